From an optimization exercise on the open Yosys and OpenROAD flow, aimed at small area; shortcuts taken in it are not production practice. Function was checked by simulation only, so behaviour that the tests miss may differ from the original. Order is by start time. A run may have started before the one above it ended, and the first run may already hold edits. The series may have gaps, and a smaller design here may also do less where the tests do not look. No driver is modelled on the clock port, so clocking that relies on it looks cheaper here than on a real chip.

==> flow/run.sh <==
#!/bin/bash
# synth_recipe.tcl (not shown) runs the flow's synth.tcl, then flattens the netlist and writes it again
# the make line also repeats each setting of config.mk as NAME=value (left out here)
make -C /OpenROAD-flow-scripts/flow DESIGN_CONFIG=/design/flow/config.mk WORK_HOME=/design/flow/orfs CLKGATE_MAP_FILE= SYNTH_SCRIPT=/design/flow/synth_recipe.tcl finish
==> flow/config.mk <==
export PLATFORM = sky130hd
export DESIGN_NAME = rv32i_core
export DESIGN_NICKNAME = rv32i_core
export VERILOG_FILES = /design/flow/design.v
export SDC_FILE = /design/flow/constraint.sdc
export NUM_CORES = 8
export LEC_CHECK = 0
export CAP_MARGIN = 30
export CORE_MARGIN = 2
export CORE_UTILIZATION = 40
export SETUP_SLACK_MARGIN = 0.5
export SLEW_MARGIN = 20
==> flow/constraint.sdc <==
create_clock -name core_clock -period 15.0 [get_ports {Clk}]
set_input_delay 3.0000 -clock core_clock [delete_from_list [all_inputs] [get_ports {Clk}]]
set_output_delay 3.0000 -clock core_clock [all_outputs]
set_load 0.01 [all_outputs]
==> flow/design.v <==
module ALU (
    input logic [31:0] inA,
    input logic [31:0] inB,
    input logic [3:0] ALUCtrlOut,
    output logic [31:0] ALUOut,
    output logic Zero
);
    logic signed [31:0] sa, sb;
    always_comb begin
        sa = $signed(inA);
        sb = $signed(inB);
        ALUOut = 0;
        case(ALUCtrlOut)
            4'b0000: ALUOut = sa + sb;
            4'b0001: ALUOut = sa - sb;
            4'b0010: ALUOut = inA & inB;
            4'b0011: ALUOut = inA | inB;
            4'b0100: ALUOut = inA ^ inB;
            4'b0101: ALUOut = inA << inB[4:0];
            4'b0110: ALUOut = inA >> inB[4:0];
            4'b0111: ALUOut = sa >>> inB[4:0];
            4'b1000: ALUOut = (sa < sb) ? 32'h1 : 32'h0;
            4'b1001: ALUOut = (inA < inB) ? 32'h1 : 32'h0;
            default begin end
        endcase
        Zero = (inA - inB == 32'h0) ? 1'b1 : 1'b0;
    end
endmodule
module ALUCtrl (
    input logic [1:0] ALUOp,
    input logic [2:0] funct3,
    input logic [6:0] funct7,
    output logic [3:0] ALUCtrlOut
);
    always_comb begin
        ALUCtrlOut = 4'b0000;
        case(ALUOp)
            2'b00: ALUCtrlOut = 4'b0000;
            2'b01: begin
                case(funct3)
                    3'b000: ALUCtrlOut = 4'b0001;
                    3'b100: ALUCtrlOut = 4'b1000;
                    3'b101: ALUCtrlOut = 4'b1000;
                    3'b110: ALUCtrlOut = 4'b1001;
                    3'b111: ALUCtrlOut = 4'b1001;
                    default begin
                    end
                endcase
            end
            2'b10: begin
                case(funct3)
                    3'b000: ALUCtrlOut = (funct7 == 7'b0100000) ? 4'b0001 : 4'b0000;
                    3'b111: ALUCtrlOut = 4'b0010;
                    3'b110: ALUCtrlOut = 4'b0011;
                    3'b100: ALUCtrlOut = 4'b0100;
                    3'b001: ALUCtrlOut = 4'b0101;
                    3'b101: ALUCtrlOut = (funct7 == 7'b0100000) ? 4'b0111 : 4'b0110;
                    3'b010: ALUCtrlOut = 4'b1000;
                    3'b011: ALUCtrlOut = 4'b1001;
                    default begin
                    end
                endcase
            end
            2'b11: begin
                case(funct3)
                    3'b000: ALUCtrlOut = 4'b0000;
                    3'b111: ALUCtrlOut = 4'b0010;
                    3'b110: ALUCtrlOut = 4'b0011;
                    3'b100: ALUCtrlOut = 4'b0100;
                    3'b001: ALUCtrlOut = 4'b0101;
                    3'b101: ALUCtrlOut = (funct7 == 7'b0100000) ? 4'b0111 : 4'b0110;
                    3'b010: ALUCtrlOut = 4'b1000;
                    3'b011: ALUCtrlOut = 4'b1001;
                    default begin
                    end
                endcase
            end
            default begin
            end
        endcase
    end
endmodule
module BranchConditionUnit (
    input logic Zero, Branch,
    input logic [31:0] ALUResult,
    input logic [2:0] funct3,
    output logic TakeBranch
);
    always_comb begin
        TakeBranch = 1'b0;
        case(funct3)
            3'b000: TakeBranch = Zero & Branch;
            3'b001: TakeBranch = ~Zero & Branch;
            3'b100: TakeBranch = ALUResult[0] & Branch;
            3'b101: TakeBranch = ~ALUResult[0] & Branch;
            3'b110: TakeBranch = ALUResult[0] & Branch;
            3'b111: TakeBranch = ~ALUResult[0] & Branch;
            default begin end
        endcase
    end
endmodule
module CtrlUnit (
    input logic [6:0] OpCode,
    output logic RegWrite, MemRead, MemWrite, Branch, Jump, JumpReg, ALUSrcA, ALUSrcB,
    output logic [1:0] ResultSrc, ALUOp,
    output logic [2:0] immSrc
);
    always_comb begin
        RegWrite = 1'b0;
        MemRead = 1'b0;
        MemWrite = 1'b0;
        Branch = 1'b0;
        Jump = 1'b0;
        JumpReg = 1'b0;
        ALUSrcA = 1'b0;
        ALUSrcB = 1'b0;
        ResultSrc = 2'b00; 
        ALUOp = 2'b00;
        immSrc = 3'b000;
        case(OpCode)
            7'h33: begin
                RegWrite = 1'b1;
                ALUSrcB = 1'b1;
                ALUOp = 2'b10;
            end
            7'h13: begin
                RegWrite = 1'b1;
                ALUOp = 2'b11;
            end
            7'h03: begin
                RegWrite = 1'b1;
                MemRead = 1'b1;
                ResultSrc = 2'b01;
            end
            7'h23: begin
                MemWrite = 1'b1;
                immSrc = 3'b001;
            end
            7'h63: begin
                Branch = 1'b1;
                ALUSrcB = 1'b1;
                ALUOp = 2'b01;
                immSrc = 3'b010;
            end
            7'h6f: begin
                RegWrite = 1'b1;
                Jump = 1'b1;
                ALUSrcA = 1'b1;
                ResultSrc = 2'b10;
                immSrc = 3'b100;
            end
            7'h67: begin
                RegWrite = 1'b1;
                JumpReg = 1'b1;
                ResultSrc = 2'b10;
            end
            7'h37: begin
                RegWrite = 1'b1;
                ResultSrc = 2'b11;
                immSrc = 3'b011;
            end
            7'h17: begin
                RegWrite = 1'b1;
                ALUSrcA = 1'b1;
                immSrc = 3'b011;
            end
            default begin
            end
        endcase
    end
endmodule
module Decoder1 (
    input logic [31:0] Inst,
    output logic [6:0] OpCode,
    output logic [4:0] rd,
    output logic [2:0] funct3,
    output logic [4:0] rs1,
    output logic [4:0] rs2,
    output logic [6:0] funct7,
    output logic [31:0] immI,
    output logic [31:0] immS,
    output logic [31:0] immB,
    output logic [31:0] immU,
    output logic [31:0] immJ
);
    assign OpCode = Inst[6:0];
    assign rd = Inst[11:7];
    assign funct3 = Inst[14:12];
    assign rs1 = Inst[19:15];
    assign rs2 = Inst[24:20];
    assign funct7 = Inst[31:25];
    assign immI = {{20{Inst[31]}}, Inst[31:20]};
    assign immS = {{20{Inst[31]}}, Inst[31:25], Inst[11:7]};
    assign immB = {{19{Inst[31]}}, Inst[31], Inst[7], Inst[30:25], Inst[11:8], 1'b0};
    assign immU = {Inst[31:12], {12{1'b0}}};
    assign immJ = {{11{Inst[31]}}, Inst[31], Inst[19:12], Inst[20], Inst[30:21], 1'b0};
endmodule
module LoadStoreUnit (
    input logic [31:0] rs,
    input logic [1:0] size, whichbit,
    output logic [3:0] wmask,
    output logic [31:0] WMemData
);
    always_comb begin
        WMemData = {4{rs[7:0]}};
        wmask = 4'b0000;
        case(size)
            2'b00: begin
                WMemData = {4{rs[7:0]}};
                case(whichbit)
                    2'b00: wmask = 4'b0001;
                    2'b01: wmask = 4'b0010;
                    2'b10: wmask = 4'b0100;
                    2'b11: wmask = 4'b1000;
                endcase
            end
            2'b01: begin
                WMemData = {2{rs[15:8], rs[7:0]}};
                case(whichbit[1])
                    1'b0: wmask = 4'b0011;
                    1'b1: wmask = 4'b1100;
                endcase
            end
            2'b10: begin
                WMemData = rs;
                wmask = 4'b1111;
            end
            default begin end
        endcase
    end
endmodule
module LoadExtend (
    input  logic SiUned,
    input  logic MemRead,
    input  logic [1:0]  size,
    input  logic [31:0] RawData,
    output logic [31:0] DataRead
);
    always_comb begin
        DataRead = 32'b0;
        if (MemRead) begin
            case(size)
                2'b00: begin
                    case(SiUned)
                        1'b0: DataRead = { {24{RawData[7]}}, RawData[7:0] };
                        1'b1: DataRead = { 24'b0, RawData[7:0] };
                    endcase
                end
                2'b01: begin
                    case(SiUned)
                        1'b0: DataRead = { {16{RawData[15]}}, RawData[15:0] };
                        1'b1: DataRead = { 16'b0, RawData[15:0] };
                    endcase
                end
                2'b10: DataRead = RawData;
                default: DataRead = 32'b0;
            endcase
        end
    end
endmodule
module PC32Bit (
    input logic Clk,
    input logic Rst,
    input logic [31:0] NewPC,
    output logic [31:0] CurPC
);
    always_ff @(posedge Clk or posedge Rst) begin
        if (Rst) begin
            CurPC <= 32'h0;
        end
        else begin
            CurPC <= NewPC;
        end
    end
endmodule
module PCCtrl (
    input logic [31:0] CurPC, immB, immJ, immI, ReadVal1,
    input logic Branch, Jump, JumpReg,
    output logic [31:0] CurPC4, NewPC
);
    logic [1:0] sel;
    always_comb begin
        if (JumpReg)
            sel = 2'b11;
        else if (Jump)
            sel = 2'b10;
        else if (Branch)
            sel = 2'b01;
        else
            sel = 2'b00;
        case(sel)
            2'b00: NewPC = CurPC + 32'h4;
            2'b01: NewPC = CurPC + (immB);
            2'b10: NewPC = CurPC + (immJ);
            2'b11: NewPC = (ReadVal1) + (immI);
            default begin end
        endcase
        CurPC4 = CurPC + 32'h4;
    end
endmodule
module RegisterFile (
    input logic Clk, Rst, RegWrite,
    input logic [31:0] wdata,
    input logic [4:0] rd, rs1, rs2,
    output logic [31:0] ReadVal1, ReadVal2
);
    logic [31:0] regs [31:0];
    assign ReadVal1 = (rs1 != 0) ? regs[rs1] : 32'b0;  
    assign ReadVal2 = (rs2 != 0) ? regs[rs2] : 32'b0;
    always_ff @(posedge Clk or posedge Rst) begin
        if (Rst) begin
            for (int i = 0; i < 32; i++) begin
                regs[i] <= 32'b0;
            end
        end else if (RegWrite && (rd != 0)) begin
            regs[rd] <= wdata;
        end
    end
endmodule
module rv32i_core (
    input  logic Rst,
    input  logic Clk,
    output logic [31:0] imem_addr,
    input  logic [31:0] imem_rdata,
    output logic        dmem_re,
    output logic        dmem_we,
    output logic [1:0]  dmem_size,
    output logic [31:0] dmem_addr,
    output logic [31:0] dmem_wdata,
    input  logic [31:0] dmem_rdata,
    output logic        retire_valid,
    output logic [31:0] retire_pc,
    output logic        retire_we,
    output logic [4:0]  retire_rd,
    output logic [31:0] retire_wdata
);
    logic [31:0] tNewPC, tCurPC, tCurPC4, tInst, timmI, timmB, timmJ, timmU, timmS, tReadVal1, tReadVal2, tA, tB;
    logic [31:0] tALUOut;
    logic [31:0] tWMemData, tDataRead, timm, twdata;
    logic [6:0] tOpCode, tfunct7;
    logic [4:0] trd, trs1, trs2;
    logic [3:0] tALUCtrlOut, twmask;
    logic [2:0] tfunct3, timmSrc;
    logic [1:0] tResultSrc, tALUOp;
    logic tBranch, tJump, tJumpReg, tRegWrite, tMemWrite, tMemRead, tALUSrcA, tALUSrcB, tZero, tTakeBranch;
    always_comb begin
        timm  = 32'b0;
        tA    = 32'b0;
        tB    = 32'b0;
        twdata = 32'b0;
        case(timmSrc)
            3'b000: timm = timmI;
            3'b001: timm = timmS;
            3'b010: timm = timmB;
            3'b011: timm = timmU;
            3'b100: timm = timmJ;
            default: timm = 32'b0;
        endcase
        case(tResultSrc)
            2'b00: twdata = tALUOut;
            2'b01: twdata = tDataRead;
            2'b10: twdata = tCurPC4;
            2'b11: twdata = timm;
            default: twdata = 32'b0;
        endcase
        case(tALUSrcA)
            1'b0: tA = tReadVal1;
            1'b1: tA = tCurPC;
            default: tA = 32'b0;
        endcase
        case(tALUSrcB)
            1'b0: tB = timm;
            1'b1: tB = tReadVal2;
            default: tB = 32'b0;
        endcase
    end
    assign imem_addr = tCurPC;
    assign tInst     = imem_rdata;
    assign dmem_re    = tMemRead & ~Rst;
    assign dmem_we    = tMemWrite & ~Rst;
    assign dmem_size  = tfunct3[1:0];
    assign dmem_addr  = tALUOut;
    assign dmem_wdata = tWMemData;
    assign retire_valid = ~Rst;
    assign retire_pc    = tCurPC;
    assign retire_we    = tRegWrite && (trd != 0);
    assign retire_rd    = trd;
    assign retire_wdata = twdata;
    PC32Bit Programm_Counter(
        .Clk(Clk),
        .Rst(Rst),
        .NewPC(tNewPC),
        .CurPC(tCurPC)
    );
    PCCtrl Next_PC(
        .CurPC(tCurPC),
        .immI(timmI),
        .immB(timmB),
        .immJ(timmJ),
        .ReadVal1(tReadVal1),
        .Branch(tTakeBranch),
        .Jump(tJump),
        .JumpReg(tJumpReg),
        .NewPC(tNewPC),
        .CurPC4(tCurPC4)
    );
    Decoder1 Decode1(
        .Inst(tInst),
        .OpCode(tOpCode),
        .rd(trd),
        .funct3(tfunct3),
        .rs1(trs1),
        .rs2(trs2),
        .funct7(tfunct7),
        .immI(timmI),
        .immS(timmS),
        .immB(timmB),
        .immU(timmU),
        .immJ(timmJ)
    );
    RegisterFile RegFile(
        .Clk(Clk),
        .Rst(Rst),
        .RegWrite(tRegWrite),
        .wdata(twdata),
        .rd(trd),
        .rs1(trs1),
        .rs2(trs2),
        .ReadVal1(tReadVal1),
        .ReadVal2(tReadVal2)
    );
    CtrlUnit CtrlU(
        .OpCode(tOpCode),
        .RegWrite(tRegWrite),
        .MemWrite(tMemWrite),
        .MemRead(tMemRead),
        .Branch(tBranch),
        .Jump(tJump),
        .JumpReg(tJumpReg),
        .ALUSrcA(tALUSrcA),
        .ALUSrcB(tALUSrcB),
        .ResultSrc(tResultSrc),
        .immSrc(timmSrc),
        .ALUOp(tALUOp)
    );
    ALUCtrl ALUControl(
        .ALUOp(tALUOp),
        .funct3(tfunct3),
        .funct7(tfunct7),
        .ALUCtrlOut(tALUCtrlOut)
    );
    ALU ALU1(
        .inA(tA),
        .inB(tB),
        .ALUCtrlOut(tALUCtrlOut),
        .ALUOut(tALUOut),
        .Zero(tZero)
    );
    BranchConditionUnit BCU(
        .Zero(tZero),
        .Branch(tBranch),
        .ALUResult(tALUOut),
        .funct3(tfunct3),
        .TakeBranch(tTakeBranch)
    );
    LoadStoreUnit LSU(
        .rs(tReadVal2),
        .size(tfunct3[1:0]),
        .whichbit(tALUOut[1:0]),
        .wmask(twmask),
        .WMemData(tWMemData)
    );
    LoadExtend LoadExt(
        .SiUned(tfunct3[2]),
        .MemRead(tMemRead),
        .size(tfunct3[1:0]),
        .RawData(dmem_rdata),
        .DataRead(tDataRead)
    );
endmodule
==> metrics.cfg, run 1 <==
[worst_setup_path]
cp-end-kind=output port
worstPathArrival_ns=11.33
critPathMaxFanout=8
criticalPathCategory=in2out
cp_data_required_time_ns=12.00
start_kind=primary input

[grt]
grt_pass1_vias=70600
grt_remaining_overflow=0
grt_max_degree=166
antenna_found_initial=38
grt_pass1_wl_mm=605
track_usage=0.498

[place]
placed_area_um2=75800
dpl.hpwl_mm=319
routabilityCongestion=1.07
io_buffers=236

[floorplan]
initial_core_util=0.402
rows=152
die-area_um2=175000
fp.dieH_um=419
fp.dieW_um=419
core_um2=171000
ios=237

[synthesis]
syn_area_per_cell_um2=8.63
yosysSeqAreaShare=0.373
async_flop_share=1.00
ys_warn_count=11
synth_edf_count=0
syn_area_um2=68700
synth_cell_types=100
synth_seq_cells=1024
syn_inst=7968
ys.flop_type=dfrtp_1

[run]
drv_cap=0

[clock_network]
cts_tree=built
clk_pin_slew_worst_paths_ns=0.06
ctsHoldBuffers=0
clock_latency_ns=0.83
cts_max_level=3
clock-root-buffer=clkbuf_16
clockBufferDepth=3
cts_sinks=1024
cts_buffers=113

[drt]
first_iter_violations=12700
wl_per_cell_um=43.2
drtPass1Iterations=10
drc=0
num_vias=76200
via_per_inst=7.33
final_antenna_net_count=0
wirelength_mm=449

[run_status]
outcome=complete, no violations

[sta]
slew_headroom=0.218
fin_skew_ns=0.0630
rsz0062_at_grt=no
setup_viol=0
fmax_mhz=69.8
finalHoldViolCount=0
post-route-period-util=0.955
worst_pin_slew_ns=1.17
layout_min_cycle_time_ns=14.33
slew_viol_final=0

[layout]
synthToLayoutAreaGrowth_pct=16.6
regArea_um2=25600
n_fill_cell=16600
drive_above_1_share=0.161
final_area_um2=80100
multi_input_area_um2=39900
nets=8270

[min_path]
min_path_type=reg2reg

==> synthesized netlist by cell type, types with 32 or more instances <==
master / count / area share
nand4_1: 136 / 0.012
and2_1: 34 / 0.0031
o31ai_1: 199 / 0.022
a22oi_1: 354 / 0.039
nand2_1: 862 / 0.047
xnor2_1: 87 / 0.011
or3_1: 38 / 0.0035
a21o_1: 50 / 0.0055
nand2b_1: 36 / 0.0033
xor2_1: 33 / 0.0042
and4_1: 34 / 0.0043
nand3_1: 403 / 0.029
dfrtp_1: 1024 / 0.37
o41ai_1: 95 / 0.012
o21ai_0: 489 / 0.036
nor2b_1: 32 / 0.0029
a22o_1: 100 / 0.013
a211oi_1: 33 / 0.0036
nor4_1: 48 / 0.0044
inv_1: 138 / 0.0075
buf_2: 92 / 0.0067
buf_1: 33 / 0.0018
and3_1: 549 / 0.050
a21oi_1: 351 / 0.026
a221oi_1: 128 / 0.016
ha_1: 165 / 0.030
clkbuf_1: 652 / 0.036
o21ai_1: 60 / 0.0044
o211ai_1: 129 / 0.014
o22ai_1: 34 / 0.0031
a31oi_1: 58 / 0.0053
mux2_2: 323 / 0.053
mux2i_1: 57 / 0.0083
nor2_1: 398 / 0.022
a2111oi_0: 123 / 0.016
nor3_1: 71 / 0.0052
a222oi_1: 32 / 0.0047
buf_4: 54 / 0.0059
==> worst max-delay path, stage by stage <==
cell             delay (ns)
clkdlybuf4s50_1        0.62
buf_4                  0.29
or3b_2                 0.60
nor2_4                 0.55
buf_4                  0.34
a22oi_1                0.13
nand4_1                0.16
or3_1                  0.41
nor2_1                 0.10
a31oi_1                0.60
buf_4                  0.24
ha_1                   0.21
inv_1                  0.07
o21ai_0                0.17
o211ai_1               0.20
a221oi_1               0.68
nor4_1                 0.14
buf_4                  0.21
o21ai_0                0.28
buf_4                  0.19
o21ba_2                0.12
o22ai_1                0.10
xnor2_1                0.42
a22oi_1                0.16
nand3_1                0.41
o22a_1                 0.29
clkdlybuf4s50_1        0.60
==> sequential cells by signal (all words and copies together) (netlist names) <==
signal                  cells
RegFile.regs              992
Programm_Counter.CurPC     32
==> through the flow <==
step	std cells	worst slack (ns)	hold WS (ns)	TNS [ns]	utilization
2_1_floorplan	7968	-3.21	0.455	-2207.31	-
3_3_place_gp	10100	0.686	0.472	0	0.442
3_5_place_dp	10100	0.736	0.485	0	0.443
4_1_cts	10300	0.713	0.500	0	0.466
5_1_grt	10400	0.692	0.514	0	0.468
6_report	10400	0.668	0.500	0	0.468
==> layout by cell type (no fill, tap or decap), types with 55 or more instances in the layout <==
cell type | netlist | final
nor2_1 | 398 | 341
clkbuf_16 | 0 | 114
clkdlybuf4s50_1 | 0 | 230
o21ai_0 | 489 | 486
a22oi_1 | 354 | 354
xnor2_1 | 87 | 86
nand2_1 | 862 | 830
a31oi_1 | 58 | 56
o21ai_1 | 60 | 55
inv_1 | 138 | 136
nor3_1 | 71 | 68
buf_4 | 54 | 506
nand4_1 | 136 | 136
o41ai_1 | 95 | 95
a21oi_1 | 351 | 347
o211ai_1 | 129 | 129
o31ai_1 | 199 | 199
and3_1 | 549 | 548
a22o_1 | 100 | 100
a221oi_1 | 128 | 125
mux2_2 | 323 | 323
nand3_1 | 403 | 401
a2111oi_0 | 123 | 122
dfrtp_1 | 1024 | 1024
ha_1 | 165 | 164
mux2i_1 | 57 | 57
==> metal layers <==
metal | track usage | routed length [µm]
met4 | 0.412 | 46800
met5 | 0 | 243
met3 | 0.194 | 61800
met2 | 0.708 | 182000
met1 | 0.593 | 158000
==> logic make-up (layout without fill, tap and decap cells) <==
group	count (synthesis)	in the layout	share of synthesized area
DFF	1024	1024	0.373
muxes	391	391	0.0648
AOI/OAI and AO/OA	2499	2499	0.254
xor gates and xnor gates	120	120	0.0153
and+or+nand+nor	2767	2767	0.202
adders and majority gates	169	169	0.0312
buffers and inverters	998	1161	0.0604
other	0	25	0
==> final timing paths <==
| kind | from | to | slack [ns] | cells after the start |
|---|---|---|---|---|
| setup reg to reg | RegFile.regs[24][16] | Programm_Counter.CurPC[29] | 5.54 | 25 |
| hold reg to reg | RegFile.regs[7][26] | RegFile.regs[7][26] | 0.50 | 2 |
| hold / removal | RegFile.regs[7][26] | RegFile.regs[7][26] | 0.50 | 2 |
| setup / recovery | imem_rdata[22] | retire_wdata[23] | 0.67 | 27 |
| max in group asynchronous | Rst | RegFile.regs[22][8] | 9.47 | 6 |
| min in group asynchronous | Rst | RegFile.regs[24][26] | 2.75 | 2 |
==> layout make-up <==
cell class / count / share of cell area
well taps: 2233 / 0.0349
diodes: 25 / 0.000781
clock buffers: 165 / 0.0411
repair buffers: 796 / 0.0899
multi-input cells: 5946 / 0.498
inverters: 154 / 0.00726
flip-flops and latches: 1024 / 0.320
clock inverters: 46 / 0.00788
==> what timing repair did <==
| item | in CTS | in global routing |
|---|---|---|
| setup buffers | 0 | 6 |
| endpoints found under the hold margin | 0 | 0 |
| setup endpoints to repair | 0 | 2 |
| resized for setup | 0 | 1 |
Power of run 1 is not shown: the default activity estimate is doubtful for this run.
==> run 2: changes to the inputs <==
==> flow/design.v (replaced) <==
module rv32i_core (
    input  logic Rst,
    input  logic Clk,
    output logic [31:0] imem_addr,
    input  logic [31:0] imem_rdata,
    output logic        dmem_re,
    output logic        dmem_we,
    output logic [1:0]  dmem_size,
    output logic [31:0] dmem_addr,
    output logic [31:0] dmem_wdata,
    input  logic [31:0] dmem_rdata,
    output logic        retire_valid,
    output logic [31:0] retire_pc,
    output logic        retire_we,
    output logic [4:0]  retire_rd,
    output logic [31:0] retire_wdata
);
    logic [4:0]  cnt;      
    logic [1:0]  fr;       
    logic        clr;      
    logic [31:2] pc;
    logic [31:0] adr, dat;
    logic        c;        
    logic        flag;     
    logic [4:0]  k;        
    wire [31:0] I = imem_rdata;
    wire [2:0]  f3 = I[14:12];
    wire [4:0]  rs1 = I[19:15];
    wire [4:0]  rs2 = I[24:20];
    wire [4:0]  rd  = I[11:7];
    wire is_ld    = ~I[6] & ~I[4] & ~I[5];
    wire is_st    = ~I[6] & ~I[4] &  I[5];
    wire is_br    =  I[6] & ~I[2];
    wire is_jalr  =  I[6] &  I[2] & ~I[3];
    wire is_jal   =  I[6] &  I[3];
    wire is_u     = ~I[6] &  I[4] &  I[2];
    wire is_lui   = is_u &  I[5];
    wire is_auipc = is_u & ~I[5];
    wire is_alu   = ~I[6] &  I[4] & ~I[2];
    wire is_op    = is_alu & I[5];
    wire is_sh    = is_alu & ~f3[1] & f3[0];
    wire is_slt   = is_alu & ~f3[2] & f3[1];
    wire left     = ~f3[2];
    wire [1:0] lastfr = is_sh ? 2'd3 : (is_ld | is_jalr | is_slt) ? 2'd2 : 2'd1;
    wire f1   = (fr == 2'd0) & ~clr;
    wire f2   = (fr == 2'd1);
    wire f3r  = (fr == 2'd2);
    wire pf   = (fr == lastfr) & ~clr;
    wire c0   = (cnt == 5'd0);
    wire c31  = (cnt == 5'd31);
    always_ff @(posedge Clk or posedge Rst)
        if (Rst) begin
            cnt <= 5'd0;
            fr  <= 2'd0;
            clr <= 1'b1;
        end else begin
            cnt <= cnt + 5'd1;
            if (c31) begin
                clr <= 1'b0;
                fr  <= (clr | pf) ? 2'd0 : fr + 2'd1;
            end
        end
    logic [31:0] rb0;                       
    logic        wbit;
    wire [4:0] ra1 = (is_sh & f3r) ? rd : rs1;
    wire r1 = rb0[ra1];
    wire r2 = rb0[rs2];
    wire rf_we = (f1 & ((is_alu & ~is_sh & ~is_slt) | is_u | is_jal)) |
                 (f2 & (is_slt | is_jalr | is_ld | is_sh));
    wire wb = wbit & ~clr;
    assign rb0[0] = 1'b0;
    for (genvar r = 1; r < 32; r++) begin : g_reg
        logic [31:0] q;
        wire sel = clr | (rf_we & (rd == r));
        always_ff @(posedge Clk)
            q <= {sel ? wb : q[0], q[31:1]};
        assign rb0[r] = q[0];
    end
    wire [31:0] pcw  = {pc, 2'b00};
    wire        pcbit = pcw[cnt];
    wire        four  = (cnt == 5'd2);
    wire [31:0] immI = {{20{I[31]}}, I[31:20]};
    wire [31:0] immS = {{20{I[31]}}, I[31:25], I[11:7]};
    wire [31:0] immB = {{19{I[31]}}, I[31], I[7], I[30:25], I[11:8], 1'b0};
    wire [31:0] immU = {I[31:12], 12'b0};
    wire [31:0] immJ = {{11{I[31]}}, I[31], I[19:12], I[20], I[30:21], 1'b0};
    logic a, b, sub;
    always_comb begin
        if (f1) begin
            a   = (is_lui | is_sh) ? 1'b0 : (is_auipc | is_jal) ? pcbit : r1;
            b   = is_jal ? four : is_u ? immU[cnt] : is_st ? immS[cnt] :
                  (is_op | is_br) ? r2 : immI[cnt];
            sub = is_br | is_slt | (is_sh & left) | (is_op & (f3 == 3'b000) & I[30]);
        end else begin
            a   = pcbit;
            b   = (pf & is_jal) ? immJ[cnt] : (pf & is_br & flag) ? immB[cnt] : four;
            sub = 1'b0;
        end
    end
    wire bx   = b ^ sub;
    wire cin  = c0 ? sub : c;
    wire sum  = a ^ bx ^ cin;
    wire cout = (a & bx) | (a & cin) | (bx & cin);
    logic res;
    always_comb
        case ({is_alu, f3})
            4'b1100: res = a ^ b;
            4'b1110: res = a | b;
            4'b1111: res = a & b;
            default: res = sum;
        endcase
    wire acc  = ~c0 & flag;
    wire neq  = acc | sum;
    wire lt_u = ~cout;
    wire lt_s = (a ^ b) ? a : sum;
    wire taken = f3[0] ^ (f3[2] ? (f3[1] ? lt_u : lt_s) : ~neq);
    wire sltv  = f3[0] ? lt_u : lt_s;
    wire kz  = (k == 5'd0);
    wire tap = dat[k];
    wire ldin = f3[1] | (f3[0] ? ~cnt[4] : (cnt[4:3] == 2'b00));
    wire ldbit = c0 ? dmem_rdata[0] : ldin ? dat[0] : (~f3[2] & dat[31]);
    wire shbit = (left & kz) ? r1 : tap;
    always_comb
        if (f1) wbit = res;
        else if (is_slt) wbit = c0 & flag;
        else if (is_jalr) wbit = sum;
        else if (is_ld) wbit = ldbit;
        else wbit = shbit;
    logic dat_in;
    always_comb
        if (is_sh) begin
            if (f3r) dat_in = r1;
            else if (f1) dat_in = ~left & r1;
            else dat_in = left ? r1 : (I[30] & dat[31]);
        end else if (f1 & is_st) dat_in = r2;
        else dat_in = wbit;
    wire dat_ld = f2 & is_ld & c0;
    wire adr_in = clr ? 1'b0 : (is_jalr & ~f1) ? adr[0] : sum;
    always_ff @(posedge Clk) begin
        c   <= cout;
        adr <= {adr_in, adr[31:1]};
        if (dat_ld) dat <= {dmem_rdata[0], dmem_rdata[31:1]};
        else dat <= {dat_in, dat[31:1]};
        if (f1) flag <= c31 ? (is_br ? taken : sltv) : neq;
        if (f1 & is_sh & (cnt < 5'd5)) k <= {sum, k[4:1]};
        if (c31 & (pf | clr)) pc <= {adr_in, adr[31:3]};
    end
    assign imem_addr    = pcw;
    assign dmem_re      = f2 & is_ld & c0;
    assign dmem_we      = pf & is_st & c0;
    assign dmem_size    = f3[1:0];
    assign dmem_addr    = adr;
    assign dmem_wdata   = dat;
    assign retire_valid = pf & c0;
    assign retire_pc    = pcw;
    assign retire_we    = ~is_br & ~is_st & (rd != 5'd0);
    assign retire_rd    = rd;
    assign retire_wdata = dat;
endmodule
==> metrics.cfg, run 2 <==
[run]
drv_cap=0

[sta]
layout_min_cycle_time_ns=9.09
slew_headroom=0.434
finalHoldViolCount=0
fmax_mhz=110
slew_viol_final=0
fin_skew_ns=0.0206
final.setup.tns_ns=0
worst_pin_slew_ns=0.846
setup_viol=0
rsz0062_at_grt=no
post-route-period-util=0.606

[place]
io_buffers=230
dpl.hpwl_mm=32.7
routabilityCongestion=0.865

[worst_setup_path]
r2r_slack_ns=9.09
cp_data_required_time_ns=12.00
criticalPathCategory=in2out
worstPathArrival_ns=6.09
critical-path-max-stage-delay_ns=0.70
path_cells=clkdlybuf4s50_1 > or3b_1 > nor3_1 > nand3_1 > a21o_1 > nor3_1 > clkdlybuf4s50_1
critPathSlowestCell=or3b_1
cp-end-kind=output port
critPathMaxFanout=14
start_kind=primary input

[min_path]
min_path_type=reg2reg

[layout]
regMostFlops=g.q
final_common_cell=dfxtp_1
largest_reg_flops=992
mostFrequentLayoutCells=dfxtp_1, clkdlybuf4s50_1, clkbuf_16
drive_above_1_share=0.122
n_fill_cell=5670
synthToLayoutAreaGrowth_pct=22.0
nets=2049
largestRegisters=g.q (992), adr (32), dat (32)

[floorplan]
die-area_um2=70100
fp.dieW_um=265
fp.dieH_um=265
core_um2=67300
ios=237
initial_core_util=0.404
rows=95

[synthesis]
synth_cell_types=85
yosys-top-cells-count=dfxtp_1, buf_4, nand2_1, a21oi_1, o21ai_0
synth_edf_count=36
synth.area.top_cells=dfxtp_1, edfxtp_1, mux4_2, buf_4, mux2_2
yosysSeqAreaShare=0.825
yosysMostFrequentCell=dfxtp_1
ys.flop_type=dfxtp_1
syn_area_per_cell_um2=15.5
synth.largest_area_cell=dfxtp_1
yosys.area.top_type_share=0.778
ys_warn_count=1
syn_inst=1754
synth_seq_cells=1101
syn_area_um2=27200
async_flop_share=0.00727

[clock_network]
cts_max_level=3
clock_latency_ns=0.64
ctsHoldBuffers=0
clk_pin_slew_worst_paths_ns=0.06
cts_resized=0
cts_sinks=1101
post_cts_buffers=0
cts_tree=built
clock-root-buffer=clkbuf_16
clockBufferDepth=3
cts_buffers=95

[drt]
drtPass1Iterations=5
num_vias=13000
first_iter_violations=722
via_per_inst=4.45
final_antenna_net_count=0
wl_per_cell_um=16.8
drc=0
wirelength_mm=49.1

[grt]
grt_pass1_vias=13000
antenna_found_initial=1
grt_max_degree=39
track_usage=0.140
grt_pass1_wl_mm=75.8
grt_remaining_overflow=0

[run_status]
outcome=complete, no violations

run 2: cell count changes after synthesis, moves of 446 or more:
cell | previous run | this run
o21ai_0 | 489 | 43
clkbuf_1 | 652 | 25
dfxtp_1 | 0 | 1057
and3_1 | 549 | 5
nand2_1 | 862 | 59
dfrtp_1 | 1024 | 7
run 2: per-stage QoR:
stage | util | area [µm²] | cells | setup WS, ns | hold slack, ns
floorplan | - | 27200 | 1757 | 7.62 | 0.310
global placement | 0.444 | 29900 | 2747 | 5.94 | 0.310
detailed placement | 0.444 | 29900 | 2749 | 5.97 | 0.312
CTS | 0.493 | 33200 | 2923 | 5.95 | 0.306
global route | 0.493 | 33200 | 2924 | 5.76 | 0.317
finish | 0.493 | 33200 | 2926 | 5.91 | 0.311
run 2: worst paths after layout:
check,startpoint,to,cells past startpoint
min reg2reg,g_reg[29].q[28],g_reg[29].q[27],0
max,imem_rdata[6],dmem_we,7
min,g_reg[29].q[28],g_reg[29].q[27],0
min in group asynchronous,Rst,cnt[0],2
max reg2reg,fr[0],g_reg[4].q[31],17
max in group asynchronous,Rst,clr,2
run 2: kinds of logic (layout without fill, tap and decap cells):
kind of cell / Yosys count / in the layout / synth area share
buffers and inverters: 137 / 431 / 0.0315
adders and majority gates: 9 / 9 / 0.00414
xor gates and xnor gates: 3 / 3 / 0.00124
other: 1 / 6 / 0.000138
AOI/OAI and AO/OA: 184 / 184 / 0.0450
muxes: 88 / 88 / 0.0467
DFF: 1101 / 1101 / 0.825
and+or+nand+nor: 231 / 231 / 0.0461
run 2: cell type report:
cell class                 instances  area [µm²]  area share
timing repair buffer             240        2390      0.0720
inverter                          17        63.8     0.00192
sequential                      1101       22400       0.676
antenna                            2        5.00    0.000151
clock buffer                     138        2790      0.0841
multi-input combinational        519        3910       0.118
tap                              873        1090      0.0329
clock inverter                    36         485      0.0146
run 2: critical path: cells and delay by family:
family                 cells  cell delay [ns]
AO/OA/AOI/OAI              1             0.25
buffers and inverters      2             1.27
AND/OR/NAND/NOR            4             1.55
run 2: routing by layer:
| layer | global-route usage | vias to the layer above | share of wire |
|---|---|---|---|
| li1 | - | 6310 | - |
| met1 | 0.197 | 6343 | 0.48 |
| met2 | 0.212 | 275 | 0.45 |
| met3 | 0.0316 | 103 | 0.044 |
| met4 | 0.0550 | 0 | 0.028 |
| met5 | 0 | - | 0 |
Power of run 2 is not shown: the default activity estimate is doubtful for this run.
==> run 3: changes to the inputs <==
--- a/flow/design.v
+++ b/flow/design.v
@@ -40,8 +40,10 @@
     wire is_op    = is_alu & I[5];
     wire is_sh    = is_alu & ~f3[1] & f3[0];
     wire is_slt   = is_alu & ~f3[2] & f3[1];
+    wire is_calc  = is_alu & ~is_sh & ~is_slt;    
     wire left     = ~f3[2];
-    wire [1:0] lastfr = is_sh ? 2'd3 : (is_ld | is_jalr | is_slt) ? 2'd2 : 2'd1;
+    wire [1:0] lastfr = (is_sh | (is_slt & is_op)) ? 2'd3 :
+                        ((is_calc & ~is_op) | is_u | is_jal) ? 2'd1 : 2'd2;
     wire f1   = (fr == 2'd0) & ~clr;
     wire f2   = (fr == 2'd1);
     wire f3r  = (fr == 2'd2);
@@ -62,19 +64,20 @@
         end
     logic [31:0] rb0;                       
     logic        wbit;
-    wire [4:0] ra1 = (is_sh & f3r) ? rd : rs1;
-    wire r1 = rb0[ra1];
-    wire r2 = rb0[rs2];
-    wire rf_we = (f1 & ((is_alu & ~is_sh & ~is_slt) | is_u | is_jal)) |
-                 (f2 & (is_slt | is_jalr | is_ld | is_sh));
+    wire use_rs2 = is_sh ? (fr == 2'd0) : (fr == 2'd1);
+    wire [4:0] ra = use_rs2 ? rs2 : rs1;
+    wire r = rb0[ra];
+    wire rf_we = (f1 & ((is_calc & ~is_op) | is_u | is_jal)) |
+                 (f2 & ((is_calc & is_op) | (is_slt & ~is_op) | is_ld | is_jalr)) |
+                 (f3r & (is_sh | is_slt));
     wire wb = wbit & ~clr;
     assign rb0[0] = 1'b0;
-    for (genvar r = 1; r < 32; r++) begin : g_reg
+    for (genvar i = 1; i < 32; i++) begin : g_reg
         logic [31:0] q;
-        wire sel = clr | (rf_we & (rd == r));
+        wire sel = clr | (rf_we & (rd == i));
         always_ff @(posedge Clk)
             q <= {sel ? wb : q[0], q[31:1]};
-        assign rb0[r] = q[0];
+        assign rb0[i] = q[0];
     end
     wire [31:0] pcw  = {pc, 2'b00};
     wire        pcbit = pcw[cnt];
@@ -84,17 +87,23 @@
     wire [31:0] immB = {{19{I[31]}}, I[31], I[7], I[30:25], I[11:8], 1'b0};
     wire [31:0] immU = {I[31:12], 12'b0};
     wire [31:0] immJ = {{11{I[31]}}, I[31], I[19:12], I[20], I[30:21], 1'b0};
+    wire [31:0] immv = is_u ? immU : is_st ? immS : is_br ? immB : is_jal ? immJ : immI;
+    wire imm = immv[cnt];
     logic a, b, sub;
     always_comb begin
+        a = pcbit;
+        b = four;
+        sub = 1'b0;
         if (f1) begin
-            a   = (is_lui | is_sh) ? 1'b0 : (is_auipc | is_jal) ? pcbit : r1;
-            b   = is_jal ? four : is_u ? immU[cnt] : is_st ? immS[cnt] :
-                  (is_op | is_br) ? r2 : immI[cnt];
-            sub = is_br | is_slt | (is_sh & left) | (is_op & (f3 == 3'b000) & I[30]);
-        end else begin
-            a   = pcbit;
-            b   = (pf & is_jal) ? immJ[cnt] : (pf & is_br & flag) ? immB[cnt] : four;
-            sub = 1'b0;
+            a   = (is_lui | is_sh) ? 1'b0 : (is_auipc | is_jal) ? pcbit : r;
+            b   = is_jal ? four : is_op ? r : imm;
+            sub = is_slt | (is_sh & left);
+        end else if (f2 & ~pf & (is_alu | is_br)) begin
+            a   = dat[0];
+            b   = r;
+            sub = is_slt | is_br | ((f3 == 3'b000) & I[30]);
+        end else if (pf) begin
+            b   = (is_jal | (is_br & flag)) ? imm : four;
         end
     end
     wire bx   = b ^ sub;
@@ -109,6 +118,7 @@
             4'b1111: res = a & b;
             default: res = sum;
         endcase
+    wire cmpf = (f1 & is_slt & ~is_op) | (f2 & ((is_slt & is_op) | is_br));
     wire acc  = ~c0 & flag;
     wire neq  = acc | sum;
     wire lt_u = ~cout;
@@ -116,32 +126,36 @@
     wire taken = f3[0] ^ (f3[2] ? (f3[1] ? lt_u : lt_s) : ~neq);
     wire sltv  = f3[0] ? lt_u : lt_s;
     wire kz  = (k == 5'd0);
-    wire tap = dat[k];
+    wire tap = adr[k];
     wire ldin = f3[1] | (f3[0] ? ~cnt[4] : (cnt[4:3] == 2'b00));
     wire ldbit = c0 ? dmem_rdata[0] : ldin ? dat[0] : (~f3[2] & dat[31]);
-    wire shbit = (left & kz) ? r1 : tap;
+    wire shbit = (left & kz) ? r : tap;
     always_comb
         if (f1) wbit = res;
+        else if (f2 & is_calc) wbit = res;
         else if (is_slt) wbit = c0 & flag;
         else if (is_jalr) wbit = sum;
         else if (is_ld) wbit = ldbit;
         else wbit = shbit;
     logic dat_in;
     always_comb
-        if (is_sh) begin
-            if (f3r) dat_in = r1;
-            else if (f1) dat_in = ~left & r1;
-            else dat_in = left ? r1 : (I[30] & dat[31]);
-        end else if (f1 & is_st) dat_in = r2;
+        if (f1 & (is_op | is_br)) dat_in = r;          
+        else if (f2 & is_st) dat_in = r;               
+        else if (f1 & is_ld) dat_in = 1'b0;            
         else dat_in = wbit;
+    logic adr_in;
+    always_comb
+        if (clr) adr_in = 1'b0;
+        else if (is_sh & f2) adr_in = ~left & r;
+        else if (is_sh & f3r) adr_in = left ? r : (I[30] & adr[31]);
+        else if ((f2 & is_st) | (~f1 & is_jalr)) adr_in = adr[0];
+        else adr_in = sum;
     wire dat_ld = f2 & is_ld & c0;
-    wire adr_in = clr ? 1'b0 : (is_jalr & ~f1) ? adr[0] : sum;
     always_ff @(posedge Clk) begin
         c   <= cout;
         adr <= {adr_in, adr[31:1]};
-        if (dat_ld) dat <= {dmem_rdata[0], dmem_rdata[31:1]};
-        else dat <= {dat_in, dat[31:1]};
-        if (f1) flag <= c31 ? (is_br ? taken : sltv) : neq;
+        dat <= {dat_in | (dat_ld & dmem_rdata[0]), dat[31:1] | ({31{dat_ld}} & dmem_rdata[31:1])};
+        if (cmpf) flag <= c31 ? (is_br ? taken : sltv) : neq;
         if (f1 & is_sh & (cnt < 5'd5)) k <= {sum, k[4:1]};
         if (c31 & (pf | clr)) pc <= {adr_in, adr[31:3]};
     end
==> flow/flow/run.sh (new file) <==
#!/bin/bash
# Standard ORFS layout with two changes: ports are buffered with the smallest
# buffer (buf_1) instead of clkdlybuf4s50_1, and CTS clusters more sinks per
# clock buffer and inserts no dummy loads.
set -euo pipefail
bash standard.sh \
  "BUFFER_PORTS_ARGS=-buffer_cell sky130_fd_sc_hd__buf_1" \
  "CTS_ARGS=-sink_clustering_enable -repair_clock_nets -dont_use_dummy_load -sink_clustering_size 25 -sink_clustering_max_diameter 100" \
  finish > standard_flow.log 2>&1
==> flow/standard.sh (new file) <==
#!/bin/bash
# synth_recipe.tcl (not shown) runs the flow's synth.tcl, then flattens the netlist and writes it again
# the make line also repeats each setting of config.mk as NAME=value (left out here)
make -C /OpenROAD-flow-scripts/flow DESIGN_CONFIG=/design/flow/config.mk WORK_HOME=/design/flow/orfs CLKGATE_MAP_FILE= SYNTH_SCRIPT=/design/flow/synth_recipe.tcl "${@:-finish}"
--- a/flow/config.mk
+++ b/flow/config.mk
@@ -5,7 +5,8 @@
 export SDC_FILE = /design/flow/constraint.sdc
 export NUM_CORES = 8
 export LEC_CHECK = 0
-export CAP_MARGIN = 30
+export ABC_AREA = 1
+export CAP_MARGIN = 20
 export CORE_MARGIN = 2
 export CORE_UTILIZATION = 40
 export SETUP_SLACK_MARGIN = 0.5
removed: flow/run.sh
==> metrics.cfg, run 3 <==
[synthesis]
synth_cell_types=45
synth_top_family_by_area=simple AND/OR/NAND/NOR gates
syn_inst=1871
ys_warn_count=1
synth_seq_cells=1101
yosys.area.top_type_share=0.795
async_flop_share=0.00727
yosys-top-cells-count=dfxtp_1, nand2_1, o21ai_0, nor2_1, inv_1
syn_area_um2=26600
synth_mux_area_frac=0
synthSimpleGateAreaFrac=0.0613
synth.largest_area_cell=dfxtp_1
synth-compound-area-share=0.0516
yosysSeqAreaShare=0.843
synthAdderAreaFrac=0.00451
synth_edf_count=36
synth.area.top_cells=dfxtp_1, edfxtp_1, buf_4, o21ai_0, nand2_1
synth-xor-area-share=0.000658
syn_area_per_cell_um2=14.2
ys.flop_type=dfxtp_1
yosysMostFrequentCell=dfxtp_1

[layout]
drive_above_1_share=0.0555
final_common_cell=dfxtp_1
nets=2132
mostFrequentLayoutCells=dfxtp_1, buf_1, nand2_1
largest_reg_flops=992
regMostFlops=g.q
synthToLayoutAreaGrowth_pct=9.76
largestRegisters=g.q (992), adr (32), dat (32)

[worst_setup_path]
r2r_slack_ns=9.81
criticalPathCategory=in2out
r2r_cells=22
crit_start=imem_rdata[11]
cp-endpoint=retire_we
cp_data_required_time_ns=12.00
start_kind=primary input
cp-end-kind=output port
reg2reg_from=fr[1]
worstPathArrival_ns=5.27
r2r_end=g_reg[5].q[31]
critPathMaxFanout=18

[sta]
finalHoldViolCount=0
rsz0062_at_grt=no
worst_pin_slew_ns=0.991
setup_viol=0
fin_skew_ns=0.0623
slew_headroom=0.339
final.setup.tns_ns=0
layout_min_cycle_time_ns=8.27
slew_viol_final=0
fmax_mhz=121
post-route-period-util=0.551

[drt]
num_vias=12800
wirelength_mm=45.1
via_per_inst=4.37
first_iter_violations=839
drtPass1Iterations=6
final_antenna_net_count=0
wl_per_cell_um=15.4
drc=0

[min_path]
min_path_type=reg2reg

[floorplan]
core_um2=65900
ios=237
initial_core_util=0.404
fp.dieH_um=262
fp.dieW_um=262
die-area_um2=68600
rows=94

[clock_network]
ctsHoldBuffers=0
clock-root-buffer=clkbuf_16
cts_max_level=2
post_cts_buffers=0
cts_resized=0
cts_buffers=51
clockBufferDepth=3
cts_tree=built
clk_pin_slew_worst_paths_ns=0.09
cts_sinks=1101
clock_latency_ns=0.61

[place]
routabilityCongestion=0.886
dpl.hpwl_mm=30.2
io_buffers=230

[grt]
grt_pass1_wl_mm=68.4
track_usage=0.130
grt_max_degree=40
grt_remaining_overflow=0
antenna_found_initial=0
grt_pass1_vias=12200

[run]
drv_cap=0

[run_status]
outcome=complete, no violations

## run 3: changes by cell type after synthesis, moves of 27 or more
cell,previous run,this run
a21o_1,2,30
a21oi_1,58,15
a21oi_2,0,29
inv_1,17,79
mux2_2,41,0
mux4_2,27,0
nand2_1,59,120
nand3_1,12,74
nor2_1,37,91
o21ai_0,43,95
## run 3: stage by stage
stage / cells / area [µm²] / setup slack, ns / util / hold WS (ns)
2_1_floorplan: 1874 / 26600 / 7.69 / - / 0.310
4_1_cts: 2919 / 29200 / 6.69 / 0.443 / 0.290
3_3_place_gp: 2867 / 27900 / 6.72 / 0.423 / 0.310
6_report: 2925 / 29200 / 6.73 / 0.444 / 0.287
5_1_grt: 2919 / 29200 / 6.53 / 0.443 / 0.292
3_5_place_dp: 2868 / 27900 / 6.70 / 0.424 / 0.312
## run 3: worst min-delay path by stage
stage                     from  depth (start not counted)         endpoint
2_1_floorplan   g_reg[10].q[1]                          0   g_reg[10].q[0]
3_3_place_gp    g_reg[28].q[5]                          0   g_reg[28].q[4]
3_5_place_dp   g_reg[13].q[29]                          0  g_reg[13].q[28]
4_1_cts        g_reg[16].q[28]                          0  g_reg[16].q[27]
5_1_grt        g_reg[16].q[28]                          0  g_reg[16].q[27]
6_report       g_reg[16].q[28]                          0  g_reg[16].q[27]
## run 3: cell families (layout without fill, tap and decap cells)
family | count (synthesis) | after routing
flops | 1101 | 1101
simple gates | 350 | 350
compound gates | 217 | 217
buf+inv | 191 | 372
fa+ha+maj | 9 | 9
xor+xnor | 2 | 2
other cells | 1 | 10
## run 3: layout make-up
type,instances,area [µm²]
Multi-Input combinational cell,582,3170
Timing Repair Buffer,233,906
Clock buffer,51,1280
Antenna cell,6,15.0
Fill cell,5946,36600
Inverter,88,330
Sequential cell,1101,22400
Tap cell,864,1080
## run 3: metal layers
| metal | vias to the layer above | part of all wire | global-route usage |
|---|---|---|---|
| li1 | 6275 | - | - |
| met1 | 6043 | 0.48 | 0.178 |
| met2 | 375 | 0.44 | 0.207 |
| met3 | 81 | 0.055 | 0.0232 |
| met4 | 0 | 0.026 | 0.0443 |
| met5 | - | 0 | 0 |
## run 3: worst max-delay path: stages
cell      delay, ns
buf_1          0.69
clkinv_1       0.82
a31oi_1        0.54
buf_1          0.21
Power of run 3 is not shown: the default activity estimate is doubtful for this run.
==> run 4: changes to the inputs <==
==> flow/flow/run.sh (replaced) <==
#!/bin/bash
# Layout flow: the standard ORFS flow with three changes.
#  1. Synthesis is the standard synthesis (same passes, same registers)
#     but Yosys's abc call uses an area-oriented ABC script (flow/area.abc)
#     without a delay target.
#  2. Ports are buffered with the smallest buffer (buf_1).
#  3. CTS clusters more sinks per clock buffer and inserts no dummy loads.
set -euo pipefail
H=$(pwd)
VARS=(
  "SYNTH_SCRIPT=$H/flow/my_synth.tcl"
  "BUFFER_PORTS_ARGS=-buffer_cell sky130_fd_sc_hd__buf_1"
  "CTS_ARGS=-sink_clustering_enable -repair_clock_nets -dont_use_dummy_load -sink_clustering_size 30 -sink_clustering_max_diameter 100"
)
bash standard.sh "${VARS[@]}" synth > synth.log 2>&1
bash standard.sh "${VARS[@]}" finish > layout.log 2>&1
==> flow/flow/area.abc (new file) <==
strash
&get -n
&deepsyn -T 60
&dch -f
&nf -R 1000
&put
==> flow/flow/my_synth.tcl (new file) <==
# The standard synthesis (synth_recipe.tcl), with Yosys's abc call given an
# area-oriented ABC script and no delay target.
proc synth {args} { yosys synth -nofsm -noshare {*}$args }
set ::my_abc_script [file join [file dirname [file normalize [info script]]] area.abc]
proc abc {args} {
  set out {}
  set skip 0
  foreach a $args {
    if {$skip} { set skip 0; continue }
    if {$a in {-script -constr -D}} { set skip 1; continue }
    lappend out $a
  }
  yosys abc -script $::my_abc_script {*}$out
}
source $::env(SCRIPTS_DIR)/synth.tcl
# left out here: clear keep_hierarchy, flatten, clean up, hide names made inside functions, write 1_2_yosys.v
==> metrics.cfg, run 4 <==
[run_status]
outcome=complete, no violations

[layout]
largest_reg_flops=992
multi_input_area_um2=2520
nets=1892
final_common_cell=dfxtp_1
final_area_um2=28000
drive_above_1_share=0.0264
regMostFlops=g.q
n_fill_cell=5653
largestRegisters=g.q (992), adr (32), dat (32)
fin_util=0.444
regArea_um2=22400
mostFrequentLayoutCells=dfxtp_1, buf_1, o21ai_0
synthToLayoutAreaGrowth_pct=9.66

[synthesis]
async_flop_share=0.00727
yosys-top-cells-count=dfxtp_1, o21ai_0, buf_4, nor2_1, nand2_1
synth_cell_types=54
yosysSeqAreaShare=0.878
synth.area.top_cells=dfxtp_1, edfxtp_1, buf_4, o21ai_0, a21o_1
synth.largest_area_cell=dfxtp_1
yosys.area.top_type_share=0.828
synth_edf_count=36
ys.flop_type=dfxtp_1
syn_area_um2=25500
syn_area_per_cell_um2=15.9
synth_seq_cells=1101
syn_inst=1610
ys_warn_count=1
yosysMostFrequentCell=dfxtp_1

[worst_setup_path]
cp-end-kind=flip-flop
cp_data_required_time_ns=15.52
cp_num_buf_inv=2
r2r_end=g_reg[23].q[31]
critPathSlowestCell=nor3b_1
reg2reg_from=fr[1]
critical-path-max-stage-delay_ns=0.82
worst-path-stages=21
worstPathArrival_ns=10.66
critPathTopFamily=simple AND/OR/NAND/NOR gates
path_common_cell=o21ai_0
critPathMaxFanout=8
cp-endpoint=g_reg[23].q[31]
r2r_slack_ns=8.30
start_kind=primary input
criticalPathCategory=in2reg
r2r_cells=20
crit_start=imem_rdata[6]
path_cells=buf_1 > nor3b_1 > nor3b_1 > mux2i_1 > mux2i_1 > nor2_1 > a222oi_1 > nand2_1 > a21oi_1 > a31oi_1 > a21oi_1 > nor4_1 > nor3_1 > clkinv_1 > fa_1 > o21ai_0 > a31oi_1 > o21ai_0 > or2_0 > or3_1 > o21ai_0

[floorplan]
die-area_um2=65900
fp.dieH_um=257
rows=92
initial_core_util=0.405
core_um2=63100
ios=237
fp.dieW_um=257

[sta]
fin_skew_ns=0.0489
final.setup.tns_ns=0
slew_viol_final=0
worst_pin_slew_ns=1.14
whs_ns=0.305
layout_min_cycle_time_ns=10.14
setup_viol=0
post-route-period-util=0.676
slew_headroom=0.239
fmax_mhz=98.6
finalHoldViolCount=0
rsz0062_at_grt=no

[run]
drv_cap=0

[grt]
antenna_found_initial=4
grt_remaining_overflow=0
grt_max_degree=33
grt_pass1_wl_mm=65.0
grt_pass1_vias=11300
track_usage=0.127

[min_path]
min_path_type=reg2reg
holdPathStages=0

[drt]
final_antenna_net_count=0
via_per_inst=4.34
drtPass1Iterations=5
first_iter_violations=770
num_vias=11600
wl_per_cell_um=16.1
drc=0
wirelength_mm=42.8

[place]
placed_area_um2=27000
routabilityCongestion=0.839
io_buffers=230
dpl.hpwl_mm=28.8

[clock_network]
post_cts_buffers=0
cts_tree=built
clk_pin_slew_worst_paths_ns=0.11
clockBufferDepth=3
cts_sinks=1101
clock_latency_ns=0.60
cts_resized=0
clock-root-buffer=clkbuf_16
cts_max_level=2
ctsHoldBuffers=0
cts_buffers=42

[run 4: worst min path at each step]
stage,end,startpoint
final,g_reg[27].q[0],g_reg[27].q[1]
after floorplan,g_reg[10].q[0],g_reg[10].q[1]
after global routing,g_reg[29].q[0],g_reg[29].q[1]
after CTS,g_reg[11].q[18],g_reg[11].q[19]
after detailed placement,g_reg[22].q[4],g_reg[22].q[5]
after global placement,g_reg[31].q[5],g_reg[31].q[6]
[run 4: metal layers]
metal  track usage  part of all wire
met4        0.0439             0.023
met5             0           0.00019
met2         0.184              0.42
met3        0.0261             0.054
met1         0.187              0.50
[run 4: cell families (layout without fill, tap and decap cells)]
kind of cell             after synthesis  count (layout)  share of synthesized area
AO/OA/AOI/OAI                        230             230                     0.0565
XOR/XNOR                               4               4                    0.00137
adder cells (fa/ha/maj)                9               9                    0.00470
buffers and inverters                 88             290                     0.0237
flip-flops                          1101            1101                      0.878
multiplexers                           9               9                    0.00362
other                                  1               6                   0.000147
AND/OR/NAND/NOR                      168             168                     0.0316
[run 4: final cells by class]
cell class | instances | share of cell area
clock buffers | 42 | 0.0375
flip-flops and latches | 1101 | 0.801
repair buffers | 233 | 0.0316
well taps | 846 | 0.0378
inverters | 15 | 0.00201
diodes | 2 | 0.000179
multi-input cells | 424 | 0.0899
[run 4: through the flow]
step / setup WS, ns / cells
after floorplan: 6.44 / 1613
after global placement: 4.27 / 2619
after detailed placement: 4.42 / 2619
after CTS: 4.99 / 2661
after global routing: 4.28 / 2661
final: 4.86 / 2663
Power of run 4 is not shown: the default activity estimate is doubtful for this run.
==> run 5: changes to the inputs <==
==> flow/design.v (replaced) <==
module rv32i_core (
    input  logic Rst,
    input  logic Clk,
    output logic [31:0] imem_addr,
    input  logic [31:0] imem_rdata,
    output logic        dmem_re,
    output logic        dmem_we,
    output logic [1:0]  dmem_size,
    output logic [31:0] dmem_addr,
    output logic [31:0] dmem_wdata,
    input  logic [31:0] dmem_rdata,
    output logic        retire_valid,
    output logic [31:0] retire_pc,
    output logic        retire_we,
    output logic [4:0]  retire_rd,
    output logic [31:0] retire_wdata
);
    logic [4:0]  cnt;      
    logic [1:0]  fr;       
    logic        clr;      
    logic [31:2] pc;
    logic [31:0] adr, dat;
    logic        c;        
    logic        flag;     
    logic [4:0]  k;        
    wire [31:0] I = imem_rdata;
    wire [2:0]  f3 = I[14:12];
    wire [4:0]  rs1 = I[19:15];
    wire [4:0]  rs2 = I[24:20];
    wire [4:0]  rd  = I[11:7];
    wire is_ld    = ~I[6] & ~I[4] & ~I[5];
    wire is_st    = ~I[6] & ~I[4] &  I[5];
    wire is_br    =  I[6] & ~I[2];
    wire is_jalr  =  I[6] &  I[2] & ~I[3];
    wire is_jal   =  I[6] &  I[3];
    wire is_u     = ~I[6] &  I[4] &  I[2];
    wire is_lui   = is_u &  I[5];
    wire is_alu   = ~I[6] &  I[4] & ~I[2];
    wire is_op    = is_alu & I[5];
    wire is_sh    = is_alu & ~f3[1] & f3[0];
    wire is_slt   = is_alu & ~f3[2] & f3[1];
    wire is_calc  = is_alu & ~is_sh & ~is_slt;    
    wire left     = ~f3[2];
    wire [1:0] lastw = (is_sh | (is_slt & is_op)) ? 2'd2 :
                       ((is_calc & ~is_op) | is_u) ? 2'd0 : 2'd1;
    wire f1   = (fr == 2'd0) & ~clr;
    wire f2   = (fr == 2'd1);
    wire f3r  = (fr == 2'd2);
    wire pf   = (fr == 2'd3);
    wire c0   = (cnt == 5'd0);
    wire c31  = (cnt == 5'd31);
    wire pcsh = (pf | clr) & (cnt[4:1] != 4'd0);    
    always_ff @(posedge Clk or posedge Rst)
        if (Rst) begin
            cnt <= 5'd0;
            fr  <= 2'd0;
            clr <= 1'b1;
        end else begin
            cnt <= cnt + 5'd1;
            if (c31) begin
                clr <= 1'b0;
                fr  <= (clr | pf) ? 2'd0 : (fr == lastw) ? 2'd3 : fr + 2'd1;
            end
        end
    logic [31:0] rb0;                       
    logic        wbit;
    wire use_rs2 = is_sh ? (fr == 2'd0) : ((fr == 2'd1) & (is_op | is_br | is_st));
    wire [4:0] ra = use_rs2 ? rs2 : rs1;
    wire r = rb0[ra];
    wire rf_we = (f1 & ((is_calc & ~is_op) | is_u | is_jal)) |
                 (f2 & ((is_calc & is_op) | (is_slt & ~is_op) | is_ld | is_jalr)) |
                 (f3r & (is_sh | (is_slt & is_op)));
    wire wb = wbit & ~clr;
    assign rb0[0] = 1'b0;
    for (genvar i = 1; i < 32; i++) begin : g_reg
        logic [31:0] q;
        wire sel = clr | (rf_we & (rd == i));
        always_ff @(posedge Clk)
            q <= {sel ? wb : q[0], q[31:1]};
        assign rb0[i] = q[0];
    end
    wire        four  = (cnt == 5'd2);
    wire [31:0] immI = {{20{I[31]}}, I[31:20]};
    wire [31:0] immS = {{20{I[31]}}, I[31:25], I[11:7]};
    wire [31:0] immB = {{19{I[31]}}, I[31], I[7], I[30:25], I[11:8], 1'b0};
    wire [31:0] immU = {I[31:12], 12'b0};
    wire [31:0] immJ = {{11{I[31]}}, I[31], I[19:12], I[20], I[30:21], 1'b0};
    wire [31:0] immv = is_u ? immU : is_st ? immS : is_br ? immB : is_jal ? immJ : immI;
    wire imm = immv[cnt];
    wire kz  = (k == 5'd0);
    wire tap = adr[k];
    wire ldin = f3[1] | (f3[0] ? ~cnt[4] : (cnt[4:3] == 2'b00));
    wire ldbit = c0 ? dmem_rdata[0] : ldin ? dat[0] : (~f3[2] & dat[31]);
    wire shbit = (left & kz) ? r : tap;
    wire cmpf = (f1 & is_slt & ~is_op) | (f2 & ((is_slt & is_op) | is_br));
    logic a, b, sub;
    always_comb begin
        a = adr[0];                         
        b = four;
        sub = 1'b0;
        if (pf) begin
            a   = pc[2] & (cnt[4:1] != 4'd0);
        end else if (f1) begin
            a   = (is_lui | is_sh) ? 1'b0 : (is_u | is_jal | is_br | is_jalr) ? adr[0] : r;
            b   = (is_jal | is_jalr) ? four : is_op ? r : imm;
            sub = is_slt | (is_sh & left);
        end else if (f2 & (is_op | is_br)) begin
            a   = dat[0];
            b   = r;
            sub = is_slt | is_br | ((f3 == 3'b000) & I[30]);
        end else if (f2 & (is_jal | is_jalr)) begin
            a   = is_jal ? adr[0] : r;
            b   = imm;
        end else if (is_slt) begin
            a   = 1'b0;
            b   = c0 & flag;
        end else if (is_ld) begin
            a   = 1'b0;
            b   = ldbit;
        end else if (is_sh) begin
            a   = 1'b0;
            b   = shbit;
        end
    end
    wire sgn  = c31 & cmpf & (is_br ? ~f3[1] : ~f3[0]);
    wire ax   = a ^ sgn;
    wire bx   = b ^ sub ^ sgn;
    wire cin  = c0 ? sub : c;
    wire sum  = ax ^ bx ^ cin;
    wire cout = (ax & bx) | (ax & cin) | (bx & cin);
    logic res;
    always_comb
        case ({is_alu & ~pf, f3})
            4'b1100: res = a ^ b;
            4'b1110: res = a | b;
            4'b1111: res = a & b;
            default: res = sum;
        endcase
    wire acc  = ~c0 & flag;
    wire neq  = acc | sum;
    wire taken = f3[0] ^ (f3[2] ? ~cout : ~neq);
    assign wbit = (f2 & is_jalr) ? dat[0] : res;
    wire npc = (clr | (cnt[4:1] == 4'd0)) ? 1'b0 : flag ? adr[0] : sum;
    logic dat_in;
    always_comb
        if (f1 & (is_op | is_br)) dat_in = r;          
        else if (f2 & is_st) dat_in = r;               
        else if (f1 & is_ld) dat_in = 1'b0;            
        else if (f2 & (is_jal | is_jalr)) dat_in = dat[0];
        else dat_in = wbit;
    logic adr_in;
    always_comb
        if (pf | clr) adr_in = npc;
        else if (is_sh & f2) adr_in = ~left & r;
        else if (is_sh & f3r) adr_in = left ? r : (I[30] & adr[31]);
        else if ((f1 & (is_ld | is_st | is_br)) | (f2 & (is_jal | is_jalr))) adr_in = sum;
        else adr_in = adr[0];
    wire dat_ld = f2 & is_ld & c0;
    always_ff @(posedge Clk) begin
        c   <= cout;
        adr <= {adr_in, adr[31:1]};
        dat <= {dat_in | (dat_ld & dmem_rdata[0]), dat[31:1] | ({31{dat_ld}} & dmem_rdata[31:1])};
        if (cmpf) flag <= c31 ? (is_br ? taken : ~cout) : neq;
        else if (pf & c0) flag <= is_jal | is_jalr | (is_br & flag);
        if (f1 & is_sh & (cnt < 5'd5)) k <= {sum, k[4:1]};
        if (pcsh) pc <= {npc, pc[31:3]};
    end
    assign imem_addr    = {pc, 2'b00};
    assign dmem_re      = f2 & is_ld & c0;
    assign dmem_we      = pf & is_st & c0;
    assign dmem_size    = f3[1:0];
    assign dmem_addr    = adr;
    assign dmem_wdata   = dat;
    assign retire_valid = pf & c0;
    assign retire_pc    = {pc, 2'b00};
    assign retire_we    = ~is_br & ~is_st & (rd != 5'd0);
    assign retire_rd    = rd;
    assign retire_wdata = dat;
endmodule
--- a/flow/flow/run.sh
+++ b/flow/flow/run.sh
@@ -10,7 +10,7 @@
 VARS=(
   "SYNTH_SCRIPT=$H/flow/my_synth.tcl"
   "BUFFER_PORTS_ARGS=-buffer_cell sky130_fd_sc_hd__buf_1"
-  "CTS_ARGS=-sink_clustering_enable -repair_clock_nets -dont_use_dummy_load -sink_clustering_size 30 -sink_clustering_max_diameter 100"
+  "CTS_ARGS=-sink_clustering_enable -repair_clock_nets -dont_use_dummy_load -sink_clustering_size 30 -sink_clustering_max_diameter 100 -root_buf sky130_fd_sc_hd__clkbuf_8 -tree_buf sky130_fd_sc_hd__clkbuf_8"
 )
 bash standard.sh "${VARS[@]}" synth > synth.log 2>&1
 bash standard.sh "${VARS[@]}" finish > layout.log 2>&1
==> flow/flow/area.abc (replaced) <==
strash
&get -n
&deepsyn -J 50
&dch -f
&nf -R 1000
&put
==> metrics.cfg, run 5 <==
[drt]
final_antenna_net_count=0
first_iter_violations=689
dr_wl_met3_mm=2.49
wl_met1_mm=19.3
wl_met2_mm=18.0
drtPass1Iterations=4
num_vias=11400
top_layer=met4
wirelength_mm=41.1
via_per_inst=4.29
drc=0
wl_per_cell_um=15.5

[floorplan]
rows=92
die-area_um2=65600
initial_core_util=0.404
core_um2=63000
fp.dieH_um=256
fp.dieW_um=256
ios=237

[clock_network]
cts_resized=0
post_cts_buffers=0
cts_tree=built
clock_latency_ns=0.73
cts_buffers=45
clk_pin_slew_worst_paths_ns=0.10
cts_max_level=2
cts_sinks=1101
clock-root-buffer=clkbuf_8
ctsHoldBuffers=0
clockBufferDepth=3

[grt]
grt_max_degree=33
track_usage=0.122
grt_pass1_wl_mm=62.3
grt_remaining_overflow=0
grt_pass1_vias=10900
antenna_found_initial=3

[worst_setup_path]
worstPathArrival_ns=10.92
criticalPathCategory=in2reg
critPathSlowestCell=fa_1
cp-end-kind=flip-flop
path_common_cell=nor2_1
critPathMaxFanout=11
r2r_cells=27
critical-path-max-stage-delay_ns=0.70
cp_data_required_time_ns=15.58
start_kind=primary input

[synthesis]
synth_cell_types=52
yosys.area.top_type_share=0.832
ys_warn_count=1
synth_edf_count=36
synth_seq_cells=1101
syn_area_um2=25400
async_flop_share=0.00727
synth.area.top_cells=dfxtp_1, edfxtp_1, buf_4, o21ai_0, a21o_1
yosys-top-cells-count=dfxtp_1, o21ai_0, buf_4, nor2_1, a21oi_1
yosysSeqAreaShare=0.883
syn_area_per_cell_um2=16.0
synth.largest_area_cell=dfxtp_1
yosysMostFrequentCell=dfxtp_1
syn_inst=1593
ys.flop_type=dfxtp_1

[layout]
drive_above_1_share=0.0288
n_fill_cell=5617
synthToLayoutAreaGrowth_pct=9.83
final_area_um2=27900
fin_util=0.444
fin_cells=2651
regMostFlops=g.q
final_common_cell=dfxtp_1
mostFrequentLayoutCells=dfxtp_1, buf_1, o21ai_0
nets=1882
largestRegisters=g.q (992), adr (32), dat (32)
largest_reg_flops=992

[sta]
rsz0062_at_grt=no
slew_headroom=0.375
finalHoldViolCount=0
fin_skew_ns=0.0913
slew_viol_final=0
final.setup.tns_ns=0
fmax_mhz=96.7
setup_viol=0
worst_pin_slew_ns=0.928
post-route-period-util=0.689
layout_min_cycle_time_ns=10.34

[run]
drv_cap=0

[place]
placed_area_um2=26900
numPlacedInstances=2604
routabilityCongestion=0.956
io_buffers=230
dpl.hpwl_mm=28.1

[min_path]
holdPathStages=0
min_path_type=reg2reg

[run_status]
outcome=complete, no violations

==> run 5: cell types whose count changed after synthesis, sizes merged, moves of 5 or more <==
| cell | change |
|---|---|
| nand2 | -9 |
| a222oi | -7 |
| nand3b | -6 |
| o21ai | +13 |
| a21oi | +5 |
| nand3 | -7 |
| or3 | -6 |
==> run 5: per-layer routing <==
| metal | global-route usage | vias to the layer above |
|---|---|---|
| li1 | - | 5569 |
| met1 | 0.164 | 5355 |
| met2 | 0.196 | 374 |
| met3 | 0.0234 | 82 |
| met4 | 0.0479 | 0 |
| met5 | 0 | - |
==> run 5: worst max-delay path: cells and delay by family <==
family                     cells  cell delay (ns)
muxes                          1             0.63
xor gates and xnor gates       1             0.20
and+or+nand+nor               13             2.97
AOI/OAI and AO/OA             12             3.10
buffers and inverters          1             0.33
adders and majority gates      1             0.70
==> run 5: final timing paths <==
path | to | startpoint | slack [ns]
worst max register to register | g_reg[23].q[31] | fr[1] | 7.52
worst min register to register | g_reg[31].q[17] | g_reg[31].q[18] | 0.27
max in group asynchronous | clr | Rst | 12.35
worst max-delay path | g_reg[23].q[31] | imem_rdata[4] | 4.66
worst min-delay path | g_reg[31].q[17] | g_reg[31].q[18] | 0.27
min in group asynchronous | cnt[1] | Rst | 2.27
==> run 5: logic make-up after synthesis <==
family	synth area share
xor gates and xnor gates	0.00172
other	0.000147
buffers and inverters	0.0238
adders and majority gates	0.00571
AOI/OAI and AO/OA	0.0576
muxes	0.00335
and+or+nand+nor	0.0250
DFF	0.883
==> run 5: cell type report <==
cell class / count / area, µm² / share of cell area
Sequential cell: 1101 / 22400 / 0.804
Multi-Input combinational cell: 407 / 2390 / 0.0857
Clock buffer: 45 / 1070 / 0.0383
Tap cell: 846 / 1060 / 0.0379
Timing Repair Buffer: 235 / 901 / 0.0323
Inverter: 15 / 56.3 / 0.00202
Antenna cell: 2 / 5.00 / 0.000179
==> run 5: stage by stage <==
stage / hold WS (ns) / setup WS [ns]
6_report: 0.267 / 4.66
5_1_grt: 0.271 / 3.84
4_1_cts: 0.269 / 4.74
3_5_place_dp: 0.312 / 4.09
3_3_place_gp: 0.310 / 4.29
2_1_floorplan: 0.310 / 6.62
Power of run 5 is not shown: the default activity estimate is doubtful for this run.
==> run 6: changes to the inputs <==
--- a/flow/design.v
+++ b/flow/design.v
@@ -165,14 +165,14 @@
         if (f1 & is_sh & (cnt < 5'd5)) k <= {sum, k[4:1]};
         if (pcsh) pc <= {npc, pc[31:3]};
     end
-    assign imem_addr    = {pc, 2'b00};
+    assign imem_addr    = {pc, cnt[1:0]};
     assign dmem_re      = f2 & is_ld & c0;
     assign dmem_we      = pf & is_st & c0;
     assign dmem_size    = f3[1:0];
     assign dmem_addr    = adr;
     assign dmem_wdata   = dat;
     assign retire_valid = pf & c0;
-    assign retire_pc    = {pc, 2'b00};
+    assign retire_pc    = {pc, cnt[1:0]};
     assign retire_we    = ~is_br & ~is_st & (rd != 5'd0);
     assign retire_rd    = rd;
     assign retire_wdata = dat;
--- a/flow/flow/run.sh
+++ b/flow/flow/run.sh
@@ -10,7 +10,7 @@
 VARS=(
   "SYNTH_SCRIPT=$H/flow/my_synth.tcl"
   "BUFFER_PORTS_ARGS=-buffer_cell sky130_fd_sc_hd__buf_1"
-  "CTS_ARGS=-sink_clustering_enable -repair_clock_nets -dont_use_dummy_load -sink_clustering_size 30 -sink_clustering_max_diameter 100 -root_buf sky130_fd_sc_hd__clkbuf_8 -tree_buf sky130_fd_sc_hd__clkbuf_8"
+  "CTS_ARGS=-sink_clustering_enable -repair_clock_nets -dont_use_dummy_load -sink_clustering_size 32 -sink_clustering_max_diameter 100 -root_buf sky130_fd_sc_hd__clkbuf_8 -tree_buf sky130_fd_sc_hd__clkbuf_8"
 )
 bash standard.sh "${VARS[@]}" synth > synth.log 2>&1
 bash standard.sh "${VARS[@]}" finish > layout.log 2>&1
--- a/flow/config.mk
+++ b/flow/config.mk
@@ -8,6 +8,7 @@
 export ABC_AREA = 1
 export CAP_MARGIN = 20
 export CORE_MARGIN = 2
-export CORE_UTILIZATION = 40
+export CORE_UTILIZATION = 65
+export PLACE_DENSITY = 0.8
 export SETUP_SLACK_MARGIN = 0.5
 export SLEW_MARGIN = 20
==> metrics.cfg, run 6 <==
[layout]
largestRegisters=g.q (992), adr (32), dat (32)
fin_util=0.709
drive_above_1_share=0.0251
n_fill_cell=2377
regMostFlops=g.q
mostFrequentLayoutCells=dfxtp_1, buf_1, o21ai_0
regArea_um2=22400
synthToLayoutAreaGrowth_pct=7.71
largest_reg_flops=992
multi_input_area_um2=2380
nets=1875
final_common_cell=dfxtp_1

[drt]
via_per_inst=5.03
num_vias=11700
drtPass1Iterations=5
wirelength_mm=48.7
drc=0
final_antenna_net_count=0
wl_per_cell_um=21.0
first_iter_violations=693

[worst_setup_path]
start_kind=primary input
criticalPathCategory=in2reg
critPathMaxFanout=11
r2r_end=g_reg[3].q[31]
reg2reg_from=fr[1]
r2r_cells=26
cp-end-kind=flip-flop
worstPathArrival_ns=11.25
cp_data_required_time_ns=15.57
r2r_slack_ns=7.24

[floorplan]
fp.dieW_um=202
fp.dieH_um=202
rows=72
initial_core_util=0.658
die-area_um2=40700
core_um2=38600
ios=237

[sta]
fmax_mhz=93.6
post-route-period-util=0.712
layout_min_cycle_time_ns=10.68
whs_ns=0.307
worst_pin_slew_ns=0.953
slew_headroom=0.361
rsz0062_at_grt=no
setup_viol=0
final.setup.tns_ns=0
slew_viol_final=0
fin_skew_ns=0.0400
finalHoldViolCount=0

[synthesis]
yosysMostFrequentCell=dfxtp_1
synth_edf_count=36
synth.area.top_cells=dfxtp_1, edfxtp_1, buf_4, o21ai_0, a21o_1
yosys-top-cells-count=dfxtp_1, o21ai_0, buf_4, nor2_1, a21oi_1
synth.largest_area_cell=dfxtp_1
syn_area_um2=25400
synth_seq_cells=1101
syn_inst=1592
synth_cell_types=51
syn_area_per_cell_um2=16.0
ys_warn_count=1
yosys.area.top_type_share=0.832
yosysSeqAreaShare=0.883
async_flop_share=0.00727
ys.flop_type=dfxtp_1

[grt]
grt_max_degree=34
antenna_found_initial=3
track_usage=0.241
grt_pass1_wl_mm=72.5
grt_pass1_vias=12000
grt_remaining_overflow=0

[clock_network]
cts_sinks=1101
ctsHoldBuffers=0
cts_buffers=40
clock_latency_ns=0.69
clockBufferDepth=3
cts_resized=0
clk_pin_slew_worst_paths_ns=0.11
clock-root-buffer=clkbuf_8
post_cts_buffers=0
cts_max_level=2
cts_tree=built

[run_status]
outcome=complete, no violations

[place]
dpl.hpwl_mm=32.0
io_buffers=234
routabilityCongestion=0.940

[run]
drv_cap=0

[min_path]
holdPathStages=0
holdCritStartpoint=g_reg[27].q[3]
hold_end=g_reg[27].q[2]
min_path_type=reg2reg

run 6: changes by cell type after synthesis, sizes merged:
cell and delta:
conb -1
run 6: how the worst max path moves through the flow:
stage,from,cells past startpoint,slack (ns),endpoint
floorplan,imem_rdata[6],27,6.62,g_reg[13].q[31]
global placement,imem_rdata[4],28,3.99,g_reg[26].q[31]
detailed placement,imem_rdata[4],28,3.80,g_reg[3].q[31]
CTS,imem_rdata[4],28,4.39,g_reg[3].q[31]
global route,imem_rdata[4],28,3.67,g_reg[3].q[31]
finish,imem_rdata[4],28,4.32,g_reg[3].q[31]
run 6: cells by family (layout without fill, tap and decap cells):
logic type | Yosys count | count (layout) | share of synthesized area
flops | 1101 | 1101 | 0.883
compound gates | 243 | 243 | 0.0576
simple gates | 136 | 136 | 0.0251
buf+inv | 88 | 292 | 0.0238
fa+ha+maj | 11 | 11 | 0.00571
mux | 8 | 8 | 0.00335
xor+xnor | 5 | 5 | 0.00172
other cells | 0 | 5 | 0
run 6: layer usage:
| metal | track usage | part of all wire | vias up |
|---|---|---|---|
| met5 | 0 | 0 | - |
| met4 | 0.0874 | 0.031 | 0 |
| met3 | 0.0363 | 0.053 | 87 |
| met2 | 0.423 | 0.50 | 392 |
| met1 | 0.305 | 0.41 | 5643 |
| li1 | - | - | 5553 |
run 6: cell type report:
| class | count | area share |
|---|---|---|
| Clock buffer | 40 | 0.0345 |
| Multi-Input combinational cell | 403 | 0.0869 |
| Tap cell | 518 | 0.0237 |
| Sequential cell | 1101 | 0.820 |
| Antenna cell | 5 | 0.000457 |
| Inverter | 15 | 0.00206 |
| Timing Repair Buffer | 237 | 0.0329 |
run 6: critical path, stage by stage:
cell and delay [ns]:
buf_1 0.41, nand2b_1 0.14, nor2_1 0.24, nand2_1 0.13, nor2_1 0.64, nor2_1 0.11, a21oi_1 0.49, mux2i_1 0.59
nor2b_1 0.16, a221o_1 0.37, a221oi_1 0.22, a31oi_1 0.07, o21ai_0 0.16, a21oi_1 0.06, nor2_1 0.51, nor2_1 0.13
a211oi_1 0.24, nor4_1 0.08, nor2_1 0.10, o21ai_0 0.08, a31oi_1 0.26, a311oi_1 0.14, xnor2_1 0.23, fa_1 0.74
o21ai_0 0.25, a211oi_1 0.86, nand3_1 0.47, o21ai_0 0.39
run 6: metrics by stage:
| step | cells | setup WS [ns] | instance area [µm²] |
|---|---|---|---|
| 6_report | 2319 | 4.32 | 27400 |
| 2_1_floorplan | 1592 | 6.62 | 25400 |
| 4_1_cts | 2314 | 4.39 | 27400 |
| 3_3_place_gp | 2274 | 3.99 | 26400 |
| 5_1_grt | 2315 | 3.67 | 27400 |
| 3_5_place_dp | 2274 | 3.80 | 26400 |
Power of run 6 is not shown: the default activity estimate is doubtful for this run.
==> run 7: changes to the inputs <==
--- a/flow/design.v
+++ b/flow/design.v
@@ -17,7 +17,8 @@
 );
     logic [4:0]  cnt;      
     logic [1:0]  fr;       
-    logic        clr;      
+    logic        run;      
+    wire         clr = ~run;
     logic [31:2] pc;
     logic [31:0] adr, dat;
     logic        c;        
@@ -54,11 +55,11 @@
         if (Rst) begin
             cnt <= 5'd0;
             fr  <= 2'd0;
-            clr <= 1'b1;
+            run <= 1'b0;
         end else begin
             cnt <= cnt + 5'd1;
             if (c31) begin
-                clr <= 1'b0;
+                run <= 1'b1;
                 fr  <= (clr | pf) ? 2'd0 : (fr == lastw) ? 2'd3 : fr + 2'd1;
             end
         end
--- a/flow/flow/run.sh
+++ b/flow/flow/run.sh
@@ -10,7 +10,7 @@
 VARS=(
   "SYNTH_SCRIPT=$H/flow/my_synth.tcl"
   "BUFFER_PORTS_ARGS=-buffer_cell sky130_fd_sc_hd__buf_1"
-  "CTS_ARGS=-sink_clustering_enable -repair_clock_nets -dont_use_dummy_load -sink_clustering_size 32 -sink_clustering_max_diameter 100 -root_buf sky130_fd_sc_hd__clkbuf_8 -tree_buf sky130_fd_sc_hd__clkbuf_8"
+  "CTS_ARGS=-sink_clustering_enable -repair_clock_nets -dont_use_dummy_load -sink_clustering_size 32 -sink_clustering_max_diameter 100 -root_buf sky130_fd_sc_hd__clkbuf_4 -tree_buf sky130_fd_sc_hd__clkbuf_4"
 )
 bash standard.sh "${VARS[@]}" synth > synth.log 2>&1
 bash standard.sh "${VARS[@]}" finish > layout.log 2>&1
==> metrics.cfg, run 7 <==
[layout]
regArea_um2=22400
largestRegisters=g.q (992), adr (32), dat (32)
mostFrequentLayoutCells=dfxtp_1, buf_1, o21ai_0
nets=1887
regMostFlops=g.q
n_fill_cell=2439
synthToLayoutAreaGrowth_pct=7.62
largest_reg_flops=992
final_area_um2=27400
drive_above_1_share=0.0260
final_common_cell=dfxtp_1
multi_input_area_um2=2440

[worst_setup_path]
worstPathArrival_ns=10.68
cp-end-kind=flip-flop
critPathSlowestCell=fa_1
cp_data_required_time_ns=15.81
cp_num_buf_inv=4
criticalPathCategory=in2reg
critPathTopFamily=compound AO/OA/AOI/OAI gates
start_kind=primary input
path_common_cell=a21oi_1
critical-path-max-stage-delay_ns=0.71
critPathMaxFanout=8

[grt]
grt_pass1_wl_mm=67.7
grt_remaining_overflow=0
grt_max_degree=34
track_usage=0.220
antenna_found_initial=1
grt_pass1_vias=11600

[synthesis]
ys.flop_type=dfxtp_1
yosysMostFrequentCell=dfxtp_1
syn_area_um2=25500
ys_warn_count=1
syn_area_per_cell_um2=15.9
synth_seq_cells=1101
synth.area.top_cells=dfxtp_1, edfxtp_1, buf_4, o21ai_0, a21o_1
yosys-top-cells-count=dfxtp_1, o21ai_0, buf_4, nand2_1, nor2_1
yosys.area.top_type_share=0.830
yosysSeqAreaShare=0.880
synth_edf_count=36
synth.largest_area_cell=dfxtp_1
async_flop_share=0.00727
synth_cell_types=55
syn_inst=1601

[clock_network]
cts_resized=0
clk_pin_slew_worst_paths_ns=0.11
post_cts_buffers=0
cts_buffers=40
cts_sinks=1101
ctsHoldBuffers=0
clock_latency_ns=0.90
clockBufferDepth=3
cts_max_level=2
clock-root-buffer=clkbuf_4
cts_tree=built

[run]
drv_cap=0

[floorplan]
ios=237
core_um2=38600
initial_core_util=0.660
rows=72
die-area_um2=40800
fp.dieW_um=202
fp.dieH_um=202

[place]
dpl.hpwl_mm=30.0
dpl_worst_slack_ns=4.39
routabilityCongestion=0.891
io_buffers=234
placed_area_um2=26500

[drt]
via_per_inst=4.97
num_vias=11600
drc=0
wl_per_cell_um=19.3
wirelength_mm=44.9
first_iter_violations=729
final_antenna_net_count=0
drtPass1Iterations=8

[sta]
finalHoldViolCount=0
slew_viol_final=0
post-route-period-util=0.659
rsz0062_at_grt=no
slew_headroom=0.505
setup_viol=0
final.setup.tns_ns=0
setup_ws_ns=5.12
fmax_mhz=101
fin_skew_ns=0.0777
worst_pin_slew_ns=0.722
layout_min_cycle_time_ns=9.88

[min_path]
min_path_type=reg2reg

[run_status]
outcome=complete, no violations

==> run 7: cell types whose count changed in the layout (fill, tap and decap cells not counted), moves of 4 or more <==
cell / delta
a222oi_1: +4
a31oi_1: -5
clkbuf_4: +5
clkbuf_8: -5
clkinv_1: +4
diode_2: -4
mux2i_1: +5
nand2_1: +10
nand3_1: +4
nor2_1: -4
nor3_1: +6
o21ai_0: -10
o22ai_1: -11
==> run 7: final cells by class <==
class,count,share of cell area
inverter,19,0.00260
clock buffer,40,0.0333
timing repair buffer,240,0.0337
sequential,1101,0.818
antenna,1,0.0000912
tap,518,0.0236
multi-input combinational,408,0.0888
==> run 7: worst paths after layout <==
path	startpoint	to	slack, ns	cells after the start
worst max-delay path	imem_rdata[12]	g_reg[23].q[31]	5.12	26
worst min-delay path	g_reg[5].q[5]	g_reg[5].q[4]	0.28	0
worst max register to register	fr[1]	g_reg[23].q[31]	7.32	26
worst min register to register	g_reg[5].q[5]	g_reg[5].q[4]	0.28	0
max in group asynchronous	Rst	run	12.73	2
min in group asynchronous	Rst	cnt[1]	2.00	2
==> run 7: routing by layer <==
layer  vias to the layer above  global-route usage  wire [µm]  part of all wire
li1                       5587                   -          -                 -
met1                      5567               0.284      19700              0.44
met2                       333               0.383      22000              0.49
met3                        77              0.0313       2060             0.046
met4                         0              0.0720       1100             0.025
met5                         -                   0          0                 0
==> run 7: metrics by stage <==
step / util / std cells / hold WS (ns)
after floorplan: - / 1601 / 0.310
after detailed placement: 0.686 / 2286 / 0.312
after global placement: 0.686 / 2286 / 0.310
after global routing: 0.710 / 2327 / 0.276
final: 0.710 / 2327 / 0.279
after CTS: 0.710 / 2326 / 0.286
==> run 7: logic make-up after synthesis <==
group                    after synthesis  synth area share
adder cells (fa/ha/maj)               11           0.00569
flip-flops                          1101             0.880
AO/OA/AOI/OAI                        222            0.0543
AND/OR/NAND/NOR                      159            0.0293
buffers and inverters                 92            0.0243
multiplexers                          11           0.00442
XOR/XNOR                               5           0.00172
Power of run 7 is not shown: the default activity estimate is doubtful for this run.
==> run 8: changes to the inputs <==
--- a/flow/design.v
+++ b/flow/design.v
@@ -17,8 +17,7 @@
 );
     logic [4:0]  cnt;      
     logic [1:0]  fr;       
-    logic        run;      
-    wire         clr = ~run;
+    logic        clr;      
     logic [31:2] pc;
     logic [31:0] adr, dat;
     logic        c;        
@@ -55,11 +54,11 @@
         if (Rst) begin
             cnt <= 5'd0;
             fr  <= 2'd0;
-            run <= 1'b0;
+            clr <= 1'b1;
         end else begin
             cnt <= cnt + 5'd1;
             if (c31) begin
-                run <= 1'b1;
+                clr <= 1'b0;
                 fr  <= (clr | pf) ? 2'd0 : (fr == lastw) ? 2'd3 : fr + 2'd1;
             end
         end
--- a/flow/flow/run.sh
+++ b/flow/flow/run.sh
@@ -10,7 +10,7 @@
 VARS=(
   "SYNTH_SCRIPT=$H/flow/my_synth.tcl"
   "BUFFER_PORTS_ARGS=-buffer_cell sky130_fd_sc_hd__buf_1"
-  "CTS_ARGS=-sink_clustering_enable -repair_clock_nets -dont_use_dummy_load -sink_clustering_size 32 -sink_clustering_max_diameter 100 -root_buf sky130_fd_sc_hd__clkbuf_4 -tree_buf sky130_fd_sc_hd__clkbuf_4"
+  "CTS_ARGS=-sink_clustering_enable -repair_clock_nets -dont_use_dummy_load -sink_clustering_size 34 -sink_clustering_max_diameter 100 -apply_ndr full -root_buf sky130_fd_sc_hd__clkbuf_8 -tree_buf sky130_fd_sc_hd__clkbuf_8"
 )
 bash standard.sh "${VARS[@]}" synth > synth.log 2>&1
 bash standard.sh "${VARS[@]}" finish > layout.log 2>&1
==> metrics.cfg, run 8 <==
[grt]
track_usage=0.238
grt_max_degree=35
antenna_found_initial=3
grt_pass1_vias=11800
grt_remaining_overflow=0
grt_pass1_wl_mm=72.0

[layout]
nets=1873
final_area_um2=27300
mostFrequentLayoutCells=dfxtp_1, buf_1, o21ai_0
synthToLayoutAreaGrowth_pct=7.50
largestRegisters=g.q (992), adr (32), dat (32)
largest_reg_flops=992
final_common_cell=dfxtp_1
n_fill_cell=2411
regMostFlops=g.q
fin_util=0.707
drive_above_1_share=0.0240

[clock_network]
clock_latency_ns=0.69
cts_max_level=2
ctsHoldBuffers=0
cts_sinks=1101
clock-root-buffer=clkbuf_8
clockBufferDepth=3
cts_tree=built
cts_resized=0
cts_buffers=38
post_cts_buffers=0
clk_pin_slew_worst_paths_ns=0.11

[sta]
post-route-period-util=0.710
slew_headroom=0.322
final.setup.tns_ns=0
fin_skew_ns=0.0607
rsz0062_at_grt=no
layout_min_cycle_time_ns=10.65
fmax_mhz=93.9
worst_pin_slew_ns=1.01
finalHoldViolCount=0
setup_viol=0
whs_ns=0.298
slew_viol_final=0

[drt]
drc=0
drtPass1Iterations=5
num_vias=11700
via_per_inst=5.05
first_iter_violations=739
wl_per_cell_um=20.9
wirelength_mm=48.4
final_antenna_net_count=0

[worst_setup_path]
criticalPathCategory=in2reg
start_kind=primary input
cp-end-kind=flip-flop
worstPathArrival_ns=11.25
critPathMaxFanout=11
cp_data_required_time_ns=15.59

[synthesis]
ys_warn_count=1
yosysMostFrequentCell=dfxtp_1
synth_cell_types=51
synth_edf_count=36
synth.largest_area_cell=dfxtp_1
yosys-top-cells-count=dfxtp_1, o21ai_0, buf_4, nor2_1, a21oi_1
syn_inst=1592
syn_area_um2=25400
synth.area.top_cells=dfxtp_1, edfxtp_1, buf_4, o21ai_0, a21o_1
ys.flop_type=dfxtp_1
synth_seq_cells=1101
yosysSeqAreaShare=0.883
async_flop_share=0.00727
yosys.area.top_type_share=0.832
syn_area_per_cell_um2=16.0

[floorplan]
fp.dieH_um=202
ios=237
core_um2=38600
rows=72
die-area_um2=40700
initial_core_util=0.658
fp.dieW_um=202

[run]
drv_cap=0

[min_path]
min_path_type=reg2reg

[place]
io_buffers=234
dpl.hpwl_mm=32.0
placed_area_um2=26400
routabilityCongestion=0.940

[run_status]
outcome=complete, no violations

==> run 8: layout make-up <==
| cell class | count | area (µm²) | area share |
|---|---|---|---|
| flip-flops and latches | 1101 | 22400 | 0.821 |
| repair buffers | 237 | 901 | 0.0330 |
| inverters | 15 | 56.3 | 0.00206 |
| well taps | 518 | 648 | 0.0237 |
| multi-input cells | 403 | 2380 | 0.0870 |
| diodes | 3 | 7.51 | 0.000275 |
| clock buffers | 38 | 895 | 0.0327 |
==> run 8: critical path: stages <==
cell      delay, ns
buf_1          0.40
nand2b_1       0.14
nor2_1         0.23
nand2_1        0.13
nor2_1         0.66
nor2_1         0.11
a21oi_1        0.47
mux2i_1        0.58
nor2b_1        0.16
a221o_1        0.37
a221oi_1       0.22
a31oi_1        0.07
o21ai_0        0.17
a21oi_1        0.06
nor2_1         0.50
nor2_1         0.13
a211oi_1       0.24
nor4_1         0.08
nor2_1         0.10
o21ai_0        0.08
a31oi_1        0.26
a311oi_1       0.14
xnor2_1        0.23
fa_1           0.74
o21ai_0        0.25
a211oi_1       0.90
nand3_1        0.47
o21ai_0        0.37
==> run 8: stage by stage <==
stage / instances / setup slack [ns]
floorplan: 1592 / 6.62
global placement: 2274 / 3.99
detailed placement: 2274 / 3.80
CTS: 2312 / 4.42
global route: 2312 / 3.72
finish: 2315 / 4.35
==> run 8: path summary, 6_finish.rpt <==
| path | startpoint | slack, ns | to | cells after the start |
|---|---|---|---|---|
| max in group asynchronous | Rst | 12.49 | clr | 2 |
| min | g_reg[9].q[3] | 0.30 | g_reg[9].q[2] | 0 |
| min reg2reg | g_reg[9].q[3] | 0.30 | g_reg[9].q[2] | 0 |
| min in group asynchronous | Rst | 2.25 | fr[0] | 2 |
| max | imem_rdata[4] | 4.35 | g_reg[6].q[31] | 28 |
| max reg2reg | fr[1] | 7.29 | g_reg[6].q[31] | 26 |
==> run 8: routing by layer <==
metal  global-route usage  wire [µm]
met5                    0          0
met4               0.0657       1190
met3               0.0418       2580
met2                0.421      24300
met1                0.305      20300
==> run 8: kinds of logic (layout without fill, tap and decap cells) <==
logic type	after synthesis	in the layout	share of synthesized area
buffers and inverters	88	290	0.0238
and+or+nand+nor	136	136	0.0251
AOI/OAI and AO/OA	243	243	0.0576
other	0	3	0
adders and majority gates	11	11	0.00571
DFF	1101	1101	0.883
xor gates and xnor gates	5	5	0.00172
muxes	8	8	0.00335
Power of run 8 is not shown: the default activity estimate is doubtful for this run.
==> run 9: changes to the inputs <==
--- a/flow/flow/run.sh
+++ b/flow/flow/run.sh
@@ -10,7 +10,7 @@
 VARS=(
   "SYNTH_SCRIPT=$H/flow/my_synth.tcl"
   "BUFFER_PORTS_ARGS=-buffer_cell sky130_fd_sc_hd__buf_1"
-  "CTS_ARGS=-sink_clustering_enable -repair_clock_nets -dont_use_dummy_load -sink_clustering_size 34 -sink_clustering_max_diameter 100 -apply_ndr full -root_buf sky130_fd_sc_hd__clkbuf_8 -tree_buf sky130_fd_sc_hd__clkbuf_8"
+  "CTS_ARGS=-sink_clustering_enable -repair_clock_nets -dont_use_dummy_load -sink_clustering_size 36 -sink_clustering_max_diameter 100 -apply_ndr full -root_buf sky130_fd_sc_hd__clkbuf_8 -tree_buf sky130_fd_sc_hd__clkbuf_8"
 )
 bash standard.sh "${VARS[@]}" synth > synth.log 2>&1
 bash standard.sh "${VARS[@]}" finish > layout.log 2>&1
==> metrics.cfg, run 9 <==
[run_status]
outcome=complete, no violations

[clock_network]
clock-root-buffer=clkbuf_8
cts_tree=built
cts_max_level=2
cts_buffers=36
clk_pin_slew_worst_paths_ns=0.12
clock_latency_ns=0.66
clockBufferDepth=3
cts_sinks=1101
post_cts_buffers=0
ctsHoldBuffers=0
cts_resized=0

[sta]
setup_viol=0
worst_pin_slew_ns=0.946
fmax_mhz=93.6
slew_viol_final=0
finalHoldViolCount=0
final.setup.tns_ns=0
fin_skew_ns=0.0665
slew_headroom=0.360
layout_min_cycle_time_ns=10.69
post-route-period-util=0.713
rsz0062_at_grt=no

[place]
routabilityCongestion=0.940
io_buffers=234
dpl.hpwl_mm=32.0

[drt]
wl_per_cell_um=20.5
first_iter_violations=774
via_per_inst=4.99
num_vias=11600
wirelength_mm=47.4
drc=0
final_antenna_net_count=0
drtPass1Iterations=7

[floorplan]
initial_core_util=0.658
ios=237
fp.dieH_um=202
die-area_um2=40700
rows=72
core_um2=38600
fp.dieW_um=202

[layout]
largest_reg_flops=992
drive_above_1_share=0.0229
nets=1871
final_common_cell=dfxtp_1
mostFrequentLayoutCells=dfxtp_1, buf_1, o21ai_0
regMostFlops=g.q
n_fill_cell=2410
largestRegisters=g.q (992), adr (32), dat (32)
synthToLayoutAreaGrowth_pct=7.30

[synthesis]
synth.largest_area_cell=dfxtp_1
ys_warn_count=1
syn_area_per_cell_um2=16.0
synth_cell_types=51
synth_seq_cells=1101
async_flop_share=0.00727
synth.area.top_cells=dfxtp_1, edfxtp_1, buf_4, o21ai_0, a21o_1
synth_edf_count=36
yosys-top-cells-count=dfxtp_1, o21ai_0, buf_4, nor2_1, a21oi_1
syn_area_um2=25400
ys.flop_type=dfxtp_1
yosysSeqAreaShare=0.883
yosys.area.top_type_share=0.832
yosysMostFrequentCell=dfxtp_1
syn_inst=1592

[grt]
grt_pass1_wl_mm=71.3
grt_max_degree=37
grt_remaining_overflow=0
grt_pass1_vias=11700
antenna_found_initial=3
track_usage=0.233

[worst_setup_path]
r2r_end=g_reg[10].q[31]
worstPathArrival_ns=11.23
r2r_slack_ns=7.26
cp-endpoint=g_reg[10].q[31]
crit_start=imem_rdata[4]
critPathMaxFanout=11
r2r_cells=26
start_kind=primary input
cp_data_required_time_ns=15.54
criticalPathCategory=in2reg
cp-end-kind=flip-flop
reg2reg_from=fr[1]

[run]
drv_cap=0

[min_path]
holdPathStages=0
min_path_type=reg2reg

[run 9: logic make-up after synthesis]
| group | synth area share |
|---|---|
| XOR/XNOR | 0.00172 |
| AND/OR/NAND/NOR | 0.0251 |
| AO/OA/AOI/OAI | 0.0576 |
| adder cells (fa/ha/maj) | 0.00571 |
| multiplexers | 0.00335 |
| flip-flops | 0.883 |
| buffers and inverters | 0.0238 |
[run 9: final cells by class]
| class | instances | area (µm²) | area share |
|---|---|---|---|
| sequential | 1101 | 22400 | 0.823 |
| multi-input combinational | 403 | 2380 | 0.0872 |
| timing repair buffer | 237 | 901 | 0.0330 |
| clock buffer | 36 | 845 | 0.0310 |
| tap | 518 | 648 | 0.0238 |
| inverter | 15 | 56.3 | 0.00206 |
| antenna | 3 | 7.51 | 0.000275 |
[run 9: worst max-delay path, stage by stage]
cell and delay [ns]:
buf_1 0.39, nand2b_1 0.14, nor2_1 0.23, nand2_1 0.13, nor2_1 0.64, nor2_1 0.11
a21oi_1 0.47, mux2i_1 0.58, nor2b_1 0.16, a221o_1 0.37, a221oi_1 0.24, a31oi_1 0.07
o21ai_0 0.17, a21oi_1 0.06, nor2_1 0.54, nor2_1 0.13, a211oi_1 0.24, nor4_1 0.08
nor2_1 0.10, o21ai_0 0.07, a31oi_1 0.25, a311oi_1 0.14, xnor2_1 0.24, fa_1 0.75
o21ai_0 0.24, a211oi_1 0.85, nand3_1 0.47, o21ai_0 0.35
[run 9: how the worst min path moves through the flow]
stage                          from         endpoint  slack (ns)
finish               g_reg[11].q[4]   g_reg[11].q[3]        0.31
floorplan            g_reg[10].q[1]   g_reg[10].q[0]        0.31
detailed placement  g_reg[10].q[13]  g_reg[10].q[12]        0.31
CTS                  g_reg[2].q[21]   g_reg[2].q[20]        0.30
global route          g_reg[9].q[3]    g_reg[9].q[2]        0.31
global placement    g_reg[10].q[14]  g_reg[10].q[13]        0.31
[run 9: through the flow]
step | util | instances | cell area (µm²) | worst slack, ns | hold WS [ns]
2_1_floorplan | - | 1592 | 25400 | 6.62 | 0.310
5_1_grt | 0.706 | 2311 | 27300 | 3.72 | 0.314
4_1_cts | 0.706 | 2310 | 27300 | 4.43 | 0.305
6_report | 0.706 | 2313 | 27300 | 4.31 | 0.313
3_3_place_gp | 0.684 | 2274 | 26400 | 3.99 | 0.310
3_5_place_dp | 0.684 | 2274 | 26400 | 3.80 | 0.312
[run 9: per-layer routing]
layer | wire length (µm) | track usage | vias up
met5 | 9 | 0 | -
met4 | 1040 | 0.0591 | 2
met3 | 2250 | 0.0343 | 58
met2 | 23600 | 0.410 | 351
met1 | 20500 | 0.307 | 5595
li1 | - | - | 5547
Power of run 9 is not shown: the default activity estimate is doubtful for this run.
==> run 10: changes to the inputs <==
--- a/flow/flow/run.sh
+++ b/flow/flow/run.sh
@@ -10,7 +10,7 @@
 VARS=(
   "SYNTH_SCRIPT=$H/flow/my_synth.tcl"
   "BUFFER_PORTS_ARGS=-buffer_cell sky130_fd_sc_hd__buf_1"
-  "CTS_ARGS=-sink_clustering_enable -repair_clock_nets -dont_use_dummy_load -sink_clustering_size 36 -sink_clustering_max_diameter 100 -apply_ndr full -root_buf sky130_fd_sc_hd__clkbuf_8 -tree_buf sky130_fd_sc_hd__clkbuf_8"
+  "CTS_ARGS=-sink_clustering_enable -repair_clock_nets -dont_use_dummy_load -sink_clustering_size 36 -sink_clustering_max_diameter 100 -apply_ndr full -root_buf sky130_fd_sc_hd__clkbuf_4 -tree_buf sky130_fd_sc_hd__clkbuf_4"
 )
 bash standard.sh "${VARS[@]}" synth > synth.log 2>&1
 bash standard.sh "${VARS[@]}" finish > layout.log 2>&1
==> metrics.cfg, run 10 <==
[min_path]
min_path_type=reg2reg
hold_end=g_reg[2].q[20]
holdPathStages=0
holdCritStartpoint=g_reg[2].q[21]

[place]
routabilityCongestion=0.940
dpl.hpwl_mm=32.0
io_buffers=234
numPlacedInstances=2274

[worst_setup_path]
r2r_slack_ns=7.34
r2r_cells=26
cp_data_required_time_ns=15.70
reg2reg_from=fr[1]
critPathMaxFanout=11
r2r_end=g_reg[10].q[31]
start_kind=primary input
cp-end-kind=flip-flop
criticalPathCategory=in2reg
worstPathArrival_ns=11.18

[sta]
final.setup.tns_ns=0
worst_pin_slew_ns=0.926
rsz0062_at_grt=no
setup_viol=0
slew_viol_final=0
fin_skew_ns=0.0792
post-route-period-util=0.699
slew_headroom=0.374
finalHoldViolCount=0
fmax_mhz=95.4
layout_min_cycle_time_ns=10.48

[grt]
grt_pass1_wl_mm=72.0
grt_remaining_overflow=0
antenna_found_initial=5
grt_pass1_vias=11800
track_usage=0.235
grt_max_degree=37

[layout]
final_common_cell=dfxtp_1
drive_above_1_share=0.0229
largestRegisters=g.q (992), adr (32), dat (32)
fin_cells=2315
n_fill_cell=2391
mostFrequentLayoutCells=dfxtp_1, buf_1, o21ai_0
regMostFlops=g.q
fin_util=0.705
nets=1871
largest_reg_flops=992
synthToLayoutAreaGrowth_pct=7.20

[clock_network]
cts_sinks=1101
clock_latency_ns=0.83
cts_buffers=36
clockBufferDepth=3
post_cts_buffers=0
clk_pin_slew_worst_paths_ns=0.12
clock-root-buffer=clkbuf_4
cts_resized=0
ctsHoldBuffers=0
cts_tree=built
cts_max_level=2

[synthesis]
syn_area_um2=25400
synth.area.top_cells=dfxtp_1, edfxtp_1, buf_4, o21ai_0, a21o_1
yosysSeqAreaShare=0.883
yosys-top-cells-count=dfxtp_1, o21ai_0, buf_4, nor2_1, a21oi_1
syn_inst=1592
ys.flop_type=dfxtp_1
yosys.area.top_type_share=0.832
synth.largest_area_cell=dfxtp_1
async_flop_share=0.00727
yosysMostFrequentCell=dfxtp_1
syn_area_per_cell_um2=16.0
synth_seq_cells=1101
ys_warn_count=1
synth_edf_count=36
synth_cell_types=51

[floorplan]
fp.dieW_um=202
rows=72
initial_core_util=0.658
core_um2=38600
die-area_um2=40700
fp.dieH_um=202
ios=237

[run]
drv_cap=0

[run_status]
outcome=complete, no violations

[drt]
drc=0
final_antenna_net_count=0
wl_per_cell_um=20.7
first_iter_violations=713
wirelength_mm=48.0
drtPass1Iterations=5
num_vias=11700
via_per_inst=5.06

## run 10: cell counts after synthesis
No cell type changed its count.
## run 10: critical path: stages
cell and delay, ns:
buf_1 0.41, nand2b_1 0.14, nor2_1 0.24, nand2_1 0.12, nor2_1 0.64, nor2_1 0.11
a21oi_1 0.47, mux2i_1 0.57, nor2b_1 0.16, a221o_1 0.37, a221oi_1 0.23, a31oi_1 0.07
o21ai_0 0.17, a21oi_1 0.06, nor2_1 0.51, nor2_1 0.13, a211oi_1 0.24, nor4_1 0.08
nor2_1 0.10, o21ai_0 0.07, a31oi_1 0.25, a311oi_1 0.14, xnor2_1 0.23, fa_1 0.76
o21ai_0 0.25, a211oi_1 0.84, nand3_1 0.47, o21ai_0 0.33
## run 10: final cells by class
type	count	area [µm²]	area share
Timing Repair Buffer	237	901	0.0331
Tap cell	518	648	0.0238
Clock buffer	36	813	0.0298
Sequential cell	1101	22400	0.824
Inverter	15	56.3	0.00207
Multi-Input combinational cell	403	2380	0.0873
Antenna cell	5	12.5	0.000459
## run 10: worst max-delay path by stage
| stage | from | endpoint | slack, ns | cells after the start |
|---|---|---|---|---|
| after floorplan | imem_rdata[6] | g_reg[13].q[31] | 6.62 | 27 |
| after CTS | imem_rdata[4] | g_reg[10].q[31] | 4.59 | 28 |
| after global routing | imem_rdata[4] | g_reg[10].q[31] | 3.89 | 28 |
| after global placement | imem_rdata[4] | g_reg[26].q[31] | 3.99 | 28 |
| final | imem_rdata[4] | g_reg[10].q[31] | 4.52 | 28 |
| after detailed placement | imem_rdata[4] | g_reg[3].q[31] | 3.80 | 28 |
## run 10: per-stage QoR
step	instance area [µm²]	hold slack (ns)	worst slack (ns)
6_report	27300	0.301	4.52
3_5_place_dp	26400	0.312	3.80
4_1_cts	27200	0.298	4.59
5_1_grt	27200	0.310	3.89
2_1_floorplan	25400	0.310	6.62
3_3_place_gp	26400	0.310	3.99
## run 10: routing by layer
metal / track usage / wire length, µm
met1: 0.308 / 20600
met5: 0 / 9
met3: 0.0334 / 2170
met2: 0.415 / 24100
met4: 0.0614 / 1080
## run 10: cells by family (layout without fill, tap and decap cells)
| kind of cell | after synthesis | after routing | synth area share |
|---|---|---|---|
| AO/OA/AOI/OAI | 243 | 243 | 0.0576 |
| XOR/XNOR | 5 | 5 | 0.00172 |
| adder cells (fa/ha/maj) | 11 | 11 | 0.00571 |
| buffers and inverters | 88 | 288 | 0.0238 |
| flip-flops | 1101 | 1101 | 0.883 |
| multiplexers | 8 | 8 | 0.00335 |
| other | 0 | 5 | 0 |
| AND/OR/NAND/NOR | 136 | 136 | 0.0251 |
Power of run 10 is not shown: the default activity estimate is doubtful for this run.
==> run 11: changes to the inputs <==
==> flow/design.v (replaced) <==
module rv32i_core (
    input  logic Rst,
    input  logic Clk,
    output logic [31:0] imem_addr,
    input  logic [31:0] imem_rdata,
    output logic        dmem_re,
    output logic        dmem_we,
    output logic [1:0]  dmem_size,
    output logic [31:0] dmem_addr,
    output logic [31:0] dmem_wdata,
    input  logic [31:0] dmem_rdata,
    output logic        retire_valid,
    output logic [31:0] retire_pc,
    output logic        retire_we,
    output logic [4:0]  retire_rd,
    output logic [31:0] retire_wdata
);
    logic [4:0]  cnt;      
    logic [1:0]  fr;       
    logic        clr;      
    logic [31:2] pc;
    logic [31:0] adr, dat;
    logic        c;        
    logic        flag;     
    logic [4:0]  k;        
    wire [31:0] I = imem_rdata;
    wire [2:0]  f3 = I[14:12];
    wire [4:0]  rs1 = I[19:15];
    wire [4:0]  rs2 = I[24:20];
    wire [4:0]  rd  = I[11:7];
    wire is_ld    = ~I[6] & ~I[4] & ~I[5];
    wire is_st    = ~I[6] & ~I[4] &  I[5];
    wire is_br    =  I[6] & ~I[2];
    wire is_jalr  =  I[6] &  I[2] & ~I[3];
    wire is_jal   =  I[6] &  I[3];
    wire is_u     = ~I[6] &  I[4] &  I[2];
    wire is_lui   = is_u &  I[5];
    wire is_alu   = ~I[6] &  I[4] & ~I[2];
    wire is_op    = is_alu & I[5];
    wire is_sh    = is_alu & ~f3[1] & f3[0];
    wire is_slt   = is_alu & ~f3[2] & f3[1];
    wire is_calc  = is_alu & ~is_sh & ~is_slt;    
    wire left     = ~f3[2];
    wire f1   = (fr == 2'd0) & ~clr;
    wire f2   = (fr == 2'd1);
    wire f3r  = (fr == 2'd2);
    wire pf   = (fr == 2'd3);
    wire c0   = (cnt == 5'd0);
    wire c31  = (cnt == 5'd31);
    wire pcsh = (pf | clr) & (cnt[4:1] != 4'd0);    
    always_ff @(posedge Clk or posedge Rst)
        if (Rst) begin
            cnt <= 5'd0;
            fr  <= 2'd0;
            clr <= 1'b1;
        end else begin
            cnt <= cnt + 5'd1;
            if (c31) begin
                clr <= 1'b0;
                if (~clr) fr <= fr + 2'd1;
            end
        end
    logic [31:0] rb0;                       
    logic        wbit;
    wire [4:0] ra = (f2 & ~is_jalr) ? rs2 : rs1;
    wire r = rb0[ra];
    wire rf_we = f3r & ~is_br & ~is_st;
    wire wb = wbit & ~clr;
    assign rb0[0] = 1'b0;
    for (genvar i = 1; i < 32; i++) begin : g_reg
        logic [31:0] q;
        wire sel = clr | (rf_we & (rd == i));
        always_ff @(posedge Clk)
            q <= {sel ? wb : q[0], q[31:1]};
        assign rb0[i] = q[0];
    end
    wire        four  = (cnt == 5'd2);
    wire [31:0] immI = {{20{I[31]}}, I[31:20]};
    wire [31:0] immS = {{20{I[31]}}, I[31:25], I[11:7]};
    wire [31:0] immB = {{19{I[31]}}, I[31], I[7], I[30:25], I[11:8], 1'b0};
    wire [31:0] immU = {I[31:12], 12'b0};
    wire [31:0] immJ = {{11{I[31]}}, I[31], I[19:12], I[20], I[30:21], 1'b0};
    wire [31:0] immv = is_u ? immU : is_st ? immS : is_br ? immB : is_jal ? immJ : immI;
    wire imm = immv[cnt];
    wire cmpf = f2 & (is_slt | is_br);
    logic a, b, sub;
    always_comb begin
        a = adr[0];                         
        b = imm;
        sub = 1'b0;
        if (pf) begin
            a   = pc[2] & (cnt[4:1] != 4'd0);
            b   = four;
        end else if (f1) begin
            b   = is_br ? imm : four;
        end else if (f2) begin
            a   = (is_lui | is_sh) ? 1'b0 : (is_u | is_jal) ? adr[0] : is_jalr ? r : dat[0];
            b   = is_jal ? four : (is_op | is_br) ? r : imm;
            sub = is_br | is_slt | (is_sh & left) | (is_op & (f3 == 3'b000) & I[30]);
        end
    end
    wire sgn  = c31 & cmpf & (is_br ? ~f3[1] : ~f3[0]);
    wire ax   = a ^ sgn;
    wire bx   = b ^ sub ^ sgn;
    wire cin  = c0 ? sub : c;
    wire sum  = ax ^ bx ^ cin;
    wire cout = (ax & bx) | (ax & cin) | (bx & cin);
    logic res;
    always_comb
        case ({is_alu & f2, f3})
            4'b1100: res = a ^ b;
            4'b1110: res = a | b;
            4'b1111: res = a & b;
            default: res = sum;
        endcase
    wire acc  = ~c0 & flag;
    wire neq  = acc | sum;
    wire taken = f3[0] ^ (f3[2] ? ~cout : ~neq);
    wire kz  = (k == 5'd0);
    wire tap = adr[k];
    wire ldin = f3[1] | (f3[0] ? ~cnt[4] : (cnt[4:3] == 2'b00));
    wire ldbit = c0 ? dmem_rdata[0] : ldin ? dat[0] : (~f3[2] & dat[31]);
    wire shbit = (left & kz) ? dat[0] : tap;
    always_comb
        if (is_ld) wbit = ldbit;
        else if (is_slt) wbit = c0 & flag;
        else if (is_sh) wbit = shbit;
        else wbit = dat[0];
    wire npc = (clr | (cnt[4:1] == 4'd0)) ? 1'b0 : flag ? adr[0] : sum;
    logic dat_in;
    always_comb
        if (f1) dat_in = is_jalr ? sum : r;            
        else if (f2) dat_in = is_st ? r : is_ld ? 1'b0 : (is_sh | is_jalr) ? dat[0] : res;
        else dat_in = wbit;
    logic adr_in;
    always_comb
        if (pf | clr) adr_in = npc;
        else if (f1) adr_in = is_br ? sum : adr[0];
        else if (f2) adr_in = (is_ld | is_st | is_jalr) ? sum : is_sh ? (~left & dat[0]) : adr[0];
        else adr_in = is_jal ? sum : is_sh ? (left ? dat[0] : (I[30] & adr[31])) : adr[0];
    wire dat_ld = f3r & is_ld & c0;
    always_ff @(posedge Clk) begin
        c   <= cout;
        adr <= {adr_in, adr[31:1]};
        dat <= {dat_in | (dat_ld & dmem_rdata[0]), dat[31:1] | ({31{dat_ld}} & dmem_rdata[31:1])};
        if (cmpf) flag <= c31 ? (is_br ? taken : ~cout) : neq;
        else if (pf & c0) flag <= is_jal | is_jalr | (is_br & flag);
        if (f2 & is_sh & (cnt < 5'd5)) k <= {sum, k[4:1]};
        if (pcsh) pc <= {npc, pc[31:3]};
    end
    assign imem_addr    = {pc, cnt[1:0]};
    assign dmem_re      = f3r & is_ld & c0;
    assign dmem_we      = pf & is_st & c0;
    assign dmem_size    = f3[1:0];
    assign dmem_addr    = adr;
    assign dmem_wdata   = dat;
    assign retire_valid = pf & c0;
    assign retire_pc    = {pc, cnt[1:0]};
    assign retire_we    = ~is_br & ~is_st & (rd != 5'd0);
    assign retire_rd    = rd;
    assign retire_wdata = dat;
endmodule
--- a/flow/flow/run.sh
+++ b/flow/flow/run.sh
@@ -10,7 +10,7 @@
 VARS=(
   "SYNTH_SCRIPT=$H/flow/my_synth.tcl"
   "BUFFER_PORTS_ARGS=-buffer_cell sky130_fd_sc_hd__buf_1"
-  "CTS_ARGS=-sink_clustering_enable -repair_clock_nets -dont_use_dummy_load -sink_clustering_size 36 -sink_clustering_max_diameter 100 -apply_ndr full -root_buf sky130_fd_sc_hd__clkbuf_4 -tree_buf sky130_fd_sc_hd__clkbuf_4"
+  "CTS_ARGS=-sink_clustering_enable -repair_clock_nets -dont_use_dummy_load -sink_clustering_size 34 -sink_clustering_max_diameter 100 -apply_ndr full -root_buf sky130_fd_sc_hd__clkbuf_8 -tree_buf sky130_fd_sc_hd__clkbuf_8"
 )
 bash standard.sh "${VARS[@]}" synth > synth.log 2>&1
 bash standard.sh "${VARS[@]}" finish > layout.log 2>&1
==> metrics.cfg, run 11 <==
[run_status]
outcome=complete, no violations

[synthesis]
ys_warn_count=1
yosysSeqAreaShare=0.886
yosys-top-cells-count=dfxtp_1, o21ai_0, buf_4, nand2_1, nor2_1
synth.largest_area_cell=dfxtp_1
synth_edf_count=36
yosys.area.top_type_share=0.835
synth_cell_types=48
synth_seq_cells=1101
yosysMostFrequentCell=dfxtp_1
syn_inst=1575
syn_area_um2=25300
synth.area.top_cells=dfxtp_1, edfxtp_1, buf_4, o21ai_0, a21o_1
async_flop_share=0.00727
ys.flop_type=dfxtp_1
syn_area_per_cell_um2=16.1

[sta]
post-route-period-util=0.529
setup_viol=0
slew_headroom=0.364
layout_min_cycle_time_ns=7.94
finalHoldViolCount=0
rsz0062_at_grt=no
final.setup.tns_ns=0
fmax_mhz=126
worst_pin_slew_ns=0.948
slew_viol_final=0
fin_skew_ns=0.0377

[clock_network]
clk_pin_slew_worst_paths_ns=0.12
post_cts_buffers=0
cts_max_level=2
cts_sinks=1101
clock_latency_ns=0.69
cts_resized=0
clockBufferDepth=3
clock-root-buffer=clkbuf_8
cts_tree=built
ctsHoldBuffers=0
cts_buffers=38

[grt]
grt_max_degree=35
grt_pass1_wl_mm=66.6
grt_remaining_overflow=0
track_usage=0.218
antenna_found_initial=6
grt_pass1_vias=11300

[drt]
via_per_inst=4.95
top_layer=met5
wl_met2_mm=21.4
final_antenna_net_count=0
wl_met1_mm=18.6
num_vias=11400
first_iter_violations=750
dr_wl_met3_mm=2.28
wl_per_cell_um=19.2
drtPass1Iterations=8
drc=0
wirelength_mm=44.1

[floorplan]
rows=72
fp.dieW_um=201
ios=237
core_um2=38600
fp.dieH_um=201
initial_core_util=0.657
die-area_um2=40600

[worst_setup_path]
critPathTopFamily=compound AO/OA/AOI/OAI gates
r2r_slack_ns=9.61
cp_data_required_time_ns=15.43
critPathMaxFanout=16
critPathSlowestCell=mux2i_1
critical-path-max-stage-delay_ns=0.72
start_kind=primary input
path_cells=buf_1 > buf_4 > and2_0 > nor2_1 > nand2_1 > nand2_1 > mux2i_1 > nand2_1 > o22ai_1 > o21ai_0 > a21oi_1 > a21oi_1 > a21oi_1 > o221ai_1 > a31oi_1 > xor2_1 > fa_1 > a21oi_1 > xor2_1 > o2111ai_1 > o211ai_1 > nand2_1
worstPathArrival_ns=8.37
criticalPathCategory=in2reg
cp-end-kind=flip-flop
cp_num_buf_inv=2

[layout]
largestRegisters=g.q (992), adr (32), dat (32)
regMostFlops=g.q
mostFrequentLayoutCells=dfxtp_1, buf_1, o21ai_0
regArea_um2=22400
final_common_cell=dfxtp_1
multi_input_area_um2=2300
nets=1857
largest_reg_flops=992
drive_above_1_share=0.0259
synthToLayoutAreaGrowth_pct=7.55
n_fill_cell=2450

[place]
dpl.hpwl_mm=29.6
io_buffers=234
routabilityCongestion=0.966

[min_path]
min_path_type=reg2reg

[run]
drv_cap=0

==> run 11: metrics by stage <==
| step | std cells | hold WS [ns] | cell area (µm²) | worst slack (ns) | utilization |
|---|---|---|---|---|---|
| 6_report | 2298 | 0.315 | 27300 | 7.06 | 0.707 |
| 5_1_grt | 2298 | 0.309 | 27300 | 6.64 | 0.707 |
| 4_1_cts | 2296 | 0.308 | 27200 | 7.13 | 0.707 |
| 3_5_place_dp | 2258 | 0.312 | 26400 | 6.37 | 0.683 |
| 3_3_place_gp | 2258 | 0.310 | 26400 | 6.49 | 0.683 |
| 2_1_floorplan | 1575 | 0.310 | 25300 | 7.49 | - |
==> run 11: layout make-up <==
type | count | area share
diodes | 2 | 0.000184
clock buffers | 38 | 0.0328
inverters | 15 | 0.00207
multi-input cells | 386 | 0.0843
flip-flops and latches | 1101 | 0.824
well taps | 518 | 0.0238
repair buffers | 238 | 0.0333
==> run 11: final timing paths <==
kind,startpoint,to,depth (start not counted)
max,imem_rdata[6],flag,22
max in group asynchronous,Rst,clr,2
min in group asynchronous,Rst,cnt[0],2
max reg2reg,fr[1],flag,19
min reg2reg,g_reg[5].q[18],g_reg[5].q[17],0
min,g_reg[5].q[18],g_reg[5].q[17],0
==> run 11: logic make-up (layout without fill, tap and decap cells) <==
| logic type | count (synthesis) | in the layout | synth area share |
|---|---|---|---|
| compound gates | 214 | 214 | 0.0523 |
| fa+ha+maj | 11 | 11 | 0.00573 |
| flops | 1101 | 1101 | 0.886 |
| xor+xnor | 6 | 6 | 0.00207 |
| buf+inv | 88 | 291 | 0.0239 |
| simple gates | 146 | 146 | 0.0262 |
| mux | 9 | 9 | 0.00410 |
| other cells | 0 | 2 | 0 |
==> run 11: metal layers <==
layer  vias up  global-route usage
met4         4              0.0898
li1       5487                   -
met1      5377               0.277
met5         -                   0
met2       396               0.371
met3       112              0.0416
Power of run 11 is not shown: the default activity estimate is doubtful for this run.
==> run 12: changes to the inputs <==
--- a/flow/flow/run.sh
+++ b/flow/flow/run.sh
@@ -10,7 +10,7 @@
 VARS=(
   "SYNTH_SCRIPT=$H/flow/my_synth.tcl"
   "BUFFER_PORTS_ARGS=-buffer_cell sky130_fd_sc_hd__buf_1"
-  "CTS_ARGS=-sink_clustering_enable -repair_clock_nets -dont_use_dummy_load -sink_clustering_size 34 -sink_clustering_max_diameter 100 -apply_ndr full -root_buf sky130_fd_sc_hd__clkbuf_8 -tree_buf sky130_fd_sc_hd__clkbuf_8"
+  "CTS_ARGS=-sink_clustering_enable -repair_clock_nets -dont_use_dummy_load -sink_clustering_size 35 -sink_clustering_max_diameter 100 -apply_ndr full -root_buf sky130_fd_sc_hd__clkbuf_8 -tree_buf sky130_fd_sc_hd__clkbuf_8"
 )
 bash standard.sh "${VARS[@]}" synth > synth.log 2>&1
 bash standard.sh "${VARS[@]}" finish > layout.log 2>&1
==> metrics.cfg, run 12 <==
[run_status]
outcome=complete, no violations

[floorplan]
core_um2=38600
fp.dieH_um=201
fp.dieW_um=201
die-area_um2=40600
ios=237
rows=72
initial_core_util=0.657

[place]
io_buffers=234
numPlacedInstances=2258
routabilityCongestion=0.966
dpl.hpwl_mm=29.6

[synthesis]
ys.flop_type=dfxtp_1
synth.area.top_cells=dfxtp_1, edfxtp_1, buf_4, o21ai_0, a21o_1
yosys.area.top_type_share=0.835
syn_area_per_cell_um2=16.1
yosysSeqAreaShare=0.886
synth.largest_area_cell=dfxtp_1
synth_edf_count=36
syn_inst=1575
synth_seq_cells=1101
async_flop_share=0.00727
yosysMostFrequentCell=dfxtp_1
yosys-top-cells-count=dfxtp_1, o21ai_0, buf_4, nand2_1, nor2_1
ys_warn_count=1
syn_area_um2=25300
synth_cell_types=48

[worst_setup_path]
reg2reg_from=fr[1]
critPathMaxFanout=16
critPathTopFamily=compound AO/OA/AOI/OAI gates
start_kind=primary input
r2r_end=flag
cp_data_required_time_ns=15.40
criticalPathCategory=in2reg
r2r_cells=19
worstPathArrival_ns=8.38
path_cells=buf_1 > buf_4 > and2_0 > nor2_1 > nand2_1 > nand2_1 > mux2i_1 > nand2_1 > o22ai_1 > o21ai_0 > a21oi_1 > a21oi_1 > a21oi_1 > o221ai_1 > a31oi_1 > xor2_1 > fa_1 > a21oi_1 > xor2_1 > o2111ai_1 > o211ai_1 > nand2_1
cp-end-kind=flip-flop
critPathSlowestCell=mux2i_1
r2r_slack_ns=9.53
cp_num_buf_inv=2
critical-path-max-stage-delay_ns=0.73

[clock_network]
post_cts_buffers=0
clk_pin_slew_worst_paths_ns=0.11
clock_latency_ns=0.68
cts_max_level=2
cts_tree=built
ctsHoldBuffers=0
cts_buffers=37
cts_resized=0
clock-root-buffer=clkbuf_8
cts_sinks=1101
clockBufferDepth=3

[grt]
grt_remaining_overflow=0
grt_pass1_vias=11400
antenna_found_initial=5
track_usage=0.225
grt_pass1_wl_mm=68.4
grt_max_degree=36

[drt]
drtPass1Iterations=6
drc=0
wl_met1_mm=18.9
num_vias=11400
final_antenna_net_count=0
dr_wl_met3_mm=2.32
via_per_inst=4.97
wirelength_mm=45.6
wl_per_cell_um=19.8
first_iter_violations=846
wl_met2_mm=22.2
top_layer=met5

[sta]
final.setup.tns_ns=0
post-route-period-util=0.532
layout_min_cycle_time_ns=7.98
fmax_mhz=125
rsz0062_at_grt=no
slew_viol_final=0
slew_headroom=0.357
setup_viol=0
finalHoldViolCount=0
worst_pin_slew_ns=0.959
fin_skew_ns=0.0461

[min_path]
holdCritStartpoint=g_reg[23].q[19]
holdPathStages=0
hold_end=g_reg[23].q[18]
min_path_type=reg2reg

[layout]
regMostFlops=g.q
fin_util=0.706
nets=1856
fin_cells=2298
n_fill_cell=2442
drive_above_1_share=0.0253
largestRegisters=g.q (992), adr (32), dat (32)
regArea_um2=22400
synthToLayoutAreaGrowth_pct=7.46
multi_input_area_um2=2300
mostFrequentLayoutCells=dfxtp_1, buf_1, o21ai_0
largest_reg_flops=992
final_common_cell=dfxtp_1

[run]
drv_cap=0

## run 12: cell counts after synthesis
Identical to the previous run, type by type.
## run 12: cell families after synthesis
| group | after synthesis | synth area share |
|---|---|---|
| adder cells (fa/ha/maj) | 11 | 0.00573 |
| buffers and inverters | 88 | 0.0239 |
| AND/OR/NAND/NOR | 146 | 0.0262 |
| XOR/XNOR | 6 | 0.00207 |
| flip-flops | 1101 | 0.886 |
| AO/OA/AOI/OAI | 214 | 0.0523 |
| multiplexers | 9 | 0.00410 |
## run 12: stage by stage
stage / worst slack (ns) / cell area, µm² / hold slack, ns
floorplan: 7.49 / 25300 / 0.310
global placement: 6.49 / 26400 / 0.310
detailed placement: 6.37 / 26400 / 0.312
CTS: 7.10 / 27200 / 0.286
global route: 6.61 / 27200 / 0.297
finish: 7.02 / 27200 / 0.288
## run 12: area by class of cell
class	count	area share
Antenna cell	3	0.000276
Clock buffer	37	0.0319
Inverter	15	0.00207
Multi-Input combinational cell	386	0.0843
Sequential cell	1101	0.824
Tap cell	518	0.0238
Timing Repair Buffer	238	0.0334
## run 12: worst max path at each step
stage | from | endpoint | slack (ns) | depth (start not counted)
after CTS | imem_rdata[6] | flag | 7.10 | 22
after detailed placement | imem_rdata[6] | flag | 6.37 | 22
after global routing | imem_rdata[6] | flag | 6.61 | 21
after floorplan | imem_rdata[6] | dmem_re | 7.49 | 3
final | imem_rdata[6] | flag | 7.02 | 22
after global placement | imem_rdata[6] | flag | 6.49 | 22
## run 12: metal layers
metal,up-vias,global-route usage
met5,-,0
met4,2,0.102
met3,116,0.0330
met2,435,0.389
met1,5373,0.282
li1,5487,-
Power of run 12 is not shown: the default activity estimate is doubtful for this run.
==> run 13: changes to the inputs <==
--- a/flow/flow/run.sh
+++ b/flow/flow/run.sh
@@ -10,7 +10,7 @@
 VARS=(
   "SYNTH_SCRIPT=$H/flow/my_synth.tcl"
   "BUFFER_PORTS_ARGS=-buffer_cell sky130_fd_sc_hd__buf_1"
-  "CTS_ARGS=-sink_clustering_enable -repair_clock_nets -dont_use_dummy_load -sink_clustering_size 35 -sink_clustering_max_diameter 100 -apply_ndr full -root_buf sky130_fd_sc_hd__clkbuf_8 -tree_buf sky130_fd_sc_hd__clkbuf_8"
+  "CTS_ARGS=-sink_clustering_enable -repair_clock_nets -dont_use_dummy_load -sink_clustering_size 36 -sink_clustering_max_diameter 100 -apply_ndr full -root_buf sky130_fd_sc_hd__clkbuf_8 -tree_buf sky130_fd_sc_hd__clkbuf_8"
 )
 bash standard.sh "${VARS[@]}" synth > synth.log 2>&1
 bash standard.sh "${VARS[@]}" finish > layout.log 2>&1
--- a/flow/config.mk
+++ b/flow/config.mk
@@ -8,7 +8,7 @@
 export ABC_AREA = 1
 export CAP_MARGIN = 20
 export CORE_MARGIN = 2
-export CORE_UTILIZATION = 65
-export PLACE_DENSITY = 0.8
+export CORE_UTILIZATION = 60
+export PLACE_DENSITY = 0.95
 export SETUP_SLACK_MARGIN = 0.5
 export SLEW_MARGIN = 20
==> metrics.cfg, run 13 <==
[synthesis]
yosysMostFrequentCell=dfxtp_1
synth_cell_types=48
synth_top_family_by_area=compound AO/OA/AOI/OAI gates
syn_area_per_cell_um2=16.1
syn_area_um2=25300
yosys-top-cells-count=dfxtp_1, o21ai_0, buf_4, nand2_1, nor2_1
yosysSeqAreaShare=0.886
synth.largest_area_cell=dfxtp_1
synth-compound-area-share=0.0523
ys_warn_count=1
synthSimpleGateAreaFrac=0.0262
synth.area.top_cells=dfxtp_1, edfxtp_1, buf_4, o21ai_0, a21o_1
ys.flop_type=dfxtp_1
synth-xor-area-share=0.00207
synth_seq_cells=1101
async_flop_share=0.00727
synthAdderAreaFrac=0.00573
synth_mux_area_frac=0.00410
syn_inst=1575
yosys.area.top_type_share=0.835
synth_edf_count=36

[place]
routabilityCongestion=0.832
dpl.hpwl_mm=32.2
io_buffers=234

[drt]
wirelength_mm=46.5
first_iter_violations=843
via_per_inst=4.93
drc=0
final_antenna_net_count=0
num_vias=11400
wl_per_cell_um=20.0
drtPass1Iterations=6

[worst_setup_path]
critPathTopFamily=compound AO/OA/AOI/OAI gates
cp_data_required_time_ns=15.41
critPathMaxFanout=9
r2r_slack_ns=9.51
critPathSlowestCell=mux2i_1
r2r_end=flag
cp-endpoint=flag
worst-path-stages=21
cp_num_buf_inv=1
start_kind=primary input
reg2reg_from=fr[1]
crit_start=imem_rdata[2]
cp-end-kind=flip-flop
critical-path-max-stage-delay_ns=0.66
criticalPathCategory=in2reg
path_cells=buf_1 > nor2b_1 > nor2_1 > nand2_1 > nand2_1 > mux2i_1 > nor2b_1 > a222oi_1 > nand3_1 > a21oi_1 > nor3_1 > a21oi_1 > o221ai_1 > a31oi_1 > xor2_1 > fa_1 > a21oi_1 > xor2_1 > o2111ai_1 > o211ai_1 > nand2_1
worstPathArrival_ns=8.57
r2r_cells=19

[sta]
final.setup.tns_ns=0
worst_pin_slew_ns=1.06
slew_headroom=0.291
fmax_mhz=123
finalHoldViolCount=0
layout_min_cycle_time_ns=8.16
slew_viol_final=0
setup_viol=0
rsz0062_at_grt=no
post-route-period-util=0.544
fin_skew_ns=0.0918

[clock_network]
cts_buffers=36
cts_resized=0
cts_tree=built
post_cts_buffers=0
cts_sinks=1101
clock_latency_ns=0.72
cts_max_level=2
clk_pin_slew_worst_paths_ns=0.12
clockBufferDepth=3
ctsHoldBuffers=0
clock-root-buffer=clkbuf_8

[floorplan]
die-area_um2=43900
rows=75
core_um2=41900
initial_core_util=0.605
ios=237
fp.dieH_um=210
fp.dieW_um=210

[run]
drv_cap=0

[layout]
largestRegisters=g.q (992), adr (32), dat (32)
drive_above_1_share=0.0259
regMostFlops=g.q
mostFrequentLayoutCells=dfxtp_1, buf_1, o21ai_0
nets=1857
n_fill_cell=2793
final_common_cell=dfxtp_1
largest_reg_flops=992
synthToLayoutAreaGrowth_pct=7.51

[grt]
grt_pass1_wl_mm=68.3
antenna_found_initial=4
track_usage=0.209
grt_max_degree=37
grt_pass1_vias=11500
grt_remaining_overflow=0

[min_path]
holdPathStages=0
min_path_type=reg2reg

[run_status]
outcome=complete, no violations

## run 13: worst min-delay path by stage
stage	endpoint	from	slack, ns
6_report	g_reg[7].q[4]	g_reg[7].q[5]	0.27
5_1_grt	g_reg[14].q[1]	g_reg[14].q[2]	0.27
3_5_place_dp	g_reg[16].q[20]	g_reg[16].q[21]	0.31
3_3_place_gp	g_reg[13].q[6]	g_reg[13].q[7]	0.31
2_1_floorplan	g_reg[10].q[0]	g_reg[10].q[1]	0.31
4_1_cts	g_reg[14].q[1]	g_reg[14].q[2]	0.26
## run 13: area by class of cell
type	count	area [µm²]	share of cell area
antenna	1	2.50	0.0000919
clock buffer	36	845	0.0310
inverter	15	56.3	0.00207
multi-input combinational	386	2300	0.0843
sequential	1101	22400	0.824
tap	539	674	0.0248
timing repair buffer	240	923	0.0339
## run 13: cell families (layout without fill, tap and decap cells)
group,Yosys count,in the layout
buf+inv,88,291
simple gates,146,146
fa+ha+maj,11,11
other cells,0,1
xor+xnor,6,6
compound gates,214,214
flops,1101,1101
mux,9,9
## run 13: per-stage QoR
stage	hold WS (ns)	cells	instance area [µm²]	utilization	setup slack [ns]
final	0.267	2318	27200	0.651	6.84
after floorplan	0.310	1575	25300	-	7.49
after global placement	0.310	2281	26400	0.631	6.30
after global routing	0.269	2318	27200	0.651	6.41
after detailed placement	0.312	2281	26400	0.631	6.27
after CTS	0.261	2317	27200	0.651	6.99
## run 13: metal layers
| layer | routed length (µm) | GRT usage |
|---|---|---|
| met5 | 0 | 0 |
| met1 | 18900 | 0.250 |
| met2 | 23500 | 0.378 |
| met4 | 1830 | 0.0929 |
| met3 | 2190 | 0.0301 |
Power of run 13 is not shown: the default activity estimate is doubtful for this run.
==> run 14: changes to the inputs <==
--- a/flow/flow/run.sh
+++ b/flow/flow/run.sh
@@ -10,7 +10,7 @@
 VARS=(
   "SYNTH_SCRIPT=$H/flow/my_synth.tcl"
   "BUFFER_PORTS_ARGS=-buffer_cell sky130_fd_sc_hd__buf_1"
-  "CTS_ARGS=-sink_clustering_enable -repair_clock_nets -dont_use_dummy_load -sink_clustering_size 36 -sink_clustering_max_diameter 100 -apply_ndr full -root_buf sky130_fd_sc_hd__clkbuf_8 -tree_buf sky130_fd_sc_hd__clkbuf_8"
+  "CTS_ARGS=-sink_clustering_enable -repair_clock_nets -dont_use_dummy_load -sink_clustering_size 35 -sink_clustering_max_diameter 100 -apply_ndr full -root_buf sky130_fd_sc_hd__clkbuf_4 -tree_buf sky130_fd_sc_hd__clkbuf_4"
 )
 bash standard.sh "${VARS[@]}" synth > synth.log 2>&1
 bash standard.sh "${VARS[@]}" finish > layout.log 2>&1
--- a/flow/config.mk
+++ b/flow/config.mk
@@ -8,7 +8,7 @@
 export ABC_AREA = 1
 export CAP_MARGIN = 20
 export CORE_MARGIN = 2
-export CORE_UTILIZATION = 60
-export PLACE_DENSITY = 0.95
+export CORE_UTILIZATION = 65
+export PLACE_DENSITY = 0.8
 export SETUP_SLACK_MARGIN = 0.5
 export SLEW_MARGIN = 20
==> metrics.cfg, run 14 <==
[min_path]
min_path_type=reg2reg
hold_end=g_reg[23].q[18]
holdPathStages=0
holdCritStartpoint=g_reg[23].q[19]

[synthesis]
yosys.area.top_type_share=0.835
syn_area_per_cell_um2=16.1
synth_seq_cells=1101
syn_area_um2=25300
synth_cell_types=48
yosysSeqAreaShare=0.886
async_flop_share=0.00727
ys_warn_count=1
syn_inst=1575
synth.area.top_cells=dfxtp_1, edfxtp_1, buf_4, o21ai_0, a21o_1
synth_edf_count=36
ys.flop_type=dfxtp_1
yosys-top-cells-count=dfxtp_1, o21ai_0, buf_4, nand2_1, nor2_1
synth.largest_area_cell=dfxtp_1
yosysMostFrequentCell=dfxtp_1

[drt]
first_iter_violations=839
drtPass1Iterations=8
final_antenna_net_count=0
wl_per_cell_um=20.0
drc=0
via_per_inst=4.98
wirelength_mm=46.0
num_vias=11400

[floorplan]
rows=72
core_um2=38600
fp.dieW_um=201
ios=237
die-area_um2=40600
fp.dieH_um=201
initial_core_util=0.657

[clock_network]
post_cts_buffers=0
ctsHoldBuffers=0
cts_resized=0
clk_pin_slew_worst_paths_ns=0.11
clock-root-buffer=clkbuf_4
cts_tree=built
cts_sinks=1101
cts_buffers=37
clock_latency_ns=0.87
clockBufferDepth=3
cts_max_level=2

[layout]
regMostFlops=g.q
drive_above_1_share=0.0253
synthToLayoutAreaGrowth_pct=7.35
largestRegisters=g.q (992), adr (32), dat (32)
largest_reg_flops=992
final_common_cell=dfxtp_1
nets=1856
mostFrequentLayoutCells=dfxtp_1, buf_1, o21ai_0

[sta]
setup_viol=0
slew_viol_final=0
slew_headroom=0.359
rsz0062_at_grt=no
finalHoldViolCount=0
worst_pin_slew_ns=0.955
post-route-period-util=0.521
final.setup.tns_ns=0
fmax_mhz=128
fin_skew_ns=0.0578
layout_min_cycle_time_ns=7.81

[grt]
grt_max_degree=36
grt_pass1_wl_mm=68.6
antenna_found_initial=7
busiest_layer=met2
track_usage=0.226
gr-usage-met1=0.283
use_met3=0.0361
grt_remaining_overflow=0
grt_pass1_vias=11500
grtUsageMet2=0.388

[place]
io_buffers=234
dpl.hpwl_mm=29.6
routabilityCongestion=0.966

[worst_setup_path]
start_kind=primary input
r2r_slack_ns=9.53
worstPathArrival_ns=8.42
critPathMaxFanout=16
r2r_cells=19
reg2reg_from=fr[1]
cp_data_required_time_ns=15.60
cp-end-kind=flip-flop
criticalPathCategory=in2reg
r2r_end=flag

[run_status]
outcome=complete, no violations

[run]
drv_cap=0

## run 14: cell types whose count changed in the layout (fill, tap and decap cells not counted), sizes merged
cell	delta
diode	+3
buf	-2
clkbuf	+1
## run 14: per-stage QoR
stage	utilization	std cells	setup WS (ns)	hold WS (ns)	instance area, µm²
2_1_floorplan	-	1575	7.49	0.310	25300
3_3_place_gp	0.683	2258	6.49	0.310	26400
3_5_place_dp	0.683	2258	6.37	0.312	26400
4_1_cts	0.705	2295	7.33	0.278	27200
5_1_grt	0.705	2298	6.82	0.284	27200
6_report	0.705	2299	7.19	0.284	27200
## run 14: area by class of cell
class	instances	area [µm²]
inverter	15	56.3
antenna	4	10.0
clock buffer	37	838
multi-input combinational	386	2300
fill	2438	11400
tap	518	648
sequential	1101	22400
timing repair buffer	238	908
## run 14: worst max path at each step
stage                  start       to  slack [ns]  cells past startpoint
6_report       imem_rdata[6]     flag        7.19                     22
5_1_grt        imem_rdata[6]     flag        6.82                     21
4_1_cts        imem_rdata[6]     flag        7.33                     22
3_5_place_dp   imem_rdata[6]     flag        6.37                     22
3_3_place_gp   imem_rdata[6]     flag        6.49                     22
2_1_floorplan  imem_rdata[6]  dmem_re        7.49                      3
## run 14: critical path, cell delays in order
cell	delay [ns]
buf_1	0.10
buf_4	0.20
and2_0	0.25
nor2_1	0.36
nand2_1	0.20
nand2_1	0.33
mux2i_1	0.74
nand2_1	0.25
o22ai_1	0.22
o21ai_0	0.12
a21oi_1	0.19
a21oi_1	0.07
a21oi_1	0.37
o221ai_1	0.16
a31oi_1	0.38
xor2_1	0.22
fa_1	0.57
a21oi_1	0.21
xor2_1	0.16
o2111ai_1	0.12
o211ai_1	0.11
nand2_1	0.06
## run 14: cell families (layout without fill, tap and decap cells)
| logic type | Yosys count | count (layout) | synth area share |
|---|---|---|---|
| xor gates and xnor gates | 6 | 6 | 0.00207 |
| AOI/OAI and AO/OA | 214 | 214 | 0.0523 |
| buffers and inverters | 88 | 290 | 0.0239 |
| other | 0 | 4 | 0 |
| adders and majority gates | 11 | 11 | 0.00573 |
| muxes | 9 | 9 | 0.00410 |
| and+or+nand+nor | 146 | 146 | 0.0262 |
| DFF | 1101 | 1101 | 0.886 |
## run 14: metal layers
layer	routed length, µm	up-vias
met5	27	-
met4	2000	4
met3	2310	111
met2	22500	425
met1	19200	5426
li1	-	5483
Power of run 14 is not shown: the default activity estimate is doubtful for this run.
==> run 15: changes to the inputs <==
--- a/flow/flow/run.sh
+++ b/flow/flow/run.sh
@@ -4,7 +4,10 @@
 #     but Yosys's abc call uses an area-oriented ABC script (flow/area.abc)
 #     without a delay target.
 #  2. Ports are buffered with the smallest buffer (buf_1).
-#  3. CTS clusters more sinks per clock buffer and inserts no dummy loads.
+#  3. CTS clusters up to 35 sinks per clock buffer, inserts no dummy loads,
+#     routes clock nets with a wider non-default rule (less capacitance per
+#     length, so each buffer can drive more sinks within the slew limit) and
+#     uses clkbuf_4 above the leaf buffers.
 set -euo pipefail
 H=$(pwd)
 VARS=(
==> metrics.cfg, run 15 <==
[run_status]
outcome=complete, no violations

[drt]
via_per_inst=4.98
num_vias=11400
drtPass1Iterations=8
final_antenna_net_count=0
wl_per_cell_um=20.0
first_iter_violations=839
drc=0
wirelength_mm=46.0

[synthesis]
yosysMostFrequentCell=dfxtp_1
synth_seq_cells=1101
ys_warn_count=1
synth.area.top_cells=dfxtp_1, edfxtp_1, buf_4, o21ai_0, a21o_1
yosys.area.top_type_share=0.835
synthSimpleGateAreaFrac=0.0262
synth_cell_types=48
yosys-top-cells-count=dfxtp_1, o21ai_0, buf_4, nand2_1, nor2_1
syn_inst=1575
synth_mux_area_frac=0.00410
synth-xor-area-share=0.00207
synthAdderAreaFrac=0.00573
syn_area_um2=25300
async_flop_share=0.00727
syn_area_per_cell_um2=16.1
yosysSeqAreaShare=0.886
synth_top_family_by_area=compound AO/OA/AOI/OAI gates
synth_edf_count=36
synth-compound-area-share=0.0523
ys.flop_type=dfxtp_1
synth.largest_area_cell=dfxtp_1

[place]
io_buffers=234
dpl.hpwl_mm=29.6
routabilityCongestion=0.966

[sta]
final.setup.tns_ns=0
finalHoldViolCount=0
post-route-period-util=0.521
worst_pin_slew_ns=0.955
setup_viol=0
rsz0062_at_grt=no
fin_skew_ns=0.0578
layout_min_cycle_time_ns=7.81
slew_headroom=0.359
fmax_mhz=128
slew_viol_final=0

[layout]
largest_reg_flops=992
largestRegisters=g.q (992), adr (32), dat (32)
final_common_cell=dfxtp_1
mostFrequentLayoutCells=dfxtp_1, buf_1, o21ai_0
regMostFlops=g.q
nets=1856
n_fill_cell=2438
synthToLayoutAreaGrowth_pct=7.35
drive_above_1_share=0.0253

[worst_setup_path]
cp_data_required_time_ns=15.60
critPathSlowestCell=mux2i_1
criticalPathCategory=in2reg
cp-end-kind=flip-flop
critPathMaxFanout=16
critical-path-max-stage-delay_ns=0.74
path_cells=buf_1 > buf_4 > and2_0 > nor2_1 > nand2_1 > nand2_1 > mux2i_1 > nand2_1 > o22ai_1 > o21ai_0 > a21oi_1 > a21oi_1 > a21oi_1 > o221ai_1 > a31oi_1 > xor2_1 > fa_1 > a21oi_1 > xor2_1 > o2111ai_1 > o211ai_1 > nand2_1
worstPathArrival_ns=8.42
start_kind=primary input
critPathTopFamily=compound AO/OA/AOI/OAI gates
cp_num_buf_inv=2

[floorplan]
initial_core_util=0.657
ios=237
core_um2=38600
fp.dieW_um=201
rows=72
fp.dieH_um=201
die-area_um2=40600

[clock_network]
cts_sinks=1101
clock-root-buffer=clkbuf_4
cts_buffers=37
post_cts_buffers=0
clockBufferDepth=3
cts_tree=built
cts_resized=0
clk_pin_slew_worst_paths_ns=0.11
ctsHoldBuffers=0
clock_latency_ns=0.87
cts_max_level=2

[grt]
grt_remaining_overflow=0
grt_pass1_vias=11500
grt_pass1_wl_mm=68.6
antenna_found_initial=7
grt_max_degree=36
track_usage=0.226

[min_path]
min_path_type=reg2reg

[run]
drv_cap=0

run 15: cell counts in the layout (fill, tap and decap cells not counted):
No cell type changed its count.
run 15: per-stage QoR:
| step | instance area [µm²] | setup WS [ns] | instances | util | hold WS (ns) |
|---|---|---|---|---|---|
| 2_1_floorplan | 25300 | 7.49 | 1575 | - | 0.310 |
| 3_3_place_gp | 26400 | 6.49 | 2258 | 0.683 | 0.310 |
| 3_5_place_dp | 26400 | 6.37 | 2258 | 0.683 | 0.312 |
| 4_1_cts | 27200 | 7.33 | 2295 | 0.705 | 0.278 |
| 5_1_grt | 27200 | 6.82 | 2298 | 0.705 | 0.284 |
| 6_report | 27200 | 7.19 | 2299 | 0.705 | 0.284 |
run 15: cell families after synthesis:
group	count (synthesis)
buf+inv	88
mux	9
compound gates	214
simple gates	146
fa+ha+maj	11
xor+xnor	6
flops	1101
run 15: worst paths after layout:
path | startpoint | endpoint | slack (ns) | depth (start not counted)
min in group asynchronous | Rst | fr[1] | 2.00 | 2
max in group asynchronous | Rst | clr | 12.74 | 2
setup / recovery | imem_rdata[6] | flag | 7.19 | 22
hold / removal | g_reg[23].q[19] | g_reg[23].q[18] | 0.28 | 0
hold reg to reg | g_reg[23].q[19] | g_reg[23].q[18] | 0.28 | 0
setup reg to reg | fr[1] | flag | 9.53 | 19
run 15: layer usage:
| metal | up-vias | routed length [µm] | global-route usage |
|---|---|---|---|
| met5 | - | 27 | 0 |
| met4 | 4 | 2000 | 0.103 |
| met3 | 111 | 2310 | 0.0361 |
| met2 | 425 | 22500 | 0.388 |
| met1 | 5426 | 19200 | 0.283 |
| li1 | 5483 | - | - |
run 15: layout make-up:
class / instances / area, µm² / share of cell area
inverters: 15 / 56.3 / 0.00207
diodes: 4 / 10.0 / 0.000368
well taps: 518 / 648 / 0.0238
flip-flops and latches: 1101 / 22400 / 0.825
clock buffers: 37 / 838 / 0.0308
repair buffers: 238 / 908 / 0.0334
multi-input cells: 386 / 2300 / 0.0844
Power of run 15 is not shown: the default activity estimate is doubtful for this run.
==> run 16: changes to the inputs <==
--- a/flow/config.mk
+++ b/flow/config.mk
@@ -6,9 +6,9 @@
 export NUM_CORES = 8
 export LEC_CHECK = 0
 export ABC_AREA = 1
-export CAP_MARGIN = 20
+export CAP_MARGIN = 0
 export CORE_MARGIN = 2
 export CORE_UTILIZATION = 65
 export PLACE_DENSITY = 0.8
 export SETUP_SLACK_MARGIN = 0.5
-export SLEW_MARGIN = 20
+export SLEW_MARGIN = 0
==> metrics.cfg, run 16 <==
[synthesis]
ys_warn_count=1
synth.area.top_cells=dfxtp_1, edfxtp_1, buf_4, o21ai_0, a21o_1
synth_seq_cells=1101
async_flop_share=0.00727
synth_edf_count=36
yosys.area.top_type_share=0.835
yosysMostFrequentCell=dfxtp_1
yosysSeqAreaShare=0.886
yosys-top-cells-count=dfxtp_1, o21ai_0, buf_4, nand2_1, nor2_1
synth.largest_area_cell=dfxtp_1
syn_area_um2=25300
syn_inst=1575
synth_cell_types=48
ys.flop_type=dfxtp_1
syn_area_per_cell_um2=16.1

[sta]
layout_min_cycle_time_ns=7.81
rsz0062_at_grt=no
setup_viol=0
final.setup.tns_ns=0
worst_pin_slew_ns=0.955
fmax_mhz=128
slew_viol_final=0
fin_skew_ns=0.0578
finalHoldViolCount=0
slew_headroom=0.359
post-route-period-util=0.521

[worst_setup_path]
cp_data_required_time_ns=15.60
criticalPathCategory=in2reg
cp-end-kind=flip-flop
critPathSlowestCell=mux2i_1
start_kind=primary input
critPathTopFamily=compound AO/OA/AOI/OAI gates
r2r_slack_ns=9.53
critPathMaxFanout=16
path_cells=buf_1 > buf_4 > and2_0 > nor2_1 > nand2_1 > nand2_1 > mux2i_1 > nand2_1 > o22ai_1 > o21ai_0 > a21oi_1 > a21oi_1 > a21oi_1 > o221ai_1 > a31oi_1 > xor2_1 > fa_1 > a21oi_1 > xor2_1 > o2111ai_1 > o211ai_1 > nand2_1
critical-path-max-stage-delay_ns=0.74
worstPathArrival_ns=8.42
cp_num_buf_inv=2

[grt]
grt_remaining_overflow=0
grt_pass1_vias=11500
track_usage=0.226
grt_max_degree=36
antenna_found_initial=7
grt_pass1_wl_mm=68.6

[layout]
mostFrequentLayoutCells=dfxtp_1, buf_1, o21ai_0
largest_reg_flops=992
nets=1856
regMostFlops=g.q
final_common_cell=dfxtp_1
largestRegisters=g.q (992), adr (32), dat (32)
multi_input_area_um2=2300
synthToLayoutAreaGrowth_pct=7.35
drive_above_1_share=0.0253
regArea_um2=22400
n_fill_cell=2438
fin_util=0.705

[clock_network]
cts_tree=built
clock_latency_ns=0.87
clockBufferDepth=3
post_cts_buffers=0
clk_pin_slew_worst_paths_ns=0.11
cts_buffers=37
cts_max_level=2
cts_sinks=1101
cts_resized=0
ctsHoldBuffers=0
clock-root-buffer=clkbuf_4

[floorplan]
core_um2=38600
rows=72
ios=237
fp.dieH_um=201
initial_core_util=0.657
die-area_um2=40600
fp.dieW_um=201

[drt]
wl_per_cell_um=20.0
via_per_inst=4.98
final_antenna_net_count=0
drtPass1Iterations=8
num_vias=11400
drc=0
first_iter_violations=839
wirelength_mm=46.0

[min_path]
min_path_type=reg2reg

[place]
routabilityCongestion=0.966
io_buffers=234
dpl.hpwl_mm=29.6

[run_status]
outcome=complete, no violations

[run]
drv_cap=0

-- run 16: routing by layer --
layer	track usage	share of wire	vias up
li1	-	-	5483
met1	0.283	0.42	5426
met2	0.388	0.49	425
met3	0.0361	0.050	111
met4	0.103	0.044	4
met5	0	0.00059	-
-- run 16: cell type report --
cell class                      instances  share of cell area
Sequential cell                      1101               0.825
Multi-Input combinational cell        386              0.0844
Timing Repair Buffer                  238              0.0334
Clock buffer                           37              0.0308
Tap cell                              518              0.0238
Inverter                               15             0.00207
Antenna cell                            4            0.000368
-- run 16: cell families (layout without fill, tap and decap cells) --
kind of cell	count (synthesis)	after routing	synth area share
AOI/OAI and AO/OA	214	214	0.0523
xor gates and xnor gates	6	6	0.00207
adders and majority gates	11	11	0.00573
buffers and inverters	88	290	0.0239
DFF	1101	1101	0.886
muxes	9	9	0.00410
other	0	4	0
and+or+nand+nor	146	146	0.0262
-- run 16: worst paths after layout --
kind                                      start               to  cells after the start
worst max register to register            fr[1]             flag                     19
worst min register to register  g_reg[23].q[19]  g_reg[23].q[18]                      0
worst min-delay path            g_reg[23].q[19]  g_reg[23].q[18]                      0
worst max-delay path              imem_rdata[6]             flag                     22
min in group asynchronous                   Rst            fr[1]                      2
max in group asynchronous                   Rst              clr                      2
-- run 16: per-stage QoR --
stage | std cells | cell area, µm² | hold WS (ns) | setup WS, ns
after floorplan | 1575 | 25300 | 0.310 | 7.49
after global placement | 2258 | 26400 | 0.310 | 6.49
after detailed placement | 2258 | 26400 | 0.312 | 6.37
after CTS | 2295 | 27200 | 0.278 | 7.33
after global routing | 2298 | 27200 | 0.284 | 6.82
final | 2299 | 27200 | 0.284 | 7.19
Power of run 16 is not shown: the default activity estimate is doubtful for this run.
==> run 17: changes to the inputs <==
--- a/flow/flow/run.sh
+++ b/flow/flow/run.sh
@@ -13,7 +13,7 @@
 VARS=(
   "SYNTH_SCRIPT=$H/flow/my_synth.tcl"
   "BUFFER_PORTS_ARGS=-buffer_cell sky130_fd_sc_hd__buf_1"
-  "CTS_ARGS=-sink_clustering_enable -repair_clock_nets -dont_use_dummy_load -sink_clustering_size 35 -sink_clustering_max_diameter 100 -apply_ndr full -root_buf sky130_fd_sc_hd__clkbuf_4 -tree_buf sky130_fd_sc_hd__clkbuf_4"
+  "CTS_ARGS=-sink_clustering_enable -repair_clock_nets -dont_use_dummy_load -sink_clustering_size 36 -sink_clustering_max_diameter 80 -apply_ndr full -root_buf sky130_fd_sc_hd__clkbuf_4 -tree_buf sky130_fd_sc_hd__clkbuf_4"
 )
 bash standard.sh "${VARS[@]}" synth > synth.log 2>&1
 bash standard.sh "${VARS[@]}" finish > layout.log 2>&1
--- a/flow/config.mk
+++ b/flow/config.mk
@@ -6,9 +6,9 @@
 export NUM_CORES = 8
 export LEC_CHECK = 0
 export ABC_AREA = 1
-export CAP_MARGIN = 0
+export CAP_MARGIN = 20
 export CORE_MARGIN = 2
 export CORE_UTILIZATION = 65
 export PLACE_DENSITY = 0.8
 export SETUP_SLACK_MARGIN = 0.5
-export SLEW_MARGIN = 0
+export SLEW_MARGIN = 20
==> metrics.cfg, run 17 <==
[clock_network]
cts_buffers=39
cts_tree=built
cts_sinks=1101
clockBufferDepth=3
cts_max_level=2
clock-root-buffer=clkbuf_4
clock_latency_ns=0.92
cts_resized=0
clk_pin_slew_worst_paths_ns=0.12
ctsHoldBuffers=0
post_cts_buffers=0

[synthesis]
ys.flop_type=dfxtp_1
yosys.area.top_type_share=0.835
yosysSeqAreaShare=0.886
synth-compound-area-share=0.0523
syn_area_um2=25300
synthAdderAreaFrac=0.00573
synth.largest_area_cell=dfxtp_1
synthSimpleGateAreaFrac=0.0262
synth_mux_area_frac=0.00410
syn_area_per_cell_um2=16.1
synth_edf_count=36
yosysMostFrequentCell=dfxtp_1
synth_seq_cells=1101
synth.area.top_cells=dfxtp_1, edfxtp_1, buf_4, o21ai_0, a21o_1
synth-xor-area-share=0.00207
async_flop_share=0.00727
yosys-top-cells-count=dfxtp_1, o21ai_0, buf_4, nand2_1, nor2_1
ys_warn_count=1
synth_cell_types=48
syn_inst=1575
synth_top_family_by_area=compound AO/OA/AOI/OAI gates

[layout]
n_fill_cell=2436
largest_reg_flops=992
largestRegisters=g.q (992), adr (32), dat (32)
final_common_cell=dfxtp_1
mostFrequentLayoutCells=dfxtp_1, buf_1, o21ai_0
synthToLayoutAreaGrowth_pct=7.53
drive_above_1_share=0.0264
nets=1858
regMostFlops=g.q

[worst_setup_path]
critical-path-max-stage-delay_ns=0.74
cp_data_required_time_ns=15.52
worstPathArrival_ns=8.43
r2r_end=flag
reg2reg_from=fr[1]
path_cells=buf_1 > buf_4 > and2_0 > nor2_1 > nand2_1 > nand2_1 > mux2i_1 > nand2_1 > o22ai_1 > o21ai_0 > a21oi_1 > a21oi_1 > a21oi_1 > o221ai_1 > a31oi_1 > xor2_1 > fa_1 > a21oi_1 > xor2_1 > o2111ai_1 > o211ai_1 > nand2_1
r2r_slack_ns=9.45
start_kind=primary input
critPathMaxFanout=16
criticalPathCategory=in2reg
r2r_cells=19
critPathSlowestCell=mux2i_1
cp-end-kind=flip-flop

[grt]
antenna_found_initial=4
grt_max_degree=37
track_usage=0.216
grt_remaining_overflow=0
grt_pass1_wl_mm=66.2
grt_pass1_vias=11300

[drt]
top_layer=met4
wl_met1_mm=18.8
wirelength_mm=44.2
drc=0
wl_met2_mm=21.0
num_vias=11300
final_antenna_net_count=0
via_per_inst=4.94
first_iter_violations=806
wl_per_cell_um=19.2
dr_wl_met3_mm=2.16
drtPass1Iterations=6

[floorplan]
rows=72
core_um2=38600
initial_core_util=0.657
fp.dieH_um=201
die-area_um2=40600
fp.dieW_um=201
ios=237

[sta]
final.setup.tns_ns=0
layout_min_cycle_time_ns=7.91
slew_headroom=0.356
slew_viol_final=0
fmax_mhz=126
fin_skew_ns=0.147
setup_viol=0
finalHoldViolCount=0
worst_pin_slew_ns=0.961
rsz0062_at_grt=no
post-route-period-util=0.527
setup_ws_ns=7.09

[place]
dpl.hpwl_mm=29.6
dpl_worst_slack_ns=6.37
io_buffers=234
routabilityCongestion=0.966

[min_path]
holdPathStages=0
min_path_type=reg2reg
hold_end=g_reg[20].q[30]
holdCritStartpoint=g_reg[20].q[31]

[run_status]
outcome=complete, no violations

[run]
drv_cap=0

run 17: worst max path at each step:
stage,startpoint,end,slack (ns),cells after the start
after floorplan,imem_rdata[6],dmem_re,7.49,3
after detailed placement,imem_rdata[6],flag,6.37,22
after global routing,imem_rdata[6],flag,6.72,21
final,imem_rdata[6],flag,7.09,22
after CTS,imem_rdata[6],flag,7.23,22
after global placement,imem_rdata[6],flag,6.49,22
run 17: layer usage:
metal  vias to the layer above  track usage
li1                       5487            -
met1                      5343        0.275
met2                       403        0.364
met3                       115       0.0368
met4                         0        0.102
met5                         -            0
run 17: per-stage QoR:
stage / instance area, µm² / hold WS [ns] / instances / util
final: 27200 / 0.252 / 2299 / 0.707
after global routing: 27200 / 0.236 / 2298 / 0.707
after CTS: 27200 / 0.227 / 2297 / 0.706
after detailed placement: 26400 / 0.312 / 2258 / 0.683
after global placement: 26400 / 0.310 / 2258 / 0.683
after floorplan: 25300 / 0.310 / 1575 / -
run 17: kinds of logic (layout without fill, tap and decap cells):
group | after synthesis | after routing
compound gates | 214 | 214
xor+xnor | 6 | 6
fa+ha+maj | 11 | 11
buf+inv | 88 | 292
flops | 1101 | 1101
mux | 9 | 9
other cells | 0 | 2
simple gates | 146 | 146
run 17: worst max-delay path: cells and delay by family:
kind            cells  cell delay (ns)
simple gates        6             1.45
xor+xnor            2             0.38
buf+inv             2             0.30
fa+ha+maj           1             0.58
compound gates     10             1.98
mux                 1             0.74
run 17: cell type report:
class | count | area (µm²) | share of cell area
timing repair buffer | 238 | 908 | 0.0333
sequential | 1101 | 22400 | 0.824
antenna | 2 | 5.00 | 0.000184
inverter | 15 | 56.3 | 0.00207
multi-input combinational | 386 | 2300 | 0.0843
clock buffer | 39 | 888 | 0.0326
tap | 518 | 648 | 0.0238
Power of run 17 is not shown: the default activity estimate is doubtful for this run.
==> run 18: changes to the inputs <==
--- a/flow/flow/run.sh
+++ b/flow/flow/run.sh
@@ -13,7 +13,7 @@
 VARS=(
   "SYNTH_SCRIPT=$H/flow/my_synth.tcl"
   "BUFFER_PORTS_ARGS=-buffer_cell sky130_fd_sc_hd__buf_1"
-  "CTS_ARGS=-sink_clustering_enable -repair_clock_nets -dont_use_dummy_load -sink_clustering_size 36 -sink_clustering_max_diameter 80 -apply_ndr full -root_buf sky130_fd_sc_hd__clkbuf_4 -tree_buf sky130_fd_sc_hd__clkbuf_4"
+  "CTS_ARGS=-sink_clustering_enable -repair_clock_nets -dont_use_dummy_load -sink_clustering_size 36 -sink_clustering_max_diameter 60 -apply_ndr full -root_buf sky130_fd_sc_hd__clkbuf_4 -tree_buf sky130_fd_sc_hd__clkbuf_4"
 )
 bash standard.sh "${VARS[@]}" synth > synth.log 2>&1
 bash standard.sh "${VARS[@]}" finish > layout.log 2>&1
==> metrics.cfg, run 18 <==
[run_status]
outcome=complete, no violations

[synthesis]
yosysSeqAreaShare=0.886
yosysMostFrequentCell=dfxtp_1
synth.area.top_cells=dfxtp_1, edfxtp_1, buf_4, o21ai_0, a21o_1
synth.largest_area_cell=dfxtp_1
ys_warn_count=1
yosys-top-cells-count=dfxtp_1, o21ai_0, buf_4, nand2_1, nor2_1
async_flop_share=0.00727
synth_seq_cells=1101
syn_area_um2=25300
syn_area_per_cell_um2=16.1
yosys.area.top_type_share=0.835
synth_edf_count=36
syn_inst=1575
synth_cell_types=48
ys.flop_type=dfxtp_1

[sta]
fmax_mhz=129
slew_viol_final=0
rsz0062_at_grt=no
worst_pin_slew_ns=0.955
post-route-period-util=0.517
layout_min_cycle_time_ns=7.76
setup_viol=0
final.setup.tns_ns=0
slew_headroom=0.359
fin_skew_ns=0.162
finalHoldViolCount=0

[worst_setup_path]
cp_data_required_time_ns=15.62
r2r_slack_ns=9.62
crit_start=imem_rdata[6]
cp-end-kind=flip-flop
r2r_cells=19
start_kind=primary input
reg2reg_from=fr[1]
cp-endpoint=flag
r2r_end=flag
critPathMaxFanout=16
criticalPathCategory=in2reg
worstPathArrival_ns=8.38

[run]
drv_cap=0

[floorplan]
die-area_um2=40600
ios=237
rows=72
core_um2=38600
initial_core_util=0.657
fp.dieH_um=201
fp.dieW_um=201

[grt]
antenna_found_initial=5
grt_pass1_wl_mm=68.7
grt_max_degree=37
grt_pass1_vias=11600
grt_remaining_overflow=0
track_usage=0.226

[layout]
largest_reg_flops=992
largestRegisters=g.q (992), adr (32), dat (32)
regMostFlops=g.q
synthToLayoutAreaGrowth_pct=8.12
mostFrequentLayoutCells=dfxtp_1, buf_1, o21ai_0
nets=1864
final_common_cell=dfxtp_1
drive_above_1_share=0.0297

[drt]
drtPass1Iterations=7
drc=0
wirelength_mm=45.5
wl_per_cell_um=19.7
final_antenna_net_count=0
num_vias=11500
via_per_inst=4.99
first_iter_violations=783

[clock_network]
clk_pin_slew_worst_paths_ns=0.13
clockBufferDepth=3
clock_latency_ns=0.94
cts_sinks=1101
clock-root-buffer=clkbuf_4
cts_tree=built
cts_max_level=2
cts_buffers=45
cts_resized=0
ctsHoldBuffers=0
post_cts_buffers=0

[min_path]
min_path_type=reg2reg

[place]
dpl.hpwl_mm=29.6
io_buffers=234
routabilityCongestion=0.966

==> run 18: metrics by stage <==
step | hold slack, ns | cell area (µm²) | util | setup slack (ns) | cells
4_1_cts | 0.262 | 27400 | 0.710 | 7.34 | 2303
3_5_place_dp | 0.312 | 26400 | 0.683 | 6.37 | 2258
6_report | 0.253 | 27400 | 0.711 | 7.24 | 2305
5_1_grt | 0.257 | 27400 | 0.711 | 6.80 | 2305
3_3_place_gp | 0.310 | 26400 | 0.683 | 6.49 | 2258
2_1_floorplan | 0.310 | 25300 | - | 7.49 | 1575
==> run 18: logic make-up (layout without fill, tap and decap cells) <==
| logic type | after synthesis | count (layout) | synth area share |
|---|---|---|---|
| xor+xnor | 6 | 6 | 0.00207 |
| buf+inv | 88 | 298 | 0.0239 |
| compound gates | 214 | 214 | 0.0523 |
| other cells | 0 | 2 | 0 |
| mux | 9 | 9 | 0.00410 |
| simple gates | 146 | 146 | 0.0262 |
| fa+ha+maj | 11 | 11 | 0.00573 |
| flops | 1101 | 1101 | 0.886 |
==> run 18: routing by layer <==
| metal | part of all wire | routed length, µm | GRT usage |
|---|---|---|---|
| met3 | 0.055 | 2490 | 0.0418 |
| met4 | 0.044 | 1990 | 0.0916 |
| met1 | 0.41 | 18800 | 0.285 |
| met2 | 0.49 | 22200 | 0.389 |
| met5 | 0.00029 | 13 | 0 |
==> run 18: worst max-delay path: stages <==
cell and delay, ns:
buf_1 0.10, buf_4 0.20, and2_0 0.25, nor2_1 0.36, nand2_1 0.20, nand2_1 0.33
mux2i_1 0.71, nand2_1 0.24, o22ai_1 0.21, o21ai_0 0.12, a21oi_1 0.19, a21oi_1 0.06
a21oi_1 0.36, o221ai_1 0.16, a31oi_1 0.39, xor2_1 0.22, fa_1 0.58, a21oi_1 0.22
xor2_1 0.16, o2111ai_1 0.12, o211ai_1 0.11, nand2_1 0.06
==> run 18: worst min path at each step <==
stage                          startpoint         endpoint  slack (ns)  cells past startpoint
after detailed placement  g_reg[29].q[27]  g_reg[29].q[26]        0.31                      0
after global placement    g_reg[14].q[17]  g_reg[14].q[16]        0.31                      0
after floorplan            g_reg[10].q[1]   g_reg[10].q[0]        0.31                      0
final                     g_reg[15].q[21]  g_reg[15].q[20]        0.25                      0
after CTS                 g_reg[15].q[21]  g_reg[15].q[20]        0.26                      0
after global routing      g_reg[15].q[21]  g_reg[15].q[20]        0.26                      0
==> run 18: layout make-up <==
class | count | area, µm²
repair buffers | 238 | 908
well taps | 518 | 648
clock buffers | 45 | 1040
inverters | 15 | 56.3
flip-flops and latches | 1101 | 22400
multi-input cells | 386 | 2300
fillers | 2411 | 11200
diodes | 2 | 5.00
Power of run 18 is not shown: the default activity estimate is doubtful for this run.

## what the ideal ports hide
In the flow no input, the clock included, has a driving cell. The finished layouts below were timed again as built, in two steps.
Step 1 sets driving cells, clkbuf_16 on the clock port and buf_2 on the other inputs (assumed; they add their load-dependent delay and slew).
Step 2, shift: input delay + t, output delay - t, t = (earliest + latest rising clock arrival at the registers) / 2. This alone moves slack from input paths to output paths.
a / b / c = ideal ports / drivers / drivers and shift; a / b = the first two.
run	t (ns)	setup slack, ns	latest minus earliest clock arrival (ns)	worst register clock-pin slew, ns	worst slew at a driven data input, ns
run 1	0.885	0.668 / 0.645 / 0.645	0.063 / 0.063	0.07 / 0.07	0.09
run 2	0.681	5.910 / 5.882 / 5.882	0.024 / 0.023	0.07 / 0.07	0.08
run 3	0.632	6.732 / 6.701 / 6.701	0.062 / 0.062	0.09 / 0.09	0.09
run 4	0.631	4.859 / 4.894 / 4.263	0.050 / 0.049	0.11 / 0.11	0.11
run 5	0.732	4.664 / 4.646 / 3.914	0.110 / 0.111	0.11 / 0.11	0.09
run 6	0.722	4.316 / 4.309 / 3.587	0.040 / 0.040	0.12 / 0.12	0.10
run 7	0.902	5.122 / 5.142 / 4.240	0.095 / 0.095	0.11 / 0.11	0.11
run 8	0.712	4.347 / 4.335 / 3.623	0.064 / 0.065	0.12 / 0.12	0.11
run 9	0.677	4.311 / 4.300 / 3.623	0.070 / 0.069	0.12 / 0.12	0.09
run 10	0.839	4.518 / 4.509 / 3.670	0.080 / 0.079	0.13 / 0.13	0.10
run 11	0.715	7.060 / 7.090 / 6.375	0.046 / 0.046	0.12 / 0.12	0.09
run 12	0.698	7.022 / 7.035 / 6.338	0.049 / 0.049	0.12 / 0.12	0.09
run 13	0.717	6.844 / 6.861 / 6.144	0.097 / 0.096	0.12 / 0.12	0.09
run 14	0.883	7.188 / 7.215 / 6.332	0.061 / 0.061	0.12 / 0.12	0.09
run 15	0.883	7.188 / 7.215 / 6.332	0.061 / 0.061	0.12 / 0.12	0.09
run 16	0.883	7.188 / 7.215 / 6.332	0.061 / 0.061	0.12 / 0.12	0.09
run 17	0.890	7.091 / 7.116 / 6.225	0.149 / 0.149	0.12 / 0.12	0.09
run 18	0.912	7.243 / 7.272 / 6.360	0.163 / 0.162	0.13 / 0.13	0.09
After both steps every run listed still meets setup and hold. The setup slack of run 18, which loses most, moves by +0.029 ns with the drivers and by -0.883 ns with both steps.
